Background: an optimization exercise with open tools, aiming at small area. Do not read the settings as production practice.
RTL that was checked went through simulation tests only; none was proved equivalent to the original.
Runs are listed by start time; runs that overlapped did not see each other's results, and the first one shown may already differ from the original design.
The series may have gaps, and a smaller design here may also do less where the tests do not look.
The RTL of runs 3 to 6 was laid out without a check of its function.
In runs 9 to 22 the design's own scripts or RTL, not TritonCTS, make the clock network.
The clock port is modelled as an ideal driver, which makes a skipped or thinned clock tree look cheaper than it is; a real chip needs a root buffer or a tree.
No activity file was given, so power comes from the tool's default toggle rates.

==> design.v <==
`timescale 1ns / 1ps
module receiver #(parameter clks_per_bit = 50)(
  input clk,
  input rst_n,
  input din,
  output reg [7:0] dout,
  output reg valid
    );
  reg [3:0] state;
  reg [13:0] counter1;
  reg [3:0] counter2;
  parameter IDLE = 3'b000;
  parameter START_BIT = 3'b001;
  parameter DATA_BIT = 3'b010;
  parameter STOP_BIT = 3'b011;
  always @(posedge clk) begin
  if(!rst_n) begin
    dout <= 0;
    valid <= 0;
    state <= 0;
    counter1 <= 0;
    counter2 <= 0;
  end
  else
  case(state)
  IDLE: begin
    counter1 <= 0;
    counter2 <= 0;
    valid <= 1'b0;
    if(din == 1'b0) begin
      state <= START_BIT;
    end
    else begin
      state <= IDLE;
    end  
  end
  START_BIT: begin
    if(counter1 < clks_per_bit/2) begin
      counter1 <= counter1+1;
      state <= START_BIT; 
    end
    else begin
      counter1 <= 0;
      state <= DATA_BIT;
    end
  end
  DATA_BIT: begin
    if(counter1 <= clks_per_bit)begin
      counter1 <= counter1+1;
      state <= DATA_BIT;
    end
    else begin
      counter1 <= 0;
      if(counter2 <= 4'b0111)begin
        dout[counter2] <= din;
        counter2 <= counter2+1;
      end
      else begin
        counter2 <= 0;
        state <= STOP_BIT;
      end
    end
  end
  STOP_BIT: begin
  if (din == 1'b1) begin
    if(counter1 <= clks_per_bit)begin
      valid <= 1'b0;
      counter1 <= counter1+1;
      state <= STOP_BIT;
    end
    else begin
      valid <= 1'b1;
      state <= IDLE;
    end
  end
  else begin
    state <= STOP_BIT;
  end
 end 
  endcase
  end  
endmodule
`timescale 1ns / 1ps
module transmitter #(parameter clks_per_bit = 50)(
  input clk,
  input rst_n,
  input valid,
  input [7:0] din,
  output reg dout,
  output reg done,
  output reg tx_busy,
  output reg valid_test
    );
  reg [3:0] state;
  reg [13:0] counter1;
  reg [3:0] counter2;
  reg [7:0] r_din;
  parameter IDLE = 3'b000;
  parameter START_BIT = 3'b001;
  parameter DATA_BIT = 3'b010;
  parameter STOP_BIT = 3'b011;
  always @(posedge clk) begin
    if(!rst_n) begin
      dout <= 0;
      done <= 0;
      tx_busy <= 0;
      valid_test <= 0;
      state <= 0;
      counter1 <= 0;
      counter2 <= 0;
      r_din <= 0;
    end
    else
    case (state)
    IDLE: begin
      counter2 <= 0;
      dout <= 1'b1;
      counter1 <= 0;
      done <= 0;
      valid_test = 0;
        if(valid) begin 
          state <= START_BIT;
          r_din <= din;
          tx_busy <= 1;
        end
        else begin
          state <= IDLE;
        end 
    end   
    START_BIT: begin
      if(counter1 <= clks_per_bit-1) begin
        counter1 <= counter1 + 1;
        state <= START_BIT;
      end
      else begin
        dout <= 1'b0;
        counter1 <= 0;
        state <= DATA_BIT;
      end
    end
    DATA_BIT: begin
      if(counter1 <= clks_per_bit-1) begin
        counter1 <= counter1 + 1;
        state <= DATA_BIT; 
      end 
      else begin
        counter1 <= 0;
        if(counter2 <= 4'b0111) begin
            dout <= r_din[counter2];
            counter2 <= counter2 + 1;
            state <= DATA_BIT;
          end 
          else begin
            counter2 <= 0;
            state <= STOP_BIT;
          end
      end        
    end    
    STOP_BIT: begin
      if(counter1 <= clks_per_bit-1) begin
        dout <= 1'b1;
        counter1 <= counter1 + 1;
        done <= 1'b0; 
        state <= STOP_BIT;
      end
      else begin
        counter1 <= 0;
        done <= 1'b1; 
        state <= IDLE;
        tx_busy <= 0;
      end
    end
    endcase  
  end  
endmodule
`timescale 1ns / 1ps
module connection_receiver_master(
  input clk,
  input rst_n,
  input valid_tx,
  input [7:0] dout,
  input pready,
  output reg [1:0] pselx_m,
  output reg [31:0] pwdata_m,
  output reg [31:0] paddr_m,
  output reg pwrite_m,
  output reg valid
    );
  reg [2:0] state;
  reg [2:0] count1;
  reg [2:0] count2;
  parameter IDLE = 3'b000;
  parameter SEL = 3'b001;
  parameter WR_EN = 3'b010;
  parameter DATA = 3'b011;
  parameter ADDR = 3'b100;
  parameter WAIT = 3'b101;
always @(posedge clk) begin
if(!rst_n) begin
  pselx_m <= 0;
  pwdata_m <= 0;
  paddr_m <= 0;
  pwrite_m <= 0;
  valid <= 0;
  state <= 0;
  count1 <= 0;
  count2 <= 0;
end
else
case(state)
IDLE: begin
  pselx_m <= 0;
  pwdata_m <= 0;
  paddr_m <= 0;
  pwrite_m <= 0;
  valid <= 0;
  count1 <= 0;
  count2 <= 0; 
  state <= SEL;           
end
SEL: begin
  if(valid_tx == 1'b1) begin
    pselx_m <= dout[1:0];
    state <= WR_EN;
  end
  else
    state <= SEL;
end
WR_EN: begin
  if(valid_tx == 1'b1)begin
    pwrite_m <= dout[0];
    state <= DATA; 
  end
  else
    state <= WR_EN;  
end
DATA: begin
  if(valid_tx == 1'b1) begin 
    if(count1 < 3)begin
      pwdata_m[32-(count1*8)-1 -:8] <= dout;
      count1 <= count1+1;
      state <= DATA;  
    end else begin
      pwdata_m[32-(count1*8)-1 -:8] <= dout;
      count1 <= 0;
      state <= ADDR;  
    end
  end
end
ADDR: begin
  if(valid_tx == 1'b1) begin
    if(count2 < 3)begin
      paddr_m[32-(count2*8)-1 -:8] <= dout;
      count2 <= count2+1; 
      state <= ADDR;
      valid <= 1'b0;
    end else begin
      paddr_m[32-(count2*8)-1 -:8] <= dout;
      count2 <= 0;
      valid <= 1'b1;
      state <= WAIT;      
    end
  end 
 end
WAIT: begin
    valid <= 0;
    if(pready) begin
      state <= IDLE;
    end
end 
endcase
end   
endmodule
`timescale 1ns / 1ps
module apb_master(
  input pclk,
  input prst_n,
  input pwrite_m,
  input [31:0] pwdata_m,
  input [31:0] paddr_m,
  input [1:0] pselx_m,
  input pready,  
  input valid,
  output pwrite_s,
  output [1:0] pselx_s,
  output reg penable,
  output [31:0] paddr_s,
  output [31:0] pwdata_s
    );
  reg [31:0] paddr_reg;
  reg pwrite_reg;
  reg [31:0] pwdata_reg;
  reg [1:0] pselx_reg;
  parameter IDLE = 2'b00;
  parameter SETUP = 2'b01;
  parameter ACCESS = 2'b10;
  reg [1:0] state;
always @(posedge pclk) begin
if(!prst_n) begin
  paddr_reg <= 0;
  pwrite_reg <= 0;
  pwdata_reg <= 0;
  pselx_reg <= 0;
  penable <= 0;
  state <= IDLE;
end
else
case(state)
IDLE: begin
  pselx_reg <= 0;
  penable <= 0;
    if(valid)begin
      state <= SETUP;
    end
    else
    state <= IDLE;
end
SETUP: begin
  pselx_reg <= pselx_m;
  penable <= 1'b0;
  state <= ACCESS;
end
ACCESS: begin
    penable <= 1'b1;
    if(pwrite_m == 1) begin   
      paddr_reg <= paddr_m;
      pwrite_reg <= pwrite_m;
      pwdata_reg <= pwdata_m;
    end
    if(pready) begin
     state <= IDLE;
     penable <= 1'b0;
    end
    else begin
      state <= ACCESS;
    end
end
endcase
end
  assign paddr_s = paddr_reg;
  assign pwrite_s = pwrite_reg;
  assign pwdata_s = pwdata_reg;
  assign pselx_s = pselx_reg;
endmodule
module demux_slave(
  input clk,
  input [1:0] sel,
  input [31:0] data,
  input [31:0] addr,
  output [65:0] psel_s1,
  output [65:0] psel_s2
);
assign psel_s1 = (sel == 2'b10)? {data, sel, addr} : 66'd0;
assign psel_s2 = (sel == 2'b01)? {data, sel, addr} : 66'd0;
endmodule
module mux_pready(
  input clk,
  input rst_n,
  input [1:0] sel,
  input pready_mas1,
  input pready_mas2,
  output reg pready
  );
  always @(posedge clk) begin
    if (!rst_n)
        pready <= 0;
    else if (sel == 2'b10)
        pready <= pready_mas1;
    else
        pready <= pready_mas2;
  end
  endmodule
module slave(
input penable,
input [31:0] pwdata_in,
input clk,
input rst_n,
input [1:0] psel,
input pready_tr_in,
input pwrite,
input [31:0] addr,
output reg [31:0] pwdata_out,
output reg valid_fsm,
output reg pready_out,
output reg [31:0] addr_out
);
reg [1:0] state;
  parameter IDLE = 2'b00;
  parameter NEXT = 2'b01;
  parameter WAIT_FOR_COMPLETION = 2'b10;
  parameter CLEANUP = 2'b11;
always @(posedge clk) begin
  if(!rst_n) begin
    pwdata_out <= 0;
    valid_fsm <= 0;
    pready_out <= 0;
    addr_out <= 0;
    state <= IDLE;
  end
  else
  case (state) 
  IDLE: begin
    pwdata_out <= 0;
    valid_fsm <= 0;
    pready_out <= 0;
    addr_out <= 0; 
      if(penable == 1'b1) begin
        state <= NEXT;
      end
   end   
  NEXT: begin   
          if(pwrite == 1'b1) begin
            pwdata_out <= pwdata_in;
            addr_out <= addr;
            valid_fsm <= 1'b1;
            pready_out <= 1'b1;  
            state <= WAIT_FOR_COMPLETION;
          end  
  end
  WAIT_FOR_COMPLETION: begin
        if (pready_out)
          state <= CLEANUP;  
  end
  CLEANUP: begin
     valid_fsm <= 1'b0;
     pready_out <= 0;
     state <= IDLE;
  end
  endcase
end    
endmodule
module connection_slave2_transmitter(
  input [31:0] data_in_s,
  input clk,
  input rst_n,
  input valid_fsm_s,
  input done,
  input tx_busy,
  input [31:0] addr_s,
  output reg valid,
  output reg [7:0] data_out,
  output reg pready_slave,
  output reg [31:0] addr_out
    );
   reg [3:0] counter;
   reg [1:0] state;
    always @(posedge clk) begin
      if(!rst_n) begin
        valid <= 0;
        data_out <= 0;
        pready_slave <= 0;
        addr_out <= 0;
        counter <= 0;
        state <= 0;
      end
      else
      case(state)
        0: begin
          valid <= 1'b0;
          pready_slave <= 1'b0;
          if(valid_fsm_s) begin
            state <= 1;
          end
          else begin
            state <= 0;
          end
        end
        1: begin
          addr_out <= addr_s;
          if(counter < 3) begin
            data_out <= data_in_s[32-(counter*8)-1 -:8];
            counter <= counter+1; 
            valid <= 1'b1;
            state <= 2;
          end
          else begin
            data_out <= data_in_s[32-(counter*8)-1 -:8];
            counter <= 0; 
            state <= 0;
          end
        end
        2: begin
          valid <= 1'b0;
          if(done) begin
            pready_slave <= 1'b1;
            state <= 1;
          end
          else begin
            state <= 2;
            pready_slave <= 1'b0;
          end
        end
       endcase      
    end
endmodule
`timescale 1ns / 1ps
module top(
  input clk,
  input rst_n,
  input din_rx,
  output dout_tx_s1,
  output dout_tx_s2,
  output [31:0] addr_tx_s1,
  output [31:0] addr_tx_s2
    );
  wire [7:0] dout_rx;
  wire valid_rx;
  wire [1:0] sel;
  wire [31:0] data;
  wire [31:0] addr_rx;
  wire en;
  wire valid_master;
  wire penable;
  wire pwrite_slave;
  wire pready_fsm;
  wire [1:0] psel_slave;
  wire pready_master;
  wire valid_slave;
  wire [31:0] addr_slave;
  wire test_valid;
  wire [31:0] din_tx;
  wire [31:0] data_fsm1;
  wire [31:0] data_fsm2;
  wire valid_fsm_s1;
  wire valid_fsm_s2;
  wire valid_tx;
  wire [7:0] data_tx;
  wire dout_tx_in;
  wire done;
  wire [31:0] addr_fsm1;
  wire [31:0] addr_fsm2;
  wire tx_busy;
  wire [65:0] psel_slave1;
  wire [65:0] psel_slave2;
  wire valid_tx2;
  wire [7:0] data_tx2;
  wire done2;
  wire tx_busy2;
  wire pready_fsm2;
  wire pready_fsm1;
  wire pready_fsm_mas;
  receiver dut0(
  .clk(clk),
  .rst_n(rst_n),
  .din(din_rx),
  .dout(dout_rx),
  .valid(valid_rx)
  );
  connection_receiver_master dut1(
  .clk(clk),
  .rst_n(rst_n),
  .valid_tx(valid_rx),
  .dout(dout_rx),
  .pselx_m(sel),
  .pwdata_m(data),
  .paddr_m(addr_rx),
  .pwrite_m(en),
  .pready(pready_fsm_mas),
  .valid(valid_master)
  );
  apb_master dut2(
  .pclk(clk),
  .prst_n(rst_n),
  .pwrite_m(en),
  .pwdata_m(data),
  .paddr_m(addr_rx),
  .pselx_m(sel),
  .pready(pready_fsm_mas),
  .valid(valid_master),
  .pwrite_s(pwrite_slave),
  .pselx_s(psel_slave),
  .penable(penable),
  .paddr_s(addr_slave),
  .pwdata_s(din_tx)
  );
  demux_slave dut3(
  .clk(clk),
  .sel(psel_slave),
  .data(din_tx),
  .addr(addr_slave),
  .psel_s1(psel_slave1),
  .psel_s2(psel_slave2)
  );
  mux_pready dut4(
  .clk(clk),
  .rst_n(rst_n),
  .sel(psel_slave),
  .pready(pready_fsm_mas),
  .pready_mas1(pready_fsm1),
  .pready_mas2(pready_fsm2)
  );
  slave dut5 (
  .penable(penable),
  .pwdata_in(psel_slave1[65:34]),
  .clk(clk),
  .rst_n(rst_n),
  .addr(psel_slave1[31:0]),
  .psel(psel_slave1[33:32]),
  .pready_tr_in(),
  .pwdata_out(data_fsm1),
  .valid_fsm(valid_fsm_s1),
  .pready_out(),
  .pwrite(pwrite_slave),
  .addr_out(addr_fsm1)
  );
  slave dut6 (
  .penable(penable),
  .pwdata_in(psel_slave2[65:34]),
  .clk(clk),
  .rst_n(rst_n),
  .addr(psel_slave2[31:0]),
  .psel(psel_slave2[33:32]),
  .pready_tr_in(),
  .pwdata_out(data_fsm2),
  .valid_fsm(valid_fsm_s2),
  .pready_out(),
  .pwrite(pwrite_slave),
  .addr_out(addr_fsm2)
  );
  connection_slave2_transmitter dut7(
  .data_in_s(data_fsm1),
  .clk(clk),
  .rst_n(rst_n),
  .addr_s(addr_fsm1),
  .valid_fsm_s(valid_fsm_s1),
  .valid(valid_tx),
  .data_out(data_tx),
  .done(done),
  .addr_out(addr_tx_s1),
  .tx_busy(tx_busy),
  .pready_slave(pready_fsm1)
    );
  connection_slave2_transmitter dut8(
  .data_in_s(data_fsm2),
  .clk(clk),
  .rst_n(rst_n),
  .addr_s(addr_fsm2),
  .valid_fsm_s(valid_fsm_s2),
  .valid(valid_tx2),
  .data_out(data_tx2),
  .done(done2),
  .addr_out(addr_tx_s2),
  .tx_busy(tx_busy2),
  .pready_slave(pready_fsm2)
    );    
  transmitter dut9(
  .clk(clk),
  .rst_n(rst_n),
  .valid(valid_tx),
  .din(data_tx),
  .dout(dout_tx_s1),
  .valid_test(),
  .tx_busy(tx_busy),
  .done(done)
  );
  transmitter dut10(
  .clk(clk),
  .rst_n(rst_n),
  .valid(valid_tx2),
  .din(data_tx2),
  .dout(dout_tx_s2),
  .valid_test(),
  .tx_busy(tx_busy2),
  .done(done2)
  );
endmodule
==> run.sh <==
#!/bin/bash
# synth_recipe.tcl (not shown) runs the flow's synth.tcl, then flattens the netlist and writes it again
# the make line also repeats each setting of config.mk as NAME=value (left out here)
make -C /OpenROAD-flow-scripts/flow DESIGN_CONFIG=/design/flow/config.mk WORK_HOME=/design/flow/orfs CLKGATE_MAP_FILE= SYNTH_SCRIPT=/design/flow/synth_recipe.tcl finish
==> config.mk <==
export PLATFORM = sky130hd
export DESIGN_NAME = top
export DESIGN_NICKNAME = top
export VERILOG_FILES = /design/flow/design.v
export SDC_FILE = /design/flow/constraint.sdc
export NUM_CORES = 4
export LEC_CHECK = 0
export CAP_MARGIN = 20
export CORE_MARGIN = 2
export CORE_UTILIZATION = 40
export PLACE_DENSITY = 0.6
export SLEW_MARGIN = 20
==> constraint.sdc <==
create_clock -name core_clock -period 5.0 [get_ports {clk}]
set_input_delay 1.0000 -clock core_clock [delete_from_list [all_inputs] [get_ports {clk}]]
set_output_delay 1.0000 -clock core_clock [all_outputs]
set_load 0.01 [all_outputs]
==> metrics.md, run 1 <==
| Metric | Value |
|---|---|
| Status | `no timing/DRC/antenna violations` |
| CTS tree | `yes` |
| Tmin final | `3.748 ns` |
| Initial core utilization | `40.73%` |
| CP Capture Type | `flip-flop` |
| Cell area after synthesis | `0.01904 mm^2` |
| CTS Sinks | `467` |
| GPL Wtd Cong | `0.8430` |
| Relative slew margins | `39.76%` |
| GR Overflow Total | `0` |
| Area Growth Syn to Fin | `14.59%` |
| Final Hold Vio Count | `0` |
| DR pass1 iterations | `5` |
| Family with the most delay on the worst path | `simple AND/OR/NAND/NOR gates` |
| Yosys Warn Count | `7` |
| Crit path cell chain | `inv_1 -> ha_1 -> nor2_1 -> nand2_1 -> ha_1 -> nor4b_1 -> and4_1 -> or3_1 -> o2111ai_4 -> nor3_4 -> a22o_1` |
| Initial DRC count | `1210` |
| Worst EP arrival | `4.27 ns` |
| Root buffer cell | `clkbuf_16` |
| Period Utilization, post-route | `74.96%` |
| Clock transition at path regs | `0.06 ns` |
| Setup ws final | `1.252 ns` |
| Worst IR Drop VDD | `0.2583 mV` |
| Die Y | `222.2 um` |
| EDFF count, synth | `0` |
| Ys flop type | `dfxtp_1` |
| GRT Util Overall | `17.95%` |
| Die footprint | `0.04937 mm^2` |
| Initial antenna violation count | `1` |
| Most common cell type on the critical path | `ha_1` |
| Setup WS pre-CTS | `1.385 ns` |
| Worst Setup Path Type | `flip-flop to flip-flop` |
| Max Cap Viol | `0` |
| Synth cell types | `80` |
| CP startpoint kind | `flip-flop` |
| P_leak | `7.603 nW` |
| H-tree levels | `2` |
| Fin Hold WS | `0.4331 ns` |
| Post-CTS setup buffers | `0` |
| Vias in the first global route | `14047` |
| Post-synthesis sequential area ratio | `49.10%` |
| Slew @ Worst Pin | `0.8995 ns` |
| CP max FO | `11` |
| Placeable Area | `0.04675 mm^2` |
| Worst-Skew Late Latency | `0.60 ns` |
| Final Power | `8.197 mW` |
| Post-cts gate resize count | `0` |
| Clock buffer depth | `3` |
| Final WL | `44.83 mm` |
| HP Class | `flip-flop to flip-flop` |
| Placed Area | `0.02010 mm^2` |
| Share of cells above drive strength 1 | `7.022%` |
| CP bufs+invs | `1` |
| Synthesized area per cell | `9.063 um^2` |
| Antenna cells | `0` |
| First-pass GRT wire length | `73.89 mm` |
| Clock skew | `0.02079 ns` |
| DRC viols | `0` |
| Final #Nets | `2164` |
| I/O Buffers | `68` |
| Pin count of the biggest net entering global routing | `138` |
| DR vias/cell | `5.393` |
| Syn Inst Count | `2101` |
| CP max stage cell | `nor4b_1` |
| Final Setup Violations | `0` |
| Critical Path RT | `5.52 ns` |
| Max Clock Freq | `266.8 MHz` |
| Post-route cell area | `0.02182 mm^2` |
| Hold_buf cts | `0` |
| IO Pins | `69` |
| Via Count | `14793` |
| Die W | `222.2 um` |
| Pwr dens | `375.7 mW/mm^2` |
| Dpl hpwl | `28.65 mm` |
| Setup TNS | `0 ns` |
| #FFs+latches synth | `467` |
| CP max stage delay | `0.57 ns` |
| RSZ-0062 raised after global routing | `false` |
| FP Rows | `79` |
| Post-DRT Antenna Nets | `0` |
| Wire per inst | `16.34 um` |
| CTS Buf Count | `50` |
| Net count after synthesis | `2170` |
| FFs w/ async S/R, synth | `0%` |
| Fin. max-slew vios | `0` |
## path summary, 6_finish.rpt
kind | from | to | slack (ns) | cells after the start
min | dut0.counter1[13]$_SDFFE_PN0P_ | dut0.counter1[13]$_SDFFE_PN0P_ | 0.43 | 2
min reg2reg | dut0.counter1[13]$_SDFFE_PN0P_ | dut0.counter1[13]$_SDFFE_PN0P_ | 0.43 | 2
max | dut1.count1[0]$_SDFFE_PN0P_ | dut1.pwdata_m[26]$_SDFFE_PN0P_ | 1.25 | 11
max reg2reg | dut1.count1[0]$_SDFFE_PN0P_ | dut1.pwdata_m[26]$_SDFFE_PN0P_ | 1.25 | 11
## worst reg2reg max path: stages (launching register included)
cell and delay [ns]:
dfxtp_1 0.53, inv_1 0.13, ha_1 0.42, nor2_1 0.21, nand2_1 0.08, ha_1 0.44, nor4b_1 0.57, and4_1 0.30
or3_1 0.19, o2111ai_4 0.19, nor3_4 0.43, a22o_1 0.20
## layout make-up
type | instances | area [um^2]
clock buffer | 67 | 1426
clock inverter | 26 | 289.0
fill | 4426 | 24930
inverter | 59 | 229.0
multi-input combinational | 1433 | 8954
sequential | 467 | 9349
tap | 607 | 759.5
timing repair buffer | 84 | 813.3
## synthesized netlist by cell type, types with 19 or more instances
cell type / count / area [um^2]
inv_1: 59 / 221.5
ha_1: 66 / 825.8
and3_1: 25 / 156.4
a22oi_1: 139 / 1044
buf_1: 19 / 71.32
a21oi_1: 171 / 855.8
nand3_1: 66 / 330.3
nor3_1: 26 / 130.1
o21ai_0: 36 / 180.2
clkbuf_1: 115 / 431.7
a22o_1: 24 / 210.2
nor2_1: 297 / 1115
nand2_1: 245 / 919.6
nor2b_1: 25 / 156.4
mux4_2: 20 / 450.4
mux2i_1: 79 / 790.8
dfxtp_1: 467 / 9349
## cell usage in the layout, fill, tap and decap left out, types with 51 or more instances in the layout
cell type        netlist  final
nand3_1               66     66
clkbuf_16              0     51
nor2_1               297    296
inv_1                 59     58
clkdlybuf4s50_1        0     68
a21oi_1              171    171
a22oi_1              139    139
ha_1                  66     64
nand2_1              245    244
dfxtp_1              467    467
mux2i_1               79     78
## per-layer routing
layer	global-route usage, %	share of wire [%]	up-vias	wire length [um]
li1	-	-	7376	-
met1	24.94	49	7093	21910
met3	3.332	4.3	67	1936
met2	28.59	45	257	20070
met4	4.904	2.0	0	915
met5	0	0	-	0
## metrics by stage
| stage | util, % | std cells |
|---|---|---|
| after global routing | 46.67 | 2743 |
| after detailed placement | 43.00 | 2650 |
| after global placement | 43.00 | 2650 |
| final | 46.67 | 2743 |
| after CTS | 46.67 | 2743 |
| after floorplan | - | 2101 |
## logic make-up after synthesis
logic type      count (synthesis)  share of synthesized area (%)
simple gates                  787                          18.86
flops                         467                          49.10
compound gates                465                          16.23
buf+inv                       201                          4.048
mux                           100                          6.577
fa+ha+maj                      66                          4.337
xor+xnor                       15                         0.8476
## power breakdown
group | internal, mW | switching [mW] | leakage [nW]
Sequential | 3.74 | 0.0252 | 3.76
Combinational | 0.126 | 0.502 | 2.99
Clock | 2.27 | 1.54 | 0.849
==> inputs of run 2 (changes only) <==
==> design.v (replaced) <==
module top(
  input clk,
  input rst_n,
  input din_rx,
  output dout_tx_s1,
  output dout_tx_s2,
  output [31:0] addr_tx_s1,
  output [31:0] addr_tx_s2
    );
  localparam R_IDLE = 2'd0, R_START = 2'd1, R_DATA = 2'd2, R_STOP = 2'd3;
  reg [1:0] rst;       
  reg [5:0] rc1;       
  reg [3:0] rc2;       
  wire rc1_25 = rc1[4] & rc1[3] & rc1[0];
  wire rc1_51 = rc1[5] & rc1[4] & rc1[1] & rc1[0];
  wire strobe = (rst == R_DATA) & rc1_51 & ~rc2[3];        
  wire rx_done = (rst == R_STOP) & din_rx & rc1_51;          
  always @(posedge clk) begin
    if (!rst_n)
      rst <= R_IDLE;
    else case (rst)
      R_IDLE:  if (!din_rx) rst <= R_START;
      R_START: if (rc1_25) rst <= R_DATA;
      R_DATA:  if (rc1_51 & rc2[3]) rst <= R_STOP;
      R_STOP:  if (rx_done) rst <= R_IDLE;
    endcase
  end
  always @(posedge clk) begin
    case (rst)
      R_IDLE: begin rc1 <= 0; rc2 <= 0; end
      R_START: rc1 <= rc1_25 ? 6'd0 : rc1 + 6'd1;
      R_DATA: begin
        if (rc1_51) begin
          rc1 <= 0;
          rc2 <= rc2[3] ? 4'd0 : rc2 + 4'd1;
        end else
          rc1 <= rc1 + 6'd1;
      end
      R_STOP: if (din_rx & ~rc1_51) rc1 <= rc1 + 6'd1;
    endcase
  end
  reg [3:0] k;
  reg [1:0] sel;        
  reg pw;               
  reg pw_seen;          
  reg [15:0] wd;        
  reg [31:0] wan;       
  reg [1:0] b;          
  reg [3:0] p;          
  reg [5:0] c;          
  reg [1:0] gn;         
  wire active = ~(b[1] & b[0]);
  wire c50 = c[5] & c[4] & c[1] & ~c[0] & ~c[3];    
  wire release_parser = active & (b == 2'd1) & (p == 4'd0) & (c == 6'd63);
  wire start = rx_done & (k == 4'd9) & (pw | pw_seen);
  always @(posedge clk) begin
    if (!rst_n) begin
      k <= 0;
      pw_seen <= 0;
    end else begin
      if (k == 4'd10) begin
        if (release_parser) k <= 0;
      end else if (rx_done)
        k <= k + 4'd1;
      if (rx_done & (k == 4'd9))
        pw_seen <= pw_seen | pw;
    end
  end
  always @(posedge clk) begin
    if (strobe & ((k == 4'd0) | (k == 4'd10))) begin
      if (rc2[2:0] == 3'd0) sel[0] <= din_rx;
      if (rc2[2:0] == 3'd1) sel[1] <= din_rx;
    end
    if (strobe & (k == 4'd1) & (rc2[2:0] == 3'd0))
      pw <= din_rx;
  end
  wire wd_rx  = strobe & pw & ((k == 4'd2) | (k == 4'd3));
  wire wd_tx  = active & c50 & (p >= 4'd1) & (p <= 4'd8) & ~b[1];
  always @(posedge clk) begin
    if (wd_rx | wd_tx)
      wd <= {wd_rx ? din_rx : wd[0], wd[15:1]};
    if (strobe & pw & (k >= 4'd6) & (k <= 4'd9))
      wan <= {~din_rx, wan[31:1]};
  end
  always @(posedge clk) begin
    if (!rst_n)
      b <= 2'd3;
    else if (start) begin
      b <= 2'd0;
      p <= 4'd0;
      c <= 6'd55;
    end else if (active) begin
      if (c50) begin
        if (p == 4'd10) begin
          b <= b + 2'd1;       
          p <= 4'd0;
          c <= 6'd61;
        end else begin
          p <= p + 4'd1;
          c <= 6'd0;
        end
      end else
        c <= c + 6'd1;
    end
  end
  always @(posedge clk) begin
    if (!rst_n)
      gn <= 2'b11;
    else if (active & (p == 4'd0) & (c == 6'd62)) begin
      if (b == 2'd0) gn <= ~{sel == 2'b01, sel == 2'b10};
      else if (b == 2'd2) gn <= 2'b11;
    end
  end
  reg tx1, tx2;
  always @(posedge clk) begin
    if (!rst_n) begin
      tx1 <= 0;
      tx2 <= 0;
    end else if (!active | (p == 4'd10)) begin
      tx1 <= 1;
      tx2 <= 1;
    end else if (c50) begin
      if (p == 4'd0) begin
        tx1 <= 0;
        tx2 <= 0;
      end else if (p <= 4'd8) begin
        tx1 <= ~gn[0] & wd[0];
        tx2 <= ~gn[1] & wd[0];
      end
    end
  end
  assign dout_tx_s1 = tx1;
  assign dout_tx_s2 = tx2;
  wire [31:0] an = {wan[7:0], wan[15:8], wan[23:16], wan[31:24]};
  assign addr_tx_s1 = ~(an | {32{gn[0]}});
  assign addr_tx_s2 = ~(an | {32{gn[1]}});
endmodule
==> metrics.md, run 2 <==
| Metric | Value |
|---|---|
| DR pass1 iterations | `4` |
| Relative slew margins | `57.77%` |
| DP Cell Count | `536` |
| Count leader, synth | `nor2_1` |
| Die footprint | `0.01061 mm^2` |
| Multi-input gate area | `0.001434 mm^2` |
| Initial DRC count | `84` |
| Initial antenna violation count | `0` |
| Final WL | `7.686 mm` |
| Via Count | `2715` |
| Commonest cells post-synth | `nor2_1, edfxtp_1, ha_1, nand2_1, inv_1` |
| Worst IR Drop VDD | `0.2163 mV` |
| Slew @ Worst Pin | `0.6319 ns` |
| Syn Inst Count | `345` |
| First-pass GRT wire length | `12.18 mm` |
| EDFF count, synth | `71` |
| Worst EP arrival | `2.98 ns` |
| Fin. max-slew vios | `0` |
| FFs w/ async S/R, synth | `0%` |
| Max Clock Freq | `335.5 MHz` |
| Worst Setup Path Type | `input port to flip-flop` |
| GR Overflow Total | `0` |
| #FFs+latches synth | `84` |
| Max Cap Viol | `0` |
| Switching power | `423.6 uW` |
| IO Pins | `69` |
| Tmin final | `2.980 ns` |
| Ys flop type | `edfxtp_1` |
| Most frequent cells in the layout | `nor2_1, edfxtp_1, clkdlybuf4s50_1, ha_1, nand2_1` |
| Post-CTS setup buffers | `0` |
| Top post-synthesis cells by area | `edfxtp_1, nor2_1, dfxtp_1` |
| Post-synth top area cell | `edfxtp_1` |
| Setup ws final | `2.020 ns` |
| Most common cell after layout, fill and taps aside | `nor2_1` |
| Hold_buf cts | `0` |
| Critical Path RT | `5.00 ns` |
| Reg area | `0.002395 mm^2` |
| Synth cell types | `47` |
| Final Setup Violations | `0` |
| GRT Util Overall | `14.92%` |
| Hold depth | `0` |
| Share of cells above drive strength 1 | `6.444%` |
| Pwr dens | `315.2 mW/mm^2` |
| HP Class | `flip-flop to flip-flop` |
| FILL cells | `879` |
| CP Capture Type | `flip-flop` |
| Setup TNS | `0 ns` |
| Clock transition at path regs | `0.09 ns` |
| CP startpoint kind | `input port` |
| CP max FO | `9` |
| Root buffer cell | `clkbuf_8` |
| Post-route cell area | `0.004935 mm^2` |
| Reg2Reg Depth | `5` |
| CTS tree | `yes` |
| Area Growth Syn to Fin | `25.81%` |
| Wire per inst | `13.92 um` |
| Post-cts gate resize count | `0` |
| CTS Sinks | `84` |
| Net count after synthesis | `367` |
| Status | `no timing/DRC/antenna violations` |
| Largest reg by FF count | `wan` |
| Synthesized area per cell | `11.37 um^2` |
| FP Rows | `36` |
| Cell Int Power | `1.132 mW` |
| H-tree levels | `3` |
| Antenna cells | `0` |
| Cell area after synthesis | `0.003923 mm^2` |
| Final #Nets | `436` |
| Layout Cells excl Fill | `552` |
| Pin count of the biggest net entering global routing | `35` |
| Initial core utilization | `40.69%` |
| Die W | `103.0 um` |
| RSZ-0062 raised after global routing | `false` |
| Placed Area | `0.004733 mm^2` |
| Yosys Warn Count | `1` |
| Max reg flops | `32` |
| Vias in the first global route | `2415` |
| I/O Buffers | `68` |
| P_leak | `1.705 nW` |
| Die Y | `103.0 um` |
| Period Utilization, post-route | `59.60%` |
| Flop pwr share | `54.7%` |
| Setup WS pre-CTS | `1.657 ns` |
| Post-synthesis sequential area ratio | `60.99%` |
| Comb pwr share | `13.8%` |
| Final Hold Vio Count | `0` |
| Worst-Skew Late Latency | `0.36 ns` |
| Dpl hpwl | `5.456 mm` |
| Post-DRT Antenna Nets | `0` |
| Clock buffer depth | `2` |
| Sw Share | `27.23%` |
| Clock skew | `0.01260 ns` |
| GPL Wtd Cong | `0.7751` |
| Top cell type's share of synthesized area | `54.35%` |
| CTS Buf Count | `9` |
| Clk pwr share | `31.5%` |
| DR vias/cell | `4.918` |
| Biggest regs | `wan (32), wd (16)` |
| Final Power | `1.555 mW` |
| Placeable Area | `0.009639 mm^2` |
| DRC viols | `0` |
==> run 2: per-stage QoR <==
stage / hold WS (ns) / util (%)
floorplan: 0.4003 / -
global placement: 0.4068 / 49.10
detailed placement: 0.4059 / 49.10
CTS: 0.4158 / 51.17
global route: 0.4398 / 51.19
finish: 0.4286 / 51.19
==> run 2: worst max-delay path, cell delays in order <==
cell and delay, ns:
clkdlybuf4s50_1 0.64, and2_1 0.21, nand2_2 0.10, or3_1 0.50
a21oi_1 0.53
==> run 2: metal layers <==
layer	vias to the layer above	share of wire [%]	global-route usage, %	wire (um)
met5	-	0	0	0
met4	0	0.96	6.377	74
met3	8	3.8	2.712	293
met2	52	46	22.38	3527
met1	1292	49	21.30	3791
li1	1363	-	-	-
==> run 2: power groups by stage <==
stage	clock [mW]	combinational [mW]	sequential (mW)
6_report	0.491	0.215	0.850
5_1_grt	0.526	0.245	0.858
4_1_cts	0.502	0.216	0.850
3_5_place_dp	0	0.213	0.867
3_3_place_gp	0	0.212	0.864
2_1_floorplan	0	0.170	0.855
==> run 2: final cells by class <==
type | instances | share of cell area [%]
Inverter | 14 | 1.065
Tap cell | 133 | 3.372
Multi-Input combinational cell | 236 | 29.06
Timing Repair Buffer | 69 | 13.95
Clock buffer | 10 | 2.586
Sequential cell | 84 | 48.53
Clock inverter | 6 | 1.445
==> run 2: final timing paths <==
path | to | startpoint | slack (ns)
worst min-delay path | wd[1]$_DFFE_PP_ | wd[2]$_DFFE_PP_ | 0.43
worst max-delay path | c[1]$_SDFFCE_PP1P_ | din_rx | 2.02
worst min register to register | wd[1]$_DFFE_PP_ | wd[2]$_DFFE_PP_ | 0.43
worst max register to register | c[1]$_SDFFCE_PP1P_ | rst[1]$_SDFFE_PN0P_ | 2.64
==> run 2: cells by family after synthesis <==
| group | after synthesis | synth area share, % |
|---|---|---|
| xor+xnor | 10 | 2.233 |
| mux | 4 | 1.085 |
| fa+ha+maj | 19 | 6.061 |
| flops | 84 | 60.99 |
| buf+inv | 25 | 2.456 |
| simple gates | 162 | 20.41 |
| compound gates | 41 | 6.763 |
==> inputs of run 3 (changes only) <==
==> design.v (replaced) <==
module top(
  input clk,
  input rst_n,
  input din_rx,
  output dout_tx_s1,
  output dout_tx_s2,
  output [31:0] addr_tx_s1,
  output [31:0] addr_tx_s2
    );
  reg [3:0] rp;
  reg [5:0] rc1;
  wire r_idle = ~rp[3] & rp[1] & ~rp[0];                     
  wire r_stop = ~rp[3] & ~rp[1] & rp[0];                     
  wire rc1_51 = ~rc1[5] & ~rc1[4] & ~rc1[3] & ~rc1[2];       
  wire strobe = rp[3] & rc1_51;                              
  wire rx_done = r_stop & din_rx & rc1_51;                   
  always @(posedge clk) begin
    if (!rst_n)
      rp <= 4'd2;
    else if (r_idle) begin
      if (!din_rx) rp <= 4'd7;
    end else if (r_stop) begin
      if (din_rx & rc1_51) rp <= 4'd2;
    end else if (rc1_51)
      rp <= rp + 4'd1;
  end
  always @(posedge clk) begin
    if (r_idle)
      rc1 <= 6'd27;
    else if (rc1_51) begin
      if (!r_stop) rc1 <= 6'd5;
    end else if (!r_stop | din_rx)
      rc1 <= {rc1[4:0], rc1[5] ^ rc1[4]};
  end
  reg [3:0] k;
  reg [1:0] sel;        
  reg pw;               
  reg pw_seen;          
  reg [15:0] wd;        
  reg [31:0] wan;       
  reg [1:0] b;          
  reg [3:0] p;          
  reg [5:0] c;
  reg [1:0] gn;         
  wire active = ~(b[1] & b[0]);
  wire c50 = c[5] & ~c[4] & c[3] & ~c[2] & c[1];
  wire c_m2 = ~c[4] & ~c[3] & ~c[2] & ~c[1] & ~c[0];
  wire c_m1 = ~c[5] & ~c[4] & ~c[3] & ~c[2] & ~c[1];
  wire release_parser = active & (b == 2'd1) & (p == 4'd0) & c_m1;
  wire k_wait = ~k[3] & ~k[2];                  
  wire k_last = k[3] & k[2] & k[1] & k[0];      
  wire start = rx_done & k_last & (pw | pw_seen);
  always @(posedge clk) begin
    if (!rst_n) begin
      k <= 4'd6;
      pw_seen <= 0;
    end else begin
      if (k_wait) begin
        if (release_parser) k <= 4'd6;
      end else if (rx_done)
        k <= k + 4'd1;
      if (rx_done & k_last)
        pw_seen <= pw_seen | pw;
    end
  end
  always @(posedge clk) begin
    if (strobe & ~k[3] & ~k[0]) begin            
      if (rp[2:0] == 3'd0) sel[0] <= din_rx;
      if (rp[2:0] == 3'd1) sel[1] <= din_rx;
    end
    if (strobe & ~k[3] & k[0] & (rp[2:0] == 3'd0))    
      pw <= din_rx;
  end
  wire wd_rx  = strobe & pw & k[3] & ~k[2] & ~k[1];
  wire wd_tx  = active & c50 & (p >= 4'd1) & (p <= 4'd8) & ~b[1];
  always @(posedge clk) begin
    if (wd_rx | wd_tx)
      wd <= {wd_rx ? din_rx : wd[0], wd[15:1]};
    if (strobe & pw & k[3] & k[2])
      wan <= {~din_rx, wan[31:1]};
  end
  always @(posedge clk) begin
    if (!rst_n)
      b <= 2'd3;
    else if (start) begin
      b <= 2'd0;
      p <= 4'd0;
      c <= 6'd47;
    end else if (active) begin
      if (c50) begin
        if (p == 4'd10) begin
          b <= b + 2'd1;       
          p <= 4'd0;
          c <= 6'd48;
        end else begin
          p <= p + 4'd1;
          c <= 6'd2;
        end
      end else
        c <= {c[4:0], c[5] ^ c[4]};
    end
  end
  always @(posedge clk) begin
    if (!rst_n)
      gn <= 2'b11;
    else if (active & (p == 4'd0) & c_m2) begin
      if (b == 2'd0) gn <= ~{sel == 2'b01, sel == 2'b10};
      else if (b == 2'd2) gn <= 2'b11;
    end
  end
  reg tx1, tx2;
  always @(posedge clk) begin
    if (!rst_n) begin
      tx1 <= 0;
      tx2 <= 0;
    end else if (!active | (p == 4'd10)) begin
      tx1 <= 1;
      tx2 <= 1;
    end else if (c50) begin
      if (p == 4'd0) begin
        tx1 <= 0;
        tx2 <= 0;
      end else if (p <= 4'd8) begin
        tx1 <= ~gn[0] & wd[0];
        tx2 <= ~gn[1] & wd[0];
      end
    end
  end
  assign dout_tx_s1 = tx1;
  assign dout_tx_s2 = tx2;
  wire [31:0] an = {wan[7:0], wan[15:8], wan[23:16], wan[31:24]};
  assign addr_tx_s1 = ~(an | {32{gn[0]}});
  assign addr_tx_s2 = ~(an | {32{gn[1]}});
endmodule
==> flow/run.sh (new file) <==
#!/bin/bash
set -euo pipefail
bash standard.sh synth > synth.log 2>&1
bash standard.sh "BUFFER_PORTS_ARGS=-buffer_cell sky130_fd_sc_hd__buf_1" finish > layout.log 2>&1
==> standard.sh (new file) <==
#!/bin/bash
# synth_recipe.tcl (not shown) runs the flow's synth.tcl, then flattens the netlist and writes it again
# the make line also repeats each setting of config.mk as NAME=value (left out here)
make -C /OpenROAD-flow-scripts/flow DESIGN_CONFIG=/design/flow/config.mk WORK_HOME=/design/flow/orfs CLKGATE_MAP_FILE= SYNTH_SCRIPT=/design/flow/synth_recipe.tcl "${@:-finish}"
--- a/config.mk
+++ b/config.mk
@@ -9,4 +9,5 @@
 export CORE_MARGIN = 2
 export CORE_UTILIZATION = 40
+export CTS_BUF_LIST = sky130_fd_sc_hd__clkbuf_8
 export PLACE_DENSITY = 0.6
 export SLEW_MARGIN = 20
removed: run.sh
==> metrics.md, run 3 <==
| Metric | Value |
|---|---|
| Final #Nets | `394` |
| P_leak | `1.464 nW` |
| CP max stage cell | `a21oi_1` |
| Period Utilization, post-route | `53.09%` |
| H-tree levels | `3` |
| Most common cell after layout, fill and taps aside | `nor2_1` |
| Final Setup Violations | `0` |
| Max Cap Viol | `0` |
| DR vias/cell | `5.051` |
| Reg2reg start | `rc1[4]$_SDFFE_PP1P_` |
| Max Clock Freq | `376.7 MHz` |
| CTS tree | `yes` |
| GPL Wtd Cong | `0.7975` |
| CP Capture Type | `flip-flop` |
| Top cell type's share of synthesized area | `51.30%` |
| CP max FO | `11` |
| Syn Inst Count | `311` |
| Fin Hold WS | `0.4260 ns` |
| Post-synthesis mux area share | `1.717%` |
| Final Hold Vio Count | `0` |
| Synth Area in Compound Gates | `6.167%` |
| Count leader, synth | `nor2_1` |
| Most frequent cells in the layout | `nor2_1, buf_1, edfxtp_1, dfxtp_1` |
| Via Count | `2470` |
| I/O Buffers | `68` |
| Status | `no timing/DRC/antenna violations` |
| Dpl hpwl | `4.715 mm` |
| FP Rows | `34` |
| Post-DRT Antenna Nets | `0` |
| Die W | `98.49 um` |
| Post-cts gate resize count | `0` |
| Post-CTS setup buffers | `0` |
| Worst EP arrival | `2.65 ns` |
| Initial DRC count | `80` |
| Worst IR Drop VDD | `0.1863 mV` |
| EDFF count, synth | `61` |
| Largest reg by FF count | `wan` |
| Slew @ Worst Pin | `0.7452 ns` |
| CTS Buf Count | `9` |
| FFs w/ async S/R, synth | `0%` |
| IO Pins | `69` |
| Setup TNS | `0 ns` |
| Synth cell types | `46` |
| Commonest cells post-synth | `nor2_1, edfxtp_1, dfxtp_1, ha_1, nand2_1` |
| Final WL | `6.757 mm` |
| Post-synth top area cell | `edfxtp_1` |
| Post-synthesis sequential area ratio | `63.07%` |
| Main combinational cell family by area after synthesis | `simple AND/OR/NAND/NOR gates` |
| Critical Path RT | `5.00 ns` |
| Family with the most delay on the worst path | `simple AND/OR/NAND/NOR gates` |
| Biggest regs | `wan (32), wd (16)` |
| Clock buffer depth | `2` |
| Synth Area in Adders | `5.256%` |
| Ys flop type | `edfxtp_1` |
| CP bufs+invs | `2` |
| GRT Util Overall | `14.16%` |
| Fin. max-slew vios | `0` |
| Die Y | `98.49 um` |
| Placeable Area | `0.008678 mm^2` |
| Antenna cells | `0` |
| FILL cells | `807` |
| Synthesized area per cell | `11.48 um^2` |
| Clock skew | `0.009385 ns` |
| CP max stage delay | `0.50 ns` |
| Worst hold path startpoint | `wd[11]$_DFFE_PP_` |
| CTS Sinks | `82` |
| Synth Area in XOR/XNOR | `1.472%` |
| Worst-Skew Late Latency | `0.36 ns` |
| Top post-synthesis cells by area | `edfxtp_1, dfxtp_1, nor2_1` |
| #FFs+latches synth | `82` |
| Initial core utilization | `41.15%` |
| Tmin final | `2.654 ns` |
| Clock transition at path regs | `0.09 ns` |
| Pwr dens | `334.3 mW/mm^2` |
| Root buffer cell | `clkbuf_8` |
| Cell area after synthesis | `0.003571 mm^2` |
| RSZ-0062 raised after global routing | `false` |
| Vias in the first global route | `2195` |
| Max reg flops | `32` |
| Die footprint | `0.009699 mm^2` |
| Post-synthesis simple-gate area fraction | `19.03%` |
| Wire per inst | `13.82 um` |
| CP startpoint kind | `input port` |
| Net count after synthesis | `329` |
| Crit path cell chain | `buf_1 -> nand4_1 -> nor4_4 -> inv_2 -> a21oi_1` |
| Share of cells above drive strength 1 | `7.349%` |
| Area Growth Syn to Fin | `14.93%` |
| CP startpoint | `din_rx` |
| DR pass1 iterations | `5` |
| HP Class | `flip-flop to flip-flop` |
| First-pass GRT wire length | `10.85 mm` |
| Pin count of the biggest net entering global routing | `35` |
| Yosys Warn Count | `1` |
| Worst Setup Path Type | `input port to flip-flop` |
| Initial antenna violation count | `0` |
| GR Overflow Total | `0` |
| Relative slew margins | `49.62%` |
| DRC viols | `0` |
| Hold_buf cts | `0` |
run 3: cell types whose count changed after synthesis, moves of 5 or more:
cell      previous run  this run
nor3b_1              1         6
dfxtp_1             13        21
o21ai_0             13         7
nor4_1               5         0
nand3_1              9         2
edfxtp_1            71        61
run 3: worst paths after layout:
check | slack [ns] | endpoint | depth (start not counted)
worst min-delay path | 0.43 | wd[10]$_DFFE_PP_ | 0
worst min register to register | 0.43 | wd[10]$_DFFE_PP_ | 0
worst max-delay path | 2.35 | c[5]$_SDFFCE_PP1P_ | 5
worst max register to register | 2.47 | wd[15]$_DFFE_PP_ | 6
run 3: power by group:
group | internal, mW | switching [mW] | total, mW
logic | 0.0603 | 0.0637 | 0.124
registers | 0.750 | 0.0306 | 0.781
clock network | 0.195 | 0.272 | 0.467
run 3: through the flow:
step | std cells | cell area (um^2) | power [mW] | util (%) | setup WS, ns
after floorplan | 311 | 3571 | 0.8966 | - | 2.129
after global placement | 473 | 3906 | 0.9183 | 45.01 | 2.067
after detailed placement | 473 | 3906 | 0.9221 | 45.01 | 1.999
after CTS | 489 | 4101 | 1.386 | 47.26 | 2.169
after global routing | 489 | 4104 | 1.434 | 47.29 | 2.182
final | 489 | 4104 | 1.372 | 47.29 | 2.346
run 3: kinds of logic after synthesis:
family / after synthesis
AOI/OAI and AO/OA: 33
xor gates and xnor gates: 6
adders and majority gates: 15
buffers and inverters: 29
DFF: 82
muxes: 6
and+or+nand+nor: 140
run 3: layout make-up:
class,count,area (um^2),area share (%)
clock buffers,9,123.9,3.018
clock inverters,7,71.32,1.738
inverters,14,52.55,1.280
well taps,108,135.1,3.293
multi-input cells,200,1204,29.33
flip-flops and latches,82,2255,54.94
repair buffers,69,262.8,6.402
run 3: worst reg2reg max path: stages (launching register included):
cell and delay, ns:
dfxtp_1 0.33, inv_1 0.06, ha_1 0.14, nor3b_1 0.56, nand4_1 0.23, nor3_1 0.23, nand2b_1 0.62
run 3: per-layer routing:
metal | wire, um | global-route usage (%)
met1 | 3153 | 19.50
met2 | 3161 | 22.08
met3 | 372 | 3.617
met4 | 70 | 4.742
met5 | 0 | 0
==> inputs of run 4 (changes only) <==
==> flow/run.sh (replaced) <==
#!/bin/bash
set -euo pipefail
bash standard.sh synth > synth.log 2>&1
bash standard.sh \
  "BUFFER_PORTS_ARGS=-buffer_cell sky130_fd_sc_hd__buf_1" \
  "CTS_ARGS=-sink_clustering_enable -repair_clock_nets -dont_use_dummy_load -buf_list sky130_fd_sc_hd__clkbuf_8" \
  finish > layout.log 2>&1
==> config.mk (replaced) <==
export PLATFORM = sky130hd
export DESIGN_NAME = top
export DESIGN_NICKNAME = top
export VERILOG_FILES = /design/flow/design.v
export SDC_FILE = /design/flow/constraint.sdc
export NUM_CORES = 4
export LEC_CHECK = 0
export CAP_MARGIN = 0
export CORE_MARGIN = 2
export CORE_UTILIZATION = 60
export PLACE_DENSITY = 0.8
export SLEW_MARGIN = 0
==> metrics.md, run 4 <==
| Metric | Value |
|---|---|
| Status | `no timing/DRC/antenna violations` |
| Die footprint | `0.006585 mm^2` |
| GRT Util Overall | `19.89%` |
| Top post-synthesis cells by area | `edfxtp_1, dfxtp_1, nor2_1` |
| FFs w/ async S/R, synth | `0%` |
| CTS Sinks | `82` |
| Main combinational cell family by area after synthesis | `simple AND/OR/NAND/NOR gates` |
| DP Cell Count | `440` |
| Post-synth top area cell | `edfxtp_1` |
| Flop2flop setup slack | `2.44 ns` |
| DRC viols | `0` |
| Initial antenna violation count | `0` |
| First-pass GRT wire length | `9.597 mm` |
| Reg2reg start | `rc1[4]$_SDFFE_PP1P_` |
| Post-DRT Antenna Nets | `0` |
| Synthesized area per cell | `11.48 um^2` |
| DR vias/cell | `5.365` |
| EDFF count, synth | `61` |
| Hold worst-path end | `wd[11]$_DFFE_PP_` |
| Placeable Area | `0.005851 mm^2` |
| Pin count of the biggest net entering global routing | `35` |
| Multi-input gate area | `0.001204 mm^2` |
| Family with the most delay on the worst path | `flip-flops` |
| Die Y | `81.15 um` |
| Reg2Reg Depth | `6` |
| Synth Area in XOR/XNOR | `1.472%` |
| Final WL | `6.346 mm` |
| CP max stage cell | `dfxtp_1` |
| Post-synthesis simple-gate area fraction | `19.03%` |
| CP bufs+invs | `1` |
| Net count after synthesis | `329` |
| Initial core utilization | `61.04%` |
| CP max FO | `34` |
| Cell area after synthesis | `0.003571 mm^2` |
| Post-cts gate resize count | `0` |
| Worst hold path startpoint | `wd[12]$_DFFE_PP_` |
| Yosys Warn Count | `1` |
| P_leak | `1.436 nW` |
| Crit path cell chain | `nor2_1 -> buf_1` |
| Final Setup Violations | `0` |
| Reg area | `0.002252 mm^2` |
| Die W | `81.15 um` |
| Max Cap Viol | `0` |
| Ys flop type | `edfxtp_1` |
| Worst Setup Path Type | `flip-flop to output port` |
| Most frequent cells in the layout | `nor2_1, buf_1, edfxtp_1, dfxtp_1` |
| Worst EP arrival | `1.74 ns` |
| HP Class | `flip-flop to flip-flop` |
| GR Overflow Total | `0` |
| Period Utilization, post-route | `54.71%` |
| #FFs+latches synth | `82` |
| Most common cell after layout, fill and taps aside | `nor2_1` |
| CP startpoint kind | `flip-flop` |
| Slew @ Worst Pin | `1.104 ns` |
| End of the worst register-to-register path | `wd[0]$_DFFE_PP_` |
| FILL cells | `434` |
| Post-synthesis mux area share | `1.717%` |
| Finished Core Util | `68.18%` |
| RSZ-0062 raised after global routing | `false` |
| Clock buffer depth | `2` |
| Tmin final | `2.735 ns` |
| CTS tree | `yes` |
| Area Growth Syn to Fin | `11.70%` |
| Initial DRC count | `213` |
| Root buffer cell | `clkbuf_8` |
| Synth Area in Compound Gates | `6.167%` |
| CP Capture Type | `output port` |
| Setup TNS | `0 ns` |
| Setup ws final | `2.265 ns` |
| Via Count | `2409` |
| Largest reg by FF count | `wan` |
| I/O Buffers | `68` |
| Count leader, synth | `nor2_1` |
| Clock skew | `0.02603 ns` |
| Post-synthesis sequential area ratio | `63.07%` |
| Synth cell types | `46` |
| Critical Path RT | `4.00 ns` |
| Final #Nets | `394` |
| Pwr dens | `316.2 mW/mm^2` |
| Max reg flops | `32` |
| Hold_buf cts | `0` |
| Worst-Skew Late Latency | `0.35 ns` |
| Final Hold Vio Count | `0` |
| CTS Buf Count | `9` |
| Setup WS pre-CTS | `1.981 ns` |
| CP max stage delay | `1.05 ns` |
| Post-CTS setup buffers | `0` |
| Top cell type's share of synthesized area | `51.30%` |
| Hold depth | `0` |
| Dpl hpwl | `4.460 mm` |
| Max Clock Freq | `365.6 MHz` |
| Antenna cells | `0` |
| Share of cells above drive strength 1 | `5.080%` |
| Vias in the first global route | `2047` |
| Relative slew margins | `26.27%` |
| FP Rows | `28` |
| H-tree levels | `3` |
| Layout Cells excl Fill | `449` |
| Clock transition at path regs | `0.08 ns` |
| Commonest cells post-synth | `nor2_1, edfxtp_1, dfxtp_1, ha_1, nand2_1` |
| Biggest regs | `wan (32), wd (16)` |
| DR pass1 iterations | `5` |
| Wire per inst | `14.13 um` |
| Syn Inst Count | `311` |
| IO Pins | `69` |
| Worst IR Drop VDD | `0.2324 mV` |
| Synth Area in Adders | `5.256%` |
| Fin. max-slew vios | `0` |
| GPL Wtd Cong | `0.7871` |
run 4: layout make-up:
cell class | instances | share of cell area [%]
Timing Repair Buffer | 69 | 6.587
Sequential cell | 82 | 56.46
Multi-Input combinational cell | 200 | 30.18
Clock buffer | 9 | 3.105
Tap cell | 75 | 2.353
Inverter | 14 | 1.317
run 4: cells by family (layout without fill, tap and decap cells):
family,after synthesis,after routing
AND/OR/NAND/NOR,140,140
XOR/XNOR,6,6
buffers and inverters,29,92
AO/OA/AOI/OAI,33,33
flip-flops,82,82
multiplexers,6,6
adder cells (fa/ha/maj),15,15
run 4: stage by stage:
| stage | cell area, um^2 | hold WS (ns) | power, mW |
|---|---|---|---|
| floorplan | 3571 | 0.4003 | 0.8966 |
| global placement | 3865 | 0.4048 | 0.9167 |
| detailed placement | 3865 | 0.4045 | 0.9218 |
| CTS | 3989 | 0.4126 | 1.269 |
| global route | 3989 | 0.4177 | 1.325 |
| finish | 3989 | 0.4139 | 1.261 |
run 4: how the worst max path moves through the flow:
| stage | from | end | depth (start not counted) |
|---|---|---|---|
| after floorplan | rc1[4]$_SDFFE_PP1P_ | wan[0]$_DFFE_PP_ | 5 |
| after global placement | din_rx | c[2]$_SDFFCE_PP1P_ | 5 |
| after detailed placement | din_rx | c[1]$_SDFFCE_PP1P_ | 5 |
| after CTS | gn[1]$_SDFFE_PN1P_ | addr_tx_s2[17] | 2 |
| after global routing | din_rx | c[1]$_SDFFCE_PP1P_ | 5 |
| final | gn[1]$_SDFFE_PN1P_ | addr_tx_s2[17] | 2 |
run 4: layer usage:
layer | up-vias | global-route usage [%] | part of all wire, %
met1 | 1139 | 26.98 | 47
met4 | 0 | 10.00 | 1.5
met2 | 50 | 30.33 | 48
met5 | - | 0 | 0
li1 | 1211 | - | -
met3 | 9 | 4.556 | 3.7
run 4: where the power goes:
group	leakage (nW)	internal, mW	switching [mW]
sequential	0.745	0.751	0.0313
combinational	0.627	0.0603	0.0643
clock	0.0647	0.161	0.194
==> inputs of run 5 (changes only) <==
==> flow/run.sh (replaced) <==
#!/bin/bash
set -euo pipefail
bash standard.sh synth > synth.log 2>&1
bash standard.sh \
  "BUFFER_PORTS_ARGS=-buffer_cell sky130_fd_sc_hd__buf_1" \
  "CTS_ARGS=-repair_clock_nets -dont_use_dummy_load -buf_list sky130_fd_sc_hd__clkbuf_16 -root_buf sky130_fd_sc_hd__clkbuf_16" \
  finish > layout.log 2>&1
==> metrics.md, run 5 <==
| Metric | Value |
|---|---|
| Net count after synthesis | `329` |
| CP max FO | `34` |
| Final #Nets | `394` |
| Final Setup Violations | `0` |
| Period Utilization, post-route | `54.35%` |
| Post-CTS setup buffers | `0` |
| Share of cells above drive strength 1 | `5.080%` |
| Post-synthesis sequential area ratio | `63.07%` |
| Placeable Area | `0.005851 mm^2` |
| Pin count of the biggest net entering global routing | `35` |
| RSZ-0062 raised after global routing | `false` |
| GPL Wtd Cong | `0.7871` |
| Area Growth Syn to Fin | `14.54%` |
| Reg2reg start | `rc1[4]$_SDFFE_PP1P_` |
| Die W | `81.15 um` |
| Yosys Warn Count | `1` |
| CTS tree | `yes` |
| Multi-input gate area | `0.001204 mm^2` |
| GR Overflow Total | `0` |
| I/O Buffers | `68` |
| Via Count | `2468` |
| Post-cts gate resize count | `0` |
| Hold depth | `0` |
| Top cell type's share of synthesized area | `51.30%` |
| Vias in the first global route | `2074` |
| Setup WS pre-CTS | `1.981 ns` |
| Wl on met1 | `2.955 mm` |
| Layout Cells excl Fill | `449` |
| Most common cell after layout, fill and taps aside | `nor2_1` |
| Syn Inst Count | `311` |
| Slew @ Worst Pin | `1.129 ns` |
| Die footprint | `0.006585 mm^2` |
| GRT Util Overall | `20.36%` |
| Max Clock Freq | `368.0 MHz` |
| Pwr dens | `352.2 mW/mm^2` |
| P_leak | `1.483 nW` |
| Max Cap Viol | `0` |
| Initial antenna violation count | `0` |
| Hold worst-path end | `wd[11]$_DFFE_PP_` |
| Synthesized area per cell | `11.48 um^2` |
| DR vias/cell | `5.497` |
| DRC viols | `0` |
| Antenna cells | `0` |
| Ys flop type | `edfxtp_1` |
| Setup TNS | `0 ns` |
| Dpl hpwl | `4.460 mm` |
| Critical Path RT | `4.00 ns` |
| Worst-Skew Late Latency | `0.33 ns` |
| Cell area after synthesis | `0.003571 mm^2` |
| CP startpoint kind | `flip-flop` |
| DP Cell Count | `440` |
| #FFs+latches synth | `82` |
| Post-DRT Antenna Nets | `0` |
| Biggest regs | `wan (32), wd (16)` |
| Setup ws final | `2.282 ns` |
| Worst Setup Path Type | `flip-flop to output port` |
| IO Pins | `69` |
| Flop2flop setup slack | `2.47 ns` |
| Initial core utilization | `61.04%` |
| Placed Area | `0.003865 mm^2` |
| Final Hold Vio Count | `0` |
| Reg2Reg Depth | `6` |
| Tmin final | `2.718 ns` |
| Top post-synthesis cells by area | `edfxtp_1, dfxtp_1, nor2_1` |
| Worst hold path startpoint | `wd[12]$_DFFE_PP_` |
| Metal2 WL | `3.228 mm` |
| Most frequent cells in the layout | `nor2_1, buf_1, edfxtp_1, dfxtp_1` |
| FFs w/ async S/R, synth | `0%` |
| Reg area | `0.002252 mm^2` |
| Clock buffer depth | `2` |
| Top layer in use | `met4` |
| Wire per inst | `14.47 um` |
| Max reg flops | `32` |
| Commonest cells post-synth | `nor2_1, edfxtp_1, dfxtp_1, ha_1, nand2_1` |
| Post-synth top area cell | `edfxtp_1` |
| Metal3 WL | `301 um` |
| H-tree levels | `3` |
| Status | `no timing/DRC/antenna violations` |
| Final WL | `6.496 mm` |
| FILL cells | `418` |
| Largest reg by FF count | `wan` |
| Clock transition at path regs | `0.06 ns` |
| Die Y | `81.15 um` |
| Relative slew margins | `24.64%` |
| Post-route cell area | `0.004090 mm^2` |
| Root buffer cell | `clkbuf_16` |
| Worst EP arrival | `1.72 ns` |
| EDFF count, synth | `61` |
| CTS Sinks | `82` |
| End of the worst register-to-register path | `c[1]$_SDFFCE_PP1P_` |
| Synth cell types | `46` |
| CTS Buf Count | `9` |
| DR pass1 iterations | `5` |
| Hold_buf cts | `0` |
| Initial DRC count | `202` |
| Count leader, synth | `nor2_1` |
| Clock skew | `0.01701 ns` |
| Worst IR Drop VDD | `0.2421 mV` |
| CP Capture Type | `output port` |
| Fin. max-slew vios | `0` |
| First-pass GRT wire length | `9.873 mm` |
| HP Class | `flip-flop to flip-flop` |
| FP Rows | `28` |
==> run 5: critical path: stages, from the launching register on <==
cell	delay (ns)
dfxtp_1	1.07
nor2_1	0.14
buf_1	0.19
==> run 5: cells by family (layout without fill, tap and decap cells) <==
| logic type | after synthesis | in the layout | synth area share, % |
|---|---|---|---|
| multiplexers | 6 | 6 | 1.717 |
| adder cells (fa/ha/maj) | 15 | 15 | 5.256 |
| AND/OR/NAND/NOR | 140 | 140 | 19.03 |
| flip-flops | 82 | 82 | 63.07 |
| XOR/XNOR | 6 | 6 | 1.472 |
| AO/OA/AOI/OAI | 33 | 33 | 6.167 |
| buffers and inverters | 29 | 92 | 3.293 |
==> run 5: worst max-delay path by stage <==
stage                        startpoint                  to  cells after the start
global placement                 din_rx  c[2]$_SDFFCE_PP1P_                      5
floorplan           rc1[4]$_SDFFE_PP1P_    wan[0]$_DFFE_PP_                      5
global route                     din_rx  c[1]$_SDFFCE_PP1P_                      5
detailed placement               din_rx  c[1]$_SDFFCE_PP1P_                      5
finish               gn[1]$_SDFFE_PN1P_       addr_tx_s2[8]                      2
CTS                  gn[1]$_SDFFE_PN1P_      addr_tx_s2[12]                      2
==> run 5: metal layers <==
layer / track usage, % / vias to the layer above
met4: 7.797 / 0
li1: - / 1216
met5: 0 / -
met2: 31.57 / 80
met3: 5.778 / 2
met1: 27.45 / 1170
==> run 5: per-stage QoR <==
stage / utilization (%) / power (mW) / hold slack (ns)
floorplan: - / 0.8966 / 0.4003
global placement: 66.06 / 0.9167 / 0.4048
detailed placement: 66.06 / 0.9218 / 0.4045
CTS: 69.91 / 1.450 / 0.4128
global route: 69.91 / 1.505 / 0.4181
finish: 69.91 / 1.440 / 0.4119
==> run 5: cell type report <==
class / count / share of cell area (%)
clock buffers: 9 / 5.506
inverters: 14 / 1.285
multi-input cells: 200 / 29.43
flip-flops and latches: 82 / 55.06
well taps: 75 / 2.294
repair buffers: 69 / 6.424
==> run 5: power by group <==
| part | leakage [nW] | internal, mW | switching (mW) | total [mW] |
|---|---|---|---|---|
| Clock | 0.111 | 0.315 | 0.216 | 0.531 |
| Sequential | 0.745 | 0.752 | 0.0317 | 0.784 |
| Combinational | 0.627 | 0.0603 | 0.0650 | 0.125 |
==> inputs of run 6 (changes only) <==
==> flow/run.sh (replaced) <==
#!/bin/bash
set -euo pipefail
bash standard.sh synth > synth.log 2>&1
bash standard.sh \
  "BUFFER_PORTS_ARGS=-buffer_cell sky130_fd_sc_hd__buf_1" \
  "CTS_ARGS=-sink_clustering_enable -sink_clustering_size 30 -sink_clustering_max_diameter 200 -repair_clock_nets -dont_use_dummy_load -buf_list sky130_fd_sc_hd__clkbuf_8" \
  finish > layout.log 2>&1
==> metrics.md, run 6 <==
| Metric | Value |
|---|---|
| Synth Area in Adders | `5.256%` |
| Clock transition at path regs | `0.08 ns` |
| Clock skew | `0.02603 ns` |
| Largest reg by FF count | `wan` |
| DRC viols | `0` |
| Share of cells above drive strength 1 | `5.080%` |
| CTS tree | `yes` |
| Comb pwr share | `9.9%` |
| I/O Buffers | `68` |
| Cell area after synthesis | `0.003571 mm^2` |
| DR pass1 iterations | `5` |
| Net count after synthesis | `329` |
| Worst EP arrival | `1.74 ns` |
| Synth Area in XOR/XNOR | `1.472%` |
| Max Cap Viol | `0` |
| Worst IR Drop VDD | `0.2324 mV` |
| Clock buffer depth | `2` |
| Max Clock Freq | `365.6 MHz` |
| CP Capture Type | `output port` |
| CP startpoint kind | `flip-flop` |
| GRT Util Overall | `19.89%` |
| DR vias/cell | `5.365` |
| Status | `no timing/DRC/antenna violations` |
| Post-synthesis simple-gate area fraction | `19.03%` |
| Root buffer cell | `clkbuf_8` |
| Main combinational cell family by area after synthesis | `simple AND/OR/NAND/NOR gates` |
| Dpl hpwl | `4.460 mm` |
| Placeable Area | `0.005851 mm^2` |
| Initial DRC count | `213` |
| Final Hold Vio Count | `0` |
| Final WL | `6.346 mm` |
| RSZ-0062 raised after global routing | `false` |
| FILL cells | `434` |
| Clk pwr share | `28.1%` |
| H-tree levels | `3` |
| Max reg flops | `32` |
| Initial core utilization | `61.04%` |
| Top post-synthesis cells by area | `edfxtp_1, dfxtp_1, nor2_1` |
| Die W | `81.15 um` |
| Pwr dens | `316.2 mW/mm^2` |
| Top cell type's share of synthesized area | `51.30%` |
| Area Growth Syn to Fin | `11.70%` |
| Post-DRT Antenna Nets | `0` |
| Post-CTS setup buffers | `0` |
| Reg area | `0.002252 mm^2` |
| Critical Path RT | `4.00 ns` |
| Fin. max-slew vios | `0` |
| Period Utilization, post-route | `54.71%` |
| First-pass GRT wire length | `9.597 mm` |
| Count leader, synth | `nor2_1` |
| Most frequent cells in the layout | `nor2_1, buf_1, edfxtp_1, dfxtp_1` |
| HP Class | `flip-flop to flip-flop` |
| IO Pins | `69` |
| Post-cts gate resize count | `0` |
| Syn Inst Count | `311` |
| Cell Int Power | `971.8 uW` |
| Most common cell after layout, fill and taps aside | `nor2_1` |
| Die footprint | `0.006585 mm^2` |
| Synth cell types | `46` |
| Flop pwr share | `62.0%` |
| GR Overflow Total | `0` |
| Die Y | `81.15 um` |
| Post-synthesis sequential area ratio | `63.07%` |
| Switching power | `289.3 uW` |
| #FFs+latches synth | `82` |
| Antenna cells | `0` |
| Relative slew margins | `26.27%` |
| Vias in the first global route | `2047` |
| Setup TNS | `0 ns` |
| Hold_buf cts | `0` |
| Multi-input gate area | `0.001204 mm^2` |
| Wire per inst | `14.13 um` |
| Setup WS pre-CTS | `1.981 ns` |
| Slew @ Worst Pin | `1.104 ns` |
| Sw Share | `22.94%` |
| Synthesized area per cell | `11.48 um^2` |
| Initial antenna violation count | `0` |
| FFs w/ async S/R, synth | `0%` |
| Yosys Warn Count | `1` |
| Pin count of the biggest net entering global routing | `35` |
| Via Count | `2409` |
| Post-synth top area cell | `edfxtp_1` |
| Post-synthesis mux area share | `1.717%` |
| Setup ws final | `2.265 ns` |
| CTS Sinks | `82` |
| FP Rows | `28` |
| Worst Setup Path Type | `flip-flop to output port` |
| Worst-Skew Late Latency | `0.35 ns` |
| Tmin final | `2.735 ns` |
| EDFF count, synth | `61` |
| CTS Buf Count | `9` |
| Final Setup Violations | `0` |
| Final #Nets | `394` |
| Synth Area in Compound Gates | `6.167%` |
| Ys flop type | `edfxtp_1` |
| CP max FO | `34` |
| Biggest regs | `wan (32), wd (16)` |
| P_leak | `1.436 nW` |
| GPL Wtd Cong | `0.7871` |
| Commonest cells post-synth | `nor2_1, edfxtp_1, dfxtp_1, ha_1, nand2_1` |
==> run 6: cell types whose count changed in the layout (fill, tap and decap cells not counted) <==
cell,previous run,this run
clkbuf_8,0,9
clkbuf_16,9,0
==> run 6: kinds of logic (layout without fill, tap and decap cells) <==
family                   after synthesis  after routing
adder cells (fa/ha/maj)               15             15
multiplexers                           6              6
AND/OR/NAND/NOR                      140            140
buffers and inverters                 29             92
XOR/XNOR                               6              6
AO/OA/AOI/OAI                         33             33
flip-flops                            82             82
==> run 6: layout make-up <==
cell class / instances / area share, %
Timing Repair Buffer: 69 / 6.587
Tap cell: 75 / 2.353
Inverter: 14 / 1.317
Clock buffer: 9 / 3.105
Sequential cell: 82 / 56.46
Multi-Input combinational cell: 200 / 30.18
==> run 6: routing by layer <==
| layer | vias up | GRT usage [%] | routed length, um |
|---|---|---|---|
| li1 | 1211 | - | - |
| met1 | 1139 | 26.98 | 2968 |
| met2 | 50 | 30.33 | 3048 |
| met3 | 9 | 4.556 | 232 |
| met4 | 0 | 10.00 | 97 |
| met5 | - | 0 | 0 |
==> run 6: critical path, stage by stage (launching register included) <==
cell	delay [ns]
dfxtp_1	1.05
nor2_1	0.15
buf_1	0.19
==> run 6: power by group through the flow <==
stage | clock, mW | combinational (mW) | sequential [mW]
floorplan | 0 | 0.112 | 0.785
global placement | 0 | 0.122 | 0.795
detailed placement | 0 | 0.125 | 0.797
CTS | 0.362 | 0.125 | 0.782
global route | 0.394 | 0.144 | 0.787
finish | 0.354 | 0.125 | 0.782
==> run 6: path summary, 6_finish.rpt <==
| kind | start | end | slack, ns | depth (start not counted) |
|---|---|---|---|---|
| setup / recovery | gn[1]$_SDFFE_PN1P_ | addr_tx_s2[17] | 2.26 | 2 |
| hold / removal | wd[12]$_DFFE_PP_ | wd[11]$_DFFE_PP_ | 0.41 | 0 |
| setup reg to reg | rc1[4]$_SDFFE_PP1P_ | wd[0]$_DFFE_PP_ | 2.44 | 6 |
| hold reg to reg | wd[12]$_DFFE_PP_ | wd[11]$_DFFE_PP_ | 0.41 | 0 |
==> run 6: through the flow <==
| stage | util [%] | instances | cell area, um^2 | hold WS, ns | power, mW |
|---|---|---|---|---|---|
| 2_1_floorplan | - | 311 | 3571 | 0.4003 | 0.8966 |
| 3_3_place_gp | 66.06 | 440 | 3865 | 0.4048 | 0.9167 |
| 3_5_place_dp | 66.06 | 440 | 3865 | 0.4045 | 0.9218 |
| 4_1_cts | 68.18 | 449 | 3989 | 0.4126 | 1.269 |
| 5_1_grt | 68.18 | 449 | 3989 | 0.4177 | 1.325 |
| 6_report | 68.18 | 449 | 3989 | 0.4139 | 1.261 |
==> inputs of run 7 (changes only) <==
--- a/design.v
+++ b/design.v
@@ -39,13 +39,18 @@
   reg [15:0] wd;        
   reg [31:0] wan;       
-  reg [1:0] b;          
-  reg [3:0] p;          
+  reg [1:0] b;
+  reg [3:0] p;
   reg [5:0] c;
   reg [1:0] gn;         
-  wire active = ~(b[1] & b[0]);
+  wire idle  = b[1] & ~b[0];
+  wire byte0 = ~b[1] & ~b[0];
+  wire byte1 = ~b[1] & b[0];
+  wire byte2 = b[1] & b[0];
+  wire p_wait = ~p[3] & p[2];                   
+  wire p_stop = ~p[3] & ~p[1] & p[0];           
   wire c50 = c[5] & ~c[4] & c[3] & ~c[2] & c[1];
   wire c_m2 = ~c[4] & ~c[3] & ~c[2] & ~c[1] & ~c[0];
   wire c_m1 = ~c[5] & ~c[4] & ~c[3] & ~c[2] & ~c[1];
-  wire release_parser = active & (b == 2'd1) & (p == 4'd0) & c_m1;
+  wire release_parser = byte1 & p_wait & c_m1;
   wire k_wait = ~k[3] & ~k[2];                  
   wire k_last = k[3] & k[2] & k[1] & k[0];      
@@ -73,5 +78,5 @@
   end
   wire wd_rx  = strobe & pw & k[3] & ~k[2] & ~k[1];
-  wire wd_tx  = active & c50 & (p >= 4'd1) & (p <= 4'd8) & ~b[1];
+  wire wd_tx  = c50 & p[3] & ~b[1];
   always @(posedge clk) begin
     if (wd_rx | wd_tx)
@@ -81,30 +86,32 @@
   end
   always @(posedge clk) begin
+    if (start) begin
+      p <= 4'd7;
+      c <= 6'd47;
+    end else if (c50) begin
+      if (p_stop) begin
+        p <= 4'd7;
+        c <= 6'd48;
+      end else begin
+        p <= p + 4'd1;
+        c <= 6'd2;
+      end
+    end else
+      c <= {c[4:0], c[5] ^ c[4]};
+  end
+  always @(posedge clk) begin
     if (!rst_n)
-      b <= 2'd3;
-    else if (start) begin
-      b <= 2'd0;
-      p <= 4'd0;
-      c <= 6'd47;
-    end else if (active) begin
-      if (c50) begin
-        if (p == 4'd10) begin
-          b <= b + 2'd1;       
-          p <= 4'd0;
-          c <= 6'd48;
-        end else begin
-          p <= p + 4'd1;
-          c <= 6'd2;
-        end
-      end else
-        c <= {c[4:0], c[5] ^ c[4]};
-    end
+      b <= 2'b10;
+    else if (start)
+      b <= 2'b00;
+    else if (~idle & c50 & p_stop)
+      b <= {b[0], ~b[1]};      
   end
   always @(posedge clk) begin
     if (!rst_n)
       gn <= 2'b11;
-    else if (active & (p == 4'd0) & c_m2) begin
-      if (b == 2'd0) gn <= ~{sel == 2'b01, sel == 2'b10};
-      else if (b == 2'd2) gn <= 2'b11;
+    else if (p_wait & c_m2) begin
+      if (byte0) gn <= ~{sel == 2'b01, sel == 2'b10};
+      else if (byte2) gn <= 2'b11;
     end
   end
@@ -114,12 +121,12 @@
       tx1 <= 0;
       tx2 <= 0;
-    end else if (!active | (p == 4'd10)) begin
+    end else if (idle | p_stop) begin
       tx1 <= 1;
       tx2 <= 1;
     end else if (c50) begin
-      if (p == 4'd0) begin
+      if (p_wait) begin
         tx1 <= 0;
         tx2 <= 0;
-      end else if (p <= 4'd8) begin
+      end else if (p[3]) begin
         tx1 <= ~gn[0] & wd[0];
         tx2 <= ~gn[1] & wd[0];
==> flow/run.sh (replaced) <==
#!/bin/bash
set -euo pipefail
bash standard.sh synth > synth.log 2>&1
bash standard.sh \
  "BUFFER_PORTS_ARGS=-buffer_cell sky130_fd_sc_hd__buf_1" \
  "CTS_ARGS=-sink_clustering_enable -repair_clock_nets -dont_use_dummy_load -buf_list sky130_fd_sc_hd__clkbuf_8" \
  finish > layout.log 2>&1
==> metrics.md, run 7 <==
| Metric | Value |
|---|---|
| Status | `no timing/DRC/antenna violations` |
| Placeable Area | `0.005540 mm^2` |
| GPL Wtd Cong | `0.8285` |
| Cell area after synthesis | `0.003483 mm^2` |
| Clock transition at path regs | `0.07 ns` |
| IO Pins | `69` |
| Post-synthesis sequential area ratio | `61.78%` |
| CP max FO | `34` |
| CTS Sinks | `82` |
| Period Utilization, post-route | `54.43%` |
| Final WL | `6.299 mm` |
| Final #Nets | `387` |
| Pin count of the biggest net entering global routing | `35` |
| CP bufs+invs | `1` |
| Family with the most delay on the worst path | `flip-flops` |
| Antenna cells | `0` |
| Max reg flops | `32` |
| DRC viols | `0` |
| H-tree levels | `3` |
| Crit path cell chain | `nor2_1 -> buf_1` |
| DR vias/cell | `5.512` |
| Top post-synthesis cells by area | `edfxtp_1, dfxtp_1, nor2_1` |
| Reg area | `0.002152 mm^2` |
| Layout Cells excl Fill | `443` |
| Tmin final | `2.722 ns` |
| Most common cell after layout, fill and taps aside | `nor2_1` |
| Initial antenna violation count | `0` |
| Die footprint | `0.006431 mm^2` |
| Critical Path RT | `4.00 ns` |
| Root buffer cell | `clkbuf_8` |
| I/O Buffers | `68` |
| Die W | `80.20 um` |
| RSZ-0062 raised after global routing | `false` |
| Setup TNS | `0 ns` |
| Fin. max-slew vios | `0` |
| Hold_buf cts | `0` |
| Count leader, synth | `nor2_1` |
| FILL cells | `402` |
| Most frequent cells in the layout | `nor2_1, buf_1, edfxtp_1, dfxtp_1, nand2_1` |
| CTS Buf Count | `9` |
| Largest reg by FF count | `wan` |
| Max Cap Viol | `0` |
| Multi-input gate area | `0.001210 mm^2` |
| Syn Inst Count | `308` |
| Relative slew margins | `25.13%` |
| Die Y | `80.20 um` |
| Initial core utilization | `62.87%` |
| Top cell type's share of synthesized area | `43.97%` |
| CP Capture Type | `output port` |
| Clock buffer depth | `2` |
| HP Class | `flip-flop to flip-flop` |
| Dpl hpwl | `4.280 mm` |
| Worst-Skew Late Latency | `0.35 ns` |
| Post-CTS setup buffers | `0` |
| CP startpoint kind | `flip-flop` |
| P_leak | `1.400 nW` |
| Max Clock Freq | `367.4 MHz` |
| Final Hold Vio Count | `0` |
| Worst EP arrival | `1.72 ns` |
| Commonest cells post-synth | `nor2_1, edfxtp_1, dfxtp_1, nand2_1, inv_1` |
| First-pass GRT wire length | `10.14 mm` |
| EDFF count, synth | `51` |
| Via Count | `2442` |
| Net count after synthesis | `322` |
| Post-cts gate resize count | `0` |
| Slew @ Worst Pin | `1.122 ns` |
| GR Overflow Total | `0` |
| Synth cell types | `55` |
| Worst IR Drop VDD | `0.2538 mV` |
| Synthesized area per cell | `11.31 um^2` |
| CTS tree | `yes` |
| Final Setup Violations | `0` |
| Worst Setup Path Type | `flip-flop to output port` |
| CP max stage cell | `dfxtp_1` |
| DP Cell Count | `434` |
| Ys flop type | `edfxtp_1` |
| Wire per inst | `14.22 um` |
| GRT Util Overall | `21.19%` |
| Pwr dens | `325.5 mW/mm^2` |
| Yosys Warn Count | `1` |
| Clock skew | `0.01805 ns` |
| FP Rows | `27` |
| Initial DRC count | `89` |
| FFs w/ async S/R, synth | `0%` |
| CP max stage delay | `1.07 ns` |
| Vias in the first global route | `2176` |
| Biggest regs | `wan (32), wd (16)` |
| Share of cells above drive strength 1 | `8.625%` |
| Post-DRT Antenna Nets | `0` |
| DR pass1 iterations | `4` |
| #FFs+latches synth | `82` |
| Area Growth Syn to Fin | `11.60%` |
| Post-synth top area cell | `edfxtp_1` |
[run 7: worst reg2reg max path: cells and delay by family (launching register included)]
kind | cells | cell delay, ns
AND/OR/NAND/NOR | 4 | 1.52
buffers and inverters | 1 | 0.07
adder cells (fa/ha/maj) | 1 | 0.16
flip-flops | 1 | 0.31
[run 7: path summary, 6_finish.rpt]
| kind | start | to | slack (ns) | cells after the start |
|---|---|---|---|---|
| setup reg to reg | rc1[4]$_SDFFE_PP1P_ | wd[1]$_DFFE_PP_ | 2.60 | 6 |
| hold reg to reg | wd[10]$_DFFE_PP_ | wd[9]$_DFFE_PP_ | 0.42 | 0 |
| setup / recovery | gn[0]$_SDFFE_PN1P_ | addr_tx_s1[2] | 2.28 | 2 |
| hold / removal | wd[10]$_DFFE_PP_ | wd[9]$_DFFE_PP_ | 0.42 | 0 |
[run 7: cell families after synthesis]
group	Yosys count	synth area share, %
AND/OR/NAND/NOR	144	21.59
flip-flops	82	61.78
AO/OA/AOI/OAI	34	6.609
buffers and inverters	28	3.556
adder cells (fa/ha/maj)	11	3.951
multiplexers	5	1.509
XOR/XNOR	4	1.006
[run 7: through the flow]
| step | area, um^2 | hold slack, ns | power (mW) | setup WS, ns | utilization, % |
|---|---|---|---|---|---|
| floorplan | 3483 | 0.4003 | 0.9008 | 2.212 | - |
| global placement | 3764 | 0.4039 | 0.9191 | 2.633 | 67.93 |
| detailed placement | 3764 | 0.4045 | 0.9245 | 2.555 | 67.93 |
| CTS | 3887 | 0.4190 | 1.274 | 2.274 | 70.17 |
| global route | 3887 | 0.4208 | 1.329 | 2.139 | 70.17 |
| finish | 3887 | 0.4204 | 1.265 | 2.278 | 70.17 |
[run 7: final cells by class]
cell class | count | share of cell area, %
Inverter | 13 | 1.255
Clock buffer | 9 | 3.186
Tap cell | 72 | 2.317
Multi-Input combinational cell | 198 | 31.12
Sequential cell | 82 | 55.36
Timing Repair Buffer | 69 | 6.759
[run 7: metal layers]
layer	global-route usage [%]	routed length, um	vias up
li1	-	-	1201
met1	25.61	2843	1150
met2	35.25	2975	83
met3	7.865	405	8
met4	6.780	76	0
met5	0	0	-
[run 7: report_power, final]
part | internal [mW] | total (mW) | switching [mW]
logic | 0.0652 | 0.133 | 0.0679
registers | 0.741 | 0.777 | 0.0360
clock network | 0.161 | 0.356 | 0.195
total | 0.966 | 1.27 | 0.299
==> inputs of run 8 (changes only) <==
--- a/flow/run.sh
+++ b/flow/run.sh
@@ -5,3 +5,4 @@
   "BUFFER_PORTS_ARGS=-buffer_cell sky130_fd_sc_hd__buf_1" \
   "CTS_ARGS=-sink_clustering_enable -repair_clock_nets -dont_use_dummy_load -buf_list sky130_fd_sc_hd__clkbuf_8" \
+  "RECOVER_POWER=100" \
   finish > layout.log 2>&1
==> metrics.md, run 8 <==
| Metric | Value |
|---|---|
| Fin. max-slew vios | `33` |
| Antenna cells | `0` |
| CP max stage cell | `clkbuf_1` |
| CTS Sinks | `82` |
| CP bufs+invs | `2` |
| Biggest regs | `wan (32), wd (16)` |
| Commonest cells post-synth | `nor2_1, edfxtp_1, dfxtp_1, nand2_1, inv_1` |
| Most common cell after layout, fill and taps aside | `nor2_1` |
| Fin Hold WS | `0.4197 ns` |
| Cell Int Power | `962.2 uW` |
| SO Viols | `capacitance limit, slew limit` |
| EDFF count, synth | `51` |
| Max reg flops | `32` |
| Via Count | `2418` |
| Synthesized area per cell | `11.31 um^2` |
| Worst-Skew Late Latency | `0.35 ns` |
| Post-synth top area cell | `edfxtp_1` |
| #FFs+latches synth | `82` |
| DR vias/cell | `5.458` |
| Switching power | `293.6 uW` |
| Initial core utilization | `62.87%` |
| H-tree levels | `3` |
| Post-synthesis sequential area ratio | `61.78%` |
| Worst Setup Path Type | `flip-flop to flip-flop` |
| CTS Buf Count | `9` |
| Net count after synthesis | `322` |
| IO Pins | `69` |
| FFs w/ async S/R, synth | `0%` |
| Period Utilization, post-route | `68.68%` |
| Max Clock Freq | `291.2 MHz` |
| Relative slew margins | `-6.886%` |
| Die W | `80.20 um` |
| Count leader, synth | `nor2_1` |
| Pin count of the biggest net entering global routing | `35` |
| I/O Buffers | `68` |
| Clk pwr share | `28.2%` |
| Initial antenna violation count | `0` |
| Most frequent cells in the layout | `nor2_1, buf_1, edfxtp_1, dfxtp_1, nand2_1` |
| Status | `failed layout checks` |
| Post-cts gate resize count | `0` |
| Cell area after synthesis | `0.003483 mm^2` |
| Die footprint | `0.006431 mm^2` |
| Post-CTS setup buffers | `0` |
| Syn Inst Count | `308` |
| Tmin final | `3.434 ns` |
| Crit path cell chain | `inv_1 -> ha_1 -> nor3b_1 -> nand3_1 -> nor2_2 -> clkbuf_1` |
| CP max stage delay | `1.16 ns` |
| RSZ-0062 raised after global routing | `false` |
| Sw Share | `23.38%` |
| Flop pwr share | `61.6%` |
| GRT Util Overall | `21.19%` |
| Yosys Warn Count | `1` |
| Clock buffer depth | `2` |
| Pwr dens | `326.4 mW/mm^2` |
| HP Class | `flip-flop to flip-flop` |
| Worst IR Drop VDD | `0.2540 mV` |
| Critical Path RT | `4.94 ns` |
| FILL cells | `412` |
| Final Power | `1.256 mW` |
| Setup TNS | `0 ns` |
| Final WL | `6.272 mm` |
| Slew @ Worst Pin | `1.603 ns` |
| Vias in the first global route | `2176` |
| CP Capture Type | `flip-flop` |
| Final Setup Violations | `0` |
| Comb pwr share | `10.2%` |
| Clock transition at path regs | `0.07 ns` |
| CP startpoint kind | `flip-flop` |
| CTS tree | `yes` |
| FP Rows | `27` |
| Clock skew | `0.01798 ns` |
| GPL Wtd Cong | `0.8285` |
| Ys flop type | `edfxtp_1` |
| Final #Nets | `387` |
| Top post-synthesis cells by area | `edfxtp_1, dfxtp_1, nor2_1` |
| Die Y | `80.20 um` |
| Final Hold Vio Count | `0` |
| DR pass1 iterations | `4` |
| Dpl hpwl | `4.280 mm` |
| Top cell type's share of synthesized area | `43.97%` |
| Root buffer cell | `clkbuf_8` |
| Area Growth Syn to Fin | `10.45%` |
| First-pass GRT wire length | `10.14 mm` |
| GR Overflow Total | `0` |
| Placeable Area | `0.005540 mm^2` |
| Finished Core Util | `69.44%` |
| Synth cell types | `55` |
| Initial DRC count | `124` |
| Hold_buf cts | `0` |
| Wire per inst | `14.16 um` |
| Max Cap Viol | `1` |
| CP max FO | `32` |
| Largest reg by FF count | `wan` |
| Post-DRT Antenna Nets | `0` |
| P_leak | `1.385 nW` |
| Worst EP arrival | `3.37 ns` |
| Share of cells above drive strength 1 | `6.739%` |
| Family with the most delay on the worst path | `simple AND/OR/NAND/NOR gates` |
| DRC viols | `0` |
==> run 8: cell counts after synthesis <==
No cell type changed its count.
==> run 8: power by group through the flow <==
stage,logic (mW),clock network [mW],registers (mW)
5_1_grt,0.144,0.396,0.780
3_3_place_gp,0.129,0,0.790
3_5_place_dp,0.134,0,0.791
2_1_floorplan,0.121,0,0.780
6_report,0.128,0.355,0.773
4_1_cts,0.134,0.364,0.776
==> run 8: logic make-up after synthesis <==
kind of cell / synth area share [%]
mux: 1.509
buf+inv: 3.556
compound gates: 6.609
simple gates: 21.59
fa+ha+maj: 3.951
xor+xnor: 1.006
flops: 61.78
==> run 8: layer usage <==
layer	global-route usage (%)	part of all wire [%]
met5	0	0
met4	6.780	1.5
met3	7.865	6.0
met2	35.25	46
met1	25.61	46
==> run 8: worst paths after layout <==
check	from	to	slack (ns)	depth (start not counted)
worst max-delay path	rc1[4]$_SDFFE_PP1P_	wan[11]$_DFFE_PP_	1.57	6
worst min-delay path	wd[10]$_DFFE_PP_	wd[9]$_DFFE_PP_	0.42	0
worst max register to register	rc1[4]$_SDFFE_PP1P_	wan[11]$_DFFE_PP_	1.57	6
worst min register to register	wd[10]$_DFFE_PP_	wd[9]$_DFFE_PP_	0.42	0
==> run 8: through the flow <==
step / area, um^2 / setup slack [ns] / std cells
global route: 3847 / 1.172 / 443
CTS: 3887 / 2.274 / 443
finish: 3847 / 1.566 / 443
floorplan: 3483 / 2.212 / 308
global placement: 3764 / 2.633 / 434
detailed placement: 3764 / 2.555 / 434
==> run 8: cell type report <==
class	count	area (um^2)	share of cell area, %
clock buffers	9	123.9	3.220
flip-flops and latches	82	2152	55.93
repair buffers	69	259.0	6.732
inverters	13	48.80	1.268
multi-input cells	198	1174	30.50
well taps	72	90.09	2.341
==> run 8: worst reg2reg max path, cell delays in order, from the launching register on <==
cell	delay, ns
dfxtp_1	0.31
inv_1	0.07
ha_1	0.15
nor3b_1	0.97
nand3_1	0.23
nor2_2	0.13
clkbuf_1	1.16
==> inputs of run 9 (changes only) <==
==> flow/run.sh (replaced) <==
#!/bin/bash
# The standard layout (standard.sh, standard synthesis) with three
# changes: the port buffers are the smallest buffer cell, the clock tree is a
# single level of buffers built by flow/cts_pre.tcl, and after the clock tree
# cells with spare slack are shrunk (flow/cts_post.tcl).
set -euo pipefail
F=$(pwd)/flow
bash standard.sh synth > synth.log 2>&1
MY_CTS_NBUF=4 MY_CTS_CELL=sky130_fd_sc_hd__clkbuf_8 bash standard.sh \
  "BUFFER_PORTS_ARGS=-buffer_cell sky130_fd_sc_hd__buf_1" \
  "PRE_CTS_TCL=$F/cts_pre.tcl" \
  "POST_CTS_TCL=$F/cts_post.tcl" \
  finish > layout.log 2>&1
==> flow/cts_post.tcl (new file) <==
# Shrink cells that have timing slack to spare, then fix any slew or
# capacitance limit that the shrinking broke.
estimate_parasitics -placement
repair_timing -recover_power 100 -verbose
repair_design -verbose
detailed_placement
==> flow/cts_pre.tcl (new file) <==
set cts_nbuf $::env(MY_CTS_NBUF)
set cts_cell $::env(MY_CTS_CELL)
set block [ord::get_db_block]
set db [ord::get_db]
set clknet [$block findNet clk]
set pts {}
foreach it [$clknet getITerms] {
  set inst [$it getInst]
  set box [$inst getBBox]
  lappend pts [list [expr {([$box xMin] + [$box xMax]) / 2.0}] [expr {([$box yMin] + [$box yMax]) / 2.0}] $it]
}
set n [llength $pts]
set sorted [lsort -real -index 0 $pts]
set cent {}
for {set g 0} {$g < $cts_nbuf} {incr g} {
  set e [lindex $sorted [expr {int(($g + 0.5) * $n / $cts_nbuf)}]]
  lappend cent [list [lindex $e 0] [lindex $e 1]]
}
set cap [expr {int(ceil(double($n) / $cts_nbuf)) + 2}]
for {set iter 0} {$iter < 50} {incr iter} {
  # balanced assignment: points in order of their best-distance, capped per cluster
  set cand {}
  foreach p $pts {
    for {set g 0} {$g < $cts_nbuf} {incr g} {
      set c [lindex $cent $g]
      lappend cand [list [expr {abs([lindex $p 0] - [lindex $c 0]) + abs([lindex $p 1] - [lindex $c 1])}] $g [lindex $p 2] [lindex $p 0] [lindex $p 1]]
    }
  }
  set cand [lsort -real -index 0 $cand]
  array unset asg
  array unset cnt
  for {set g 0} {$g < $cts_nbuf} {incr g} { set cnt($g) 0; set sx($g) 0.0; set sy($g) 0.0 }
  foreach c $cand {
    set it [lindex $c 2]
    if {[info exists asg($it)]} continue
    set g [lindex $c 1]
    if {$cnt($g) >= $cap} continue
    set asg($it) $g
    incr cnt($g)
    set sx($g) [expr {$sx($g) + [lindex $c 3]}]
    set sy($g) [expr {$sy($g) + [lindex $c 4]}]
  }
  set cent {}
  for {set g 0} {$g < $cts_nbuf} {incr g} {
    lappend cent [list [expr {$sx($g) / max(1, $cnt($g))}] [expr {$sy($g) / max(1, $cnt($g))}]]
  }
}
set master [$db findMaster $cts_cell]
for {set g 0} {$g < $cts_nbuf} {incr g} {
  set inst [odb::dbInst_create $block $master "clkbuf_leaf_$g"]
  set net [odb::dbNet_create $block "clknet_leaf_$g"]
  $net setSigType CLOCK
  [$inst findITerm A] connect $clknet
  [$inst findITerm X] connect $net
  set c [lindex $cent $g]
  set w [$master getWidth]
  $inst setLocation [expr {int([lindex $c 0])}] [expr {int([lindex $c 1])}]
  $inst setPlacementStatus PLACED
  set gnet($g) $net
}
foreach p $pts {
  set it [lindex $p 2]
  $it disconnect
  $it connect $gnet($asg($it))
}
puts "my_cts: $n sinks in $cts_nbuf clusters of [array get cnt] driven by $cts_cell"
rename clock_tree_synthesis orfs_clock_tree_synthesis
proc clock_tree_synthesis {args} {
  set_propagated_clock [all_clocks]
}
==> metrics.md, run 9 <==
| Metric | Value |
|---|---|
| Placeable Area | `0.005540 mm^2` |
| Biggest regs | `wan (32), wd (16)` |
| Share of cells above drive strength 1 | `5.738%` |
| Vias in the first global route | `2090` |
| Status | `no timing/DRC/antenna violations` |
| CP startpoint kind | `flip-flop` |
| Final #Nets | `382` |
| Post-route cell area | `0.003780 mm^2` |
| CP startpoint | `rc1[4]$_SDFFE_PP1P_` |
| Worst Setup Path Type | `flip-flop to flip-flop` |
| Worst EP arrival | `2.84 ns` |
| Tmin final | `3.013 ns` |
| GR Overflow Total | `0` |
| Max Clock Freq | `331.9 MHz` |
| Most common cell after layout, fill and taps aside | `nor2_1` |
| First-pass GRT wire length | `9.804 mm` |
| Top post-synthesis cells by area | `edfxtp_1, dfxtp_1, nor2_1` |
| Setup TNS | `0 ns` |
| Ys flop type | `edfxtp_1` |
| DRC viols | `0` |
| Most frequent cells in the layout | `nor2_1, buf_1, edfxtp_1, dfxtp_1, nand2_1` |
| Clock transition at path regs | `0.12 ns` |
| Fin. max-slew vios | `0` |
| Reg area | `0.002152 mm^2` |
| Post-DRT Antenna Nets | `0` |
| Syn Inst Count | `308` |
| FILL cells | `419` |
| DR vias/cell | `5.429` |
| Worst-Skew Late Latency | `0.17 ns` |
| EDFF count, synth | `51` |
| Top cell type's share of synthesized area | `43.97%` |
| DR pass1 iterations | `4` |
| Yosys Warn Count | `1` |
| Largest reg by FF count | `wan` |
| Max Cap Viol | `0` |
| Cell area after synthesis | `0.003483 mm^2` |
| Pwr dens | `298.2 mW/mm^2` |
| Via Count | `2378` |
| Multi-input gate area | `0.001174 mm^2` |
| Initial DRC count | `130` |
| Commonest cells post-synth | `nor2_1, edfxtp_1, dfxtp_1, nand2_1, inv_1` |
| P_leak | `1.353 nW` |
| Placed Area | `0.003764 mm^2` |
| Die Y | `80.20 um` |
| Final Hold Vio Count | `0` |
| Synthesized area per cell | `11.31 um^2` |
| GRT Util Overall | `18.95%` |
| Dpl hpwl | `4.280 mm` |
| End of the worst register-to-register path | `wd[14]$_DFFE_PP_` |
| #FFs+latches synth | `82` |
| Antenna cells | `0` |
| HP Class | `flip-flop to flip-flop` |
| Post-synthesis sequential area ratio | `61.78%` |
| Wire per inst | `13.96 um` |
| Flop2flop setup slack | `1.99 ns` |
| Count leader, synth | `nor2_1` |
| Post-synth top area cell | `edfxtp_1` |
| Synth cell types | `55` |
| CP Capture Type | `flip-flop` |
| GPL Wtd Cong | `0.8285` |
| Die W | `80.20 um` |
| Worst hold path startpoint | `wd[10]$_DFFE_PP_` |
| I/O Buffers | `68` |
| Net count after synthesis | `322` |
| Die footprint | `0.006431 mm^2` |
| Area Growth Syn to Fin | `8.513%` |
| Relative slew margins | `20.22%` |
| IO Pins | `69` |
| Initial antenna violation count | `0` |
| Period Utilization, post-route | `60.26%` |
| Worst IR Drop VDD | `0.2636 mV` |
| Slew @ Worst Pin | `1.194 ns` |
| FFs w/ async S/R, synth | `0%` |
| Critical Path RT | `4.82 ns` |
| CP max FO | `16` |
| Max reg flops | `32` |
| Final Setup Violations | `0` |
| RSZ-0062 raised after global routing | `false` |
| FP Rows | `27` |
| Reg2reg start | `rc1[4]$_SDFFE_PP1P_` |
| Worst setup path endpoint | `wd[14]$_DFFE_PP_` |
| Final WL | `6.115 mm` |
| Initial core utilization | `62.87%` |
| Pin count of the biggest net entering global routing | `35` |
| Clock skew | `0.03005 ns` |
| Reg2Reg Depth | `6` |
==> run 9: cell counts after synthesis <==
Identical to the previous run, type by type.
==> run 9: layout make-up <==
class	instances	share of cell area, %
sequential	82	56.93
tap	72	2.383
buffer	4	1.456
inverter	13	1.291
multi-input combinational	198	31.05
timing repair buffer	69	6.885
==> run 9: metrics by stage <==
stage                     power (mW)  instances  hold slack (ns)  setup WS (ns)  util (%)
after global routing           1.179        438           0.4524          1.686     68.22
final                          1.127        438           0.4337          1.987     68.22
after floorplan               0.9008        308           0.4003          2.212         -
after global placement        0.9191        434           0.4039          2.633     67.93
after detailed placement      0.9245        434           0.4045          2.555     67.93
==> run 9: cell families (layout without fill, tap and decap cells) <==
| kind of cell | Yosys count | after routing | synth area share [%] |
|---|---|---|---|
| AND/OR/NAND/NOR | 144 | 144 | 21.59 |
| flip-flops | 82 | 82 | 61.78 |
| AO/OA/AOI/OAI | 34 | 34 | 6.609 |
| buffers and inverters | 28 | 86 | 3.556 |
| adder cells (fa/ha/maj) | 11 | 11 | 3.951 |
| multiplexers | 5 | 5 | 1.509 |
| XOR/XNOR | 4 | 4 | 1.006 |
==> run 9: worst min path at each step <==
stage                                  end  slack (ns)  cells after the start
after global routing       wd[3]$_DFFE_PP_        0.45                      0
final                      wd[9]$_DFFE_PP_        0.43                      0
after detailed placement   wd[9]$_DFFE_PP_        0.40                      0
after floorplan            wd[0]$_DFFE_PP_        0.40                      0
after global placement    wd[12]$_DFFE_PP_        0.40                      0
==> run 9: worst max-delay path, cell delays in order (launching register included) <==
cell     delay [ns]
dfxtp_1        0.33
inv_1          0.07
ha_1           0.15
nor3b_1        0.95
nand3_1        0.23
or3b_1         0.44
nand2_1        0.48
==> run 9: where the power goes <==
group	switching (mW)	leakage [nW]	internal, mW
Clock	0.151	0.0288	0.0749
Sequential	0.0329	0.714	0.740
Combinational	0.0671	0.610	0.0610
Total	0.251	1.35	0.876
==> run 9: metal layers <==
metal	vias up	wire length [um]	track usage [%]
met5	-	0	0
met4	0	55	3.220
met3	6	292	1.124
met2	74	2930	34.42
met1	1112	2836	25.53
li1	1186	-	-
==> inputs of run 10 (changes only) <==
--- a/flow/cts_pre.tcl
+++ b/flow/cts_pre.tcl
@@ -17,5 +17,5 @@
   lappend cent [list [lindex $e 0] [lindex $e 1]]
 }
-set cap [expr {int(ceil(double($n) / $cts_nbuf)) + 2}]
+set cap [expr {int(ceil(double($n) / $cts_nbuf))}]
 for {set iter 0} {$iter < 50} {incr iter} {
   # balanced assignment: points in order of their best-distance, capped per cluster
--- a/config.mk
+++ b/config.mk
@@ -8,5 +8,5 @@
 export CAP_MARGIN = 0
 export CORE_MARGIN = 2
-export CORE_UTILIZATION = 60
-export PLACE_DENSITY = 0.8
+export CORE_UTILIZATION = 70
+export PLACE_DENSITY = 0.9
 export SLEW_MARGIN = 0
==> metrics.md, run 10 <==
| Metric | Value |
|---|---|
| CP max FO | `16` |
| DR pass1 iterations | `4` |
| DRC viols | `0` |
| Synth cell types | `55` |
| FP Rows | `25` |
| Fin Hold WS | `0.4209 ns` |
| Clock transition at path regs | `0.11 ns` |
| Setup ws final | `1.934 ns` |
| Tmin final | `3.066 ns` |
| Syn Inst Count | `308` |
| CP Capture Type | `flip-flop` |
| Worst Setup Path Type | `flip-flop to flip-flop` |
| Area Growth Syn to Fin | `8.333%` |
| GRT Util Overall | `24.00%` |
| Most common cell after layout, fill and taps aside | `nor2_1` |
| Critical Path RT | `4.81 ns` |
| GR Overflow Total | `0` |
| Commonest cells post-synth | `nor2_1, edfxtp_1, dfxtp_1, nand2_1, inv_1` |
| Post-DRT Antenna Nets | `0` |
| DR vias/cell | `5.707` |
| Reg2reg start | `rc1[4]$_SDFFE_PP1P_` |
| Hold depth | `0` |
| Pin count of the biggest net entering global routing | `35` |
| Status | `no timing/DRC/antenna violations` |
| Worst hold path startpoint | `wd[7]$_DFFE_PP_` |
| Initial DRC count | `202` |
| Die W | `74.54 um` |
| IO Pins | `69` |
| EDFF count, synth | `51` |
| Placeable Area | `0.004755 mm^2` |
| Period Utilization, post-route | `61.31%` |
| GPL Wtd Cong | `0.8073` |
| Initial core utilization | `73.26%` |
| Count leader, synth | `nor2_1` |
| Post-synthesis sequential area ratio | `61.78%` |
| Max Clock Freq | `326.2 MHz` |
| Synthesized area per cell | `11.31 um^2` |
| Yosys Warn Count | `1` |
| Final Power | `1.133 mW` |
| Pwr dens | `300.2 mW/mm^2` |
| Most frequent cells in the layout | `nor2_1, buf_1, edfxtp_1, dfxtp_1, nand2_1` |
| Largest reg by FF count | `wan` |
| First-pass GRT wire length | `10.40 mm` |
| Die footprint | `0.005556 mm^2` |
| Final Hold Vio Count | `0` |
| Max Cap Viol | `0` |
| Setup TNS | `0 ns` |
| Biggest regs | `wan (32), wd (16)` |
| Antenna cells | `0` |
| RSZ-0062 raised after global routing | `false` |
| Cell area after synthesis | `0.003483 mm^2` |
| Fin. max-slew vios | `0` |
| FFs w/ async S/R, synth | `0%` |
| Via Count | `2471` |
| End of the worst register-to-register path | `wd[1]$_DFFE_PP_` |
| Wire per inst | `15.59 um` |
| Hold worst-path end | `wd[6]$_DFFE_PP_` |
| Ys flop type | `edfxtp_1` |
| Vias in the first global route | `2224` |
| Top cell type's share of synthesized area | `43.97%` |
| Flop2flop setup slack | `1.93 ns` |
| Top post-synthesis cells by area | `edfxtp_1, dfxtp_1, nor2_1` |
| FILL cells | `275` |
| Setup WS pre-CTS | `2.536 ns` |
| Worst IR Drop VDD | `0.2622 mV` |
| Worst EP arrival | `2.87 ns` |
| P_leak | `1.353 nW` |
| Final #Nets | `382` |
| Share of cells above drive strength 1 | `5.738%` |
| Final Setup Violations | `0` |
| I/O Buffers | `68` |
| Initial antenna violation count | `0` |
| Clock skew | `0.01107 ns` |
| CP startpoint kind | `flip-flop` |
| Slew @ Worst Pin | `1.182 ns` |
| Net count after synthesis | `322` |
| HP Class | `flip-flop to flip-flop` |
| #FFs+latches synth | `82` |
| Relative slew margins | `21.01%` |
| Dpl hpwl | `4.845 mm` |
| Worst-Skew Late Latency | `0.17 ns` |
| Reg2Reg Depth | `6` |
| Max reg flops | `32` |
| Die Y | `74.54 um` |
| Final WL | `6.749 mm` |
| Post-synth top area cell | `edfxtp_1` |
==> run 10: cell counts after synthesis <==
No cell type changed its count.
==> run 10: final cells by class <==
| type | instances | area [um^2] | area share (%) |
|---|---|---|---|
| Buffer | 4 | 55.05 | 1.459 |
| Inverter | 13 | 48.80 | 1.293 |
| Multi-Input combinational cell | 198 | 1174 | 31.10 |
| Sequential cell | 82 | 2152 | 57.03 |
| Timing Repair Buffer | 69 | 260.3 | 6.897 |
| Tap cell | 67 | 83.83 | 2.221 |
==> run 10: kinds of logic (layout without fill, tap and decap cells) <==
kind of cell | count (synthesis) | in the layout | synth area share [%]
and+or+nand+nor | 144 | 144 | 21.59
DFF | 82 | 82 | 61.78
AOI/OAI and AO/OA | 34 | 34 | 6.609
buffers and inverters | 28 | 86 | 3.556
adders and majority gates | 11 | 11 | 3.951
muxes | 5 | 5 | 1.509
xor gates and xnor gates | 4 | 4 | 1.006
==> run 10: worst max-delay path: stages (launching register included) <==
cell     delay, ns
dfxtp_1       0.33
inv_1         0.08
ha_1          0.17
nor3b_1       0.95
nand3_1       0.24
or3b_1        0.43
nand2_1       0.50
==> run 10: power by group <==
part | total [mW] | switching (mW) | internal, mW
Clock | 0.228 | 0.153 | 0.0750
Sequential | 0.774 | 0.0336 | 0.740
Combinational | 0.131 | 0.0693 | 0.0620
==> run 10: worst max path at each step <==
stage                        to  slack, ns  cells past startpoint           startpoint
2_1_floorplan  wan[0]$_DFFE_PP_       2.21                      5  rc1[4]$_SDFFE_PP1P_
3_3_place_gp    c[3]$_SDFF_PP1_       2.64                      4               din_rx
3_5_place_dp    wd[3]$_DFFE_PP_       2.54                      6  rc1[4]$_SDFFE_PP1P_
5_1_grt        wd[13]$_DFFE_PP_       1.61                      6  rc1[4]$_SDFFE_PP1P_
6_report        wd[1]$_DFFE_PP_       1.93                      6  rc1[4]$_SDFFE_PP1P_
==> run 10: through the flow <==
step	util [%]	cells	instance area [um^2]
detailed placement	79.03	429	3757
global placement	79.03	429	3757
floorplan	-	308	3483
finish	79.37	433	3774
global route	79.37	433	3774
==> run 10: layer usage <==
layer	track usage, %	share of wire [%]
met2	45.72	51
met5	0	0
met4	3.770	1.5
met3	1.355	5.2
met1	30.80	42
==> inputs of run 11 (changes only) <==
--- a/flow/run.sh
+++ b/flow/run.sh
@@ -7,5 +7,5 @@
 F=$(pwd)/flow
 bash standard.sh synth > synth.log 2>&1
-MY_CTS_NBUF=4 MY_CTS_CELL=sky130_fd_sc_hd__clkbuf_8 bash standard.sh \
+MY_CTS_NBUF=3 MY_CTS_CELL=sky130_fd_sc_hd__clkbuf_16 bash standard.sh \
   "BUFFER_PORTS_ARGS=-buffer_cell sky130_fd_sc_hd__buf_1" \
   "PRE_CTS_TCL=$F/cts_pre.tcl" \
==> metrics.md, run 11 <==
| Metric | Value |
|---|---|
| Pin count of the biggest net entering global routing | `35` |
| Count leader, synth | `nor2_1` |
| CP max stage cell | `nor3b_1` |
| Die Y | `74.54 um` |
| Final #Nets | `381` |
| Final Hold Vio Count | `0` |
| Post-DRT Antenna Nets | `0` |
| DR pass1 iterations | `4` |
| RSZ-0062 raised after global routing | `false` |
| Cell area after synthesis | `0.003483 mm^2` |
| Clock skew | `0.01280 ns` |
| DRC viols | `0` |
| GPL Wtd Cong | `0.8073` |
| Largest reg by FF count | `wan` |
| Wire per inst | `15.77 um` |
| Critical Path RT | `4.80 ns` |
| Fin. max-slew vios | `0` |
| Worst-Skew Late Latency | `0.17 ns` |
| Post-synth top area cell | `edfxtp_1` |
| Initial core utilization | `73.26%` |
| Clock transition at path regs | `0.10 ns` |
| CP startpoint kind | `flip-flop` |
| CP max stage delay | `0.95 ns` |
| Vias in the first global route | `2205` |
| Die W | `74.54 um` |
| Worst hold path startpoint | `wd[10]$_DFFE_PP_` |
| Via Count | `2474` |
| Top post-synthesis cells by area | `edfxtp_1, dfxtp_1, nor2_1` |
| Placeable Area | `0.004755 mm^2` |
| Worst Setup Path Type | `flip-flop to flip-flop` |
| Antenna cells | `0` |
| Status | `no timing/DRC/antenna violations` |
| Max Cap Viol | `0` |
| Ys flop type | `edfxtp_1` |
| IO Pins | `69` |
| Pwr dens | `309.2 mW/mm^2` |
| Yosys Warn Count | `1` |
| Setup ws final | `1.930 ns` |
| DR vias/cell | `5.727` |
| Worst IR Drop VDD | `0.2553 mV` |
| Final WL | `6.811 mm` |
| GR Overflow Total | `0` |
| P_leak | `1.361 nW` |
| Net count after synthesis | `322` |
| Synth cell types | `55` |
| I/O Buffers | `68` |
| Hold depth | `0` |
| EDFF count, synth | `51` |
| Most common cell after layout, fill and taps aside | `nor2_1` |
| Die footprint | `0.005556 mm^2` |
| Max reg flops | `32` |
| Biggest regs | `wan (32), wd (16)` |
| Most frequent cells in the layout | `nor2_1, buf_1, edfxtp_1, dfxtp_1, nand2_1` |
| Crit path cell chain | `inv_1 -> ha_1 -> nor3b_1 -> nand3_1 -> or3b_1 -> nand2_1` |
| Syn Inst Count | `308` |
| Final Power | `1.173 mW` |
| Post-synthesis sequential area ratio | `61.78%` |
| Top cell type's share of synthesized area | `43.97%` |
| Initial DRC count | `284` |
| FP Rows | `25` |
| Relative slew margins | `21.21%` |
| Dpl hpwl | `4.845 mm` |
| Worst EP arrival | `2.87 ns` |
| First-pass GRT wire length | `10.56 mm` |
| Commonest cells post-synth | `nor2_1, edfxtp_1, dfxtp_1, nand2_1, inv_1` |
| Max Clock Freq | `325.7 MHz` |
| Reg2Reg Depth | `6` |
| Final Setup Violations | `0` |
| Setup WS pre-CTS | `2.536 ns` |
| #FFs+latches synth | `82` |
| FFs w/ async S/R, synth | `0%` |
| Area Growth Syn to Fin | `8.908%` |
| GRT Util Overall | `24.43%` |
| Slew @ Worst Pin | `1.179 ns` |
| Reg2reg start | `rc1[4]$_SDFFE_PP1P_` |
| HP Class | `flip-flop to flip-flop` |
| Tmin final | `3.070 ns` |
| Period Utilization, post-route | `61.40%` |
| Initial antenna violation count | `0` |
| Synthesized area per cell | `11.31 um^2` |
| Share of cells above drive strength 1 | `5.479%` |
| Setup TNS | `0 ns` |
| CP startpoint | `rc1[4]$_SDFFE_PP1P_` |
| CP max FO | `16` |
| CP Capture Type | `flip-flop` |
run 11: stage by stage:
step | area (um^2) | cells | util (%) | hold slack, ns
6_report | 3794 | 432 | 79.79 | 0.4315
5_1_grt | 3794 | 432 | 79.79 | 0.4446
3_5_place_dp | 3757 | 429 | 79.03 | 0.4045
3_3_place_gp | 3757 | 429 | 79.03 | 0.4010
2_1_floorplan | 3483 | 308 | - | 0.4003
run 11: critical path: cells and delay by family (launching register included):
family | cells | cell delay [ns]
adders and majority gates | 1 | 0.17
and+or+nand+nor | 4 | 2.14
buffers and inverters | 1 | 0.08
DFF | 1 | 0.33
run 11: power breakdown:
group	internal [mW]	total, mW	switching [mW]
logic	0.0621	0.132	0.0695
clock network	0.111	0.268	0.157
registers	0.740	0.773	0.0335
run 11: cell type report:
| class | instances | area, um^2 |
|---|---|---|
| buffer | 3 | 75.07 |
| fill | 277 | 960.9 |
| inverter | 13 | 48.80 |
| multi-input combinational | 198 | 1174 |
| sequential | 82 | 2152 |
| tap | 67 | 83.83 |
| timing repair buffer | 69 | 260.3 |
run 11: metal layers:
layer	vias up	track usage, %	part of all wire, %
met4	0	2.976	1.2
li1	1190	-	-
met5	-	0	0
met2	105	46.12	51
met3	9	0.9485	5.8
met1	1170	32.42	42
run 11: path summary, 6_finish.rpt:
kind	endpoint	slack, ns
setup reg to reg	wd[3]$_DFFE_PP_	1.93
hold / removal	wd[9]$_DFFE_PP_	0.43
hold reg to reg	wd[9]$_DFFE_PP_	0.43
setup / recovery	wd[3]$_DFFE_PP_	1.93
run 11: kinds of logic after synthesis:
family	Yosys count	synth area share, %
fa+ha+maj	11	3.951
compound gates	34	6.609
buf+inv	28	3.556
flops	82	61.78
xor+xnor	4	1.006
mux	5	1.509
simple gates	144	21.59
==> inputs of run 12 (changes only) <==
--- a/design.v
+++ b/design.v
@@ -10,18 +10,17 @@
   reg [3:0] rp;
   reg [5:0] rc1;
-  wire r_idle = ~rp[3] & rp[1] & ~rp[0];                     
-  wire r_stop = ~rp[3] & ~rp[1] & rp[0];                     
+  wire r_idle = rp[3] & ~rp[2] & rp[1];                      
+  wire r_stop = rp[3] & rp[1] & ~rp[0];                      
+  wire r_data = ~rp[1] | (~rp[2] & ~rp[0]) | (~rp[3] & rp[0]);
+  wire r_bit0 = rp[3] & rp[2];                               
+  wire r_bit1 = rp[3] & rp[0];                               
   wire rc1_51 = ~rc1[5] & ~rc1[4] & ~rc1[3] & ~rc1[2];       
-  wire strobe = rp[3] & rc1_51;                              
+  wire strobe = r_data & rc1_51;                             
   wire rx_done = r_stop & din_rx & rc1_51;                   
   always @(posedge clk) begin
-    if (!rst_n)
-      rp <= 4'd2;
-    else if (r_idle) begin
-      if (!din_rx) rp <= 4'd7;
-    end else if (r_stop) begin
-      if (din_rx & rc1_51) rp <= 4'd2;
-    end else if (rc1_51)
-      rp <= rp + 4'd1;
+    if (!rst_n | rx_done)
+      rp <= 4'd11;
+    else if (r_idle ? !din_rx : (rc1_51 & ~r_stop))
+      rp <= {rp[2:0], rp[3] ^ rp[0]};
   end
   always @(posedge clk) begin
@@ -53,16 +52,16 @@
   wire c_m1 = ~c[5] & ~c[4] & ~c[3] & ~c[2] & ~c[1];
   wire release_parser = byte1 & p_wait & c_m1;
-  wire k_wait = ~k[3] & ~k[2];                  
-  wire k_last = k[3] & k[2] & k[1] & k[0];      
+  wire k_wait = k[2] & ~k[1] & k[0];            
+  wire k_last = k[2] & k[1] & ~k[0];            
   wire start = rx_done & k_last & (pw | pw_seen);
   always @(posedge clk) begin
     if (!rst_n) begin
-      k <= 4'd6;
+      k <= 4'd12;
       pw_seen <= 0;
     end else begin
       if (k_wait) begin
-        if (release_parser) k <= 4'd6;
+        if (release_parser) k <= 4'd12;
       end else if (rx_done)
-        k <= k + 4'd1;
+        k <= {k[2:0], k[3] ^ k[0]};
       if (rx_done & k_last)
         pw_seen <= pw_seen | pw;
@@ -70,17 +69,17 @@
   end
   always @(posedge clk) begin
-    if (strobe & ~k[3] & ~k[0]) begin            
-      if (rp[2:0] == 3'd0) sel[0] <= din_rx;
-      if (rp[2:0] == 3'd1) sel[1] <= din_rx;
+    if (strobe & k[3] & k[2] & ~k[1]) begin      
+      if (r_bit0) sel[0] <= din_rx;
+      if (r_bit1) sel[1] <= din_rx;
     end
-    if (strobe & ~k[3] & k[0] & (rp[2:0] == 3'd0))    
+    if (strobe & k[3] & ~k[2] & k[0] & r_bit0)    
       pw <= din_rx;
   end
-  wire wd_rx  = strobe & pw & k[3] & ~k[2] & ~k[1];
+  wire wd_rx  = strobe & pw & ~k[3] & ~k[0];         
   wire wd_tx  = c50 & p[3] & ~b[1];
   always @(posedge clk) begin
     if (wd_rx | wd_tx)
       wd <= {wd_rx ? din_rx : wd[0], wd[15:1]};
-    if (strobe & pw & k[3] & k[2])
+    if (strobe & pw & k[1] & (k[0] | k[2]))           
       wan <= {~din_rx, wan[31:1]};
   end
==> metrics.md, run 12 <==
| Metric | Value |
|---|---|
| Flop pwr share | `70.1%` |
| Reg2reg start | `rc1[4]$_SDFFE_PP1P_` |
| Sw Share | `18.68%` |
| Dpl hpwl | `4.367 mm` |
| Slew @ Worst Pin | `1.140 ns` |
| Cell area after synthesis | `0.003368 mm^2` |
| Post-route cell area | `0.003704 mm^2` |
| Ys flop type | `edfxtp_1` |
| Die Y | `73.37 um` |
| Vias in the first global route | `2111` |
| DR vias/cell | `5.739` |
| Hold depth | `0` |
| Top post-synthesis cells by area | `edfxtp_1, dfxtp_1, nor2_1` |
| Clk pwr share | `25.0%` |
| Final Hold Vio Count | `0` |
| First-pass GRT wire length | `9.618 mm` |
| #FFs+latches synth | `82` |
| Tmin final | `2.687 ns` |
| Pin count of the biggest net entering global routing | `35` |
| GPL Wtd Cong | `0.8802` |
| Largest reg by FF count | `wan` |
| Synthesized area per cell | `10.94 um^2` |
| Fin. max-slew vios | `0` |
| Post-synth top area cell | `edfxtp_1` |
| Worst hold path startpoint | `wd[7]$_DFFE_PP_` |
| Worst-Skew Late Latency | `0.16 ns` |
| Reg2Reg Depth | `7` |
| Relative slew margins | `23.87%` |
| Post-synthesis sequential area ratio | `63.89%` |
| EDFF count, synth | `51` |
| Period Utilization, post-route | `53.73%` |
| Setup TNS | `0 ns` |
| HP Class | `flip-flop to flip-flop` |
| IO Pins | `69` |
| Initial DRC count | `171` |
| GR Overflow Total | `0` |
| Syn Inst Count | `308` |
| CP startpoint kind | `input port` |
| Switching power | `197.3 uW` |
| Pwr dens | `285.3 mW/mm^2` |
| Net count after synthesis | `320` |
| Worst Setup Path Type | `input port to flip-flop` |
| Placed Area | `0.003651 mm^2` |
| Biggest regs | `wan (32), wd (16)` |
| Cell Int Power | `859.2 uW` |
| Flop2flop setup slack | `2.42 ns` |
| Max Clock Freq | `372.2 MHz` |
| FILL cells | `278` |
| Hold worst-path end | `wd[6]$_DFFE_PP_` |
| DRC viols | `0` |
| DR pass1 iterations | `4` |
| Initial core utilization | `71.79%` |
| Top cell type's share of synthesized area | `45.47%` |
| Placeable Area | `0.004692 mm^2` |
| Max Cap Viol | `0` |
| Initial antenna violation count | `0` |
| CP Capture Type | `flip-flop` |
| Wire per inst | `15.02 um` |
| Final #Nets | `381` |
| Synth cell types | `44` |
| Die W | `73.37 um` |
| Commonest cells post-synth | `nor2_1, edfxtp_1, dfxtp_1, nand2_1, o21ai_0` |
| Worst EP arrival | `2.69 ns` |
| Status | `no timing/DRC/antenna violations` |
| FFs w/ async S/R, synth | `0%` |
| Antenna cells | `0` |
| Clock transition at path regs | `0.10 ns` |
| I/O Buffers | `68` |
| FP Rows | `25` |
| Share of cells above drive strength 1 | `2.452%` |
| Most common cell after layout, fill and taps aside | `nor2_1` |
| Final Power | `1.056 mW` |
| Most frequent cells in the layout | `nor2_1, buf_1, edfxtp_1, dfxtp_1, nand2_1` |
| Via Count | `2416` |
| GRT Util Overall | `22.38%` |
| End of the worst register-to-register path | `wd[1]$_DFFE_PP_` |
| RSZ-0062 raised after global routing | `false` |
| Clock skew | `0.009572 ns` |
| Critical Path RT | `5.01 ns` |
| Die footprint | `0.005382 mm^2` |
| Worst IR Drop VDD | `0.2327 mV` |
| Max reg flops | `32` |
| Count leader, synth | `nor2_1` |
| Post-DRT Antenna Nets | `0` |
| Area Growth Syn to Fin | `9.955%` |
| Final Setup Violations | `0` |
| P_leak | `1.371 nW` |
| Yosys Warn Count | `1` |
| CP max FO | `11` |
| Comb pwr share | `4.9%` |
| Final WL | `6.325 mm` |
| CP startpoint | `din_rx` |
[run 12: area by class of cell]
class | instances | area [um^2] | share of cell area, %
Buffer | 3 | 75.07 | 2.027
Inverter | 10 | 37.54 | 1.014
Multi-Input combinational cell | 202 | 1107 | 29.90
Sequential cell | 82 | 2152 | 58.11
Tap cell | 54 | 67.56 | 1.824
Timing Repair Buffer | 70 | 264.0 | 7.128
[run 12: logic make-up (layout without fill, tap and decap cells)]
group	Yosys count	count (layout)	share of synthesized area [%]
DFF	82	82	63.89
AOI/OAI and AO/OA	39	39	7.652
buffers and inverters	24	83	2.749
and+or+nand+nor	147	147	20.32
xor gates and xnor gates	2	2	0.5202
adders and majority gates	9	9	3.343
muxes	5	5	1.523
[run 12: power by group through the flow]
stage	Combinational [mW]	Clock (mW)	Sequential, mW
after floorplan	0.0424	0	0.753
after global placement	0.0501	0	0.755
after detailed placement	0.0519	0	0.756
after global routing	0.0597	0.288	0.743
final	0.0514	0.264	0.741
[run 12: per-stage QoR]
step	hold slack, ns	std cells	setup slack (ns)	util [%]
finish	0.4276	421	2.313	78.93
global placement	0.4066	418	2.361	77.81
detailed placement	0.4052	418	2.319	77.81
global route	0.4437	421	2.156	78.93
floorplan	0.4003	308	2.311	-
[run 12: layer usage]
| metal | global-route usage (%) | share of wire, % | up-vias | wire length [um] |
|---|---|---|---|---|
| li1 | - | - | 1189 | - |
| met2 | 39.74 | 49 | 83 | 3106 |
| met4 | 2.828 | 1.1 | 0 | 67 |
| met3 | 1.783 | 5.1 | 7 | 320 |
| met1 | 31.36 | 45 | 1137 | 2831 |
| met5 | 0 | 0 | - | 0 |
[run 12: how the worst max path moves through the flow]
stage,end,slack (ns),cells after the start
5_1_grt,c[5]$_SDFF_PP1_,2.16,5
6_report,b[1]$_SDFFE_PN1P_,2.31,4
3_3_place_gp,b[0]$_SDFFE_PP0P_,2.36,5
2_1_floorplan,wd[0]$_DFFE_PP_,2.31,6
3_5_place_dp,b[0]$_SDFFE_PP0P_,2.32,5
[run 12: critical path, stage by stage]
cell	delay [ns]
clkbuf_1	0.35
nand4b_1	0.24
nor4_1	0.87
o21ai_0	0.23
==> inputs of run 13 (changes only) <==
--- a/design.v
+++ b/design.v
@@ -48,7 +48,7 @@
   wire p_wait = ~p[3] & p[2];                   
   wire p_stop = ~p[3] & ~p[1] & p[0];           
-  wire c50 = c[5] & ~c[4] & c[3] & ~c[2] & c[1];
-  wire c_m2 = ~c[4] & ~c[3] & ~c[2] & ~c[1] & ~c[0];
-  wire c_m1 = ~c[5] & ~c[4] & ~c[3] & ~c[2] & ~c[1];
+  wire c50 = ~c[5] & c[4] & ~c[3] & c[2] & ~c[1] & ~c[0];
+  wire c_m2 = ~c[4] & c[3] & ~c[2] & ~c[1] & ~c[0];
+  wire c_m1 = ~c[5] & ~c[3] & ~c[2] & ~c[1] & ~c[0];
   wire release_parser = byte1 & p_wait & c_m1;
   wire k_wait = k[2] & ~k[1] & k[0];            
@@ -87,15 +87,15 @@
     if (start) begin
       p <= 4'd7;
-      c <= 6'd47;
+      c <= 6'd6;
     end else if (c50) begin
       if (p_stop) begin
         p <= 4'd7;
-        c <= 6'd48;
+        c <= 6'd4;
       end else begin
         p <= p + 4'd1;
-        c <= 6'd2;
+        c <= 6'd32;
       end
     end else
-      c <= {c[4:0], c[5] ^ c[4]};
+      c <= {c[4:0], c[5] ^ c[0]};
   end
   always @(posedge clk) begin
==> metrics.md, run 13 <==
| Metric | Value |
|---|---|
| Max reg flops | `32` |
| Hold depth | `0` |
| Area Growth Syn to Fin | `10.44%` |
| Count leader, synth | `nor2_1` |
| Worst IR Drop VDD | `0.3036 mV` |
| End of the worst register-to-register path | `wan[31]$_DFFE_PP_` |
| Top cell type's share of synthesized area | `45.96%` |
| Placeable Area | `0.004661 mm^2` |
| Initial core utilization | `71.49%` |
| DR pass1 iterations | `4` |
| Synth Area in XOR/XNOR | `0.7886%` |
| Max Clock Freq | `315.0 MHz` |
| Multi-input gate area | `0.001062 mm^2` |
| Vias in the first global route | `2066` |
| GPL Wtd Cong | `0.8012` |
| Final WL | `6.414 mm` |
| Die Y | `72.99 um` |
| Post-synthesis simple-gate area fraction | `19.11%` |
| Via Count | `2381` |
| Antenna cells | `0` |
| Initial DRC count | `162` |
| Commonest cells post-synth | `nor2_1, edfxtp_1, dfxtp_1, nand2_1, clkbuf_1` |
| Pin count of the biggest net entering global routing | `35` |
| DRC viols | `0` |
| Slew @ Worst Pin | `1.117 ns` |
| Hold worst-path end | `wd[8]$_DFFE_PP_` |
| Final Setup Violations | `0` |
| EDFF count, synth | `51` |
| Setup TNS | `0 ns` |
| Share of cells above drive strength 1 | `2.260%` |
| Yosys Warn Count | `1` |
| Top post-synthesis cells by area | `edfxtp_1, dfxtp_1, nor2_1` |
| RSZ-0062 raised after global routing | `false` |
| I/O Buffers | `68` |
| #FFs+latches synth | `82` |
| Synth cell types | `41` |
| FILL cells | `277` |
| Pwr dens | `310.1 mW/mm^2` |
| GR Overflow Total | `0` |
| Worst hold path startpoint | `wd[9]$_DFFE_PP_` |
| Tmin final | `3.175 ns` |
| Die W | `72.99 um` |
| Wire per inst | `15.72 um` |
| Layout Cells excl Fill | `408` |
| CP Capture Type | `flip-flop` |
| Synth Area in Compound Gates | `7.998%` |
| FP Rows | `25` |
| GRT Util Overall | `22.76%` |
| Reg area | `0.002152 mm^2` |
| Reg2reg start | `rc1[4]$_SDFFE_PP1P_` |
| Relative slew margins | `25.43%` |
| CP max FO | `19` |
| Worst-Skew Late Latency | `0.16 ns` |
| Worst Setup Path Type | `flip-flop to flip-flop` |
| Most frequent cells in the layout | `nor2_1, buf_1, edfxtp_1, dfxtp_1, nand2_1` |
| HP Class | `flip-flop to flip-flop` |
| CP max stage cell | `nor3b_1` |
| Main combinational cell family by area after synthesis | `simple AND/OR/NAND/NOR gates` |
| Worst EP arrival | `3.04 ns` |
| Setup WS pre-CTS | `2.267 ns` |
| Status | `no timing/DRC/antenna violations` |
| Net count after synthesis | `305` |
| Synth Area in Adders | `2.629%` |
| IO Pins | `69` |
| Critical Path RT | `4.86 ns` |
| First-pass GRT wire length | `9.611 mm` |
| Final #Nets | `366` |
| Largest reg by FF count | `wan` |
| Syn Inst Count | `295` |
| Synthesized area per cell | `11.29 um^2` |
| Dpl hpwl | `4.478 mm` |
| Post-synthesis sequential area ratio | `64.59%` |
| Fin. max-slew vios | `0` |
| FFs w/ async S/R, synth | `0%` |
| DR vias/cell | `5.836` |
| Clock transition at path regs | `0.10 ns` |
| Crit path cell chain | `inv_1 -> ha_1 -> nor3b_1 -> o211ai_1 -> nor2_1 -> clkbuf_1 -> buf_8` |
| Clock skew | `0.01234 ns` |
| Cell area after synthesis | `0.003332 mm^2` |
| Setup ws final | `1.825 ns` |
| P_leak | `1.365 nW` |
| Post-synthesis mux area share | `1.840%` |
| Final Hold Vio Count | `0` |
| Reg2Reg Depth | `7` |
| DP Cell Count | `403` |
| Die footprint | `0.005328 mm^2` |
| CP startpoint kind | `flip-flop` |
| Biggest regs | `wan (32), wd (16)` |
| Flop2flop setup slack | `1.83 ns` |
| Post-DRT Antenna Nets | `0` |
| Max Cap Viol | `0` |
| Initial antenna violation count | `0` |
| Most common cell after layout, fill and taps aside | `nor2_1` |
| Post-synth top area cell | `edfxtp_1` |
| Ys flop type | `edfxtp_1` |
| CP max stage delay | `0.88 ns` |
| Period Utilization, post-route | `63.49%` |
[run 13: routing by layer]
layer	vias up	GRT usage (%)	wire length (um)
met5	-	0	0
met4	0	3.498	85
met3	8	1.519	341
met2	77	40.84	3267
met1	1139	31.19	2720
li1	1157	-	-
[run 13: through the flow]
stage | power [mW] | hold WS (ns) | util (%) | instance area (um^2)
after floorplan | 0.8693 | 0.4003 | - | 3332
after global placement | 0.8871 | 0.4032 | 77.34 | 3605
after detailed placement | 0.8944 | 0.4045 | 77.34 | 3605
after global routing | 1.186 | 0.4418 | 78.95 | 3680
final | 1.141 | 0.4287 | 78.95 | 3680
[run 13: worst max-delay path by stage]
stage | from | endpoint | slack [ns] | depth (start not counted)
6_report | rc1[4]$_SDFFE_PP1P_ | wan[31]$_DFFE_PP_ | 1.83 | 7
5_1_grt | rc1[4]$_SDFFE_PP1P_ | wan[30]$_DFFE_PP_ | 1.58 | 7
3_5_place_dp | c[0]$_SDFF_PP0_ | wd[11]$_DFFE_PP_ | 2.27 | 4
3_3_place_gp | din_rx | b[1]$_SDFFE_PN1P_ | 2.39 | 5
2_1_floorplan | rc1[4]$_SDFFE_PP1P_ | wan[0]$_DFFE_PP_ | 2.21 | 5
[run 13: area by class of cell]
class                           count  share of cell area [%]
Tap cell                           54                   1.836
Buffer                              3                   2.040
Sequential cell                    82                   58.48
Inverter                           11                   1.122
Multi-Input combinational cell    187                   28.87
Timing Repair Buffer               71                   7.650
[run 13: kinds of logic after synthesis]
logic type / Yosys count
compound gates: 40
xor+xnor: 3
fa+ha+maj: 7
buf+inv: 26
flops: 82
mux: 6
simple gates: 131
[run 13: power breakdown]
part           leakage, nW  total (mW)  internal (mW)  switching [mW]
Clock               0.0370       0.262          0.110           0.151
Sequential           0.715       0.770          0.741          0.0288
Combinational        0.613       0.110         0.0477          0.0618
Total                 1.36        1.14          0.899           0.242
[run 13: worst max-delay path, delay by kind of cell (launching register included)]
kind / cells / cell delay, ns
AO/OA/AOI/OAI: 1 / 0.23
adder cells (fa/ha/maj): 1 / 0.17
buffers and inverters: 3 / 0.88
flip-flops: 1 / 0.32
AND/OR/NAND/NOR: 2 / 1.27
==> inputs of run 14 (changes only) <==
==> flow/run.sh (replaced) <==
#!/bin/bash
# The standard layout (standard.sh) with these changes:
#  - after the standard synthesis, flow/resyn.sh re-maps its combinational
#    logic for area (flip-flops untouched, equivalence proven by Yosys);
#  - the port buffers are the smallest buffer cell;
#  - the clock tree is a single level of buffers built by flow/cts_pre.tcl;
#  - after the clock tree, cells with spare slack are shrunk (flow/cts_post.tcl).
set -euo pipefail
F=$(pwd)/flow
R=$(pwd)/orfs/results/$FLOW_PLATFORM/top/base
bash standard.sh synth > synth.log 2>&1
bash $F/resyn.sh $R $FLOW_HOME/platforms/$FLOW_PLATFORM > resyn.log 2>&1
rm -f $R/1_synth.odb $R/1_synth.sdc
MY_CTS_NBUF=3 MY_CTS_CELL=sky130_fd_sc_hd__clkbuf_16 bash standard.sh \
  "BUFFER_PORTS_ARGS=-buffer_cell sky130_fd_sc_hd__buf_1" \
  "PRE_CTS_TCL=$F/cts_pre.tcl" \
  "POST_CTS_TCL=$F/cts_post.tcl" \
  finish > layout.log 2>&1
==> flow/area.abc (new file) <==
strash
dch -f
amap
strash
dch -f
amap
==> flow/cutff.py (new file) <==
#!/usr/bin/env python3
"""Turns a flat gate-level netlist into a purely combinational one for an
equivalence check: every flip-flop instance is removed, its Q net becomes an
input port and its D / DE nets become output ports, all named after the
instance, so two netlists with the same flip-flops can be compared with a
combinational miter."""
import re, sys
src, dst = sys.argv[1], sys.argv[2]
t = open(src).read()
ff = re.compile(r'\n\s*sky130_fd_sc_hd__(?:dfxtp|edfxtp)_\d+\s+(\S+)\s*\((.*?)\);', re.S)
ins, outs, assigns = [], [], []
def key(name):
    return 'ff_' + re.sub(r'[^A-Za-z0-9]', '_', name)
def repl(m):
    k = key(m.group(1))
    pins = dict((p, v.strip()) for p, v in re.findall(r'\.(\w+)\(([^()]*)\)', m.group(2)))
    ins.append(k + '_Q')
    assigns.append('  assign %s = %s_Q ;' % (pins['Q'], k))
    for p in ('D', 'DE'):
        if p in pins:
            outs.append('%s_%s' % (k, p))
            assigns.append('  assign %s_%s = %s ;' % (k, p, pins[p]))
    return '\n'
t = ff.sub(repl, t)
m = re.search(r'module\s+top\s*\((.*?)\);', t, re.S)
ports = m.group(1).strip() + ', ' + ', '.join(ins + outs)
decl = ''.join('  input %s;\n' % p for p in ins) + ''.join('  output %s;\n' % p for p in outs)
t = t[:m.start()] + 'module top(' + ports + ');\n' + decl + t[m.end():]
t = t.replace('endmodule', '\n'.join(assigns) + '\nendmodule', 1)
open(dst, 'w').write(t)
==> flow/resyn.sh (new file) <==
#!/bin/bash
# Re-maps the combinational logic of the standard synthesis netlist for area
# with ABC, leaving every flip-flop instance (name, cell type, connections)
# exactly as the standard synthesis made it. The result replaces
# 1_2_yosys.v only if Yosys proves it equivalent to the standard netlist
# and the flip-flop lists match; otherwise the standard netlist is kept.
# usage: resyn.sh RESULTS_DIR PLATFORM_DIR
set -euo pipefail
R=$1; P=$2
F=$(cd "$(dirname "$0")" && pwd)
LIB=$(ls $P/lib/sky130_fd_sc_hd__tt_025C_1v80.lib)
YOSYS=yosys
if [[ -x $FLOW_HOME/../tools/install/yosys/bin/yosys ]]; then YOSYS=$FLOW_HOME/../tools/install/yosys/bin/yosys; fi
DU=$(sed -n '/DONT_USE_CELLS += /,/^$/p' $P/config.mk | grep -o 'sky130_fd_sc_hd__[a-z0-9_]*' | sort -u | sed 's/^/-dont_use /' | tr '\n' ' ')
cp $R/1_2_yosys.v $R/1_2_yosys_standard.v
# the library's combinational cells as Verilog modules (sequential ones stay
# black boxes)
$YOSYS -p "read_liberty -ignore_miss_func $LIB; write_verilog -noattr cells_all.v" > cells_yosys.log 2>&1
awk '/^module /{buf=""; keep=1} {buf=buf $0 "\n"} /always|reg /{keep=0} /^endmodule/{if(keep) printf "%s", buf}' cells_all.v > cells_comb.v
cat > resyn.ys <<EOY
read_liberty -lib -ignore_miss_func $LIB
read_verilog -overwrite cells_comb.v
read_verilog $R/1_2_yosys_standard.v
hierarchy -top top
flatten
delete t:\$scopeinfo
techmap
opt -fast
abc -liberty $LIB $DU -script $F/area.abc
opt_clean -purge
rename -hide {w:*\$func\$*}
write_verilog -noattr -nohex -nodec resyn.v
tee -o resyn_stat.txt stat -liberty $LIB
EOY
$YOSYS -s resyn.ys > resyn_yosys.log 2>&1
ffs() { grep -E '^ *sky130_fd_sc_hd__(dfxtp|edfxtp|dfrtp|dfstp|sdfxtp|dfxbp)_[0-9]+ ' "$1" | awk '{sub(/_[0-9]+$/,"",$1); print $1, $2}' | sort; }
ffs $R/1_2_yosys_standard.v > ff_standard.txt
ffs resyn.v > ff_resyn.txt
# combinational check: flip-flops cut into ports, then a SAT miter
python3 $F/cutff.py $R/1_2_yosys_standard.v cut_standard.v
python3 $F/cutff.py resyn.v cut_resyn.v
cat > equiv.ys <<EOY
read_liberty -lib -ignore_miss_func $LIB
read_verilog -overwrite cells_comb.v
read_verilog cut_standard.v
rename top gold
read_verilog cut_resyn.v
rename top gate
flatten gold gate
delete t:\$scopeinfo
miter -equiv -flatten -make_assert gold gate miter
hierarchy -top miter
sat -verify -prove-asserts miter
EOY
if cmp -s ff_standard.txt ff_resyn.txt && [[ -s ff_standard.txt ]] && $YOSYS -s equiv.ys > equiv_yosys.log 2>&1; then
  cp resyn.v $R/1_2_yosys.v
  echo "resyn: using the re-mapped netlist ($(grep -i 'chip area' resyn_stat.txt))"
else
  echo "resyn: keeping the standard netlist"
fi
==> metrics.md, run 14 <==
| Metric | Value |
|---|---|
| Sw Share | `20.94%` |
| FILL cells | `253` |
| Final WL | `7.242 mm` |
| Status | `no timing/DRC/antenna violations` |
| Period Utilization, post-route | `57.89%` |
| DRC viols | `0` |
| Worst IR Drop VDD | `0.2677 mV` |
| Switching power | `232.4 uW` |
| Final Setup Violations | `0` |
| GR Overflow Total | `0` |
| Die W | `70.66 um` |
| Worst EP arrival | `2.70 ns` |
| CP Capture Type | `flip-flop` |
| Clock skew | `0.007123 ns` |
| Slew @ Worst Pin | `1.159 ns` |
| Final #Nets | `367` |
| First-pass GRT wire length | `11.47 mm` |
| Die Y | `70.66 um` |
| Relative slew margins | `22.65%` |
| Area Growth Syn to Fin | `13.39%` |
| Cell area after synthesis | `0.003110 mm^2` |
| HP Class | `flip-flop to flip-flop` |
| GRT Util Overall | `28.98%` |
| Share of cells above drive strength 1 | `1.381%` |
| Die footprint | `0.004993 mm^2` |
| P_leak | `1.164 nW` |
| Worst-Skew Late Latency | `0.16 ns` |
| Pin count of the biggest net entering global routing | `35` |
| Initial antenna violation count | `0` |
| FP Rows | `24` |
| DR pass1 iterations | `5` |
| Clk pwr share | `24.6%` |
| CP max FO | `16` |
| Tmin final | `2.894 ns` |
| Initial DRC count | `274` |
| Critical Path RT | `4.80 ns` |
| Flop pwr share | `68.5%` |
| Clock transition at path regs | `0.10 ns` |
| CP startpoint | `rc1[4]$_SDFFE_PP1P_` |
| I/O Buffers | `68` |
| Biggest regs | `wan (32), wd (16)` |
| Most common cell after layout, fill and taps aside | `nor2_1` |
| Max reg flops | `32` |
| Placeable Area | `0.004324 mm^2` |
| Most frequent cells in the layout | `nor2_1, buf_1, edfxtp_1, dfxtp_1, clkinv_1` |
| Fin Hold WS | `0.4292 ns` |
| Dpl hpwl | `5.152 mm` |
| GPL Wtd Cong | `0.9251` |
| DR vias/cell | `5.957` |
| Pwr dens | `314.6 mW/mm^2` |
| Via Count | `2466` |
| Comb pwr share | `6.9%` |
| IO Pins | `69` |
| Initial core utilization | `71.93%` |
| Largest reg by FF count | `wan` |
| Antenna cells | `0` |
| Reg2reg start | `rc1[4]$_SDFFE_PP1P_` |
| Post-DRT Antenna Nets | `0` |
| Final Hold Vio Count | `0` |
| Max Clock Freq | `345.5 MHz` |
| Net count after synthesis | `292` |
| Worst hold path startpoint | `wd[4]$_DFFE_PP_` |
| Setup TNS | `0 ns` |
| Syn Inst Count | `289` |
| Vias in the first global route | `2337` |
| CP startpoint kind | `flip-flop` |
| Cell Int Power | `877.2 uW` |
| Wire per inst | `17.49 um` |
| Max Cap Viol | `0` |
| Fin. max-slew vios | `0` |
| Yosys Warn Count | `1` |
| Worst Setup Path Type | `flip-flop to flip-flop` |
| Synthesized area per cell | `10.76 um^2` |
| RSZ-0062 raised after global routing | `false` |
-- run 14: power groups by stage --
stage	combinational [mW]	clock [mW]	sequential, mW
floorplan	0.0551	0	0.770
global placement	0.0699	0	0.772
detailed placement	0.0746	0	0.775
global route	0.0851	0.294	0.763
finish	0.0765	0.273	0.760
-- run 14: area by class of cell --
class	count	area [um^2]	area share (%)
plain buffers	3	75.07	2.128
inverters	28	105.1	2.980
multi-input cells	179	865.8	24.55
flip-flops and latches	82	2152	61.01
well taps	52	65.06	1.845
repair buffers	70	264.0	7.485
-- run 14: through the flow --
| stage | worst slack, ns | area [um^2] | total power [mW] | util (%) | instances |
|---|---|---|---|---|---|
| after detailed placement | 2.131 | 3458 | 0.8499 | 79.98 | 411 |
| after global placement | 2.342 | 3458 | 0.8418 | 79.98 | 411 |
| after floorplan | 0.9120 | 3110 | 0.8251 | - | 289 |
| after global routing | 1.806 | 3527 | 1.143 | 81.57 | 414 |
| final | 2.106 | 3527 | 1.110 | 81.57 | 414 |
-- run 14: worst max-delay path, cell delays in order, from the launching register on --
cell      delay, ns
dfxtp_1        0.36
nor4_1         0.90
nand3b_1       0.27
nor3_1         0.38
a31o_1         0.62
-- run 14: worst paths after layout --
| check | endpoint | slack (ns) | depth (start not counted) |
|---|---|---|---|
| worst max-delay path | wd[9]$_DFFE_PP_ | 2.11 | 4 |
| worst min-delay path | wd[3]$_DFFE_PP_ | 0.43 | 0 |
| worst max register to register | wd[9]$_DFFE_PP_ | 2.11 | 4 |
| worst min register to register | wd[3]$_DFFE_PP_ | 0.43 | 0 |
-- run 14: routing by layer --
metal	up-vias	part of all wire [%]	global-route usage, %
li1	1153	-	-
met1	1145	37	35.67
met2	150	53	55.45
met3	18	7.4	2.137
met4	0	2.5	7.547
met5	-	0	0
==> inputs of run 15 (changes only) <==
--- a/design.v
+++ b/design.v
@@ -15,5 +15,5 @@
   wire r_bit0 = rp[3] & rp[2];                               
   wire r_bit1 = rp[3] & rp[0];                               
-  wire rc1_51 = ~rc1[5] & ~rc1[4] & ~rc1[3] & ~rc1[2];       
+  wire rc1_51 = rc1[5] & ~rc1[3] & rc1[2] & ~rc1[1] & ~rc1[0];       
   wire strobe = r_data & rc1_51;                             
   wire rx_done = r_stop & din_rx & rc1_51;                   
@@ -26,9 +26,9 @@
   always @(posedge clk) begin
     if (r_idle)
-      rc1 <= 6'd27;
+      rc1 <= 6'd7;
     else if (rc1_51) begin
       if (!r_stop) rc1 <= 6'd5;
     end else if (!r_stop | din_rx)
-      rc1 <= {rc1[4:0], rc1[5] ^ rc1[4]};
+      rc1 <= {rc1[4:0], rc1[5] ^ rc1[0]};
   end
   reg [3:0] k;
==> flow/area1.abc (new file) <==
strash
dch -f
amap
strash
dch -f
amap
==> flow/area2.abc (new file) <==
strash
&get -n
&deepsyn -T 20
&put
dch -f
amap
--- a/flow/resyn.sh
+++ b/flow/resyn.sh
@@ -18,5 +18,8 @@
 $YOSYS -p "read_liberty -ignore_miss_func $LIB; write_verilog -noattr cells_all.v" > cells_yosys.log 2>&1
 awk '/^module /{buf=""; keep=1} {buf=buf $0 "\n"} /always|reg /{keep=0} /^endmodule/{if(keep) printf "%s", buf}' cells_all.v > cells_comb.v
-cat > resyn.ys <<EOY
+best=""
+for A in $F/area*.abc; do
+n=$(basename $A .abc)
+cat > resyn_$n.ys <<EOY
 read_liberty -lib -ignore_miss_func $LIB
 read_verilog -overwrite cells_comb.v
@@ -27,11 +30,17 @@
 techmap
 opt -fast
-abc -liberty $LIB $DU -script $F/area.abc
+abc -liberty $LIB $DU -script $A
 opt_clean -purge
 rename -hide {w:*\$func\$*}
-write_verilog -noattr -nohex -nodec resyn.v
-tee -o resyn_stat.txt stat -liberty $LIB
+write_verilog -noattr -nohex -nodec resyn_$n.v
+tee -o resyn_stat_$n.txt stat -liberty $LIB
 EOY
-$YOSYS -s resyn.ys > resyn_yosys.log 2>&1
+$YOSYS -s resyn_$n.ys > resyn_yosys_$n.log 2>&1
+area=$(grep -i 'chip area' resyn_stat_$n.txt | awk '{print $NF}')
+echo "resyn: $n gives $area"
+if [[ -z $best ]] || awk -v a=$area -v b=$bestarea 'BEGIN{exit !(a<b)}'; then best=$n; bestarea=$area; fi
+done
+cp resyn_$best.v resyn.v
+cp resyn_stat_$best.txt resyn_stat.txt
 ffs() { grep -E '^ *sky130_fd_sc_hd__(dfxtp|edfxtp|dfrtp|dfstp|sdfxtp|dfxbp)_[0-9]+ ' "$1" | awk '{sub(/_[0-9]+$/,"",$1); print $1, $2}' | sort; }
 ffs $R/1_2_yosys_standard.v > ff_standard.txt
removed: flow/area.abc
==> metrics.md, run 15 <==
| Metric | Value |
|---|---|
| Status | `no timing/DRC/antenna violations` |
| I/O Buffers | `68` |
| Worst EP arrival | `2.71 ns` |
| First-pass GRT wire length | `9.729 mm` |
| Most common cell type on the critical path | `clkinv_1` |
| Biggest regs | `wan (32), wd (16)` |
| Setup TNS | `0 ns` |
| Layout Cells excl Fill | `408` |
| Die W | `70.23 um` |
| DP Cell Count | `405` |
| DR pass1 iterations | `5` |
| Finished Core Util | `80.89%` |
| GR Overflow Total | `0` |
| Worst IR Drop VDD | `0.4663 mV` |
| CP startpoint kind | `input port` |
| Yosys Warn Count | `1` |
| Slew @ Worst Pin | `1.071 ns` |
| Period Utilization, post-route | `53.08%` |
| Pwr dens | `377.0 mW/mm^2` |
| Worst-Skew Late Latency | `0.16 ns` |
| Share of cells above drive strength 1 | `1.404%` |
| Pin count of the biggest net entering global routing | `34` |
| CP max stage cell | `or3_1` |
| Placeable Area | `0.004294 mm^2` |
| Die Y | `70.23 um` |
| FILL cells | `274` |
| Antenna cells | `0` |
| CP Capture Type | `flip-flop` |
| Most common cell after layout, fill and taps aside | `nor2_1` |
| Initial antenna violation count | `0` |
| Final Setup Violations | `0` |
| Final WL | `6.056 mm` |
| Fin. max-slew vios | `0` |
| Synthesized area per cell | `10.81 um^2` |
| DRC viols | `0` |
| Via Count | `2294` |
| GRT Util Overall | `24.43%` |
| End of the worst register-to-register path | `p[3]$_SDFFE_PP0N_` |
| DR vias/cell | `5.623` |
| Initial DRC count | `213` |
| Vias in the first global route | `2072` |
| CP max stage delay | `0.41 ns` |
| CP bufs+invs | `3` |
| CP max FO | `10` |
| Max reg flops | `32` |
| Initial core utilization | `71.50%` |
| Cell area after synthesis | `0.003070 mm^2` |
| Net count after synthesis | `287` |
| CP startpoint | `din_rx` |
| Flop2flop setup slack | `2.52 ns` |
| Wire per inst | `14.84 um` |
| Dpl hpwl | `4.528 mm` |
| Tmin final | `2.654 ns` |
| Clock skew | `0.01149 ns` |
| WP depth | `8` |
| Setup WS pre-CTS | `2.185 ns` |
| Worst setup path endpoint | `p[0]$_SDFFE_PP1N_` |
| Most frequent cells in the layout | `nor2_1, buf_1, edfxtp_1, dfxtp_1, clkinv_1` |
| Reg2reg start | `c[0]$_SDFF_PP0_` |
| Final #Nets | `361` |
| GPL Wtd Cong | `0.8341` |
| Die footprint | `0.004932 mm^2` |
| Largest reg by FF count | `wan` |
| Post-DRT Antenna Nets | `0` |
| Relative slew margins | `28.52%` |
| Max Cap Viol | `0` |
| Area Growth Syn to Fin | `13.12%` |
| FP Rows | `24` |
| Crit path cell chain | `buf_1 -> clkinv_1 -> o21a_1 -> nand2_1 -> nor3_1 -> o21ai_0 -> clkinv_1 -> or3_1` |
| Syn Inst Count | `284` |
| Critical Path RT | `5.05 ns` |
| HP Class | `flip-flop to flip-flop` |
| Setup ws final | `2.346 ns` |
| RSZ-0062 raised after global routing | `false` |
| Final Hold Vio Count | `0` |
| P_leak | `1.176 nW` |
| Reg2Reg Depth | `8` |
| IO Pins | `69` |
| Worst Setup Path Type | `input port to flip-flop` |
| Clock transition at path regs | `0.10 ns` |
| Max Clock Freq | `376.8 MHz` |
| Family with the most delay on the worst path | `buffers and inverters` |
==> run 15: stage by stage <==
| step | instance area [um^2] | total power [mW] | hold WS, ns |
|---|---|---|---|
| finish | 3473 | 1.310 | 0.4308 |
| global route | 3473 | 1.372 | 0.4361 |
| detailed placement | 3401 | 1.062 | 0.4059 |
| global placement | 3401 | 1.037 | 0.4035 |
| floorplan | 3070 | 1.001 | 0.4003 |
==> run 15: report_power, final <==
part	switching, mW	internal (mW)	leakage [nW]
combinational	0.127	0.0769	0.425
sequential	0.0577	0.788	0.714
clock	0.150	0.110	0.0370
total	0.334	0.975	1.18
==> run 15: how the worst min path moves through the flow <==
stage / start / endpoint / slack, ns / cells after the start
after global placement: wd[10]$_DFFE_PP_ / wd[9]$_DFFE_PP_ / 0.40 / 0
after detailed placement: wd[8]$_DFFE_PP_ / wd[7]$_DFFE_PP_ / 0.41 / 0
final: wd[4]$_DFFE_PP_ / wd[3]$_DFFE_PP_ / 0.43 / 0
after global routing: wd[9]$_DFFE_PP_ / wd[8]$_DFFE_PP_ / 0.44 / 0
after floorplan: wd[1]$_DFFE_PP_ / wd[0]$_DFFE_PP_ / 0.40 / 0
==> run 15: area by class of cell <==
type                       count  area [um^2]  share of cell area (%)
sequential                    82         2152                   61.96
buffer                         3        75.07                   2.161
inverter                      30        112.6                   3.242
multi-input combinational    172        808.3                   23.27
timing repair buffer          69        260.3                   7.493
tap                           52        65.06                   1.873
==> run 15: routing by layer <==
layer | global-route usage [%] | part of all wire (%) | vias up
met5 | 0 | 0 | -
met4 | 5.556 | 1.6 | 0
met3 | 1.154 | 5.3 | 10
met2 | 43.61 | 52 | 86
met1 | 33.50 | 41 | 1081
li1 | - | - | 1117
==> inputs of run 16 (changes only) <==
--- a/flow/run.sh
+++ b/flow/run.sh
@@ -12,5 +12,5 @@
 bash $F/resyn.sh $R $FLOW_HOME/platforms/$FLOW_PLATFORM > resyn.log 2>&1
 rm -f $R/1_synth.odb $R/1_synth.sdc
-MY_CTS_NBUF=3 MY_CTS_CELL=sky130_fd_sc_hd__clkbuf_16 bash standard.sh \
+MY_CTS_NBUF=4 MY_CTS_CELL=sky130_fd_sc_hd__clkbuf_8 bash standard.sh \
   "BUFFER_PORTS_ARGS=-buffer_cell sky130_fd_sc_hd__buf_1" \
   "PRE_CTS_TCL=$F/cts_pre.tcl" \
--- a/config.mk
+++ b/config.mk
@@ -8,5 +8,5 @@
 export CAP_MARGIN = 0
 export CORE_MARGIN = 2
-export CORE_UTILIZATION = 70
-export PLACE_DENSITY = 0.9
+export CORE_UTILIZATION = 80
+export PLACE_DENSITY = 0.95
 export SLEW_MARGIN = 0
==> metrics.md, run 16 <==
| Metric | Value |
|---|---|
| Tmin final | `3.226 ns` |
| Most common cell after layout, fill and taps aside | `nor2_1` |
| Flop2flop setup slack | `1.77 ns` |
| Die W | `65.95 um` |
| Pin count of the biggest net entering global routing | `34` |
| Die footprint | `0.004349 mm^2` |
| Final Setup Violations | `0` |
| Fin. max-slew vios | `0` |
| Area Growth Syn to Fin | `12.31%` |
| End of the worst register-to-register path | `p[3]$_SDFFE_PP0N_` |
| DRC viols | `0` |
| Period Utilization, post-route | `64.52%` |
| FP Rows | `22` |
| Vias in the first global route | `2474` |
| Hold depth | `0` |
| GPL Wtd Cong | `0.8854` |
| Net count after synthesis | `287` |
| Final WL | `8.931 mm` |
| Biggest regs | `wan (32), wd (16)` |
| Clock transition at path regs | `0.12 ns` |
| Final Hold Vio Count | `0` |
| Via Count | `2673` |
| Worst EP arrival | `3.28 ns` |
| CP max FO | `5` |
| CP startpoint kind | `flip-flop` |
| IO Pins | `69` |
| Finished Core Util | `93.49%` |
| Yosys Warn Count | `1` |
| GRT Util Overall | `43.46%` |
| Critical Path RT | `5.05 ns` |
| Dpl hpwl | `5.297 mm` |
| Relative slew margins | `20.64%` |
| Hold worst-path end | `wd[7]$_DFFE_PP_` |
| Placeable Area | `0.003689 mm^2` |
| P_leak | `1.168 nW` |
| Clock skew | `0.01507 ns` |
| Setup TNS | `0 ns` |
| Reg2Reg Depth | `8` |
| Worst Setup Path Type | `flip-flop to flip-flop` |
| HP Class | `flip-flop to flip-flop` |
| Placed Area | `0.003396 mm^2` |
| Initial core utilization | `83.24%` |
| Most frequent cells in the layout | `nor2_1, buf_1, edfxtp_1, dfxtp_1, clkinv_1` |
| CP Capture Type | `flip-flop` |
| DR vias/cell | `6.600` |
| I/O Buffers | `68` |
| Synthesized area per cell | `10.81 um^2` |
| Slew @ Worst Pin | `1.189 ns` |
| Cell area after synthesis | `0.003070 mm^2` |
| Syn Inst Count | `284` |
| Final #Nets | `362` |
| DR pass1 iterations | `5` |
| Die Y | `65.95 um` |
| Max Clock Freq | `310.0 MHz` |
| Largest reg by FF count | `wan` |
| Worst-Skew Late Latency | `0.17 ns` |
| Initial DRC count | `495` |
| GR Overflow Total | `0` |
| Worst hold path startpoint | `wd[8]$_DFFE_PP_` |
| Post-route cell area | `0.003448 mm^2` |
| Pwr dens | `392.4 mW/mm^2` |
| Status | `no timing/DRC/antenna violations` |
| Wire per inst | `22.05 um` |
| Antenna cells | `0` |
| Post-DRT Antenna Nets | `0` |
| Max reg flops | `32` |
| Fin Hold WS | `0.4414 ns` |
| Share of cells above drive strength 1 | `1.681%` |
| Worst IR Drop VDD | `0.4619 mV` |
| First-pass GRT wire length | `13.83 mm` |
| Initial antenna violation count | `0` |
| RSZ-0062 raised after global routing | `false` |
| Max Cap Viol | `0` |
| Reg2reg start | `c[0]$_SDFF_PP0_` |
## run 16: how the worst max path moves through the flow
| stage | startpoint | endpoint | slack [ns] | cells after the start |
|---|---|---|---|---|
| 6_report | c[0]$_SDFF_PP0_ | p[3]$_SDFFE_PP0N_ | 1.77 | 8 |
| 5_1_grt | c[0]$_SDFF_PP0_ | p[3]$_SDFFE_PP0N_ | 1.67 | 8 |
| 3_5_place_dp | din_rx | c[2]$_SDFF_PP1_ | 1.92 | 8 |
| 3_3_place_gp | din_rx | c[2]$_SDFF_PP1_ | 2.26 | 8 |
| 2_1_floorplan | rc1[2]$_SDFFE_PP1P_ | wan[0]$_DFFE_PP_ | 2.37 | 6 |
## run 16: stage by stage
| stage | power (mW) | std cells | setup WS (ns) |
|---|---|---|---|
| after floorplan | 1.001 | 284 | 2.375 |
| after global placement | 1.039 | 401 | 2.257 |
| after detailed placement | 1.075 | 401 | 1.925 |
| after global routing | 1.385 | 405 | 1.672 |
| final | 1.353 | 405 | 1.774 |
## run 16: critical path, stage by stage (launching register included)
cell      delay [ns]
dfxtp_1         0.36
or2_0           0.26
nor4_1          0.89
clkinv_1        0.37
nor2_1          0.31
nand2_1         0.12
nor2_1          0.29
nor2_1          0.13
a211oi_1        0.37
## run 16: metal layers
layer  vias up  global-route usage (%)  part of all wire, %
met3        52                   8.177                   13
met5         -                       0                    0
met2       297                   75.76                   49
met1      1203                   54.10                   33
li1       1121                       -                    -
met4         0                   16.84                  5.0
## run 16: power breakdown
group          switching (mW)  internal (mW)
registers              0.0803          0.788
clock network           0.155         0.0750
logic                   0.178         0.0771
total                   0.413          0.940
## run 16: area by class of cell
type,instances,area (um^2)
inverters,30,112.6
repair buffers,69,260.3
well taps,48,60.06
plain buffers,4,55.05
fillers,113,240.2
flip-flops and latches,82,2152
multi-input cells,172,808.3
==> inputs of run 17 (changes only) <==
--- a/design.v
+++ b/design.v
@@ -27,7 +27,9 @@
     if (r_idle)
       rc1 <= 6'd7;
-    else if (rc1_51) begin
-      if (!r_stop) rc1 <= 6'd5;
-    end else if (!r_stop | din_rx)
+    else if (r_stop & !din_rx)
+      rc1 <= rc1;                    
+    else if (rc1_51)
+      rc1 <= 6'd5;                   
+    else
       rc1 <= {rc1[4:0], rc1[5] ^ rc1[0]};
   end
@@ -110,8 +112,6 @@
     if (!rst_n)
       gn <= 2'b11;
-    else if (p_wait & c_m2) begin
-      if (byte0) gn <= ~{sel == 2'b01, sel == 2'b10};
-      else if (byte2) gn <= 2'b11;
-    end
+    else if (p_wait & c_m2 & (b[1] == b[0]))    
+      gn <= b[1] ? 2'b11 : ~{sel == 2'b01, sel == 2'b10};
   end
   reg tx1, tx2;
--- a/flow/run.sh
+++ b/flow/run.sh
@@ -12,5 +12,5 @@
 bash $F/resyn.sh $R $FLOW_HOME/platforms/$FLOW_PLATFORM > resyn.log 2>&1
 rm -f $R/1_synth.odb $R/1_synth.sdc
-MY_CTS_NBUF=4 MY_CTS_CELL=sky130_fd_sc_hd__clkbuf_8 bash standard.sh \
+MY_CTS_NBUF=3 MY_CTS_CELL=sky130_fd_sc_hd__clkbuf_16 bash standard.sh \
   "BUFFER_PORTS_ARGS=-buffer_cell sky130_fd_sc_hd__buf_1" \
   "PRE_CTS_TCL=$F/cts_pre.tcl" \
==> flow/area3.abc (new file) <==
strash
&get -n
&deepsyn -T 20 -S 3
&put
dch -f
amap
==> flow/area4.abc (new file) <==
strash
&get -n
&deepsyn -T 20
&put
strash
dch -f
amap
topo
dnsize
--- a/config.mk
+++ b/config.mk
@@ -8,5 +8,5 @@
 export CAP_MARGIN = 0
 export CORE_MARGIN = 2
-export CORE_UTILIZATION = 80
-export PLACE_DENSITY = 0.95
+export CORE_UTILIZATION = 70
+export PLACE_DENSITY = 0.9
 export SLEW_MARGIN = 0
==> metrics.md, run 17 <==
| Metric | Value |
|---|---|
| CP max FO | `22` |
| Relative slew margins | `19.08%` |
| Sw Share | `25.31%` |
| DR vias/cell | `5.698` |
| Synthesized area per cell | `10.97 um^2` |
| Clock transition at path regs | `0.10 ns` |
| Period Utilization, post-route | `69.85%` |
| FP Rows | `24` |
| Critical Path RT | `4.78 ns` |
| Pwr dens | `381.0 mW/mm^2` |
| Area Growth Syn to Fin | `13.16%` |
| CP startpoint kind | `flip-flop` |
| Most frequent cells in the layout | `nor2_1, buf_1, edfxtp_1, dfxtp_1, clkinv_1` |
| HP Class | `flip-flop to flip-flop` |
| Syn Inst Count | `279` |
| Post-DRT Antenna Nets | `0` |
| Layout Cells excl Fill | `404` |
| Initial antenna violation count | `0` |
| CP max stage cell | `clkbuf_1` |
| Die Y | `70.14 um` |
| CP Capture Type | `flip-flop` |
| Flop pwr share | `64.3%` |
| Clk pwr share | `19.8%` |
| Largest reg by FF count | `wan` |
| Final Setup Violations | `0` |
| GR Overflow Total | `0` |
| Tmin final | `3.492 ns` |
| Dpl hpwl | `4.581 mm` |
| Via Count | `2302` |
| Max Cap Viol | `0` |
| Final WL | `6.240 mm` |
| DP Cell Count | `401` |
| Setup WS pre-CTS | `2.192 ns` |
| IO Pins | `69` |
| Worst Setup Path Type | `flip-flop to flip-flop` |
| Biggest regs | `wan (32), wd (16)` |
| CP max stage delay | `0.96 ns` |
| Most common cell after layout, fill and taps aside | `nor2_1` |
| Antenna cells | `0` |
| Final Hold Vio Count | `0` |
| Pin count of the biggest net entering global routing | `35` |
| I/O Buffers | `68` |
| GRT Util Overall | `24.92%` |
| Clock skew | `0.01158 ns` |
| Worst IR Drop VDD | `0.3074 mV` |
| Met3 GRT Util | `1.876%` |
| Initial DRC count | `229` |
| Status | `no timing/DRC/antenna violations` |
| Cell area after synthesis | `0.003062 mm^2` |
| DR pass1 iterations | `4` |
| Max reg flops | `32` |
| Yosys Warn Count | `1` |
| Share of cells above drive strength 1 | `0.8523%` |
| CP bufs+invs | `2` |
| Slew @ Worst Pin | `1.214 ns` |
| FILL cells | `274` |
| Setup TNS | `0 ns` |
| Fin Hold WS | `0.4181 ns` |
| Crit path cell chain | `clkinv_1 -> or2_0 -> nor4_1 -> o211ai_1 -> nor2_1 -> clkbuf_1` |
| Placeable Area | `0.004294 mm^2` |
| P_leak | `1.147 nW` |
| GPL Wtd Cong | `0.8953` |
| Vias in the first global route | `2047` |
| Net count after synthesis | `282` |
| Cell Int Power | `985.9 uW` |
| Fin. max-slew vios | `0` |
| Setup ws final | `1.508 ns` |
| Met1 Resource Use GR | `35.17%` |
| DRC viols | `0` |
| Wire per inst | `15.45 um` |
| Initial core utilization | `71.30%` |
| M2 GR Usage | `44.76%` |
| Worst EP arrival | `3.27 ns` |
| First-pass GRT wire length | `9.915 mm` |
| Switching power | `334.0 uW` |
| Family with the most delay on the worst path | `simple AND/OR/NAND/NOR gates` |
| Max Clock Freq | `286.3 MHz` |
| GR peak layer | `met2` |
| Comb pwr share | `15.9%` |
| Die W | `70.14 um` |
| RSZ-0062 raised after global routing | `false` |
| Die footprint | `0.004919 mm^2` |
| Worst-Skew Late Latency | `0.16 ns` |
| Final #Nets | `357` |
[run 17: through the flow]
step | utilization (%) | total power, mW | area, um^2
3_5_place_dp | 79.17 | 1.070 | 3400
2_1_floorplan | - | 1.013 | 3062
5_1_grt | 80.68 | 1.386 | 3465
3_3_place_gp | 79.17 | 1.054 | 3400
6_report | 80.68 | 1.320 | 3465
[run 17: path summary, 6_finish.rpt]
path,slack (ns),endpoint,cells past startpoint,startpoint
worst max register to register,1.51,wan[30]$_DFFE_PP_,6,rc1[5]$_SDFFE_PP0N_
worst min-delay path,0.42,wd[5]$_DFFE_PP_,0,wd[6]$_DFFE_PP_
worst min register to register,0.42,wd[5]$_DFFE_PP_,0,wd[6]$_DFFE_PP_
worst max-delay path,1.51,wan[30]$_DFFE_PP_,6,rc1[5]$_SDFFE_PP0N_
[run 17: layer usage]
metal / share of wire [%] / vias up / routed length (um)
li1: - / 1119 / -
met3: 6.7 / 6 / 421
met4: 1.0 / 0 / 65
met2: 51 / 105 / 3196
met1: 41 / 1072 / 2556
met5: 0 / - / 0
[run 17: final cells by class]
| class | count | area (um^2) | share of cell area, % |
|---|---|---|---|
| flip-flops and latches | 82 | 2152 | 62.12 |
| multi-input cells | 171 | 812.0 | 23.44 |
| repair buffers | 70 | 262.8 | 7.584 |
| inverters | 26 | 97.59 | 2.817 |
| plain buffers | 3 | 75.07 | 2.167 |
| well taps | 52 | 65.06 | 1.878 |
[run 17: power by group through the flow]
stage	Sequential [mW]	Combinational [mW]	Clock [mW]
global route	0.858	0.245	0.283
global placement	0.857	0.197	0
floorplan	0.846	0.168	0
detailed placement	0.862	0.208	0
finish	0.849	0.210	0.261
==> inputs of run 18 (changes only) <==
--- a/flow/run.sh
+++ b/flow/run.sh
@@ -12,5 +12,5 @@
 bash $F/resyn.sh $R $FLOW_HOME/platforms/$FLOW_PLATFORM > resyn.log 2>&1
 rm -f $R/1_synth.odb $R/1_synth.sdc
-MY_CTS_NBUF=3 MY_CTS_CELL=sky130_fd_sc_hd__clkbuf_16 bash standard.sh \
+MY_CTS_CELLS="sky130_fd_sc_hd__buf_12 sky130_fd_sc_hd__buf_12 sky130_fd_sc_hd__buf_12" bash standard.sh \
   "BUFFER_PORTS_ARGS=-buffer_cell sky130_fd_sc_hd__buf_1" \
   "PRE_CTS_TCL=$F/cts_pre.tcl" \
--- a/flow/cts_pre.tcl
+++ b/flow/cts_pre.tcl
@@ -1,4 +1,4 @@
-set cts_nbuf $::env(MY_CTS_NBUF)
-set cts_cell $::env(MY_CTS_CELL)
+set cts_cells $::env(MY_CTS_CELLS)
+set cts_nbuf [llength $cts_cells]
 set block [ord::get_db_block]
 set db [ord::get_db]
@@ -17,5 +17,9 @@
   lappend cent [list [lindex $e 0] [lindex $e 1]]
 }
-set cap [expr {int(ceil(double($n) / $cts_nbuf))}]
+set wsum 0
+foreach c $cts_cells { set wsum [expr {$wsum + [lindex [split $c _] end]}] }
+for {set g 0} {$g < $cts_nbuf} {incr g} {
+  set capg($g) [expr {int(ceil(double($n) * [lindex [split [lindex $cts_cells $g] _] end] / $wsum))}]
+}
 for {set iter 0} {$iter < 50} {incr iter} {
   # balanced assignment: points in order of their best-distance, capped per cluster
@@ -35,5 +39,5 @@
     if {[info exists asg($it)]} continue
     set g [lindex $c 1]
-    if {$cnt($g) >= $cap} continue
+    if {$cnt($g) >= $capg($g)} continue
     set asg($it) $g
     incr cnt($g)
@@ -46,6 +50,6 @@
   }
 }
-set master [$db findMaster $cts_cell]
 for {set g 0} {$g < $cts_nbuf} {incr g} {
+  set master [$db findMaster [lindex $cts_cells $g]]
   set inst [odb::dbInst_create $block $master "clkbuf_leaf_$g"]
   set net [odb::dbNet_create $block "clknet_leaf_$g"]
@@ -64,5 +68,5 @@
   $it connect $gnet($asg($it))
 }
-puts "my_cts: $n sinks in $cts_nbuf clusters of [array get cnt] driven by $cts_cell"
+puts "my_cts: $n sinks in $cts_nbuf clusters of [array get cnt] driven by $cts_cells"
 rename clock_tree_synthesis orfs_clock_tree_synthesis
 proc clock_tree_synthesis {args} {
==> metrics.md, run 18 <==
| Metric | Value |
|---|---|
| Status | `no timing/DRC/antenna violations` |
| Dpl hpwl | `4.581 mm` |
| Final #Nets | `357` |
| Vias in the first global route | `2043` |
| Worst-Skew Late Latency | `0.13 ns` |
| Initial antenna violation count | `0` |
| Cell area after synthesis | `0.003062 mm^2` |
| Finished Core Util | `80.33%` |
| IO Pins | `69` |
| Die Y | `70.14 um` |
| GR Overflow Total | `0` |
| Net count after synthesis | `282` |
| Setup TNS | `0 ns` |
| Max Clock Freq | `285.5 MHz` |
| FILL cells | `277` |
| Fin Hold WS | `0.4187 ns` |
| Family with the most delay on the worst path | `simple AND/OR/NAND/NOR gates` |
| Setup WS pre-CTS | `2.192 ns` |
| Tmin final | `3.503 ns` |
| Yosys Warn Count | `1` |
| Layout Cells excl Fill | `404` |
| Multi-input gate area | `812.0 um^2` |
| Synthesized area per cell | `10.97 um^2` |
| Final Hold Vio Count | `0` |
| Largest reg by FF count | `wan` |
| DP Cell Count | `401` |
| Pwr dens | `379.6 mW/mm^2` |
| Placed Area | `0.003400 mm^2` |
| Biggest regs | `wan (32), wd (16)` |
| Syn Inst Count | `279` |
| Die W | `70.14 um` |
| RSZ-0062 raised after global routing | `false` |
| DRC viols | `0` |
| Die footprint | `0.004919 mm^2` |
| Worst IR Drop VDD | `0.3403 mV` |
| Max reg flops | `32` |
| CP startpoint kind | `flip-flop` |
| P_leak | `1.139 nW` |
| CP Capture Type | `flip-flop` |
| Crit path cell chain | `clkinv_1 -> or2_0 -> nor4_1 -> o211ai_1 -> nor2_1 -> clkbuf_1` |
| Pin count of the biggest net entering global routing | `35` |
| Period Utilization, post-route | `70.06%` |
| DR pass1 iterations | `5` |
| Max Cap Viol | `0` |
| Worst Setup Path Type | `flip-flop to flip-flop` |
| Slew @ Worst Pin | `1.217 ns` |
| CP max stage delay | `0.96 ns` |
| Setup ws final | `1.497 ns` |
| Post-DRT Antenna Nets | `0` |
| CP max stage cell | `clkbuf_1` |
| Clock skew | `0.01138 ns` |
| Via Count | `2285` |
| Fin. max-slew vios | `0` |
| Most common cell after layout, fill and taps aside | `nor2_1` |
| CP max FO | `22` |
| Relative slew margins | `18.88%` |
| Worst EP arrival | `3.25 ns` |
| Critical Path RT | `4.75 ns` |
| GRT Util Overall | `25.16%` |
| DR vias/cell | `5.656` |
| Antenna cells | `0` |
| Wire per inst | `15.44 um` |
| Most frequent cells in the layout | `nor2_1, buf_1, edfxtp_1, dfxtp_1, clkinv_1` |
| First-pass GRT wire length | `10.02 mm` |
| I/O Buffers | `68` |
| FP Rows | `24` |
| Initial DRC count | `228` |
| Final Setup Violations | `0` |
| CP bufs+invs | `2` |
| Post-route cell area | `0.003450 mm^2` |
| Share of cells above drive strength 1 | `0.8523%` |
| Area Growth Syn to Fin | `12.67%` |
| Clock transition at path regs | `0.10 ns` |
| Final WL | `6.238 mm` |
| Initial core utilization | `71.30%` |
| HP Class | `flip-flop to flip-flop` |
| Reg area | `0.002152 mm^2` |
| GPL Wtd Cong | `0.8953` |
| Placeable Area | `0.004294 mm^2` |
| Final Power | `1.309 mW` |
## run 18: path summary, 6_finish.rpt
check	from	to	slack [ns]	cells past startpoint
min reg2reg	wd[6]$_DFFE_PP_	wd[5]$_DFFE_PP_	0.42	0
min	wd[6]$_DFFE_PP_	wd[5]$_DFFE_PP_	0.42	0
max reg2reg	rc1[5]$_SDFFE_PP0N_	wan[30]$_DFFE_PP_	1.50	6
max	rc1[5]$_SDFFE_PP0N_	wan[30]$_DFFE_PP_	1.50	6
## run 18: final cells by class
class	count	share of cell area, %
flip-flops and latches	82	62.39
repair buffers	70	7.617
multi-input cells	171	23.54
well taps	52	1.886
plain buffers	3	1.741
inverters	26	2.829
## run 18: where the power goes
part           leakage [nW]  switching [mW]  internal, mW
logic                 0.396           0.127        0.0854
registers             0.715          0.0584         0.790
clock network        0.0282           0.150        0.0979
## run 18: worst reg2reg max path: stages, from the launching register on
cell      delay [ns]
dfxtp_1         0.33
clkinv_1        0.09
or2_0           0.26
nor4_1          0.47
o211ai_1        0.22
nor2_1          0.78
clkbuf_1        0.97
## run 18: per-layer routing
metal	up-vias	track usage, %	part of all wire, %
met2	96	44.87	51
met1	1067	35.82	41
met5	-	0	0
met3	5	1.876	6.2
li1	1117	-	-
met4	0	2.350	1.1
==> inputs of run 19 (changes only) <==
--- a/config.mk
+++ b/config.mk
@@ -8,5 +8,5 @@
 export CAP_MARGIN = 0
 export CORE_MARGIN = 2
-export CORE_UTILIZATION = 70
-export PLACE_DENSITY = 0.9
+export CORE_UTILIZATION = 80
+export PLACE_DENSITY = 0.95
 export SLEW_MARGIN = 0
==> metrics.md, run 19 <==
| Metric | Value |
|---|---|
| Worst Setup Path Type | `flip-flop to flip-flop` |
| Finished Core Util | `94.36%` |
| Die Y | `65.87 um` |
| Cell area after synthesis | `0.003062 mm^2` |
| Relative slew margins | `22.65%` |
| Hold worst-path end | `wd[14]$_DFFE_PP_` |
| Most common cell after layout, fill and taps aside | `nor2_1` |
| Area Growth Syn to Fin | `12.83%` |
| Worst hold path startpoint | `wd[15]$_DFFE_PP_` |
| Status | `no timing/DRC/antenna violations` |
| Post-DRT Antenna Nets | `0` |
| Setup ws final | `1.128 ns` |
| FP Rows | `22` |
| Max reg flops | `32` |
| Slew @ Worst Pin | `1.159 ns` |
| Final Setup Violations | `0` |
| Flop2flop setup slack | `1.13 ns` |
| I/O Buffers | `68` |
| Setup WS pre-CTS | `1.993 ns` |
| Die W | `65.87 um` |
| Clock skew | `0.009956 ns` |
| Pin count of the biggest net entering global routing | `35` |
| Hold depth | `0` |
| GPL Wtd Cong | `0.9886` |
| GR Overflow Total | `0` |
| Dpl hpwl | `5.615 mm` |
| Worst IR Drop VDD | `0.3508 mV` |
| Worst EP arrival | `3.85 ns` |
| Placeable Area | `0.003661 mm^2` |
| Initial core utilization | `83.63%` |
| CP Capture Type | `flip-flop` |
| Initial antenna violation count | `0` |
| Vias in the first global route | `2658` |
| Pwr dens | `396.5 mW/mm^2` |
| Wire per inst | `23.82 um` |
| Reg2reg start | `rc1[5]$_SDFFE_PP0N_` |
| Worst-Skew Late Latency | `0.14 ns` |
| Final Hold Vio Count | `0` |
| CP max FO | `13` |
| FILL cells | `108` |
| End of the worst register-to-register path | `b[0]$_SDFFE_PP0P_` |
| Reg area | `0.002152 mm^2` |
| Final #Nets | `357` |
| Critical Path RT | `4.97 ns` |
| Setup TNS | `0 ns` |
| First-pass GRT wire length | `14.48 mm` |
| Biggest regs | `wan (32), wd (16)` |
| Final WL | `9.529 mm` |
| Synthesized area per cell | `10.97 um^2` |
| HP Class | `flip-flop to flip-flop` |
| P_leak | `1.142 nW` |
| Share of cells above drive strength 1 | `1.705%` |
| DR vias/cell | `6.905` |
| Die footprint | `0.004338 mm^2` |
| IO Pins | `69` |
| CP startpoint kind | `flip-flop` |
| Fin. max-slew vios | `0` |
| Multi-input gate area | `820.8 um^2` |
| Clock transition at path regs | `0.10 ns` |
| Tmin final | `3.872 ns` |
| Yosys Warn Count | `1` |
| Period Utilization, post-route | `77.43%` |
| Antenna cells | `0` |
| RSZ-0062 raised after global routing | `false` |
| Net count after synthesis | `282` |
| Reg2Reg Depth | `9` |
| DRC viols | `0` |
| Via Count | `2762` |
| Syn Inst Count | `279` |
| Fin Hold WS | `0.4294 ns` |
| Most frequent cells in the layout | `nor2_1, buf_1, edfxtp_1, dfxtp_1, clkinv_1` |
| Initial DRC count | `368` |
| Largest reg by FF count | `wan` |
| DR pass1 iterations | `5` |
| GRT Util Overall | `46.30%` |
| Max Clock Freq | `258.3 MHz` |
| Max Cap Viol | `0` |
==> run 19: power breakdown <==
group	internal (mW)	switching, mW	leakage, nW
clock network	0.0980	0.161	0.0282
registers	0.790	0.0732	0.715
logic	0.0856	0.162	0.399
==> run 19: cell type report <==
class	instances	share of cell area, %
flip-flops and latches	82	62.30
repair buffers	70	7.642
multi-input cells	171	23.76
inverters	26	2.825
plain buffers	3	1.739
well taps	48	1.739
==> run 19: how the worst max path moves through the flow <==
stage / startpoint / end / slack (ns) / cells after the start
global route: rc1[5]$_SDFFE_PP0N_ / b[0]$_SDFFE_PP0P_ / 1.04 / 9
detailed placement: rc1[5]$_SDFFE_PP0N_ / b[1]$_SDFFE_PN1P_ / 1.99 / 9
floorplan: rc1[5]$_SDFFE_PP0N_ / wan[0]$_DFFE_PP_ / 2.06 / 5
finish: rc1[5]$_SDFFE_PP0N_ / b[0]$_SDFFE_PP0P_ / 1.13 / 9
global placement: din_rx / b[1]$_SDFFE_PN1P_ / 2.37 / 7
==> run 19: critical path, stage by stage, from the launching register on <==
cell and delay (ns):
dfxtp_1 0.34, clkinv_1 0.11, or2_0 0.29, nor4_1 0.64, clkinv_1 0.33, nor3_1 0.58, clkinv_1 0.31, nor4_1 0.39
clkbuf_1 0.49, a2111oi_0 0.23
==> run 19: layer usage <==
metal	vias to the layer above	wire (um)	global-route usage [%]
met3	82	1144	10.05
met5	-	0	0
met1	1250	2902	52.02
met4	0	723	30.21
li1	1114	-	-
met2	316	4758	79.29
==> run 19: through the flow <==
step	power [mW]	instance area, um^2	std cells
global placement	1.053	3395	397
floorplan	1.013	3062	279
finish	1.370	3455	400
global route	1.402	3455	400
detailed placement	1.086	3395	397
==> inputs of run 20 (changes only) <==
--- a/flow/run.sh
+++ b/flow/run.sh
@@ -12,5 +12,5 @@
 bash $F/resyn.sh $R $FLOW_HOME/platforms/$FLOW_PLATFORM > resyn.log 2>&1
 rm -f $R/1_synth.odb $R/1_synth.sdc
-MY_CTS_CELLS="sky130_fd_sc_hd__buf_12 sky130_fd_sc_hd__buf_12 sky130_fd_sc_hd__buf_12" bash standard.sh \
+MY_CTS_CELLS="sky130_fd_sc_hd__buf_8 sky130_fd_sc_hd__buf_8 sky130_fd_sc_hd__buf_8 sky130_fd_sc_hd__buf_6" bash standard.sh \
   "BUFFER_PORTS_ARGS=-buffer_cell sky130_fd_sc_hd__buf_1" \
   "PRE_CTS_TCL=$F/cts_pre.tcl" \
--- a/config.mk
+++ b/config.mk
@@ -8,5 +8,5 @@
 export CAP_MARGIN = 0
 export CORE_MARGIN = 2
-export CORE_UTILIZATION = 80
-export PLACE_DENSITY = 0.95
+export CORE_UTILIZATION = 70
+export PLACE_DENSITY = 0.9
 export SLEW_MARGIN = 0
==> metrics.md, run 20 <==
| Metric | Value |
|---|---|
| Final Hold Vio Count | `0` |
| Biggest regs | `wan (32), wd (16)` |
| DR vias/cell | `5.636` |
| GPL Wtd Cong | `0.8542` |
| Most frequent cells in the layout | `nor2_1, buf_1, edfxtp_1, dfxtp_1, clkinv_1` |
| Max Clock Freq | `388.3 MHz` |
| CP max stage cell | `dfxtp_1` |
| Vias in the first global route | `2062` |
| Net count after synthesis | `286` |
| I/O Buffers | `68` |
| Setup ws final | `2.425 ns` |
| HP Class | `flip-flop to flip-flop` |
| Worst Setup Path Type | `flip-flop to output port` |
| Via Count | `2305` |
| Max Cap Viol | `0` |
| Family with the most delay on the worst path | `flip-flops` |
| CP max stage delay | `1.08 ns` |
| Final WL | `6.297 mm` |
| Setup WS pre-CTS | `2.621 ns` |
| CP max FO | `34` |
| First-pass GRT wire length | `10.21 mm` |
| Status | `no timing/DRC/antenna violations` |
| Initial core utilization | `71.36%` |
| Pin count of the biggest net entering global routing | `35` |
| P_leak | `1.157 nW` |
| FP Rows | `24` |
| Share of cells above drive strength 1 | `1.681%` |
| Worst EP arrival | `1.58 ns` |
| Tmin final | `2.575 ns` |
| Most common cell after layout, fill and taps aside | `nor2_1` |
| Final Setup Violations | `0` |
| Largest reg by FF count | `wan` |
| Final #Nets | `362` |
| Post-DRT Antenna Nets | `0` |
| Crit path cell chain | `nor2_1 -> buf_1` |
| Pwr dens | `359.6 mW/mm^2` |
| Syn Inst Count | `283` |
| Multi-input gate area | `823.3 um^2` |
| Initial antenna violation count | `0` |
| RSZ-0062 raised after global routing | `false` |
| Critical Path RT | `4.00 ns` |
| IO Pins | `69` |
| Max reg flops | `32` |
| Antenna cells | `0` |
| Dpl hpwl | `4.549 mm` |
| Worst IR Drop VDD | `0.3565 mV` |
| Clock transition at path regs | `0.11 ns` |
| Worst-Skew Late Latency | `0.13 ns` |
| Flop2flop setup slack | `2.63 ns` |
| Relative slew margins | `24.83%` |
| Synthesized area per cell | `10.83 um^2` |
| Slew @ Worst Pin | `1.126 ns` |
| Die footprint | `0.004922 mm^2` |
| Post-route cell area | `0.003462 mm^2` |
| Fin. max-slew vios | `0` |
| Placed Area | `0.003412 mm^2` |
| CP bufs+invs | `1` |
| FILL cells | `273` |
| Setup TNS | `0 ns` |
| GRT Util Overall | `25.75%` |
| DR pass1 iterations | `4` |
| Cell area after synthesis | `0.003064 mm^2` |
| Clock skew | `0.006247 ns` |
| Die W | `70.16 um` |
| Die Y | `70.16 um` |
| Reg area | `0.002152 mm^2` |
| Wire per inst | `15.40 um` |
| Yosys Warn Count | `1` |
| CP Capture Type | `output port` |
| Fin Hold WS | `0.4257 ns` |
| Area Growth Syn to Fin | `12.98%` |
| DRC viols | `0` |
| Placeable Area | `0.004294 mm^2` |
| CP startpoint kind | `flip-flop` |
| Initial DRC count | `267` |
| Period Utilization, post-route | `51.51%` |
| GR Overflow Total | `0` |
## run 20: routing by layer
metal / share of wire (%) / vias up / wire, um / GRT usage, %
met5: 0 / - / 0 / 0
met4: 1.3 / 0 / 84 / 3.632
met3: 6.2 / 10 / 388 / 3.030
met2: 50 / 96 / 3121 / 43.81
met1: 43 / 1064 / 2702 / 37.31
li1: - / 1135 / - / -
## run 20: worst paths after layout
kind                      start                 to  depth (start not counted)
max          gn[0]$_SDFFE_PN1P_     addr_tx_s1[18]                          2
min             wd[9]$_DFFE_PP_    wd[8]$_DFFE_PP_                          0
max reg2reg     c[0]$_SDFF_PP0_  p[3]$_SDFFE_PP0N_                          8
min reg2reg     wd[9]$_DFFE_PP_    wd[8]$_DFFE_PP_                          0
## run 20: final cells by class
type,instances,share of cell area [%]
Tap cell,52,1.879
Inverter,27,2.927
Sequential cell,82,62.16
Buffer,4,1.626
Multi-Input combinational cell,174,23.78
Timing Repair Buffer,70,7.626
## run 20: metrics by stage
step | utilization, % | power [mW] | instances
global placement | 79.46 | 1.002 | 405
global route | 80.62 | 1.299 | 409
detailed placement | 79.46 | 1.018 | 405
finish | 80.62 | 1.245 | 409
floorplan | - | 0.9657 | 283
## run 20: power breakdown
part / internal [mW] / switching (mW) / leakage (nW)
registers: 0.773 / 0.0452 / 0.715
logic: 0.0695 / 0.119 / 0.414
clock network: 0.0851 / 0.153 / 0.0283
total: 0.927 / 0.318 / 1.16
==> inputs of run 21 (changes only) <==
--- a/flow/run.sh
+++ b/flow/run.sh
@@ -12,5 +12,5 @@
 bash $F/resyn.sh $R $FLOW_HOME/platforms/$FLOW_PLATFORM > resyn.log 2>&1
 rm -f $R/1_synth.odb $R/1_synth.sdc
-MY_CTS_CELLS="sky130_fd_sc_hd__buf_8 sky130_fd_sc_hd__buf_8 sky130_fd_sc_hd__buf_8 sky130_fd_sc_hd__buf_6" bash standard.sh \
+MY_CTS_CELLS="sky130_fd_sc_hd__buf_12 sky130_fd_sc_hd__buf_12 sky130_fd_sc_hd__buf_12" bash standard.sh \
   "BUFFER_PORTS_ARGS=-buffer_cell sky130_fd_sc_hd__buf_1" \
   "PRE_CTS_TCL=$F/cts_pre.tcl" \
==> flow/area_s0.abc (new file) <==
strash
&get -n
&deepsyn -J 300 -S 0
&put
dch -f
amap
==> flow/area_s12.abc (new file) <==
strash
&get -n
&deepsyn -J 300 -S 12
&put
dch -f
amap
==> flow/area_s15.abc (new file) <==
strash
&get -n
&deepsyn -J 300 -S 15
&put
dch -f
amap
==> flow/area_s3.abc (new file) <==
strash
&get -n
&deepsyn -J 300 -S 3
&put
dch -f
amap
removed: flow/area2.abc
removed: flow/area3.abc
removed: flow/area4.abc
==> metrics.md, run 21 <==
| Metric | Value |
|---|---|
| Tmin final | `3.255 ns` |
| Die Y | `70.14 um` |
| HP Class | `flip-flop to flip-flop` |
| GR Overflow Total | `0` |
| Initial antenna violation count | `0` |
| Reg2Reg Depth | `7` |
| Clock skew | `0.01207 ns` |
| Cell area after synthesis | `0.003062 mm^2` |
| Placed Area | `0.003407 mm^2` |
| DRC viols | `0` |
| CP bufs+invs | `5` |
| Final Setup Violations | `0` |
| DR pass1 iterations | `5` |
| Antenna cells | `0` |
| Largest reg by FF count | `wan` |
| FP Rows | `24` |
| Initial core utilization | `71.30%` |
| Placeable Area | `0.004294 mm^2` |
| Max reg flops | `32` |
| CP max stage delay | `0.43 ns` |
| RSZ-0062 raised after global routing | `false` |
| Clock transition at path regs | `0.10 ns` |
| Final Power | `1.153 mW` |
| DR vias/cell | `5.795` |
| I/O Buffers | `68` |
| Critical Path RT | `5.02 ns` |
| Post-DRT Antenna Nets | `0` |
| Initial DRC count | `264` |
| IO Pins | `69` |
| GPL Wtd Cong | `0.8873` |
| Pin count of the biggest net entering global routing | `35` |
| CP startpoint | `din_rx` |
| Final Hold Vio Count | `0` |
| Finished Core Util | `80.51%` |
| Biggest regs | `wan (32), wd (16)` |
| Setup TNS | `0 ns` |
| CP startpoint kind | `input port` |
| Max Clock Freq | `307.2 MHz` |
| Crit path cell chain | `clkbuf_1 -> clkinv_1 -> nor3_1 -> clkinv_1 -> nor4_1 -> clkbuf_1 -> clkinv_1 -> o21ai_0 -> a21oi_1` |
| Die W | `70.14 um` |
| Worst Setup Path Type | `input port to flip-flop` |
| Setup WS pre-CTS | `1.855 ns` |
| Most common cell type on the critical path | `clkinv_1` |
| DP Cell Count | `407` |
| Worst IR Drop VDD | `0.3020 mV` |
| Most frequent cells in the layout | `nor2_1, buf_1, edfxtp_1, dfxtp_1, clkinv_1` |
| Syn Inst Count | `284` |
| Share of cells above drive strength 1 | `1.397%` |
| Post-route cell area | `0.003457 mm^2` |
| Wire per inst | `16.57 um` |
| Reg2reg start | `c[5]$_SDFF_PP0_` |
| CP max stage cell | `nor3_1` |
| Relative slew margins | `22.39%` |
| Setup ws final | `1.745 ns` |
| Fin Hold WS | `0.4290 ns` |
| Flop2flop setup slack | `2.00 ns` |
| Pwr dens | `333.4 mW/mm^2` |
| Max Cap Viol | `0` |
| Period Utilization, post-route | `65.10%` |
| Yosys Warn Count | `1` |
| WP depth | `9` |
| Final #Nets | `363` |
| Via Count | `2376` |
| Worst EP arrival | `3.28 ns` |
| Slew @ Worst Pin | `1.163 ns` |
| Die footprint | `0.004919 mm^2` |
| Final WL | `6.794 mm` |
| P_leak | `1.086 nW` |
| End of the worst register-to-register path | `b[0]$_SDFFE_PP0P_` |
| Net count after synthesis | `287` |
| CP Capture Type | `flip-flop` |
| Fin. max-slew vios | `0` |
| Worst setup path endpoint | `p[3]$_SDFFE_PP0N_` |
| Synthesized area per cell | `10.78 um^2` |
| CP max FO | `11` |
| Vias in the first global route | `2178` |
| Status | `no timing/DRC/antenna violations` |
| Family with the most delay on the worst path | `buffers and inverters` |
| First-pass GRT wire length | `10.83 mm` |
| FILL cells | `251` |
| Layout Cells excl Fill | `410` |
| Most common cell after layout, fill and taps aside | `nor2_1` |
| Worst-Skew Late Latency | `0.14 ns` |
| GRT Util Overall | `27.84%` |
| Area Growth Syn to Fin | `12.91%` |
| Dpl hpwl | `4.986 mm` |
-- run 21: changes by cell type in the layout (fill, tap and decap cells not counted), sizes merged, moves of 2 or more --
cell   before  now
a21oi      11    7
nor3b       2    0
nor2       93   98
nor2b       1    3
nand3       4    2
a22oi       2    0
o32a        0    3
-- run 21: cell type report --
class                      instances  area, um^2  share of cell area, %
buffer                             3       60.06                  1.737
multi-input combinational        174       807.0                  23.34
timing repair buffer              71       267.8                  7.745
inverter                          28       105.1                  3.040
sequential                        82        2152                  62.25
tap                               52       65.06                  1.882
-- run 21: how the worst min path moves through the flow --
stage | start | end | slack, ns | cells past startpoint
floorplan | wd[1]$_DFFE_PP_ | wd[0]$_DFFE_PP_ | 0.40 | 0
detailed placement | wd[6]$_DFFE_PP_ | wd[5]$_DFFE_PP_ | 0.41 | 0
global route | wd[6]$_DFFE_PP_ | wd[5]$_DFFE_PP_ | 0.44 | 0
global placement | wd[11]$_DFFE_PP_ | wd[10]$_DFFE_PP_ | 0.40 | 0
finish | wd[4]$_DFFE_PP_ | wd[3]$_DFFE_PP_ | 0.43 | 0
-- run 21: power by group --
| part | switching, mW | leakage [nW] | internal [mW] | total, mW |
|---|---|---|---|---|
| sequential | 0.0371 | 0.659 | 0.761 | 0.798 |
| clock | 0.154 | 0.0282 | 0.0979 | 0.252 |
| combinational | 0.0626 | 0.398 | 0.0400 | 0.103 |
| total | 0.254 | 1.09 | 0.899 | 1.15 |
-- run 21: layer usage --
layer / GRT usage (%) / vias up / part of all wire [%]
met5: 0 / - / 0
met4: 5.128 / 0 / 1.7
met3: 2.165 / 13 / 5.3
met2: 52.49 / 105 / 54
met1: 35.60 / 1131 / 39
li1: - / 1127 / -
==> inputs of run 22 (changes only) <==
--- a/flow/run.sh
+++ b/flow/run.sh
@@ -12,5 +12,5 @@
 bash $F/resyn.sh $R $FLOW_HOME/platforms/$FLOW_PLATFORM > resyn.log 2>&1
 rm -f $R/1_synth.odb $R/1_synth.sdc
-MY_CTS_CELLS="sky130_fd_sc_hd__buf_12 sky130_fd_sc_hd__buf_12 sky130_fd_sc_hd__buf_12" bash standard.sh \
+MY_CTS_CELLS="sky130_fd_sc_hd__buf_8 sky130_fd_sc_hd__buf_8 sky130_fd_sc_hd__buf_8 sky130_fd_sc_hd__buf_6" bash standard.sh \
   "BUFFER_PORTS_ARGS=-buffer_cell sky130_fd_sc_hd__buf_1" \
   "PRE_CTS_TCL=$F/cts_pre.tcl" \
==> metrics.md, run 22 <==
| Metric | Value |
|---|---|
| Post-route cell area | `0.003453 mm^2` |
| RSZ-0062 raised after global routing | `false` |
| Hold worst-path end | `wd[5]$_DFFE_PP_` |
| Final #Nets | `364` |
| I/O Buffers | `68` |
| Tmin final | `3.225 ns` |
| Worst EP arrival | `3.25 ns` |
| Pwr dens | `332.2 mW/mm^2` |
| Post-DRT Antenna Nets | `0` |
| Worst IR Drop VDD | `0.2524 mV` |
| CP Capture Type | `flip-flop` |
| Final WL | `6.913 mm` |
| Max Cap Viol | `0` |
| Net count after synthesis | `287` |
| GR Overflow Total | `0` |
| First-pass GRT wire length | `11.03 mm` |
| Critical Path RT | `5.02 ns` |
| Wire per inst | `16.82 um` |
| Worst-Skew Late Latency | `0.14 ns` |
| Initial antenna violation count | `0` |
| Max reg flops | `32` |
| P_leak | `1.086 nW` |
| Yosys Warn Count | `1` |
| Pin count of the biggest net entering global routing | `35` |
| HP Class | `flip-flop to flip-flop` |
| Area Growth Syn to Fin | `12.79%` |
| Biggest regs | `wan (32), wd (16)` |
| Initial DRC count | `323` |
| Fin. max-slew vios | `0` |
| Most frequent cells in the layout | `nor2_1, buf_1, edfxtp_1, dfxtp_1, clkinv_1` |
| Setup TNS | `0 ns` |
| Antenna cells | `0` |
| Placeable Area | `0.004294 mm^2` |
| Final Setup Violations | `0` |
| Placed Area | `0.003407 mm^2` |
| Clock skew | `0.006924 ns` |
| Hold depth | `0` |
| Relative slew margins | `24.19%` |
| Reg2reg start | `c[5]$_SDFF_PP0_` |
| Reg2Reg Depth | `7` |
| CP startpoint kind | `input port` |
| Via Count | `2410` |
| Status | `no timing/DRC/antenna violations` |
| Synthesized area per cell | `10.78 um^2` |
| Share of cells above drive strength 1 | `1.671%` |
| Largest reg by FF count | `wan` |
| Vias in the first global route | `2149` |
| End of the worst register-to-register path | `b[0]$_SDFFE_PP0P_` |
| Worst hold path startpoint | `wd[6]$_DFFE_PP_` |
| Die W | `70.14 um` |
| Die Y | `70.14 um` |
| IO Pins | `69` |
| Initial core utilization | `71.30%` |
| Slew @ Worst Pin | `1.136 ns` |
| Period Utilization, post-route | `64.51%` |
| Flop2flop setup slack | `2.22 ns` |
| Max Clock Freq | `310.1 MHz` |
| FP Rows | `24` |
| GPL Wtd Cong | `0.8873` |
| Clock transition at path regs | `0.11 ns` |
| Final Hold Vio Count | `0` |
| Die footprint | `0.004919 mm^2` |
| DR pass1 iterations | `5` |
| Most common cell after layout, fill and taps aside | `nor2_1` |
| DRC viols | `0` |
| Worst Setup Path Type | `input port to flip-flop` |
| Dpl hpwl | `4.986 mm` |
| DR vias/cell | `5.864` |
| GRT Util Overall | `28.32%` |
| Syn Inst Count | `284` |
| Cell area after synthesis | `0.003062 mm^2` |
| CP max FO | `11` |
==> run 22: critical path: stages <==
cell,delay (ns)
clkbuf_1,0.24
clkinv_1,0.17
nor3_1,0.44
clkinv_1,0.24
nor4_1,0.40
clkbuf_1,0.41
clkinv_1,0.17
o21ai_0,0.11
a21oi_1,0.06
==> run 22: worst max-delay path by stage <==
stage / start / to / cells after the start
after floorplan: din_rx / p[3]$_SDFFE_PP0N_ / 7
final: din_rx / p[3]$_SDFFE_PP0N_ / 9
after detailed placement: din_rx / p[3]$_SDFFE_PP0N_ / 9
after global placement: din_rx / p[3]$_SDFFE_PP0N_ / 9
after global routing: din_rx / p[3]$_SDFFE_PP0N_ / 9
==> run 22: where the power goes <==
part | total, mW | leakage (nW) | internal (mW) | switching [mW]
registers | 0.798 | 0.659 | 0.761 | 0.0371
clock network | 0.246 | 0.0283 | 0.0852 | 0.161
logic | 0.103 | 0.398 | 0.0400 | 0.0629
total | 1.15 | 1.09 | 0.886 | 0.261
==> run 22: layout make-up <==
| class | instances | area, um^2 |
|---|---|---|
| buffer | 4 | 56.30 |
| fill | 257 | 840.8 |
| inverter | 28 | 105.1 |
| multi-input combinational | 174 | 807.0 |
| sequential | 82 | 2152 |
| tap | 52 | 65.06 |
| timing repair buffer | 71 | 267.8 |
==> run 22: routing by layer <==
metal	vias up	share of wire [%]	wire length (um)	global-route usage [%]
met1	1142	39	2684	37.73
li1	1127	-	-	-
met5	-	0	0	0
met3	17	5.9	406	2.020
met4	0	2.4	164	6.197
met2	124	53	3657	51.43
==> run 22: stage by stage <==
stage | power (mW) | utilization (%) | instances | setup slack [ns] | hold slack (ns)
after detailed placement | 0.9128 | 79.34 | 407 | 1.855 | 0.4054
after floorplan | 0.8810 | - | 284 | 2.043 | 0.4003
after global routing | 1.190 | 80.42 | 411 | 1.478 | 0.4370
final | 1.147 | 80.42 | 411 | 1.775 | 0.4335
after global placement | 0.9012 | 79.34 | 407 | 2.239 | 0.4035

-- port drivers added, routing unchanged --
No port has a modelled driver above. Below, the same layouts with a new extraction and two added sets of constraints.
Step 1 (the two cells are an assumption about what drives the block):
set clk [get_ports {clk}]
set_driving_cell -lib_cell sky130_fd_sc_hd__clkbuf_16 $clk
set_driving_cell -lib_cell sky130_fd_sc_hd__buf_2 [delete_from_list [all_inputs] $clk]
Step 2 also shifts input and output timing later by t, the mid clock arrival at the registers, as if the neighbouring blocks saw the same clock.
a / b / c = no drivers / after step 1 / after step 2; a / b = the first two.
| run | shift t [ns] | setup WS [ns] | worst hold slack (ns) | latest minus earliest clock arrival (ns) | cell pins on the clock port's net |
|---|---|---|---|---|---|
| run 1 | 0.642 | 1.252 / 1.252 / 1.252 | 0.433 / 0.433 / 0.433 | 0.021 / 0.022 | 1 |
| run 2 | 0.379 | 2.020 / 2.024 / 1.646 | 0.429 / 0.429 / 0.429 | 0.012 / 0.013 | 1 |
| run 3 | 0.383 | 2.346 / 2.350 / 1.967 | 0.426 / 0.426 / 0.426 | 0.010 / 0.010 | 1 |
| run 4 | 0.364 | 2.265 / 2.238 / 1.961 | 0.414 / 0.414 / 0.414 | 0.027 / 0.027 | 1 |
| run 5 | 0.352 | 2.282 / 2.251 / 1.959 | 0.412 / 0.412 / 0.412 | 0.017 / 0.017 | 1 |
| run 6 | 0.364 | 2.265 / 2.238 / 1.961 | 0.414 / 0.414 / 0.414 | 0.027 / 0.027 | 1 |
| run 7 | 0.368 | 2.278 / 2.250 / 2.570 | 0.420 / 0.420 / 0.420 | 0.018 / 0.018 | 1 |
| run 8 | 0.368 | 1.566 / 1.566 / 1.566 | 0.420 / 0.420 / 0.420 | 0.018 / 0.018 | 1 |
| run 9 | 0.219 | 1.987 / 1.987 / 1.987 | 0.434 / 0.434 / 0.434 | 0.031 / 0.031 | 4 |
| run 10 | 0.222 | 1.934 / 1.934 / 1.934 | 0.421 / 0.421 / 0.421 | 0.011 / 0.011 | 4 |
| run 11 | 0.221 | 1.930 / 1.930 / 1.930 | 0.431 / 0.432 / 0.432 | 0.013 / 0.013 | 3 |
| run 12 | 0.217 | 2.313 / 2.339 / 2.135 | 0.428 / 0.428 / 0.428 | 0.010 / 0.010 | 3 |
| run 13 | 0.216 | 1.825 / 1.825 / 1.825 | 0.429 / 0.429 / 0.429 | 0.013 / 0.012 | 3 |
| run 14 | 0.220 | 2.106 / 2.106 / 2.106 | 0.429 / 0.429 / 0.429 | 0.007 / 0.007 | 3 |
| run 15 | 0.208 | 2.346 / 2.379 / 2.171 | 0.431 / 0.431 / 0.431 | 0.012 / 0.012 | 3 |
| run 16 | 0.228 | 1.774 / 1.774 / 1.611 | 0.441 / 0.441 / 0.441 | 0.015 / 0.015 | 4 |
| run 17 | 0.214 | 1.508 / 1.508 / 1.508 | 0.418 / 0.418 / 0.418 | 0.012 / 0.012 | 3 |
| run 18 | 0.193 | 1.497 / 1.497 / 1.497 | 0.419 / 0.419 / 0.419 | 0.012 / 0.011 | 3 |
| run 19 | 0.205 | 1.128 / 1.128 / 1.128 | 0.429 / 0.429 / 0.429 | 0.010 / 0.011 | 3 |
| run 20 | 0.201 | 2.425 / 2.356 / 2.331 | 0.426 / 0.426 / 0.426 | 0.006 / 0.007 | 4 |
| run 21 | 0.195 | 1.745 / 1.788 / 1.593 | 0.429 / 0.429 / 0.429 | 0.012 / 0.012 | 3 |
| run 22 | 0.204 | 1.775 / 1.821 / 1.617 | 0.434 / 0.434 / 0.434 | 0.007 / 0.007 | 4 |
The setup slack of run 3, which loses most, moves by +0.004 ns with the drivers and by -0.379 ns with both steps.
